From an optimization exercise on the open Yosys and OpenROAD flow, aimed at small area; shortcuts taken in it are not production practice.
Where RTL was checked, it was by simulation tests only, not by an equivalence proof against the original.
The runs stand in the order in which they began. Some may have run side by side, so a run need not build on the results above it, and the first need not be the original design.
The series may have gaps, and a smaller design here may also do less where the tests do not look.
Function not checked in runs 2 and 3: the RTL went through the layout flow alone.
The flow treats the clock pin as an ideal source, which a real chip does not have.
Power is estimated from default activity; no workload was simulated.

<file path="flow/run.sh">
#!/bin/bash
# synth_recipe.tcl (not shown) runs the flow's synth.tcl, then flattens the netlist and writes it again
# the make line also repeats each setting of config.mk as NAME=value (left out here)
make -C /OpenROAD-flow-scripts/flow DESIGN_CONFIG=/design/flow/config.mk WORK_HOME=/design/flow/orfs CLKGATE_MAP_FILE= SYNTH_SCRIPT=/design/flow/synth_recipe.tcl finish
</file>
<file path="flow/config.mk">
export PLATFORM = sky130hd
export DESIGN_NAME = fifo_sync
export DESIGN_NICKNAME = fifo_sync
export VERILOG_FILES = /design/flow/design.v
export SDC_FILE = /design/flow/constraint.sdc
export NUM_CORES = 4
export LEC_CHECK = 0
export CAP_MARGIN = 20
export CORE_MARGIN = 2
export CORE_UTILIZATION = 40
export SLEW_MARGIN = 20
</file>
<file path="flow/constraint.sdc">
create_clock -name core_clock -period 6.0 [get_ports {clkIn}]
set_input_delay 1.2000 -clock core_clock [delete_from_list [all_inputs] [get_ports {clkIn}]]
set_output_delay 1.2000 -clock core_clock [all_outputs]
set_load 0.01 [all_outputs]
</file>
<file path="flow/design.v">
module fifo_sync 
  #(
    parameter DATA_WIDTH = 16,
    parameter FIFO_DEPTH = 16)
  (
    input clkIn,
    input rstIn,
    input wrEnIn,
    input rdEnIn,
    input [DATA_WIDTH-1:0] wrDataIn,
    output reg [DATA_WIDTH-1:0] rdDataOut,
    output isEmptyOut,
    output isFullOut);
  reg [DATA_WIDTH-1:0] fifoBuffer [FIFO_DEPTH-1:0];
  integer fifoDataCount;
  integer wrAddr;
  integer rdAddr;
  wire wrAccept = (wrEnIn == 1'b1 & fifoDataCount < FIFO_DEPTH);
  wire rdAccept = (rdEnIn == 1'b1 & fifoDataCount > 0);
  always @ (posedge clkIn)
  begin
    if (rstIn == 1'b1) begin
      fifoDataCount <= 0;
    end
    else begin
      if (rdAccept == 1'b1 & wrAccept == 1'b0) begin
        fifoDataCount <= fifoDataCount - 1;
      end
      else if (rdAccept == 1'b0 & wrAccept == 1'b1) begin
        fifoDataCount <= fifoDataCount + 1;
      end
    end
  end
  always @ (posedge clkIn)
  begin
    if (rstIn == 1'b1) begin
      wrAddr <= 0;
    end
    else if (wrAccept == 1'b1) begin
      fifoBuffer[wrAddr] <= wrDataIn;
      if (wrAddr == FIFO_DEPTH-1) begin
        wrAddr <= 0;
      end
      else begin
        wrAddr <= wrAddr + 1;
      end
    end
  end
  always @ (posedge clkIn)
  begin
    if (rstIn == 1'b1) begin
      rdAddr <= 0;
    end
    else if (rdAccept == 1'b1) begin
      rdDataOut <= fifoBuffer[rdAddr];
      if (rdAddr == FIFO_DEPTH-1) begin
        rdAddr <= 0;
      end
      else begin
        rdAddr <= rdAddr + 1;
      end
    end
  end
  assign isFullOut  = (fifoDataCount == FIFO_DEPTH) ? 1'b1 : 1'b0;
  assign isEmptyOut = (fifoDataCount == 0) ? 1'b1 : 1'b0;
endmodule
</file>
==> results of run 1 <==
## cell usage in the layout (no fill, tap or decap), drive strengths merged, types with 7 or more instances in the layout
cell type	count
dfxtp	96
nor3	14
nand3	35
nand2b	8
o21ai	33
a21o	15
nand4	17
and3	11
buf	25
edfxtp	272
mux4	80
nor2	136
xor2	51
a21oi	51
inv	24
clkinv	9
clkdlybuf4s50	36
nor4	23
nor2b	7
nand2	57
xnor2	30
or3	15
o22ai	7
ha	36
clkbuf	50
## logic make-up (layout without fill, tap and decap cells)
group	count (synthesis)	after routing	share of synthesized area, %
buffers and inverters	68	149	1.68
AO/OA/AOI/OAI	142	142	5.70
flip-flops	368	368	63.3
XOR/XNOR	81	81	4.45
AND/OR/NAND/NOR	338	338	10.5
multiplexers	81	81	11.4
adder cells (fa/ha/maj)	37	37	2.95
## worst reg2reg max path: stages, from the launching register on
cell and delay, ns:
sky130_fd_sc_hd__dfxtp_1 0.34, sky130_fd_sc_hd__nor4_1 0.41, sky130_fd_sc_hd__nand3_1 0.28, sky130_fd_sc_hd__o41ai_4 0.57, sky130_fd_sc_hd__inv_1 0.16, sky130_fd_sc_hd__ha_2 0.38, sky130_fd_sc_hd__fa_1 0.49, sky130_fd_sc_hd__a211oi_1 0.32
sky130_fd_sc_hd__o21ai_0 0.22, sky130_fd_sc_hd__a41oi_2 0.33, sky130_fd_sc_hd__o31ai_1 0.15, sky130_fd_sc_hd__a31o_2 0.31, sky130_fd_sc_hd__a31o_2 0.29, sky130_fd_sc_hd__o31ai_1 0.24, sky130_fd_sc_hd__xor2_1 0.17, sky130_fd_sc_hd__o22ai_1 0.09
## per-layer routing
| layer | part of all wire, % | routed length [µm] | track usage [%] | up-vias |
|---|---|---|---|---|
| met5 | 0 | 0 | 0 | - |
| met4 | 2.1 | 672 | 5.03 | 0 |
| met3 | 4.5 | 1460 | 2.76 | 53 |
| met2 | 49 | 16100 | 27.3 | 160 |
| met1 | 44 | 14500 | 22.0 | 4594 |
| li1 | - | - | - | 4380 |
## synthesized netlist by cell type (3+ instances only)
master / instances
sky130_fd_sc_hd__nor3_2: 4
sky130_fd_sc_hd__mux4_2: 80
sky130_fd_sc_hd__clkbuf_1: 36
sky130_fd_sc_hd__o21ai_0: 29
sky130_fd_sc_hd__a21o_1: 15
sky130_fd_sc_hd__buf_1: 5
sky130_fd_sc_hd__and4_1: 5
sky130_fd_sc_hd__edfxtp_1: 272
sky130_fd_sc_hd__inv_1: 22
sky130_fd_sc_hd__nand4_1: 15
sky130_fd_sc_hd__a211oi_1: 3
sky130_fd_sc_hd__dfxtp_1: 96
sky130_fd_sc_hd__nor2b_1: 7
sky130_fd_sc_hd__o21a_1: 3
sky130_fd_sc_hd__nand2b_1: 8
sky130_fd_sc_hd__o21bai_1: 4
sky130_fd_sc_hd__a21oi_1: 51
sky130_fd_sc_hd__nand2_1: 57
sky130_fd_sc_hd__and3_1: 11
sky130_fd_sc_hd__nand3_1: 35
sky130_fd_sc_hd__ha_1: 36
sky130_fd_sc_hd__nand3b_1: 3
sky130_fd_sc_hd__xnor2_1: 30
sky130_fd_sc_hd__nor3_1: 10
sky130_fd_sc_hd__buf_2: 3
sky130_fd_sc_hd__o22ai_1: 7
sky130_fd_sc_hd__nor4_1: 21
sky130_fd_sc_hd__or3_1: 15
sky130_fd_sc_hd__xor2_1: 51
sky130_fd_sc_hd__nor2_1: 136
## final timing paths
path                            slack, ns         startpoint                 to
worst min register to register       0.50  fifoDataCount[25]  fifoDataCount[25]
worst max-delay path                 1.12  fifoDataCount[26]  fifoDataCount[24]
worst max register to register       1.12  fifoDataCount[26]  fifoDataCount[24]
worst min-delay path                 0.50  fifoDataCount[25]  fifoDataCount[25]
## layout make-up
type,count,area (µm²)
clock buffers,50,1070
clock inverters,16,154
fillers,3464,21300
inverters,22,82.6
multi-input cells,679,5620
flip-flops and latches,368,10100
well taps,525,657
repair buffers,61,546
## registers in the layout, indices dropped and copies added, names as in the netlist
register / flops
wrAddr: 32
rdDataOut: 16
fifoBuffer: 256
fifoDataCount: 32
rdAddr: 32
## stage by stage
| stage | util [%] | setup WS, ns | power (mW) | instances |
|---|---|---|---|---|
| 6_report | 46.1 | 1.12 | 7.49 | 1721 |
| 5_1_grt | 46.1 | 0.718 | 7.92 | 1721 |
| 4_1_cts | 46.1 | 1.10 | 7.58 | 1721 |
| 3_5_place_dp | 43.0 | 0.665 | 5.23 | 1655 |
| 3_3_place_gp | 43.0 | 0.724 | 5.21 | 1655 |
| 2_1_floorplan | - | 1.26 | 4.74 | 1115 |
## power by group through the flow
stage / registers (mW) / clock network (mW) / logic, mW
3_3_place_gp: 3.11 / 0 / 2.10
3_5_place_dp: 3.11 / 0 / 2.11
6_report: 3.05 / 2.33 / 2.11
5_1_grt: 3.08 / 2.49 / 2.36
2_1_floorplan: 3.02 / 0 / 1.71
4_1_cts: 3.06 / 2.39 / 2.13
==> impl_results.md, run 1 <==
* Fraction of power consumed by sequential logic at 40.8%
* Post-CTS repair timing setup buffer count at 0
* Peak VDD IR at 368 µV
* Seq cells post-synth at 368
* Period utilization at 81.3%
* CP arrival at 5.29 ns
* CTS tree: yes
* Worst Path Buf+Inv at 1
* Antenna viol nets, final at 0
* EDFF count, synth at 272
* Fraction of layout instances using a drive strength above 1 at 16.4%
* Max-cap viol count at 0
* WL/cell at 19.0 µm
* Proportion of netlist area held by the largest area contributor at 51.3%
* Worst setup SP type: register
* Post-route worst hold slack at 0.502 ns
* Top flip-flop cell by instance count after synthesis: sky130_fd_sc_hd__edfxtp_1
* Placeable core area at 39,500 µm²
* Main area contributors after synthesis: sky130_fd_sc_hd__edfxtp_1 51%, sky130_fd_sc_hd__dfxtp_1 12%, sky130_fd_sc_hd__mux4_2 11%, sky130_fd_sc_hd__nor2_1 3.2%, sky130_fd_sc_hd__ha_1 2.8%
* Largest fanout on the critical path at 22
* Sequential element share of the synthesized area at 63.3%
* Switching Fraction at 30.6%
* Overall die area at 41,400 µm²
* Count of yosys warnings during synthesis at 1
* Sinks on the clock net at 368
* Detailed-route wire length at 32.7 mm
* Setup Skew at 0.0124 ns
* Gate count after technology mapping at 1,115
* Path depth of the worst reg2reg path at 15
* Netlist Area Pre-Place at 15,900 µm²
* Starting DRC count in detailed routing at 496
* Worst min-delay path class: reg -> reg
* CTS H-tree depth at 2
* Kind of end point of the critical path: register
* Net switching power at 2.29 mW
* Syn-to-layout area delta at 14.4%
* Crit-path max cell delay at 0.57 ns
* Global-route wire length before repair at 52.5 mm
* Placement row count at 73
* Worst rel slew slack at 34.3%
* Num CTS Buffers at 39
* Final Wtd Congestion at 0.805
* Setup repair after global routing missed its margin: false
* Global route total overflow at 0
* PD cells at 411 nW/µm²
* Worst Path Required at 6.41 ns
* Yosys cell types at 65
* Post-synth top area cell: sky130_fd_sc_hd__edfxtp_1
* Total number of nets in the final design at 1,228
* Clock network latency to the later pin of the worst-skew pair at 0.55 ns
* Post-CTS resize count at 0
* Net count after synthesis at 1,172
* Sequence of cells on the critical path: nor4_1, nand3_1, o41ai_4, inv_1, ha_2, fa_1, a211oi_1, o21ai_0, a41oi_2, o31ai_1, a31o_2, a31o_2, o31ai_1, xor2_1, o22ai_1
* CP max-delay cell: sky130_fd_sc_hd__o41ai_4
* Starting density of the core at 40.3%
* Maximum operating frequency at 205 MHz
* Dpl hpwl at 19.7 mm
* Clock edge transition at the registers on the reported setup and hold paths at 0.06 ns
* Total Negative Setup Slacks at 0 ns
* Family of cells with the greatest summed delay on the critical path: compound AO/OA/AOI/OAI gates
* Number of antenna violations at the first check in global routing at 0
* Number of buffers inserted for hold repair after clock tree synthesis at 0
* Syn avg cell area at 14.3 µm²
* Maximum number of pins on one net before global-route repair at 56
* Final Critical Period at 4.88 ns
* GRT Util Overall at 16.4%
* Post-detailed-route DRC marker count at 0
* Final number of max-transition violations at 0
* Total internal power at 5.20 mW
* Outcome: no timing/DRC/antenna violations
* Worst Hold Path Cells at 2
* Classification of the worst setup path: reg -> reg
* Cell depth of the worst setup path at 15
* Static leakage at 6.04 nW
* Io pins at 38
* # setup viols final at 0
* Die Height at 204 µm
* Number of buffers added on ports at 37
* Library cell used as clock root buffer: sky130_fd_sc_hd__clkbuf_16
* Share of power burned in combinational logic at 28.2%
* Detail-routed via count per cell at 5.34
* Post-placement cell area at 17,000 µm²
* Transition time at the pin with the least slew margin at 0.985 ns
* Share of flip-flops with an asynchronous set or reset at 0%
* Length of the first detailed-routing pass in iterations at 4
* Final standard cell area without fillers at 18,200 µm²
* Via count of the first global-routing pass at 9,304
* Relative contribution of the clock network to total power at 31.0%
* Buffer depth of the longest clock path at 3
* Final Hold Viols at 0
* Total vias in the final route at 9,187
* Die W at 204 µm
* # diodes at 0
==> inputs of run 2 (changes only) <==
==> flow/design.v (replaced) <==
module fifo_sync
  #(
    parameter DATA_WIDTH = 16,
    parameter FIFO_DEPTH = 16)
  (
    input clkIn,
    input rstIn,
    input wrEnIn,
    input rdEnIn,
    input [DATA_WIDTH-1:0] wrDataIn,
    output reg [DATA_WIDTH-1:0] rdDataOut,
    output isEmptyOut,
    output isFullOut);
  reg [DATA_WIDTH-1:0] fifoBuffer [FIFO_DEPTH-1:0];
  reg [4:0] lastIdx;
  assign isEmptyOut = lastIdx[4];
  assign isFullOut  = ~lastIdx[4] & (&lastIdx[3:0]);
  wire wrAccept = wrEnIn & ~isFullOut;
  wire rdAccept = rdEnIn & ~isEmptyOut;
  integer i;
  always @(posedge clkIn) begin
    if (wrAccept) begin
      fifoBuffer[0] <= wrDataIn;
      for (i = 1; i < FIFO_DEPTH; i = i + 1)
        fifoBuffer[i] <= fifoBuffer[i-1];
    end
  end
  always @(posedge clkIn) begin
    if (rdAccept)
      rdDataOut <= fifoBuffer[lastIdx[3:0]];
  end
  always @(posedge clkIn) begin
    if (rstIn)
      lastIdx <= 5'b11111;
    else if (wrAccept & ~rdAccept)
      lastIdx <= lastIdx + 5'd1;
    else if (rdAccept & ~wrAccept)
      lastIdx <= lastIdx - 5'd1;
  end
endmodule
--- a/flow/config.mk
+++ b/flow/config.mk
@@ -8,4 +8,6 @@
 export CAP_MARGIN = 20
 export CORE_MARGIN = 2
-export CORE_UTILIZATION = 40
+export CORE_UTILIZATION = 65
+export CTS_BUF_LIST = sky130_fd_sc_hd__clkbuf_4
+export PLACE_DENSITY = 0.75
 export SLEW_MARGIN = 20
==> impl_results.md, run 2 <==
* Period utilization at 61.4% (-20 points)
* Final standard cell area without fillers at 12,100 µm² (-34%)
* Setup Skew at 0.0304 ns (+0.0180 ns)
* Detailed-route wire length at 23.2 mm (-29%)
* Global route total overflow at 0 (unchanged)
* Net switching power at 1.84 mW (-20%)
* Placement row count at 46 (-37%)
* CTS H-tree depth at 3 (+1)
* Max-cap viol count at 0 (unchanged)
* Top flip-flop cell by instance count after synthesis: sky130_fd_sc_hd__edfxtp_1
* Registers with the most flip-flops: fifoBuffer (256), rdDataOut (16), lastIdx (5)
* Global-route wire length before repair at 35.8 mm (-32%)
* Kind of end point of the critical path: output pin
* Clock edge transition at the registers on the reported setup and hold paths at 0.07 ns (about the same)
* Share of power burned in combinational logic at 24.1% (-4.1 points)
* Io pins at 38 (unchanged)
* Final Critical Period at 3.68 ns (-1.19 ns)
* Most frequent cells in the layout: 272 x sky130_fd_sc_hd__edfxtp_1, 107 x sky130_fd_sc_hd__clkbuf_4, 37 x sky130_fd_sc_hd__clkdlybuf4s50_1, 29 x sky130_fd_sc_hd__a22oi_1, 27 x sky130_fd_sc_hd__nand3_1
* Final number of max-transition violations at 0 (unchanged)
* Worst Path Required at 4.80 ns (-1.61 ns)
* Starting density of the core at 66.8% (+27 points)
* Share of flip-flops with an asynchronous set or reset at 0% (unchanged)
* Sequential element share of the synthesized area at 77.6% (+14 points)
* Number of antenna violations at the first check in global routing at 0 (unchanged)
* Seq cells post-synth at 277 (-25%)
* PD cells at 490 nW/µm² (+19%)
* Total internal power at 4.09 mW (-21%)
* Setup repair after global routing missed its margin: false
* Netlist Area Pre-Place at 10,700 µm² (-33%)
* Syn avg cell area at 17.2 µm² (+20%)
* Transition time at the pin with the least slew margin at 1.19 ns (+0.208 ns)
* Layout fillers at 997 (-71%)
* Yosys cell types at 47 (-28%)
* Register with the most flip-flops: fifoBuffer
* Worst min-delay path class: reg -> reg
* Placeable core area at 15,900 µm² (-60%)
* Starting DRC count in detailed routing at 995 (+100%)
* Static leakage at 4.18 nW (-31%)
* WL/cell at 24.1 µm (+27%)
* Critical hold path startpoint: fifoBuffer[13][10]
* Die Height at 132 µm (-35%)
* Net count after synthesis at 644 (-45%)
* Via count of the first global-routing pass at 6,390 (-31%)
* Syn-to-layout area delta at 13.6%
* Dpl hpwl at 12.4 mm (-37%)
* Maximum number of pins on one net before global-route repair at 176 (+210%)
* Length of the first detailed-routing pass in iterations at 7 (+3)
* # diodes at 0 (unchanged)
* Reg-to-reg critical path startpoint: lastIdx[3]
* Largest fanout on the critical path at 19 (-14%)
* Relative contribution of the clock network to total power at 26.8% (-4.2 points)
* Die W at 132 µm (-35%)
* Outcome: no timing/DRC/antenna violations
* Worst setup path start: lastIdx[3]
* Post-CTS repair timing setup buffer count at 0 (unchanged)
* Sinks on the clock net at 277 (-25%)
* Maximum operating frequency at 271 MHz (+32%)
* Post-CTS resize count at 0 (unchanged)
* Number of buffers added on ports at 37 (unchanged)
* Post-detailed-route DRC marker count at 0 (unchanged)
* # setup viols final at 0 (unchanged)
* Worst rel slew slack at 20.0% (-14 points)
* Commonest cells in the netlist: 272 x sky130_fd_sc_hd__edfxtp_1, 29 x sky130_fd_sc_hd__a22oi_1, 27 x sky130_fd_sc_hd__nand3_1
* Total vias in the final route at 6,376 (-31%)
* Fraction of layout instances using a drive strength above 1 at 18.8% (+2.4 points)
* Flip-flop count of the largest register after layout at 256 (unchanged)
* Count of yosys warnings during synthesis at 2 (+1)
* Final Hold Viols at 0 (unchanged)
* Count leader, synth: sky130_fd_sc_hd__edfxtp_1
* CP arrival at 2.48 ns (-2.81 ns)
* Detail-routed via count per cell at 6.61 (+24%)
* Num CTS Buffers at 69 (+77%)
* Proportion of netlist area held by the largest area contributor at 76.7% (+25 points)
* Gate count after technology mapping at 619 (-44%)
* EDFF count, synth at 272 (unchanged)
* Antenna viol nets, final at 0 (unchanged)
* CTS tree: yes
* Library cell used as clock root buffer: sky130_fd_sc_hd__clkbuf_4
* Final Wtd Congestion at 0.831 (+3.2%)
* Buffer depth of the longest clock path at 3 (unchanged)
* Filler-free cell count of the finished design at 965 (-44%)
* Peak VDD IR at 358 µV (-2.6%)
* Post-synth top area cell: sky130_fd_sc_hd__edfxtp_1
* Placed Cells at 846 (-49%)
* Post-placement cell area at 11,200 µm² (-34%)
* Switching Fraction at 31.0% (+0.37 points)
* Leading cell type in the layout, fill and taps excluded: sky130_fd_sc_hd__edfxtp_1
* Clock network latency to the later pin of the worst-skew pair at 0.66 ns (+0.11 ns)
* Total number of nets in the final design at 726 (-41%)
* Number of buffers inserted for hold repair after clock tree synthesis at 0 (unchanged)
* Classification of the worst setup path: reg -> out
* Worst setup SP type: register
* Fraction of power consumed by sequential logic at 49.1% (+8.3 points)
* Main area contributors after synthesis: sky130_fd_sc_hd__edfxtp_1 77%, sky130_fd_sc_hd__a22oi_1 2.0%, sky130_fd_sc_hd__a22o_1 1.6%, sky130_fd_sc_hd__o22a_1 1.6%, sky130_fd_sc_hd__nand3_1 1.3%
* Overall die area at 17,400 µm² (-58%)
* GRT Util Overall at 27.2% (+11 points)
run 2: power by group through the flow:
stage	Combinational, mW	Clock (mW)	Sequential, mW
2_1_floorplan	0.981	0	2.89
3_3_place_gp	1.37	0	2.92
3_5_place_dp	1.39	0	2.94
4_1_cts	1.40	1.61	2.91
5_1_grt	1.52	1.72	2.95
6_report	1.43	1.59	2.91
run 2: area by class of cell:
| type | count | area [µm²] | area share (%) |
|---|---|---|---|
| clock buffers | 107 | 803 | 6.64 |
| clock inverters | 12 | 72.6 | 0.600 |
| inverters | 14 | 52.6 | 0.434 |
| multi-input cells | 292 | 2170 | 18.0 |
| flip-flops and latches | 277 | 8270 | 68.4 |
| well taps | 216 | 270 | 2.23 |
| repair buffers | 47 | 458 | 3.78 |
run 2: metal layers:
layer	GRT usage [%]	share of wire (%)	up-vias
met5	0	0	-
met4	11.0	2.4	0
met3	8.61	12	68
met2	38.2	45	481
met1	40.1	40	3111
li1	-	-	2716
run 2: final timing paths:
check / cells past startpoint / endpoint / slack [ns]
max: 3 / isFullOut / 2.32
max reg2reg: 5 / fifoBuffer[8][14] / 2.86
min reg2reg: 0 / fifoBuffer[14][10] / 0.43
min: 0 / fifoBuffer[14][10] / 0.43
run 2: cells by family (layout without fill, tap and decap cells):
| family | after synthesis | in the layout | synth area share, % |
|---|---|---|---|
| xor+xnor | 4 | 4 | 0.329 |
| mux | 24 | 24 | 2.97 |
| flops | 277 | 277 | 77.6 |
| simple gates | 105 | 105 | 5.26 |
| compound gates | 154 | 154 | 11.0 |
| buf+inv | 50 | 180 | 2.22 |
| fa+ha+maj | 5 | 5 | 0.658 |
run 2: critical path: stages, from the launching register on:
cell	delay [ns]
sky130_fd_sc_hd__dfxtp_1	0.85
sky130_fd_sc_hd__nand3_1	0.14
sky130_fd_sc_hd__nor2_1	0.26
sky130_fd_sc_hd__clkdlybuf4s50_1	0.59
run 2: per-stage QoR:
step                      power [mW]  util [%]  hold WS [ns]  setup TNS (ns)  setup slack, ns
after global routing            6.19      75.9         0.450               0             2.20
after floorplan                 3.87         -         0.417           -2.91           -0.991
final                           5.93      75.9         0.434               0             2.32
after detailed placement        4.33      70.4         0.427               0             2.13
after CTS                       5.93      75.9         0.435               0             2.25
after global placement          4.29      70.4         0.422               0             2.24
==> inputs of run 3 (changes only) <==
==> flow/flow/run.sh (new file) <==
#!/bin/bash
# Own layout flow: the standard flow (standard.sh) with three changes.
#  1. Synthesis runs ORFS's own synthesis script unchanged, but with the ABC
#     area script replaced by flow/abc_area.script (an area-oriented mapping).
#     Flip-flops are mapped before ABC runs, so the registers (names, count
#     and cell types) are those of the standard synthesis.
#  2. Ports are buffered with buf_1 instead of the default buffer cell.
#  3. CTS uses small clock buffers and inserts no dummy loads.
# Each tool's output goes to a log file in this folder.
set -euo pipefail
HERE=$(pwd)

# scripts folder: ORFS's scripts, with our ABC area script
mkdir -p "$HERE/scripts_alt"
for f in "$FLOW_HOME"/scripts/*; do
  ln -sf "$f" "$HERE/scripts_alt/$(basename "$f")"
done
rm -f "$HERE/scripts_alt/abc_area.script"
cp "$HERE/flow/abc_area.script" "$HERE/scripts_alt/abc_area.script"

SCRIPTS_DIR="$HERE/scripts_alt" bash standard.sh synth > "$HERE/synth.log" 2>&1

export BUFFER_PORTS_ARGS="-buffer_cell sky130_fd_sc_hd__buf_1"
export CTS_ARGS="-sink_clustering_enable -repair_clock_nets -buf_list sky130_fd_sc_hd__clkbuf_8 -dont_use_dummy_load"
bash standard.sh finish > "$HERE/layout.log" 2>&1
==> flow/flow/abc_area.script (new file) <==
strash
dch -f
amap
==> flow/standard.sh (new file) <==
#!/bin/bash
# synth_recipe.tcl (not shown) runs the flow's synth.tcl, then flattens the netlist and writes it again
# the make line also repeats each setting of config.mk as NAME=value (left out here)
make -C /OpenROAD-flow-scripts/flow DESIGN_CONFIG=/design/flow/config.mk WORK_HOME=/design/flow/orfs CLKGATE_MAP_FILE= SYNTH_SCRIPT=/design/flow/synth_recipe.tcl "${@:-finish}"
--- a/flow/config.mk
+++ b/flow/config.mk
@@ -6,8 +6,8 @@
 export NUM_CORES = 4
 export LEC_CHECK = 0
+export ABC_AREA = 1
 export CAP_MARGIN = 20
 export CORE_MARGIN = 2
 export CORE_UTILIZATION = 65
-export CTS_BUF_LIST = sky130_fd_sc_hd__clkbuf_4
 export PLACE_DENSITY = 0.75
 export SLEW_MARGIN = 20
removed: flow/run.sh
==> impl_results.md, run 3 <==
* Outcome: no timing/DRC/antenna violations
* Met1 routed wirelength after detailed routing at 8.65 mm (-7.6%)
* Proportion of netlist area held by the largest area contributor at 78.6% (+1.9 points)
* Flip-flop count of the largest register after layout at 256 (unchanged)
* Final Hold Viols at 0 (unchanged)
* Netlist Area Pre-Place at 10,400 µm² (-2.4%)
* Placement row count at 46 (unchanged)
* # diodes at 0 (unchanged)
* Global-route wire length before repair at 33.3 mm (-6.9%)
* Gate count after technology mapping at 652 (+5.3%)
* Path depth of the worst reg2reg path at 15 (+10)
* Starting DRC count in detailed routing at 832 (-16%)
* Placeable core area at 15,800 µm² (-1.1%)
* Transition time at the pin with the least slew margin at 1.11 ns (-0.0850 ns)
* Share of flip-flops with an asynchronous set or reset at 0% (unchanged)
* Total vias in the final route at 5,982 (-6.2%)
* Fraction of layout instances using a drive strength above 1 at 9.45% (-9.4 points)
* Total number of nets in the final design at 778 (+7.2%)
* Registers with the most flip-flops: fifoBuffer (256), rdDataOut (16), lastIdx (5)
* Count of yosys warnings during synthesis at 2 (unchanged)
* Maximum operating frequency at 262 MHz (-3.5%)
* Post-CTS resize count at 0 (unchanged)
* # setup viols final at 0 (unchanged)
* Syn-to-layout area delta at 11.9%
* Final number of max-transition violations at 0 (unchanged)
* Die W at 130 µm (-1.2%)
* Register-to-register path setup slack at 2.18 ns (-0.68 ns)
* Maximum number of pins on one net before global-route repair at 103 (-41%)
* Max-cap viol count at 0 (unchanged)
* WL/cell at 22.6 µm (-6.1%)
* Most common cell type on the critical path: sky130_fd_sc_hd__nor2_1
* Seq cells post-synth at 277 (unchanged)
* Via count of the first global-routing pass at 6,138 (-3.9%)
* Detailed-routed wire length on met3 at 1.91 mm (-33%)
* GRT Util Overall at 26.7% (-0.40 points)
* Reg-to-reg critical path startpoint: lastIdx[0]
* Final standard cell area without fillers at 11,600 µm² (-3.8%)
* EDFF count, synth at 272 (unchanged)
* Final Critical Period at 3.82 ns (+0.133 ns)
* Number of buffers added on ports at 37 (unchanged)
* Endpoint of the worst hold-timing path: fifoBuffer[7][12]
* Die Height at 130 µm (-1.2%)
* Io pins at 38 (unchanged)
* PD cells at 469 nW/µm² (-4.2%)
* Placed Cells at 923 (+9.1%)
* Antenna viol nets, final at 0 (unchanged)
* Crit-path max cell delay at 0.68 ns (-0.17 ns)
* Static leakage at 3.83 nW (-8.4%)
* Setup repair after global routing missed its margin: false
* Main area contributors after synthesis: sky130_fd_sc_hd__edfxtp_1 79%, sky130_fd_sc_hd__clkinv_1 4.9%, sky130_fd_sc_hd__o221ai_1 2.7%, sky130_fd_sc_hd__a22oi_1 2.3%, sky130_fd_sc_hd__nor2b_1 2.0%
* CTS tree: yes
* Sinks on the clock net at 277 (unchanged)
* Setup Skew at 0.0328 ns (+0.00237 ns)
* Worst min-delay path class: reg -> reg
* Setup WS pre-CTS at 1.74 ns (-0.382 ns)
* Syn avg cell area at 15.9 µm² (-7.4%)
* Classification of the worst setup path: reg -> reg
* Detail-routed via count per cell at 6.19 (-6.4%)
* Largest fanout on the critical path at 77 (+58)
* Area occupied by registers at 8270 µm² (about the same)
* Post-CTS repair timing setup buffer count at 0 (unchanged)
* Global route total overflow at 0 (unchanged)
* Filler-free cell count of the finished design at 967 (+0.21%)
* Terminus of the critical flop-to-flop path: lastIdx[4]
* Number of buffers inserted for hold repair after clock tree synthesis at 0 (unchanged)
* Post-synth top area cell: sky130_fd_sc_hd__edfxtp_1
* Sequential element share of the synthesized area at 79.5% (+1.9 points)
* CP arrival at 4.21 ns (+1.73 ns)
* Layout fillers at 990 (-0.70%)
* Worst rel slew slack at 25.5% (+5.5 points)
* Worst setup SP type: register
* Starting density of the core at 65.9% (-0.90 points)
* Yosys cell types at 19 (-60%)
* Library cell used as clock root buffer: sky130_fd_sc_hd__clkbuf_8
* Critical hold path startpoint: fifoBuffer[6][12]
* Post-route worst hold slack at 0.426 ns (-0.00848 ns)
* Most frequent cells in the layout: 272 x sky130_fd_sc_hd__edfxtp_1, 136 x sky130_fd_sc_hd__clkinv_1, 42 x sky130_fd_sc_hd__clkbuf_8, 37 x sky130_fd_sc_hd__buf_1, 33 x sky130_fd_sc_hd__o22ai_1
* Dpl hpwl at 12.8 mm (+3.5%)
* CTS H-tree depth at 2 (-1)
* Worst Hold Path Cells at 0 (unchanged)
* Detail Route met2 WL at 10.5 mm (about the same)
* Register with the most flip-flops: fifoBuffer
* Final Wtd Congestion at 0.783 (-5.7%)
* Post-placement cell area at 11,000 µm² (-1.7%)
* Least setup slack across all paths after layout at 2.18 ns (-0.133 ns)
* Kind of end point of the critical path: register
* CP max-delay cell: sky130_fd_sc_hd__dfxtp_1
* Total Negative Setup Slacks at 0 ns (unchanged)
* Commonest cells in the netlist: 272 x sky130_fd_sc_hd__edfxtp_1, 137 x sky130_fd_sc_hd__clkinv_1, 34 x sky130_fd_sc_hd__nor2b_1
* Worst Path Buf+Inv at 4 (+3)
* Length of the first detailed-routing pass in iterations at 5 (-2)
* Sequence of cells on the critical path: nand4_1, buf_8, nor2_1, nor2b_4, buf_4, ha_1, clkinv_2, ha_1, clkinv_1, nor2b_4, o21a_1, nor2_1, nor2_1, a21oi_1, o21ai_0
* Top flip-flop cell by instance count after synthesis: sky130_fd_sc_hd__edfxtp_1
* Number of antenna violations at the first check in global routing at 0 (unchanged)
* Buffer depth of the longest clock path at 3 (unchanged)
* Clock network latency to the later pin of the worst-skew pair at 0.55 ns (-0.11 ns)
* Family of cells with the greatest summed delay on the critical path: simple AND/OR/NAND/NOR gates
* Area of the multi-input gates at 1660 µm² (-23%)
* Count leader, synth: sky130_fd_sc_hd__edfxtp_1
* Post-detailed-route DRC marker count at 0 (unchanged)
* Peak VDD IR at 223 µV (-38%)
* Detailed-route wire length at 21.9 mm (-5.9%)
* Leading cell type in the layout, fill and taps excluded: sky130_fd_sc_hd__edfxtp_1
* Top routing layer in use: met4
* Worst Path Required at 6.39 ns (+1.59 ns)
* Clock edge transition at the registers on the reported setup and hold paths at 0.06 ns (about the same)
* Net count after synthesis at 677 (+5.1%)
* Overall die area at 17,000 µm² (-2.3%)
* Period utilization at 63.6% (+2.2 points)
* Num CTS Buffers at 42 (-39%)
[run 3: through the flow]
stage,util [%],power (mW)
6_report,73.8,5.46
3_3_place_gp,69.4,4.09
5_1_grt,73.8,5.72
3_5_place_dp,69.9,4.20
4_1_cts,73.6,5.46
2_1_floorplan,-,3.74
[run 3: area by class of cell]
type	count	area share, %
Sequential cell	277	71.1
Tap cell	216	2.32
Multi-Input combinational cell	238	14.3
Clock buffer	42	4.97
Timing Repair Buffer	57	2.90
Inverter	137	4.43
[run 3: worst max path at each step]
stage | startpoint | end | slack, ns | cells after the start
3_5_place_dp | lastIdx[0] | lastIdx[4] | 1.74 | 14
4_1_cts | lastIdx[0] | lastIdx[4] | 1.76 | 14
2_1_floorplan | wrEnIn | lastIdx[4] | -0.80 | 10
6_report | lastIdx[0] | lastIdx[4] | 2.18 | 15
5_1_grt | lastIdx[0] | lastIdx[4] | 1.85 | 15
3_3_place_gp | lastIdx[0] | lastIdx[4] | 1.98 | 14
[run 3: routing by layer]
metal / track usage [%] / up-vias
met5: 0 / -
li1: - / 2680
met4: 13.4 / 0
met3: 5.74 / 83
met1: 37.0 / 2928
met2: 41.2 / 291
[run 3: cell families after synthesis]
kind of cell    after synthesis  synth area share (%)
simple gates                 90                  5.03
flops                       277                  79.5
compound gates              143                  9.83
buf+inv                     137                  4.95
fa+ha+maj                     5                 0.674
[run 3: report_power, final]
| part | leakage, nW | switching [mW] | internal, mW |
|---|---|---|---|
| clock network | 0.302 | 0.629 | 0.619 |
| logic | 0.846 | 0.759 | 0.411 |
| registers | 2.68 | 0.264 | 2.78 |
[run 3: worst reg2reg max path, delay by kind of cell, from the launching register on]
kind / cells / cell delay (ns)
simple gates: 6 / 1.09
buf+inv: 4 / 0.95
flops: 1 / 0.68
fa+ha+maj: 2 / 0.62
compound gates: 3 / 0.35
==> inputs of run 4 (changes only) <==
--- a/flow/design.v
+++ b/flow/design.v
@@ -26,8 +26,13 @@
     end
   end
-  always @(posedge clkIn) begin
-    if (rdAccept)
-      rdDataOut <= fifoBuffer[lastIdx[3:0]];
+  reg [DATA_WIDTH-1:0] rdNext;
+  integer k;
+  always @(*) begin
+    rdNext = rdDataOut & {DATA_WIDTH{~rdAccept}};
+    for (k = 0; k < FIFO_DEPTH; k = k + 1)
+      rdNext = rdNext | (fifoBuffer[k] & {DATA_WIDTH{rdAccept & (lastIdx[3:0] == k)}});
   end
+  always @(posedge clkIn)
+    rdDataOut <= rdNext;
   always @(posedge clkIn) begin
     if (rstIn)
--- a/flow/flow/run.sh
+++ b/flow/flow/run.sh
@@ -22,4 +22,4 @@
 
 export BUFFER_PORTS_ARGS="-buffer_cell sky130_fd_sc_hd__buf_1"
-export CTS_ARGS="-sink_clustering_enable -repair_clock_nets -buf_list sky130_fd_sc_hd__clkbuf_8 -dont_use_dummy_load"
+export CTS_ARGS="-sink_clustering_enable -repair_clock_nets -dont_use_dummy_load -buf_list sky130_fd_sc_hd__clkbuf_8 -sink_clustering_size 20 -sink_clustering_max_diameter 60"
 bash standard.sh finish > "$HERE/layout.log" 2>&1
==> flow/flow/abc_area.script (replaced) <==
strash
dc2
dc2
dc2
dch -f
amap
==> impl_results.md, run 4 <==
* Outcome: no timing/DRC/antenna violations
* Worst Path Required at 6.40 ns (about the same)
* Num CTS Buffers at 17 (-60%)
* Registers with the most flip-flops: fifoBuffer (256), rdDataOut (16), lastIdx (5)
* Worst min-delay path class: reg -> reg
* Yosys cell types at 24 (+5)
* Final Hold Viols at 0 (unchanged)
* Family of cells with the greatest summed delay on the critical path: simple AND/OR/NAND/NOR gates
* Post-CTS repair timing setup buffer count at 0 (unchanged)
* Net count after synthesis at 515 (-24%)
* Syn avg cell area at 19.7 µm² (+24%)
* Post-route worst hold slack at 0.459 ns (+0.0332 ns)
* Register with the most flip-flops: fifoBuffer
* Final Wtd Congestion at 0.894 (+14%)
* Netlist Area Pre-Place at 9660 µm² (-7.1%)
* Via count of the first global-routing pass at 5,394 (-12%)
* Maximum number of pins on one net before global-route repair at 179 (+74%)
* # diodes at 0 (unchanged)
* Placement row count at 44 (-4.3%)
* Commonest cells in the netlist: 256 x sky130_fd_sc_hd__edfxtp_1, 49 x sky130_fd_sc_hd__a22oi_1, 47 x sky130_fd_sc_hd__a222oi_1
* Final number of max-transition violations at 0 (unchanged)
* Largest fanout on the critical path at 18 (-77%)
* Number of antenna violations at the first check in global routing at 0 (unchanged)
* Fraction of layout instances using a drive strength above 1 at 7.49% (-2.0 points)
* Post-placement cell area at 10,200 µm² (-7.5%)
* Die W at 126 µm (-3.5%)
* PD cells at 418 nW/µm² (-11%)
* Classification of the worst setup path: in -> reg
* Most frequent cells in the layout: 256 x sky130_fd_sc_hd__edfxtp_1, 49 x sky130_fd_sc_hd__a22oi_1, 47 x sky130_fd_sc_hd__a222oi_1, 37 x sky130_fd_sc_hd__buf_1, 21 x sky130_fd_sc_hd__dfxtp_1
* Starting density of the core at 66.4% (+0.51 points)
* Setup WS pre-CTS at 2.04 ns (+0.299 ns)
* Library cell used as clock root buffer: sky130_fd_sc_hd__clkbuf_8
* CP max-delay cell: sky130_fd_sc_hd__nand2_1
* Total number of nets in the final design at 588 (-24%)
* GRT Util Overall at 26.2% (-0.52 points)
* Least setup slack across all paths after layout at 2.52 ns (+0.339 ns)
* GR met1 Demand/Resource at 40.6% (+3.6 points)
* Leading cell type in the layout, fill and taps excluded: sky130_fd_sc_hd__edfxtp_1
* Post-synth top area cell: sky130_fd_sc_hd__edfxtp_1
* EDFF count, synth at 256 (-5.9%)
* Global-route wire length before repair at 31.4 mm (-5.9%)
* Overall die area at 15,800 µm² (-6.9%)
* Final Critical Period at 3.48 ns (-0.339 ns)
* Count of yosys warnings during synthesis at 2 (unchanged)
* Detailed-route wire length at 20.5 mm (-6.2%)
* Proportion of netlist area held by the largest area contributor at 79.6% (+1.1 points)
* Buffer depth of the longest clock path at 3 (unchanged)
* Clock edge transition at the registers on the reported setup and hold paths at 0.11 ns (+0.05 ns)
* Share of flip-flops with an asynchronous set or reset at 0% (unchanged)
* Io pins at 38 (unchanged)
* Total vias in the final route at 5,390 (-9.9%)
* CTS tree: yes
* Transition time at the pin with the least slew margin at 1.02 ns (-0.0903 ns)
* Placeable core area at 14,500 µm² (-7.8%)
* Maximum operating frequency at 287 MHz (+9.7%)
* Worst Path Buf+Inv at 3 (-1)
* Period utilization at 58.0% (-5.6 points)
* Sequence of cells on the critical path: buf_1, nand2_1, clkinv_1, nand3_1, nor2_1, buf_4, a222oi_1, nand2_1, a2111oi_0, nand3_1
* Peak VDD IR at 293 µV (+31%)
* Total Negative Setup Slacks at 0 ns (unchanged)
* Setup Skew at 0.0270 ns (-0.00576 ns)
* Max-cap viol count at 0 (unchanged)
* Global route total overflow at 0 (unchanged)
* CTS H-tree depth at 1 (-1)
* Sinks on the clock net at 277 (unchanged)
* Placed Cells at 727 (-21%)
* Crit-path max cell delay at 0.73 ns (+0.05 ns)
* Dpl hpwl at 11.7 mm (-8.5%)
* Top flip-flop cell by instance count after synthesis: sky130_fd_sc_hd__edfxtp_1
* Die Height at 126 µm (-3.5%)
* Main area contributors after synthesis: sky130_fd_sc_hd__edfxtp_1 80%, sky130_fd_sc_hd__a222oi_1 4.9%, sky130_fd_sc_hd__dfxtp_1 4.4%, sky130_fd_sc_hd__a22oi_1 3.8%, sky130_fd_sc_hd__nand4b_1 1.1%
* Kind of end point of the critical path: register
* Antenna viol nets, final at 0 (unchanged)
* Length of the first detailed-routing pass in iterations at 6 (+1)
* Worst setup SP type: input port
* Filler-free cell count of the finished design at 745 (-23%)
* # setup viols final at 0 (unchanged)
* Starting DRC count in detailed routing at 1,074 (+29%)
* WL/cell at 27.6 µm (+22%)
* Flip-flop count of the largest register after layout at 256 (unchanged)
* Number of buffers added on ports at 37 (unchanged)
* Syn-to-layout area delta at 8.08%
* Layer carrying the most global-route usage: met1
* Final standard cell area without fillers at 10,400 µm² (-10%)
* Sequential element share of the synthesized area at 84.0% (+4.4 points)
* Worst rel slew slack at 31.9% (+6.4 points)
* Routing usage on met2 at 38.8% (-2.4 points)
* Gate count after technology mapping at 490 (-25%)
* Detail-routed via count per cell at 7.23 (+17%)
* Static leakage at 3.33 nW (-13%)
* Count leader, synth: sky130_fd_sc_hd__edfxtp_1
* Setup repair after global routing missed its margin: false
* Number of buffers inserted for hold repair after clock tree synthesis at 0 (unchanged)
* CP arrival at 3.87 ns (-0.34 ns)
* Clock network latency to the later pin of the worst-skew pair at 0.53 ns (-0.02 ns)
* Post-detailed-route DRC marker count at 0 (unchanged)
* Post-CTS resize count at 0 (unchanged)
* Seq cells post-synth at 277 (unchanged)
* Met3 Use GR at 4.76% (-0.98 points)
[run 4: changes by cell type after synthesis, sizes merged, moves of 17 or more]
| cell | change |
|---|---|
| a21oi | -17 |
| o221ai | -28 |
| a222oi | +47 |
| nor2b | -33 |
| o22ai | -33 |
| a22oi | +17 |
| clkinv | -124 |
[run 4: power breakdown]
group	switching [mW]	internal, mW	total [mW]
Clock	0.527	0.259	0.786
Combinational	0.410	0.208	0.618
Sequential	0.262	2.70	2.96
[run 4: cell families after synthesis]
family / synth area share (%)
buf+inv: 0.505
fa+ha+maj: 0.726
flops: 84.0
compound gates: 10.8
simple gates: 4.03
[run 4: worst paths after layout]
check	start	cells past startpoint	endpoint	slack, ns
max reg2reg	lastIdx[3]	14	lastIdx[4]	2.77
min reg2reg	fifoBuffer[2][12]	0	fifoBuffer[3][12]	0.46
min	fifoBuffer[2][12]	0	fifoBuffer[3][12]	0.46
max	rdEnIn	10	rdDataOut[0]	2.52
[run 4: layout make-up]
type | count | area [µm²]
well taps | 184 | 230
multi-input cells | 200 | 1540
repair buffers | 54 | 279
clock buffers | 17 | 234
flip-flops and latches | 277 | 8110
fillers | 892 | 4100
inverters | 13 | 51.3
[run 4: layer usage]
metal | up-vias | wire (µm)
li1 | 2278 | -
met5 | - | 0
met1 | 2662 | 8000
met3 | 54 | 2530
met4 | 0 | 535
met2 | 396 | 9460
[run 4: stage by stage]
step	power [mW]	util (%)
after global routing	4.54	71.8
after detailed placement	3.61	70.2
after CTS	4.37	71.8
after global placement	3.55	70.2
final	4.37	71.8
after floorplan	3.34	-
==> inputs of run 5 (changes only) <==
==> flow/flow/run.sh (replaced) <==
#!/bin/bash
# Own layout flow: the standard flow (standard.sh) with these changes.
#  1. Synthesis runs ORFS's synthesis script unchanged, with the ABC area
#     script replaced by flow/abc_area.script.
#  2. The combinational logic is then replaced by a hand-placed netlist:
#     flow/gen_hand.py writes the read multiplexer, decoder and flags as
#     library cells (the counter stays behavioural and yosys/ABC maps it).
#     Its registers carry the names and cell types of the standard
#     synthesis; if they differ from the netlist of step 1, step 1's
#     netlist is kept.
#  3. Ports are buffered with buf_1 instead of the default buffer cell.
#  4. CTS uses clkbuf_8 with larger sink clusters and no dummy loads.
# Each tool's output goes to a log file of its own in this folder.
set -euo pipefail
HERE=$(pwd)
YOSYS=${YOSYS_EXE:-yosys}
LIB=$FLOW_HOME/platforms/sky130hd/lib/sky130_fd_sc_hd__tt_025C_1v80.lib
RES=$HERE/orfs/results/sky130hd/fifo_sync/base

# 1. synthesis with our ABC script
mkdir -p "$HERE/scripts_alt"
for f in "$FLOW_HOME"/scripts/*; do
  ln -sf "$f" "$HERE/scripts_alt/$(basename "$f")"
done
rm -f "$HERE/scripts_alt/abc_area.script"
cp "$HERE/flow/abc_area.script" "$HERE/scripts_alt/abc_area.script"
SCRIPTS_DIR="$HERE/scripts_alt" bash standard.sh synth > "$HERE/synth.log" 2>&1

# 2. hand-placed combinational logic
python3 "$HERE/flow/gen_hand.py" "$HERE/hand.v" > "$HERE/gen_hand.log" 2>&1
DU=$(grep -o 'sky130_fd_sc_hd__[a-z0-9_]*' "$FLOW_HOME/platforms/sky130hd/config.mk" | sort -u | sed 's/^/-dont_use /' | tr '\n' ' ')
cat > "$HERE/hand_map.ys" <<EOY
read_liberty -lib $LIB
read_verilog $HERE/hand.v
hierarchy -top fifo_sync
proc
flatten
opt
wreduce
alumacc
opt
techmap
opt
abc -script $HERE/flow/abc_area.script -liberty $LIB $DU
opt_clean -purge
hilomap -singleton -hicell sky130_fd_sc_hd__conb_1 HI -locell sky130_fd_sc_hd__conb_1 LO
splitnets
opt_clean -purge
check -assert -mapped
stat -liberty $LIB
write_verilog -noattr -nohex -nodec $HERE/hand_mapped.v
EOY
"$YOSYS" -s "$HERE/hand_map.ys" > "$HERE/hand_map.log" 2>&1 || true
regs() { grep -E '^ *sky130_fd_sc_hd__[a-z0-9_]*df[a-z0-9_]* ' "$1" | awk '{print $1, $2}' | sort; }
cp "$RES/1_2_yosys.v" "$HERE/std_1_2_yosys.v"
if [[ -s "$HERE/hand_mapped.v" ]] && [[ "$(regs "$HERE/std_1_2_yosys.v")" == "$(regs "$HERE/hand_mapped.v")" ]]; then
  echo "using the hand-placed netlist" > "$HERE/netlist_choice.log"
  cp "$HERE/hand_mapped.v" "$RES/1_2_yosys.v"
  touch "$RES/1_2_yosys.v"
else
  echo "registers differ: keeping the synthesized netlist" > "$HERE/netlist_choice.log"
fi

# 3., 4. the rest of the standard flow
export BUFFER_PORTS_ARGS="-buffer_cell sky130_fd_sc_hd__buf_1"
export CTS_ARGS="-sink_clustering_enable -repair_clock_nets -dont_use_dummy_load -buf_list sky130_fd_sc_hd__clkbuf_8 -sink_clustering_size 20 -sink_clustering_max_diameter 60"
bash standard.sh finish > "$HERE/layout.log" 2>&1
==> flow/flow/gen_hand.py (new file) <==
#!/usr/bin/env python3
"""Write a gate-level fifo_sync for sky130hd whose read multiplexer, decoder
and flags are placed by hand; the occupancy counter stays behavioural and is
mapped by yosys/ABC (see run.sh). The registers carry the names and cell
types that the standard synthesis of rtl/fifo_sync.v gives them.

usage: gen_hand.py OUT.v
"""
import sys

W, D = 16, 16
P = "sky130_fd_sc_hd__"
out = []
cells = 0


def cell(typ, pins):
    global cells
    cells += 1
    conns = ", ".join(".%s(%s)" % (p, n) for p, n in pins)
    out.append("  %s%s g%d (%s);" % (P, typ, cells, conns))


def R(k, b):
    return "\\fifoBuffer[%d][%d] " % (k, b)


out.append("module fifo_sync(clkIn, rstIn, wrEnIn, rdEnIn, wrDataIn, rdDataOut, isEmptyOut, isFullOut);")
out.append("  input clkIn; input rstIn; input wrEnIn; input rdEnIn;")
out.append("  input [15:0] wrDataIn;")
out.append("  output [15:0] rdDataOut; output isEmptyOut; output isFullOut;")
out.append("  wire [4:0] c;")
out.append("  wire [4:0] cNext;")
out.append("  wire fullN, wrAcc, rdAcc, hold;")
out.append("  wire c0n, c1n, c2n, c3n;")
out.append("  wire [3:0] plN, phN;")
out.append("  wire [15:0] sel;")
out.append("  wire [15:0] rdNext;")
for k in range(D):
    for b in range(W):
        out.append("  wire %s;" % R(k, b))

# registers, named as the standard synthesis names them
for k in range(D):
    for b in range(W):
        d = "wrDataIn[%d]" % b if k == 0 else R(k - 1, b)
        out.append("  %sedfxtp_1 \\fifoBuffer[%d][%d]$_DFFE_PP_  (.CLK(clkIn), .D(%s), .DE(wrAcc), .Q(%s));"
                   % (P, k, b, d, R(k, b)))
for b in range(W):
    out.append("  %sdfxtp_1 \\rdDataOut[%d]$_DFF_P_  (.CLK(clkIn), .D(rdNext[%d]), .Q(rdDataOut[%d]));"
               % (P, b, b, b))
for i in range(5):
    out.append("  %sdfxtp_1 \\lastIdx[%d]$_SDFFE_PP1P_  (.CLK(clkIn), .D(cNext[%d]), .Q(c[%d]));"
               % (P, i, i, i))

# flags: empty = c[4]; full = ~c[4] & (&c[3:0])
out.append("  assign isEmptyOut = c[4];")
cell("nand4_1", [("A", "c[0]"), ("B", "c[1]"), ("C", "c[2]"), ("D", "c[3]"), ("Y", "fullN")])
cell("nor2_1", [("A", "fullN"), ("B", "c[4]"), ("Y", "isFullOut")])
# wrAcc = wrEnIn & ~isFull ; rdAcc = rdEnIn & ~c[4] ; hold = ~rdAcc
cell("nor2b_1", [("A", "isFullOut"), ("B_N", "wrEnIn"), ("Y", "wrAcc")])
cell("nand2b_1", [("A_N", "c[4]"), ("B", "rdEnIn"), ("Y", "hold")])
cell("inv_1", [("A", "hold"), ("Y", "rdAcc")])

# read address decoder: sel[k] = rdAcc & (c[3:0] == k)
for i in range(4):
    cell("inv_1", [("A", "c[%d]" % i), ("Y", "c%dn" % i)])
for j in range(4):
    a = "c[0]" if j & 1 else "c0n"
    bb = "c[1]" if j & 2 else "c1n"
    cell("nand3_1", [("A", "rdAcc"), ("B", bb), ("C", a), ("Y", "plN[%d]" % j)])
for j in range(4):
    a = "c[2]" if j & 1 else "c2n"
    bb = "c[3]" if j & 2 else "c3n"
    cell("nand2_1", [("A", bb), ("B", a), ("Y", "phN[%d]" % j)])
for k in range(16):
    cell("nor2_1", [("A", "plN[%d]" % (k & 3)), ("B", "phN[%d]" % (k >> 2)), ("Y", "sel[%d]" % k)])

# read multiplexer with hold: rdNext = |(sel[k] & word k) | (hold & rdDataOut)
for b in range(W):
    ys = []
    for g in range(5):
        y = "m%d_%d" % (b, g)
        out.append("  wire %s;" % y)
        ks = [3 * g, 3 * g + 1, 3 * g + 2]
        cell("a222oi_1", [("A1", "sel[%d]" % ks[0]), ("A2", R(ks[0], b)),
                          ("B1", "sel[%d]" % ks[1]), ("B2", R(ks[1], b)),
                          ("C1", "sel[%d]" % ks[2]), ("C2", R(ks[2], b)), ("Y", y)])
        ys.append(y)
    y5 = "m%d_5" % b
    x = "m%d_x" % b
    out.append("  wire %s, %s;" % (y5, x))
    cell("a22oi_1", [("A1", "sel[15]"), ("A2", R(15, b)), ("B1", "hold"), ("B2", "rdDataOut[%d]" % b), ("Y", y5)])
    cell("nand4_1", [("A", ys[0]), ("B", ys[1]), ("C", ys[2]), ("D", ys[3]), ("Y", x)])
    cell("nand3b_1", [("A_N", x), ("B", ys[4]), ("C", y5), ("Y", "rdNext[%d]" % b)])

# occupancy counter (behavioural, mapped by ABC)
out.append("  assign cNext = rstIn ? 5'b11111 :")
out.append("                 (wrAcc & ~rdAcc) ? c + 5'd1 :")
out.append("                 (rdAcc & ~wrAcc) ? c - 5'd1 : c;")
out.append("endmodule")

open(sys.argv[1], "w").write("\n".join(out) + "\n")
==> impl_results.md, run 5 <==
* Outcome: no timing/DRC/antenna violations
* Path depth of the worst reg2reg path at 8 (-6)
* Maximum number of pins on one net before global-route repair at 202 (+13%)
* Layout fillers at 888 (-0.45%)
* Worst Hold Path Cells at 0 (unchanged)
* Leading cell type in the layout, fill and taps excluded: sky130_fd_sc_hd__edfxtp_1
* Number of buffers added on ports at 37 (unchanged)
* Most frequent cells in the layout: 256 x sky130_fd_sc_hd__edfxtp_1, 80 x sky130_fd_sc_hd__a222oi_1, 37 x sky130_fd_sc_hd__buf_1, 21 x sky130_fd_sc_hd__dfxtp_1, 18 x sky130_fd_sc_hd__clkbuf_8
* Buffer depth of the longest clock path at 3 (unchanged)
* Placeable core area at 14,400 µm² (-0.76%)
* Registers with the most flip-flops: fifoBuffer (256), rdDataOut (16), lastIdx (5)
* Post-detailed-route DRC marker count at 0 (unchanged)
* WL/cell at 24.3 µm (-12%)
* Post-route worst hold slack at 0.377 ns (-0.0816 ns)
* Setup Skew at 0.0676 ns (+0.0406 ns)
* Flip-flop count of the largest register after layout at 256 (unchanged)
* Net count after synthesis at 486 (-5.6%)
* Max-cap viol count at 0 (unchanged)
* Total number of nets in the final design at 557 (-5.3%)
* Number of buffers inserted for hold repair after clock tree synthesis at 0 (unchanged)
* Die Height at 125 µm (-0.65%)
* Total vias in the final route at 5,119 (-5.0%)
* Final core utilization at 71.3% (-0.51 points)
* Terminus of the critical flop-to-flop path: rdDataOut[9]
* Starting density of the core at 66.1% (-0.39 points)
* Post-placement cell area at 10,000 µm² (-1.6%)
* Transition time at the pin with the least slew margin at 1.11 ns (+0.0948 ns)
* PD cells at 345 nW/µm² (-18%)
* Final Wtd Congestion at 0.810 (-9.4%)
* Worst Path Required at 6.38 ns (-0.02 ns)
* Classification of the worst setup path: in -> reg
* CTS tree: yes
* Setup repair after global routing missed its margin: false
* Detail-routed via count per cell at 7.12 (-1.6%)
* GRT Util Overall at 22.2% (-4.0 points)
* Worst rel slew slack at 25.8% (-6.1 points)
* CTS H-tree depth at 1 (unchanged)
* Global-route wire length before repair at 27.3 mm (-13%)
* Final Hold Viols at 0 (unchanged)
* Endpoint of the worst hold-timing path: fifoBuffer[3][15]
* Count of yosys warnings during synthesis at 2 (unchanged)
* Detailed-route wire length at 17.5 mm (-15%)
* Antenna viol nets, final at 0 (unchanged)
* Fraction of layout instances using a drive strength above 1 at 7.29% (-0.20 points)
* Final Critical Period at 3.38 ns (-0.0963 ns)
* Syn-to-layout area delta at 7.95%
* Die W at 125 µm (-0.65%)
* Post-CTS resize count at 0 (unchanged)
* Largest fanout on the critical path at 17 (-1)
* Number of antenna violations at the first check in global routing at 0 (unchanged)
* Io pins at 38 (unchanged)
* Area occupied by registers at 8110 µm² (unchanged)
* Num CTS Buffers at 18 (+1)
* Least setup slack across all paths after layout at 2.62 ns (+0.0963 ns)
* Critical hold path startpoint: fifoBuffer[2][15]
* Placed Cells at 701 (-3.6%)
* Length of the first detailed-routing pass in iterations at 10 (+4)
* Setup WS pre-CTS at 2.15 ns (+0.109 ns)
* Post-CTS repair timing setup buffer count at 0 (unchanged)
* Worst min-delay path class: reg -> reg
* # diodes at 0 (unchanged)
* Via count of the first global-routing pass at 4,751 (-12%)
* Register with the most flip-flops: fifoBuffer
* Peak VDD IR at 234 µV (-20%)
* Total Negative Setup Slacks at 0 ns (unchanged)
* Starting DRC count in detailed routing at 1,211 (+13%)
* Static leakage at 3.37 nW (+1.1%)
* Pwr Total at 3.55 mW (-19%)
* Gate count after technology mapping at 466 (-4.9%)
* Area of the multi-input gates at 1390 µm² (-9.5%)
* Final number of max-transition violations at 0 (unchanged)
* Global route total overflow at 0 (unchanged)
* Netlist Area Pre-Place at 9530 µm² (-1.3%)
* Final standard cell area without fillers at 10,300 µm² (-1.5%)
* Placement row count at 44 (unchanged)
* Library cell used as clock root buffer: sky130_fd_sc_hd__clkbuf_8
* Register-to-register path setup slack at 2.90 ns (+0.13 ns)
* Filler-free cell count of the finished design at 719 (-3.5%)
* # setup viols final at 0 (unchanged)
* Sinks on the clock net at 277 (unchanged)
* Worst setup SP type: input port
* Clock network latency to the later pin of the worst-skew pair at 0.52 ns (about the same)
* Period utilization at 56.4% (-1.6 points)
* Syn avg cell area at 20.4 µm² (+3.7%)
* CP arrival at 3.77 ns (-0.10 ns)
* Clock edge transition at the registers on the reported setup and hold paths at 0.11 ns (about the same)
* Overall die area at 15,600 µm² (-1.3%)
* Maximum operating frequency at 296 MHz (+2.8%)
* Dpl hpwl at 11.0 mm (-6.5%)
* Kind of end point of the critical path: register
* Reg-to-reg critical path startpoint: lastIdx[4]
run 5: how the worst max path moves through the flow:
stage,from,end,depth (start not counted)
2_1_floorplan,wrEnIn,lastIdx[4],9
3_3_place_gp,rdEnIn,rdDataOut[9],8
3_5_place_dp,rdEnIn,rdDataOut[9],9
4_1_cts,rdEnIn,rdDataOut[9],9
5_1_grt,rdEnIn,rdDataOut[9],9
6_report,rdEnIn,rdDataOut[9],9
run 5: layer usage:
metal  up-vias  wire [µm]  GRT usage (%)
li1       2221          -              -
met4         0        204           4.31
met3        21       1810           4.54
met2       321       7760           31.9
met1      2556       7690           36.5
met5         -          0              0
run 5: worst max-delay path, cell delays in order:
cell and delay (ns):
sky130_fd_sc_hd__buf_1 0.07, sky130_fd_sc_hd__nand2b_1 0.57, sky130_fd_sc_hd__inv_1 0.25, sky130_fd_sc_hd__nand3_1 0.22
sky130_fd_sc_hd__nor2_1 0.19, sky130_fd_sc_hd__buf_4 0.23, sky130_fd_sc_hd__a222oi_1 0.50, sky130_fd_sc_hd__nand4_1 0.29
sky130_fd_sc_hd__nand3b_1 0.24
run 5: report_power, final:
group / leakage (nW) / internal [mW] / switching (mW)
Sequential: 2.67 / 2.38 / 0.126
Combinational: 0.570 / 0.0866 / 0.179
Clock: 0.129 / 0.272 / 0.502
Total: 3.37 / 2.74 / 0.808
run 5: final cells by class:
type,count,share of cell area (%)
Sequential cell,277,78.8
Multi-Input combinational cell,175,13.5
Timing Repair Buffer,51,2.49
Clock buffer,18,2.41
Tap cell,184,2.24
Inverter,14,0.523
==> inputs of run 6 (changes only) <==
==> flow/run.sh (new file) <==
#!/bin/bash
# synth_recipe.tcl (not shown) runs the flow's synth.tcl, then flattens the netlist and writes it again
# the make line also repeats each setting of config.mk as NAME=value (left out here)
make -C /OpenROAD-flow-scripts/flow DESIGN_CONFIG=/design/flow/config.mk WORK_HOME=/design/flow/orfs CLKGATE_MAP_FILE= SYNTH_SCRIPT=/design/flow/synth_recipe.tcl finish
--- a/flow/config.mk
+++ b/flow/config.mk
@@ -6,8 +6,10 @@
 export NUM_CORES = 4
 export LEC_CHECK = 0
-export ABC_AREA = 1
 export CAP_MARGIN = 20
 export CORE_MARGIN = 2
-export CORE_UTILIZATION = 65
-export PLACE_DENSITY = 0.75
+export CORE_UTILIZATION = 60
+export CTS_BUF_LIST = sky130_fd_sc_hd__clkbuf_8
+export CTS_CLUSTER_DIAMETER = 45
+export CTS_CLUSTER_SIZE = 14
+export PLACE_DENSITY = 0.7
 export SLEW_MARGIN = 20
removed: flow/flow/run.sh
removed: flow/flow/abc_area.script
removed: flow/flow/gen_hand.py
removed: flow/standard.sh
==> impl_results.md, run 6 <==
* Sinks on the clock net at 277 (unchanged)
* Critical hold path startpoint: fifoBuffer[10][15]
* EDFF count, synth at 256
* Peak VDD IR at 306 µV (+31%)
* Die Height at 137 µm (+9.2%)
* Buffer depth of the longest clock path at 3 (unchanged)
* Num CTS Buffers at 29 (+11)
* GR met1 Demand/Resource at 37.6% (+1.1 points)
* Number of buffers inserted for hold repair after clock tree synthesis at 0 (unchanged)
* Layout fillers at 1,139 (+28%)
* Endpoint of the worst hold-timing path: fifoBuffer[11][15]
* Flip-flop count of the largest register after layout at 256 (unchanged)
* Net switching power at 1.78 mW (+120%)
* Count of yosys warnings during synthesis at 2 (unchanged)
* Total number of nets in the final design at 679 (+22%)
* Switching Fraction at 31.8% (+9.0 points)
* Relative contribution of the clock network to total power at 23.1% (+1.3 points)
* Gate count after technology mapping at 606 (+30%)
* Fraction of layout instances using a drive strength above 1 at 13.6% (+6.3 points)
* Path depth of the worst reg2reg path at 11 (+3)
* Leading cell type in the layout, fill and taps excluded: sky130_fd_sc_hd__edfxtp_1
* Starting density of the core at 61.2% (-4.9 points)
* Global route total overflow at 0 (unchanged)
* Total internal power at 3.81 mW (+39%)
* Length of the first detailed-routing pass in iterations at 5 (-5)
* Global-route wire length before repair at 35.3 mm (+29%)
* Seq cells post-synth at 277
* Antenna viol nets, final at 0 (unchanged)
* Placement row count at 48 (+9.1%)
* Syn-to-layout area delta at 11.9%
* Post-placement cell area at 11,200 µm² (+11%)
* WL/cell at 25.9 µm (+6.6%)
* Proportion of netlist area held by the largest area contributor at 72.9%
* Yosys cell types at 57
* Post-CTS repair timing setup buffer count at 0 (unchanged)
* Met3 Use GR at 5.30% (+0.76 points)
* Library cell used as clock root buffer: sky130_fd_sc_hd__clkbuf_8
* Outcome: no timing/DRC/antenna violations
* Final Hold Viols at 0 (unchanged)
* Worst Hold Path Cells at 0 (unchanged)
* Final number of max-transition violations at 0 (unchanged)
* CP arrival at 3.05 ns (-0.72 ns)
* Filler-free cell count of the finished design at 900 (+25%)
* # diodes at 0 (unchanged)
* Post-CTS resize count at 0 (unchanged)
* Number of buffers added on ports at 37 (unchanged)
* Syn avg cell area at 17.4 µm² (-15%)
* Most frequent cells in the layout: 256 x sky130_fd_sc_hd__edfxtp_1, 37 x sky130_fd_sc_hd__clkdlybuf4s50_1, 34 x sky130_fd_sc_hd__mux2i_1, 29 x sky130_fd_sc_hd__nand2_1, 29 x sky130_fd_sc_hd__clkbuf_8
* Period utilization at 70.8% (+14 points)
* Reg-to-reg critical path startpoint: lastIdx[1]
* Final Critical Period at 4.25 ns (+0.868 ns)
* Static leakage at 4.13 nW (+23%)
* Largest fanout on the critical path at 25 (+8)
* Top flip-flop cell by instance count after synthesis: sky130_fd_sc_hd__edfxtp_1
* Registers with the most flip-flops: fifoBuffer (256), rdDataOut (16), lastIdx (5)
* Worst Path Required at 4.80 ns (-1.58 ns)
* Classification of the worst setup path: reg -> out
* Final standard cell area without fillers at 11,800 µm² (+15%)
* Commonest cells in the netlist: 256 x sky130_fd_sc_hd__edfxtp_1, 34 x sky130_fd_sc_hd__mux2i_1, 29 x sky130_fd_sc_hd__nand2_1
* Layer carrying the most global-route usage: met2
* Kind of end point of the critical path: output pin
* Worst setup SP type: register
* Worst rel slew slack at 28.1% (+2.3 points)
* Io pins at 38 (unchanged)
* Routing usage on met2 at 39.6% (+7.6 points)
* Fraction of power consumed by sequential logic at 53.4% (-17 points)
* Count leader, synth: sky130_fd_sc_hd__edfxtp_1
* Netlist Area Pre-Place at 10,500 µm² (+11%)
* Worst min-delay path class: reg -> reg
* Clock edge transition at the registers on the reported setup and hold paths at 0.09 ns (-0.02 ns)
* # setup viols final at 0 (unchanged)
* Maximum operating frequency at 235 MHz (-20%)
* Placeable core area at 17,200 µm² (+20%)
* CTS tree: yes
* Max-cap viol count at 0 (unchanged)
* Sequential element share of the synthesized area at 76.9%
* Post-detailed-route DRC marker count at 0 (unchanged)
* Die W at 137 µm (+9.2%)
* Main area contributors after synthesis: sky130_fd_sc_hd__edfxtp_1 73%, sky130_fd_sc_hd__dfxtp_1 4.0%, sky130_fd_sc_hd__mux2i_1 3.2%, sky130_fd_sc_hd__mux4_2 1.9%, sky130_fd_sc_hd__a22oi_1 1.6%
* Net count after synthesis at 631 (+30%)
* Detailed-route wire length at 23.3 mm (+33%)
* Register with the most flip-flops: fifoBuffer
* Overall die area at 18,600 µm² (+19%)
* CTS H-tree depth at 1 (unchanged)
* PD cells at 474 nW/µm² (+37%)
* Terminus of the critical flop-to-flop path: lastIdx[4]
* Final Wtd Congestion at 0.841 (+3.8%)
* Share of flip-flops with an asynchronous set or reset at 0%
* Post-route worst hold slack at 0.448 ns (+0.0708 ns)
* Placed Cells at 848 (+21%)
* Via count of the first global-routing pass at 5,966 (+26%)
* GRT Util Overall at 25.8% (+3.5 points)
* Setup repair after global routing missed its margin: false
* Pwr Total at 5.59 mW (+58%)
* Starting DRC count in detailed routing at 738 (-39%)
* Detail-routed via count per cell at 6.62 (-7.0%)
* Dpl hpwl at 13.9 mm (+27%)
* Post-synth top area cell: sky130_fd_sc_hd__edfxtp_1
* Number of antenna violations at the first check in global routing at 0 (unchanged)
* Transition time at the pin with the least slew margin at 1.08 ns (-0.0347 ns)
* Setup Skew at 0.0169 ns (-0.0507 ns)
* Register-to-register path setup slack at 2.35 ns (-0.55 ns)
* Total Negative Setup Slacks at 0 ns (unchanged)
* Maximum number of pins on one net before global-route repair at 94 (-53%)
* Clock network latency to the later pin of the worst-skew pair at 0.58 ns (+0.06 ns)
* Total vias in the final route at 5,961 (+16%)
* Share of power burned in combinational logic at 23.5% (+16 points)
==> run 6: layout make-up <==
type | instances | area (µm²) | share of cell area (%)
flip-flops and latches | 277 | 8110 | 68.8
multi-input cells | 291 | 2290 | 19.4
repair buffers | 50 | 472 | 4.00
clock buffers | 29 | 399 | 3.38
well taps | 225 | 282 | 2.39
clock inverters | 23 | 219 | 1.86
inverters | 5 | 18.8 | 0.159
==> run 6: critical path: stages (launching register included) <==
cell	delay [ns]
sky130_fd_sc_hd__dfxtp_2	0.80
sky130_fd_sc_hd__nand2_1	0.48
sky130_fd_sc_hd__nor3_1	0.55
sky130_fd_sc_hd__clkdlybuf4s50_1	0.64
==> run 6: worst max path at each step <==
stage	start	end	slack, ns	cells past startpoint
after floorplan	wrEnIn	lastIdx[4]	-1.08	9
after global placement	wrEnIn	fifoBuffer[0][7]	1.90	4
after detailed placement	wrEnIn	fifoBuffer[2][9]	1.76	4
after CTS	lastIdx[1]	isFullOut	1.72	3
after global routing	lastIdx[1]	isFullOut	1.58	3
final	lastIdx[1]	isFullOut	1.75	3
==> run 6: logic make-up after synthesis <==
family | share of synthesized area (%)
fa+ha+maj | 0.665
flops | 76.9
xor+xnor | 0.332
compound gates | 8.82
buf+inv | 1.71
simple gates | 5.46
mux | 6.11
==> run 6: metal layers <==
metal	share of wire [%]	up-vias	wire length, µm
li1	-	2571	-
met1	41	3021	9580
met2	47	307	11000
met3	8.6	62	2010
met4	3.2	0	739
met5	0	-	0
==> run 6: through the flow <==
step / utilization (%) / worst slack, ns
after floorplan: - / -1.08
after global placement: 64.8 / 1.90
after detailed placement: 64.8 / 1.76
final: 68.4 / 1.75
after CTS: 68.4 / 1.72
after global routing: 68.4 / 1.58
==> run 6: power by group through the flow <==
stage / clock (mW) / sequential, mW / combinational, mW
global route: 1.37 / 3.04 / 1.42
floorplan: 0 / 2.91 / 0.910
CTS: 1.31 / 2.99 / 1.32
finish: 1.29 / 2.98 / 1.32
detailed placement: 0 / 3.02 / 1.31
global placement: 0 / 3.00 / 1.28
==> inputs of run 7 (changes only) <==
==> flow/flow/run.sh (new file) <==
#!/bin/bash
# Own layout flow: the standard flow (standard.sh) with these changes.
#  1. Synthesis runs ORFS's synthesis script unchanged, with the ABC area
#     script replaced by flow/abc_area.script.
#  2. The combinational logic is then replaced by a hand-placed netlist:
#     flow/gen_hand.py writes the read multiplexer, decoder and flags as
#     library cells (the counter stays behavioural and yosys/ABC maps it).
#     Its registers carry the names and cell types of the standard
#     synthesis; if they differ from the netlist of step 1, step 1's
#     netlist is kept.
#  3. Ports are buffered with buf_1 instead of the default buffer cell.
#  4. CTS uses clkbuf_4 with no dummy loads; flow/upsize_clk.tcl then turns
#     any clkbuf_4 whose flip-flops see a high clock slew into a clkbuf_8.
# Each tool's output goes to a log file of its own in this folder.
set -euo pipefail
HERE=$(pwd)
YOSYS=${YOSYS_EXE:-yosys}
LIB=$FLOW_HOME/platforms/sky130hd/lib/sky130_fd_sc_hd__tt_025C_1v80.lib
RES=$HERE/orfs/results/sky130hd/fifo_sync/base

# 1. synthesis with our ABC script
mkdir -p "$HERE/scripts_alt"
for f in "$FLOW_HOME"/scripts/*; do
  ln -sf "$f" "$HERE/scripts_alt/$(basename "$f")"
done
rm -f "$HERE/scripts_alt/abc_area.script"
cp "$HERE/flow/abc_area.script" "$HERE/scripts_alt/abc_area.script"
SCRIPTS_DIR="$HERE/scripts_alt" bash standard.sh synth > "$HERE/synth.log" 2>&1

# 2. hand-placed combinational logic
python3 "$HERE/flow/gen_hand.py" "$HERE/hand.v" > "$HERE/gen_hand.log" 2>&1
DU=$(grep -o 'sky130_fd_sc_hd__[a-z0-9_]*' "$FLOW_HOME/platforms/sky130hd/config.mk" | sort -u | sed 's/^/-dont_use /' | tr '\n' ' ')
cat > "$HERE/hand_map.ys" <<EOY
read_liberty -lib $LIB
read_verilog $HERE/hand.v
hierarchy -top fifo_sync
proc
flatten
opt
wreduce
alumacc
opt
techmap
opt
abc -script $HERE/flow/abc_area.script -liberty $LIB $DU
opt_clean -purge
hilomap -singleton -hicell sky130_fd_sc_hd__conb_1 HI -locell sky130_fd_sc_hd__conb_1 LO
splitnets
opt_clean -purge
check -assert -mapped
stat -liberty $LIB
write_verilog -noattr -nohex -nodec $HERE/hand_mapped.v
EOY
"$YOSYS" -s "$HERE/hand_map.ys" > "$HERE/hand_map.log" 2>&1 || true
regs() { grep -E '^ *sky130_fd_sc_hd__[a-z0-9_]*df[a-z0-9_]* ' "$1" | awk '{print $1, $2}' | sort; }
cp "$RES/1_2_yosys.v" "$HERE/std_1_2_yosys.v"
if [[ -s "$HERE/hand_mapped.v" ]] && [[ "$(regs "$HERE/std_1_2_yosys.v")" == "$(regs "$HERE/hand_mapped.v")" ]]; then
  echo "using the hand-placed netlist" > "$HERE/netlist_choice.log"
  cp "$HERE/hand_mapped.v" "$RES/1_2_yosys.v"
  touch "$RES/1_2_yosys.v"
else
  echo "registers differ: keeping the synthesized netlist" > "$HERE/netlist_choice.log"
fi

# 3., 4. the rest of the standard flow
export BUFFER_PORTS_ARGS="-buffer_cell sky130_fd_sc_hd__buf_1"
export CTS_ARGS="-sink_clustering_enable -repair_clock_nets -dont_use_dummy_load -buf_list sky130_fd_sc_hd__clkbuf_4 -sink_clustering_size 9 -sink_clustering_max_diameter 45"
export POST_CTS_TCL="$HERE/flow/upsize_clk.tcl"
bash standard.sh finish > "$HERE/layout.log" 2>&1
==> flow/flow/abc_area.script (new file) <==
strash
dc2
dc2
dc2
dch -f
amap
==> flow/flow/gen_hand.py (new file) <==
#!/usr/bin/env python3
"""Write a gate-level fifo_sync for sky130hd whose read multiplexer, decoder
and flags are placed by hand; the occupancy counter stays behavioural and is
mapped by yosys/ABC (see run.sh). The registers carry the names and cell
types that the standard synthesis of rtl/fifo_sync.v gives them.

usage: gen_hand.py OUT.v
"""
import sys

W, D = 16, 16
P = "sky130_fd_sc_hd__"
out = []
cells = 0


def cell(typ, pins):
    global cells
    cells += 1
    conns = ", ".join(".%s(%s)" % (p, n) for p, n in pins)
    out.append("  %s%s g%d (%s);" % (P, typ, cells, conns))


def R(k, b):
    return "\\fifoBuffer[%d][%d] " % (k, b)


out.append("module fifo_sync(clkIn, rstIn, wrEnIn, rdEnIn, wrDataIn, rdDataOut, isEmptyOut, isFullOut);")
out.append("  input clkIn; input rstIn; input wrEnIn; input rdEnIn;")
out.append("  input [15:0] wrDataIn;")
out.append("  output [15:0] rdDataOut; output isEmptyOut; output isFullOut;")
out.append("  wire [4:0] c;")
out.append("  wire [4:0] cNext;")
out.append("  wire fullN, wrAcc, wrAccB, rdAcc, hold;")
out.append("  wire [15:0] de;")
out.append("  wire c0n, c1n, c2n, c3n;")
out.append("  wire [3:0] plN, phN;")
out.append("  wire [15:0] sel;")
out.append("  wire [15:0] rdNext;")
for k in range(D):
    for b in range(W):
        out.append("  wire %s;" % R(k, b))

# registers, named as the standard synthesis names them
for k in range(D):
    for b in range(W):
        d = "wrDataIn[%d]" % b if k == 0 else R(k - 1, b)
        out.append("  %sedfxtp_1 \\fifoBuffer[%d][%d]$_DFFE_PP_  (.CLK(clkIn), .D(%s), .DE(de[%d]), .Q(%s));"
                   % (P, k, b, d, b, R(k, b)))
for b in range(W):
    out.append("  %sdfxtp_1 \\rdDataOut[%d]$_DFF_P_  (.CLK(clkIn), .D(rdNext[%d]), .Q(rdDataOut[%d]));"
               % (P, b, b, b))
for i in range(5):
    out.append("  %sdfxtp_1 \\lastIdx[%d]$_SDFFE_PP1P_  (.CLK(clkIn), .D(cNext[%d]), .Q(c[%d]));"
               % (P, i, i, i))

# flags: empty = c[4]; full = ~c[4] & (&c[3:0])
out.append("  assign isEmptyOut = c[4];")
cell("nand4_1", [("A", "c[0]"), ("B", "c[1]"), ("C", "c[2]"), ("D", "c[3]"), ("Y", "fullN")])
cell("nor2_1", [("A", "fullN"), ("B", "c[4]"), ("Y", "isFullOut")])
# wrAcc = wrEnIn & ~isFull ; rdAcc = rdEnIn & ~c[4] ; hold = ~rdAcc
cell("nor2b_1", [("A", "isFullOut"), ("B_N", "wrEnIn"), ("Y", "wrAcc")])
cell("nand2b_1", [("A_N", "c[4]"), ("B", "rdEnIn"), ("Y", "hold")])
cell("inv_1", [("A", "hold"), ("Y", "rdAcc")])

# write enable tree: one buf_1 per bit column (the 16 words' flip-flops of
# that bit, which also share the column's shift chain and multiplexer)
cell("buf_2", [("A", "wrAcc"), ("X", "wrAccB")])
for b in range(W):
    cell("buf_1", [("A", "wrAccB"), ("X", "de[%d]" % b)])

# read address decoder: sel[k] = rdAcc & (c[3:0] == k)
for i in range(4):
    cell("inv_1", [("A", "c[%d]" % i), ("Y", "c%dn" % i)])
for j in range(4):
    a = "c[0]" if j & 1 else "c0n"
    bb = "c[1]" if j & 2 else "c1n"
    cell("nand3_1", [("A", "rdAcc"), ("B", bb), ("C", a), ("Y", "plN[%d]" % j)])
for j in range(4):
    a = "c[2]" if j & 1 else "c2n"
    bb = "c[3]" if j & 2 else "c3n"
    cell("nand2_1", [("A", bb), ("B", a), ("Y", "phN[%d]" % j)])
for k in range(16):
    cell("nor2_1", [("A", "plN[%d]" % (k & 3)), ("B", "phN[%d]" % (k >> 2)), ("Y", "sel[%d]" % k)])

# read multiplexer with hold: rdNext = |(sel[k] & word k) | (hold & rdDataOut)
for b in range(W):
    ys = []
    for g in range(5):
        y = "m%d_%d" % (b, g)
        out.append("  wire %s;" % y)
        ks = [3 * g, 3 * g + 1, 3 * g + 2]
        cell("a222oi_1", [("A1", "sel[%d]" % ks[0]), ("A2", R(ks[0], b)),
                          ("B1", "sel[%d]" % ks[1]), ("B2", R(ks[1], b)),
                          ("C1", "sel[%d]" % ks[2]), ("C2", R(ks[2], b)), ("Y", y)])
        ys.append(y)
    y5 = "m%d_5" % b
    x = "m%d_x" % b
    out.append("  wire %s, %s;" % (y5, x))
    cell("a22oi_1", [("A1", "sel[15]"), ("A2", R(15, b)), ("B1", "hold"), ("B2", "rdDataOut[%d]" % b), ("Y", y5)])
    cell("nand4_1", [("A", ys[0]), ("B", ys[1]), ("C", ys[2]), ("D", ys[3]), ("Y", x)])
    cell("nand3b_1", [("A_N", x), ("B", ys[4]), ("C", y5), ("Y", "rdNext[%d]" % b)])

# occupancy counter (behavioural, mapped by ABC)
out.append("  assign cNext = rstIn ? 5'b11111 :")
out.append("                 (wrAcc & ~rdAcc) ? c + 5'd1 :")
out.append("                 (rdAcc & ~wrAcc) ? c - 5'd1 : c;")
out.append("endmodule")

open(sys.argv[1], "w").write("\n".join(out) + "\n")
==> flow/flow/upsize_clk.tcl (new file) <==
estimate_parasitics -placement
set limit 0.105
set changed 0
foreach inst [get_cells *] {
  if { [get_property $inst ref_name] ne "sky130_fd_sc_hd__clkbuf_4" } { continue }
  set worst 0
  foreach opin [get_pins -of_objects $inst -filter "direction==output"] {
    foreach p [get_pins -of_objects [get_nets -of_objects $opin] -filter "direction==input"] {
      set s [get_property $p slew_max]
      if { $s > $worst } { set worst $s }
    }
  }
  if { $worst > $limit } {
    replace_cell $inst sky130_fd_sc_hd__clkbuf_8
    incr changed
  }
}
puts "upsize_clk: $changed clock buffers upsized to clkbuf_8 (limit $limit ns)"
if { $changed } {
  detailed_placement
  estimate_parasitics -placement
}
==> flow/standard.sh (new file) <==
#!/bin/bash
# synth_recipe.tcl (not shown) runs the flow's synth.tcl, then flattens the netlist and writes it again
# the make line also repeats each setting of config.mk as NAME=value (left out here)
make -C /OpenROAD-flow-scripts/flow DESIGN_CONFIG=/design/flow/config.mk WORK_HOME=/design/flow/orfs CLKGATE_MAP_FILE= SYNTH_SCRIPT=/design/flow/synth_recipe.tcl "${@:-finish}"
==> flow/config.mk (replaced) <==
export PLATFORM = sky130hd
export DESIGN_NAME = fifo_sync
export DESIGN_NICKNAME = fifo_sync
export VERILOG_FILES = /design/flow/design.v
export SDC_FILE = /design/flow/constraint.sdc
export NUM_CORES = 4
export LEC_CHECK = 0
export ABC_AREA = 1
export CAP_MARGIN = 20
export CORE_MARGIN = 2
export CORE_UTILIZATION = 65
export GPL_TIMING_DRIVEN = 0
export PLACE_DENSITY = 0.75
export SLEW_MARGIN = 20
removed: flow/run.sh
==> impl_results.md, run 7 <==
* Outcome: no timing/DRC/antenna violations
* CP max-delay cell: sky130_fd_sc_hd__or3_1
* Syn-to-layout area delta at 9.70%
* Placement row count at 44 (-8.3%)
* Final Wtd Congestion at 0.795 (-5.4%)
* Netlist Area Pre-Place at 9590 µm² (-9.0%)
* Pwr Total at 3.67 mW (-34%)
* Clock edge transition at the registers on the reported setup and hold paths at 0.10 ns (about the same)
* Kind of end point of the critical path: register
* Starting density of the core at 66.3% (+5.1 points)
* Worst min-delay path class: reg -> reg
* Count of yosys warnings during synthesis at 2 (unchanged)
* Worst setup SP type: input port
* Gate count after technology mapping at 483 (-20%)
* Crit-path max cell delay at 0.40 ns (-0.40 ns)
* Via count of the first global-routing pass at 5,520 (-7.5%)
* Maximum operating frequency at 324 MHz (+38%)
* Die Height at 125 µm (-8.1%)
* # diodes at 0 (unchanged)
* Family of cells with the greatest summed delay on the critical path: simple AND/OR/NAND/NOR gates
* Final Hold Viols at 0 (unchanged)
* Setup Skew at 0.0624 ns (+0.0455 ns)
* Worst Path Buf+Inv at 4 (+3)
* CTS tree: yes
* Number of antenna violations at the first check in global routing at 0 (unchanged)
* Sinks on the clock net at 277 (unchanged)
* Io pins at 38 (unchanged)
* Fraction of layout instances using a drive strength above 1 at 12.2% (-1.4 points)
* Net count after synthesis at 503 (-20%)
* Leading cell type in the layout, fill and taps excluded: sky130_fd_sc_hd__edfxtp_1
* Global route total overflow at 0 (unchanged)
* Peak VDD IR at 192 µV (-37%)
* Antenna viol nets, final at 0 (unchanged)
* Starting DRC count in detailed routing at 1,056 (+43%)
* Period utilization at 51.4% (-19 points)
* Worst rel slew slack at 42.0% (+14 points)
* Share of power burned in combinational logic at 7.5% (-16 points)
* Fraction of power consumed by sequential logic at 68.4% (+15 points)
* PD cells at 349 nW/µm² (-26%)
* Global-route wire length before repair at 31.2 mm (-11%)
* Static leakage at 3.46 nW (-16%)
* Die W at 125 µm (-8.1%)
* Max-cap viol count at 0 (unchanged)
* Setup repair after global routing missed its margin: false
* Final Critical Period at 3.09 ns (-1.16 ns)
* WL/cell at 27.2 µm (+5.1%)
* Worst Path Required at 6.46 ns (+1.66 ns)
* Detail-routed via count per cell at 7.24 (+9.3%)
* Syn avg cell area at 19.9 µm² (+14%)
* GRT Util Overall at 26.4% (+0.68 points)
* Flip-flop count of the largest register after layout at 256 (unchanged)
* CP arrival at 3.54 ns (+0.49 ns)
* # setup viols final at 0 (unchanged)
* Relative contribution of the clock network to total power at 24.1% (+1.0 points)
* Overall die area at 15,700 µm² (-16%)
* Number of buffers added on ports at 37 (unchanged)
* Placeable core area at 14,500 µm² (-16%)
* Detailed-route wire length at 20.6 mm (-12%)
* Switching Fraction at 24.1% (-7.7 points)
* Total Negative Setup Slacks at 0 ns (unchanged)
* Total internal power at 2.79 mW (-27%)
* Total vias in the final route at 5,475 (-8.2%)
* Total number of nets in the final design at 594 (-13%)
* Filler-free cell count of the finished design at 756 (-16%)
* Clock network latency to the later pin of the worst-skew pair at 0.57 ns (about the same)
* Net switching power at 882 µW (-50%)
* Layout fillers at 879 (-23%)
* Largest fanout on the critical path at 17 (-32%)
* Sequence of cells on the critical path: buf_1, nand2b_2, inv_1, clkinv_1, or3_1, or2_0, nor2_1, o21ai_0, clkinv_1, o221ai_1, a21oi_1, o21ai_0
* Classification of the worst setup path: in -> reg
* Placed Cells at 720 (-15%)
* Registers with the most flip-flops: fifoBuffer (256), rdDataOut (16), lastIdx (5)
* Register with the most flip-flops: fifoBuffer
* Post-route worst hold slack at 0.409 ns (-0.0396 ns)
* Maximum number of pins on one net before global-route repair at 18 (-81%)
* Post-detailed-route DRC marker count at 0 (unchanged)
* Final number of max-transition violations at 0 (unchanged)
* Most frequent cells in the layout: 256 x sky130_fd_sc_hd__edfxtp_1, 80 x sky130_fd_sc_hd__a222oi_1, 53 x sky130_fd_sc_hd__buf_1, 31 x sky130_fd_sc_hd__clkbuf_4, 21 x sky130_fd_sc_hd__dfxtp_1
* Length of the first detailed-routing pass in iterations at 7 (+2)
* Transition time at the pin with the least slew margin at 0.870 ns (-0.208 ns)
* Dpl hpwl at 12.6 mm (-9.8%)
-- run 7: layout make-up --
type                            instances  area [µm²]  share of cell area (%)
Inverter                               14        52.6                   0.499
Multi-Input combinational cell        175        1410                    13.4
Sequential cell                       277        8110                    77.0
Tap cell                              184         230                    2.19
Clock buffer                           36         302                    2.87
Timing Repair Buffer                   53         357                    3.39
Buffer                                 17        65.1                   0.618
-- run 7: path summary, 6_finish.rpt --
| kind | to | slack, ns | start | depth (start not counted) |
|---|---|---|---|---|
| setup reg to reg | lastIdx[4] | 3.15 | lastIdx[4] | 11 |
| hold / removal | fifoBuffer[7][7] | 0.41 | fifoBuffer[6][7] | 0 |
| setup / recovery | lastIdx[4] | 2.91 | rdEnIn | 12 |
| hold reg to reg | fifoBuffer[7][7] | 0.41 | fifoBuffer[6][7] | 0 |
-- run 7: stage by stage --
step | area (µm²) | util (%) | setup slack (ns)
floorplan | 9590 | - | 2.98
global placement | 9960 | 68.8 | 1.50
detailed placement | 10200 | 70.6 | 2.03
global route | 10500 | 72.7 | 2.75
finish | 10500 | 72.7 | 2.91
-- run 7: layer usage --
metal	global-route usage [%]	share of wire, %	vias to the layer above
li1	-	-	2308
met1	38.3	38	2725
met2	38.2	46	391
met3	7.27	13	51
met4	12.4	2.8	0
met5	0	0	-
-- run 7: power groups by stage --
stage | combinational [mW] | sequential [mW] | clock [mW]
global route | 0.300 | 2.53 | 0.984
finish | 0.274 | 2.51 | 0.885
global placement | 0.250 | 2.53 | 0
floorplan | 0.144 | 2.53 | 0
detailed placement | 0.275 | 2.55 | 0
==> inputs of run 8 (changes only) <==
--- a/flow/flow/run.sh
+++ b/flow/flow/run.sh
@@ -10,6 +10,6 @@
 #     netlist is kept.
 #  3. Ports are buffered with buf_1 instead of the default buffer cell.
-#  4. CTS uses clkbuf_4 with no dummy loads; flow/upsize_clk.tcl then turns
-#     any clkbuf_4 whose flip-flops see a high clock slew into a clkbuf_8.
+#  4. CTS uses clkbuf_8 with no dummy loads; flow/upsize_clk.tcl then turns
+#     any clkbuf_8 whose flip-flops see a high clock slew into a clkbuf_16.
 # Each tool's output goes to a log file of its own in this folder.
 set -euo pipefail
@@ -65,5 +65,5 @@
 # 3., 4. the rest of the standard flow
 export BUFFER_PORTS_ARGS="-buffer_cell sky130_fd_sc_hd__buf_1"
-export CTS_ARGS="-sink_clustering_enable -repair_clock_nets -dont_use_dummy_load -buf_list sky130_fd_sc_hd__clkbuf_4 -sink_clustering_size 9 -sink_clustering_max_diameter 45"
+export CTS_ARGS="-sink_clustering_enable -repair_clock_nets -dont_use_dummy_load -buf_list sky130_fd_sc_hd__clkbuf_8 -sink_clustering_size 18 -sink_clustering_max_diameter 60"
 export POST_CTS_TCL="$HERE/flow/upsize_clk.tcl"
 bash standard.sh finish > "$HERE/layout.log" 2>&1
--- a/flow/flow/gen_hand.py
+++ b/flow/flow/gen_hand.py
@@ -64,9 +64,9 @@
 cell("inv_1", [("A", "hold"), ("Y", "rdAcc")])
 
-# write enable tree: one buf_1 per bit column (the 16 words' flip-flops of
+# write enable tree: one buf_2 per bit column (the 16 words' flip-flops of
 # that bit, which also share the column's shift chain and multiplexer)
-cell("buf_2", [("A", "wrAcc"), ("X", "wrAccB")])
+cell("buf_4", [("A", "wrAcc"), ("X", "wrAccB")])
 for b in range(W):
-    cell("buf_1", [("A", "wrAccB"), ("X", "de[%d]" % b)])
+    cell("buf_2", [("A", "wrAccB"), ("X", "de[%d]" % b)])
 
 # read address decoder: sel[k] = rdAcc & (c[3:0] == k)
@@ -82,5 +82,5 @@
     cell("nand2_1", [("A", bb), ("B", a), ("Y", "phN[%d]" % j)])
 for k in range(16):
-    cell("nor2_1", [("A", "plN[%d]" % (k & 3)), ("B", "phN[%d]" % (k >> 2)), ("Y", "sel[%d]" % k)])
+    cell("nor2_2", [("A", "plN[%d]" % (k & 3)), ("B", "phN[%d]" % (k >> 2)), ("Y", "sel[%d]" % k)])
 
 # read multiplexer with hold: rdNext = |(sel[k] & word k) | (hold & rdDataOut)
@@ -99,6 +99,6 @@
     out.append("  wire %s, %s;" % (y5, x))
     cell("a22oi_1", [("A1", "sel[15]"), ("A2", R(15, b)), ("B1", "hold"), ("B2", "rdDataOut[%d]" % b), ("Y", y5)])
-    cell("nand4_1", [("A", ys[0]), ("B", ys[1]), ("C", ys[2]), ("D", ys[3]), ("Y", x)])
-    cell("nand3b_1", [("A_N", x), ("B", ys[4]), ("C", y5), ("Y", "rdNext[%d]" % b)])
+    cell("and3_1", [("A", ys[0]), ("B", ys[1]), ("C", ys[2]), ("X", x)])
+    cell("nand4_1", [("A", x), ("B", ys[3]), ("C", ys[4]), ("D", y5), ("Y", "rdNext[%d]" % b)])
 
 # occupancy counter (behavioural, mapped by ABC)
==> flow/flow/upsize_clk.tcl (replaced) <==
estimate_parasitics -placement
set limit 0.108
set changed 0
foreach inst [get_cells *] {
  if { [get_property $inst ref_name] ne "sky130_fd_sc_hd__clkbuf_8" } { continue }
  set worst 0
  foreach opin [get_pins -of_objects $inst -filter "direction==output"] {
    foreach p [get_pins -of_objects [get_nets -of_objects $opin] -filter "direction==input"] {
      set s [get_property $p slew_max]
      if { $s > $worst } { set worst $s }
    }
  }
  if { $worst > $limit } {
    replace_cell $inst sky130_fd_sc_hd__clkbuf_16
    incr changed
  }
}
puts "upsize_clk: $changed clock buffers upsized to clkbuf_16 (limit $limit ns)"
if { $changed } {
  detailed_placement
  estimate_parasitics -placement
}
==> impl_results.md, run 8 <==
* Outcome: no timing/DRC/antenna violations
* Number of antenna violations at the first check in global routing at 0 (unchanged)
* Sequence of cells on the critical path: buf_1, nand2b_1, inv_1, nand3_1, nor2_2, a222oi_1, and3_1, nand4_1
* Total number of nets in the final design at 561 (-5.6%)
* Terminus of the critical flop-to-flop path: rdDataOut[14]
* Worst setup SP type: input port
* Io pins at 38 (unchanged)
* Total Negative Setup Slacks at 0 ns (unchanged)
* Crit-path max cell delay at 0.88 ns (+0.48 ns)
* Fraction of power consumed by sequential logic at 69.2% (+0.8 points)
* Path depth of the worst reg2reg path at 7 (-4)
* Area of the multi-input gates at 1390 µm² (-1.6%)
* Most frequent cells in the layout: 256 x sky130_fd_sc_hd__edfxtp_1, 80 x sky130_fd_sc_hd__a222oi_1, 37 x sky130_fd_sc_hd__buf_1, 21 x sky130_fd_sc_hd__dfxtp_1
* CP max-delay cell: sky130_fd_sc_hd__nor2_2
* Share of power burned in combinational logic at 7.5% (about the same)
* Setup repair after global routing missed its margin: false
* Family of cells with the greatest summed delay on the critical path: simple AND/OR/NAND/NOR gates
* Worst Path Required at 6.41 ns (-0.05 ns)
* Transition time at the pin with the least slew margin at 1.15 ns (+0.275 ns)
* Reg-to-reg critical path startpoint: lastIdx[4]
* Via count of the first global-routing pass at 5,146 (-6.8%)
* Net count after synthesis at 503 (unchanged)
* Antenna viol nets, final at 0 (unchanged)
* Max-cap viol count at 0 (unchanged)
* # diodes at 0 (unchanged)
* Worst rel slew slack at 23.6% (-18 points)
* Peak VDD IR at 220 µV (+14%)
* Pwr Total at 3.62 mW (-1.3%)
* Syn-to-layout area delta at 6.78%
* Worst min-delay path class: reg -> reg
* Starting density of the core at 66.3% (about the same)
* Worst Path Buf+Inv at 2 (-2)
* CP arrival at 3.97 ns (+0.43 ns)
* Placeable core area at 14,500 µm² (+0.38%)
* Final Critical Period at 3.56 ns (+0.479 ns)
* Area occupied by registers at 8110 µm² (unchanged)
* Overall die area at 15,800 µm² (+0.43%)
* Registers with the most flip-flops: fifoBuffer (256), rdDataOut (16), lastIdx (5)
* Length of the first detailed-routing pass in iterations at 6 (-1)
* Detailed-route wire length at 19.2 mm (-6.7%)
* Clock edge transition at the registers on the reported setup and hold paths at 0.10 ns (about the same)
* CTS tree: yes
* Syn avg cell area at 19.9 µm² (+0.44%)
* # setup viols final at 0 (unchanged)
* Switching Fraction at 23.0% (-1.0 points)
* Endpoint of the worst hold-timing path: fifoBuffer[5][14]
* Register-to-register path setup slack at 2.79 ns (-0.36 ns)
* Maximum number of pins on one net before global-route repair at 19 (+1)
* Final core utilization at 70.8% (-1.9 points)
* Layout fillers at 917 (+4.3%)
* Critical hold path startpoint: fifoBuffer[4][14]
* Sinks on the clock net at 277 (unchanged)
* Global-route wire length before repair at 28.8 mm (-7.8%)
* Post-detailed-route DRC marker count at 0 (unchanged)
* WL/cell at 26.5 µm (-2.5%)
* Leading cell type in the layout, fill and taps excluded: sky130_fd_sc_hd__edfxtp_1
* Worst Hold Path Cells at 0 (unchanged)
* PD cells at 352 nW/µm² (+1.0%)
* Largest fanout on the critical path at 17 (unchanged)
* Register with the most flip-flops: fifoBuffer
* Detail-routed via count per cell at 7.24 (about the same)
* Die W at 126 µm (+0.22%)
* Final Hold Viols at 0 (unchanged)
* Filler-free cell count of the finished design at 723 (-4.4%)
* Fraction of layout instances using a drive strength above 1 at 9.65% (-2.6 points)
* Total vias in the final route at 5,235 (-4.4%)
* Kind of end point of the critical path: register
* Flip-flop count of the largest register after layout at 256 (unchanged)
* Number of buffers added on ports at 37 (unchanged)
* Die Height at 126 µm (+0.22%)
* Starting DRC count in detailed routing at 913 (-14%)
* GRT Util Overall at 23.8% (-2.7 points)
* Dpl hpwl at 10.8 mm (-14%)
* Placed Cells at 704 (-2.2%)
* Global route total overflow at 0 (unchanged)
* Final number of max-transition violations at 0 (unchanged)
* Relative contribution of the clock network to total power at 23.4% (-0.7 points)
* Net switching power at 834 µW (-5.5%)
* Clock network latency to the later pin of the worst-skew pair at 0.49 ns (-0.08 ns)
* Classification of the worst setup path: in -> reg
* Static leakage at 3.30 nW (-4.7%)
* Total internal power at 2.79 mW (about the same)
* Setup Skew at 0.0375 ns (-0.0249 ns)
* Final Wtd Congestion at 0.752 (-5.4%)
* Maximum operating frequency at 281 MHz (-13%)
* Period utilization at 59.4% (+8.0 points)
* Gate count after technology mapping at 483 (unchanged)
* Netlist Area Pre-Place at 9640 µm² (+0.44%)
* Placement row count at 44 (unchanged)
* Count of yosys warnings during synthesis at 2 (unchanged)
run 8: worst max path at each step:
stage,from,endpoint,slack [ns],cells after the start
floorplan,rdEnIn,lastIdx[4],2.98,11
global placement,rdEnIn,rdDataOut[10],2.11,8
detailed placement,rdEnIn,rdDataOut[14],2.03,8
global route,rdEnIn,rdDataOut[12],2.37,8
finish,rdEnIn,rdDataOut[14],2.44,8
run 8: power groups by stage:
stage | Clock [mW] | Combinational (mW) | Sequential (mW)
after floorplan | 0 | 0.153 | 2.53
after global placement | 0 | 0.259 | 2.53
after detailed placement | 0 | 0.274 | 2.54
after global routing | 0.928 | 0.299 | 2.53
final | 0.848 | 0.270 | 2.51
run 8: final cells by class:
class / count / share of cell area (%)
buffer: 17 / 0.851
tap: 184 / 2.24
timing repair buffer: 37 / 1.35
clock buffer: 19 / 2.76
sequential: 277 / 78.8
inverter: 14 / 0.511
multi-input combinational: 175 / 13.5
run 8: through the flow:
| step | worst slack, ns | hold slack, ns | cell area, µm² |
|---|---|---|---|
| final | 2.44 | 0.440 | 10300 |
| after detailed placement | 2.03 | 0.433 | 10000 |
| after global routing | 2.37 | 0.439 | 10300 |
| after floorplan | 2.98 | 0.426 | 9640 |
| after global placement | 2.11 | 0.429 | 10000 |
run 8: metal layers:
layer | track usage, % | vias up | part of all wire, %
met5 | 0 | - | 0
met3 | 4.12 | 53 | 10
met1 | 33.6 | 2646 | 38
met2 | 39.0 | 308 | 49
met4 | 7.56 | 0 | 2.8
li1 | - | 2228 | -
run 8: worst reg2reg max path, cell delays in order (launching register included):
cell                       delay, ns
sky130_fd_sc_hd__dfxtp_1        0.35
sky130_fd_sc_hd__nand2b_1       0.65
sky130_fd_sc_hd__inv_1          0.38
sky130_fd_sc_hd__nand3_1        0.28
sky130_fd_sc_hd__nor2_2         0.88
sky130_fd_sc_hd__a222oi_1       0.28
sky130_fd_sc_hd__and3_1         0.27
sky130_fd_sc_hd__nand4_1        0.07
==> inputs of run 9 (changes only) <==
--- a/flow/flow/run.sh
+++ b/flow/flow/run.sh
@@ -65,5 +65,5 @@
 # 3., 4. the rest of the standard flow
 export BUFFER_PORTS_ARGS="-buffer_cell sky130_fd_sc_hd__buf_1"
-export CTS_ARGS="-sink_clustering_enable -repair_clock_nets -dont_use_dummy_load -buf_list sky130_fd_sc_hd__clkbuf_8 -sink_clustering_size 18 -sink_clustering_max_diameter 60"
+export CTS_ARGS="-sink_clustering_enable -repair_clock_nets -dont_use_dummy_load -buf_list sky130_fd_sc_hd__clkbuf_8 -sink_clustering_size 20 -sink_clustering_max_diameter 60"
 export POST_CTS_TCL="$HERE/flow/upsize_clk.tcl"
 bash standard.sh finish > "$HERE/layout.log" 2>&1
--- a/flow/flow/gen_hand.py
+++ b/flow/flow/gen_hand.py
@@ -64,9 +64,9 @@
 cell("inv_1", [("A", "hold"), ("Y", "rdAcc")])
 
-# write enable tree: one buf_2 per bit column (the 16 words' flip-flops of
+# write enable tree: one buf_1 per bit column (the 16 words' flip-flops of
 # that bit, which also share the column's shift chain and multiplexer)
-cell("buf_4", [("A", "wrAcc"), ("X", "wrAccB")])
+cell("buf_2", [("A", "wrAcc"), ("X", "wrAccB")])
 for b in range(W):
-    cell("buf_2", [("A", "wrAccB"), ("X", "de[%d]" % b)])
+    cell("buf_1", [("A", "wrAccB"), ("X", "de[%d]" % b)])
 
 # read address decoder: sel[k] = rdAcc & (c[3:0] == k)
==> impl_results.md, run 9 <==
* Syn avg cell area at 19.9 µm² (-0.23%)
* Registers with the most flip-flops: fifoBuffer (256), rdDataOut (16), lastIdx (5)
* Detail-routed via count per cell at 7.20 (-0.59%)
* Path depth of the worst reg2reg path at 7 (unchanged)
* # setup viols final at 0 (unchanged)
* # diodes at 0 (unchanged)
* Length of the first detailed-routing pass in iterations at 7 (+1)
* Peak VDD IR at 226 µV (+2.9%)
* Leading cell type in the layout, fill and taps excluded: sky130_fd_sc_hd__edfxtp_1
* Register with the most flip-flops: fifoBuffer
* CP arrival at 4.02 ns (+0.05 ns)
* Post-route worst hold slack at 0.415 ns (-0.0253 ns)
* Post-placement cell area at 9980 µm² (-0.23%)
* Total vias in the final route at 5,197 (-0.73%)
* Number of antenna violations at the first check in global routing at 0 (unchanged)
* Net count after synthesis at 503 (unchanged)
* Die W at 126 µm (-0.12%)
* Reg-to-reg critical path startpoint: lastIdx[4]
* Terminus of the critical flop-to-flop path: rdDataOut[1]
* Gate count after technology mapping at 483 (unchanged)
* Maximum operating frequency at 278 MHz (-0.95%)
* Post-detailed-route DRC marker count at 0 (unchanged)
* Maximum number of pins on one net before global-route repair at 21 (+2)
* Critical hold path startpoint: fifoBuffer[8][14]
* Antenna viol nets, final at 0 (unchanged)
* Placeable core area at 14,500 µm² (-0.38%)
* WL/cell at 27.0 µm (+1.7%)
* Worst Hold Path Cells at 0 (unchanged)
* Die Height at 126 µm (-0.12%)
* Transition time at the pin with the least slew margin at 1.18 ns (+0.0358 ns)
* Total number of nets in the final design at 560 (-0.18%)
* Routing usage on met2 at 40.7% (+1.8 points)
* Period utilization at 60.0% (+0.57 points)
* Clock edge transition at the registers on the reported setup and hold paths at 0.08 ns (-0.02 ns)
* Final core utilization at 71.6% (+0.80 points)
* Global route total overflow at 0 (unchanged)
* Endpoint of the worst hold-timing path: fifoBuffer[9][14]
* Starting DRC count in detailed routing at 945 (+3.5%)
* Register-to-register path setup slack at 2.74 ns (-0.05 ns)
* PD cells at 364 nW/µm² (+3.3%)
* Worst Path Buf+Inv at 2 (unchanged)
* Final Critical Period at 3.60 ns (+0.0342 ns)
* Outcome: no timing/DRC/antenna violations
* Starting density of the core at 66.4% (+0.097 points)
* CTS tree: yes
* Largest fanout on the critical path at 17 (unchanged)
* Final number of max-transition violations at 0 (unchanged)
* GRT Util Overall at 25.0% (+1.3 points)
* Netlist Area Pre-Place at 9610 µm² (-0.23%)
* Global-route wire length before repair at 30.1 mm (+4.6%)
* Most frequent cells in the layout: 256 x sky130_fd_sc_hd__edfxtp_1, 80 x sky130_fd_sc_hd__a222oi_1, 53 x sky130_fd_sc_hd__buf_1, 21 x sky130_fd_sc_hd__dfxtp_1, 17 x sky130_fd_sc_hd__nand4_1
* Worst min-delay path class: reg -> reg
* Family of cells with the greatest summed delay on the critical path: simple AND/OR/NAND/NOR gates
* Pwr Total at 3.77 mW (+4.1%)
* Fraction of layout instances using a drive strength above 1 at 6.51% (-3.1 points)
* Overall die area at 15,800 µm² (-0.23%)
* Dpl hpwl at 10.9 mm (+0.30%)
* Max-cap viol count at 0 (unchanged)
* Setup repair after global routing missed its margin: false
* Io pins at 38 (unchanged)
* Sinks on the clock net at 277 (unchanged)
* Kind of end point of the critical path: register
* Detailed-route wire length at 19.5 mm (+1.5%)
* CP max-delay cell: sky130_fd_sc_hd__nor2_2
* Placement row count at 44 (unchanged)
* Clock network latency to the later pin of the worst-skew pair at 0.53 ns (+0.04 ns)
* Syn-to-layout area delta at 7.82%
* Sequence of cells on the critical path: buf_1, nand2b_1, inv_1, nand3_1, nor2_2, a222oi_1, and3_1, nand4_1
* Final Wtd Congestion at 0.803 (+6.7%)
* Total Negative Setup Slacks at 0 ns (unchanged)
* Flip-flop count of the largest register after layout at 256 (unchanged)
* Final Hold Viols at 0 (unchanged)
* Worst rel slew slack at 21.2% (-2.4 points)
* Crit-path max cell delay at 0.97 ns (+0.09 ns)
* Worst Path Required at 6.43 ns (+0.02 ns)
* Final standard cell area without fillers at 10,400 µm² (+0.74%)
* Via count of the first global-routing pass at 5,232 (+1.7%)
* GR met1 Demand/Resource at 35.8% (+2.2 points)
* Count of yosys warnings during synthesis at 2 (unchanged)
* Worst setup SP type: input port
* Setup Skew at 0.0595 ns (+0.0220 ns)
* Number of buffers added on ports at 37 (unchanged)
* Worst setup path start: rdEnIn
* Classification of the worst setup path: in -> reg
* Layer carrying the most global-route usage: met2
* Met3 Use GR at 4.72% (+0.59 points)
* Static leakage at 3.30 nW (about the same)
-- run 9: final cells by class --
cell class	instances	area, µm²
inverters	14	52.6
flip-flops and latches	277	8110
repair buffers	37	139
well taps	184	230
fillers	854	4110
clock buffers	18	383
plain buffers	17	65.1
multi-input cells	175	1390
-- run 9: layer usage --
metal	vias to the layer above	part of all wire (%)
met5	-	0
met4	0	2.3
met3	35	11
met2	301	49
met1	2630	38
li1	2231	-
-- run 9: how the worst max path moves through the flow --
stage | cells after the start | end | slack (ns)
global placement | 8 | rdDataOut[9] | 2.09
floorplan | 11 | lastIdx[4] | 2.98
global route | 8 | rdDataOut[0] | 2.28
finish | 8 | rdDataOut[1] | 2.40
detailed placement | 8 | rdDataOut[15] | 2.02
-- run 9: worst register-to-register path, stage by stage (launching register included) --
cell                       delay (ns)
sky130_fd_sc_hd__dfxtp_1         0.34
sky130_fd_sc_hd__nand2b_1        0.67
sky130_fd_sc_hd__inv_1           0.37
sky130_fd_sc_hd__nand3_1         0.25
sky130_fd_sc_hd__nor2_2          0.97
sky130_fd_sc_hd__a222oi_1        0.28
sky130_fd_sc_hd__and3_1          0.25
sky130_fd_sc_hd__nand4_1         0.06
-- run 9: where the power goes --
part	leakage [nW]	total (mW)	switching, mW	internal, mW
clock network	0.191	0.992	0.545	0.447
registers	2.67	2.51	0.129	2.38
logic	0.434	0.269	0.180	0.0885
total	3.30	3.77	0.854	2.92
-- run 9: stage by stage --
| step | std cells | setup slack (ns) |
|---|---|---|
| floorplan | 483 | 2.98 |
| global placement | 704 | 2.09 |
| detailed placement | 704 | 2.02 |
| global route | 722 | 2.28 |
| finish | 722 | 2.40 |
==> inputs of run 10 (changes only) <==
--- a/flow/flow/run.sh
+++ b/flow/flow/run.sh
@@ -65,5 +65,5 @@
 # 3., 4. the rest of the standard flow
 export BUFFER_PORTS_ARGS="-buffer_cell sky130_fd_sc_hd__buf_1"
-export CTS_ARGS="-sink_clustering_enable -repair_clock_nets -dont_use_dummy_load -buf_list sky130_fd_sc_hd__clkbuf_8 -sink_clustering_size 20 -sink_clustering_max_diameter 60"
+export CTS_ARGS="-sink_clustering_enable -repair_clock_nets -dont_use_dummy_load -buf_list sky130_fd_sc_hd__clkbuf_8 -sink_clustering_size 18 -sink_clustering_max_diameter 60"
 export POST_CTS_TCL="$HERE/flow/upsize_clk.tcl"
 bash standard.sh finish > "$HERE/layout.log" 2>&1
--- a/flow/config.mk
+++ b/flow/config.mk
@@ -9,6 +9,6 @@
 export CAP_MARGIN = 20
 export CORE_MARGIN = 2
-export CORE_UTILIZATION = 65
+export CORE_UTILIZATION = 70
 export GPL_TIMING_DRIVEN = 0
-export PLACE_DENSITY = 0.75
+export PLACE_DENSITY = 0.85
 export SLEW_MARGIN = 20
==> impl_results.md, run 10 <==
* Worst rel slew slack at 21.7% (+0.52 points)
* Peak VDD IR at 219 µV (-3.0%)
* Flip-flop count of the largest register after layout at 256 (unchanged)
* Outcome: no timing/DRC/antenna violations
* Fraction of layout instances using a drive strength above 1 at 6.68% (+0.17 points)
* Net switching power at 847 µW (-0.74%)
* Setup repair after global routing missed its margin: false
* Final Critical Period at 3.49 ns (-0.111 ns)
* Static leakage at 3.25 nW (-1.3%)
* GRT Util Overall at 27.8% (+2.8 points)
* Worst min-delay path class: reg -> reg
* Count of yosys warnings during synthesis at 2 (unchanged)
* Starting DRC count in detailed routing at 1,060 (+12%)
* Worst Hold Path Cells at 0 (unchanged)
* Period utilization at 58.1% (-1.8 points)
* Worst setup SP type: input port
* Pwr Total at 3.63 mW (-3.6%)
* Cell depth of the worst setup path at 8 (unchanged)
* Maximum operating frequency at 287 MHz (+3.2%)
* Clock network latency to the later pin of the worst-skew pair at 0.53 ns (about the same)
* Register with the most flip-flops: fifoBuffer
* Sinks on the clock net at 277 (unchanged)
* Die Height at 121 µm (-3.5%)
* Family of cells with the greatest summed delay on the critical path: simple AND/OR/NAND/NOR gates
* Leading cell type in the layout, fill and taps excluded: sky130_fd_sc_hd__edfxtp_1
* PD cells at 354 nW/µm² (-2.6%)
* CP arrival at 3.96 ns (-0.06 ns)
* Final number of max-transition violations at 0 (unchanged)
* Filler-free cell count of the finished design at 715 (-0.97%)
* CTS tree: yes
* Worst Path Required at 6.47 ns (+0.04 ns)
* Post-placement cell area at 9970 µm² (-0.10%)
* Gate count after technology mapping at 483 (unchanged)
* Largest fanout on the critical path at 17 (unchanged)
* Starting density of the core at 72.0% (+5.6 points)
* Length of the first detailed-routing pass in iterations at 9 (+2)
* Total internal power at 2.79 mW (-4.5%)
* Number of antenna violations at the first check in global routing at 0 (unchanged)
* Classification of the worst setup path: in -> reg
* Io pins at 38 (unchanged)
* Placed Cells at 696 (-1.1%)
* Total vias in the final route at 5,348 (+2.9%)
* Syn avg cell area at 19.9 µm² (unchanged)
* Final standard cell area without fillers at 10,300 µm² (-1.0%)
* Setup Skew at 0.0554 ns (-0.00415 ns)
* Placeable core area at 13,300 µm² (-7.8%)
* Placement row count at 42 (-4.5%)
* Die W at 121 µm (-3.5%)
* Post-detailed-route DRC marker count at 0 (unchanged)
* Overall die area at 14,700 µm² (-6.9%)
* Switching Fraction at 23.3% (+0.68 points)
* Registers with the most flip-flops: fifoBuffer (256), rdDataOut (16), lastIdx (5)
* Most frequent cells in the layout: 256 x sky130_fd_sc_hd__edfxtp_1, 80 x sky130_fd_sc_hd__a222oi_1, 53 x sky130_fd_sc_hd__buf_1, 21 x sky130_fd_sc_hd__dfxtp_1
* Syn-to-layout area delta at 6.69%
* Sequence of cells on the critical path: buf_1, nand2b_1, inv_1, nand3_1, nor2_2, a222oi_1, and3_1, nand4_1
* Maximum number of pins on one net before global-route repair at 19 (-9.5%)
* Netlist Area Pre-Place at 9610 µm² (unchanged)
* Global-route wire length before repair at 30.0 mm (-0.39%)
* Total Negative Setup Slacks at 0 ns (unchanged)
* Relative contribution of the clock network to total power at 23.2% (-3.1 points)
* Crit-path max cell delay at 0.85 ns (-0.12 ns)
* Fraction of power consumed by sequential logic at 69.3% (+2.7 points)
* Via count of the first global-routing pass at 5,255 (+0.44%)
* Net count after synthesis at 503 (unchanged)
* Layout fillers at 735 (-14%)
* Share of power burned in combinational logic at 7.5% (+0.4 points)
* Total number of nets in the final design at 561 (+0.18%)
* Final Wtd Congestion at 0.808 (+0.55%)
* WL/cell at 28.4 µm (+5.2%)
* Clock edge transition at the registers on the reported setup and hold paths at 0.10 ns (+0.02 ns)
* Register-to-register path setup slack at 2.82 ns (+0.08 ns)
* Detailed-route wire length at 20.3 mm (+4.2%)
* Detail-routed via count per cell at 7.48 (+3.9%)
* Worst Path Buf+Inv at 2 (unchanged)
* Antenna viol nets, final at 0 (unchanged)
* # setup viols final at 0 (unchanged)
* CP max-delay cell: sky130_fd_sc_hd__nor2_2
* Transition time at the pin with the least slew margin at 1.17 ns (-0.00781 ns)
* Dpl hpwl at 11.6 mm (+7.2%)
* Max-cap viol count at 0 (unchanged)
* # diodes at 0 (unchanged)
* Global route total overflow at 0 (unchanged)
* Number of buffers added on ports at 37 (unchanged)
* Final Hold Viols at 0 (unchanged)
* Kind of end point of the critical path: register
* Path depth of the worst reg2reg path at 7 (unchanged)
==> run 10: metal layers <==
layer / up-vias / track usage, % / part of all wire, %
met2: 379 / 45.6 / 50
li1: 2229 / - / -
met3: 54 / 4.84 / 12
met5: - / 0 / 0
met4: 0 / 8.55 / 3.0
met1: 2686 / 39.2 / 35
==> run 10: worst paths after layout <==
check                                 startpoint                to
worst max-delay path                      rdEnIn      rdDataOut[2]
worst max register to register        lastIdx[4]      rdDataOut[2]
worst min-delay path            fifoBuffer[6][7]  fifoBuffer[7][7]
worst min register to register  fifoBuffer[6][7]  fifoBuffer[7][7]
==> run 10: power by group through the flow <==
stage,Combinational (mW),Sequential (mW),Clock [mW]
5_1_grt,0.297,2.54,0.925
6_report,0.271,2.52,0.843
2_1_floorplan,0.150,2.53,0
3_3_place_gp,0.253,2.53,0
3_5_place_dp,0.272,2.55,0
==> run 10: per-stage QoR <==
step / util (%) / setup WS [ns] / hold WS, ns
global route: 76.8 / 2.42 / 0.417
global placement: 74.7 / 2.18 / 0.430
detailed placement: 74.7 / 2.04 / 0.432
floorplan: - / 2.98 / 0.426
finish: 76.8 / 2.51 / 0.413
==> run 10: layout make-up <==
type                       instances  area (µm²)  share of cell area, %
buffer                            17        65.1                  0.634
clock buffer                      19         284                   2.77
inverter                          14        52.6                  0.512
multi-input combinational        175        1390                   13.5
sequential                       277        8110                   79.1
tap                              176         220                   2.15
timing repair buffer              37         139                   1.35
==> inputs of run 11 (changes only) <==
--- a/flow/config.mk
+++ b/flow/config.mk
@@ -9,6 +9,6 @@
 export CAP_MARGIN = 20
 export CORE_MARGIN = 2
-export CORE_UTILIZATION = 70
+export CORE_UTILIZATION = 65
 export GPL_TIMING_DRIVEN = 0
-export PLACE_DENSITY = 0.85
+export PLACE_DENSITY = 0.75
 export SLEW_MARGIN = 20
==> impl_results.md, run 11 <==
* Detailed-route wire length at 19.6 mm (-3.4%)
* Outcome: no timing/DRC/antenna violations
* Number of antenna violations at the first check in global routing at 0 (unchanged)
* Syn-to-layout area delta at 6.79% (about the same)
* Max-cap viol count at 0 (unchanged)
* Post-detailed-route DRC marker count at 0 (unchanged)
* Placeable core area at 14,500 µm² (+8.5%)
* Maximum operating frequency at 272 MHz (-5.1%)
* Setup Skew at 0.0378 ns (-0.0176 ns)
* GRT Util Overall at 25.3% (-2.5 points)
* Pwr Total at 3.63 mW (-0.14%)
* Count of yosys warnings during synthesis at 2 (unchanged)
* Io pins at 38 (unchanged)
* Largest fanout on the critical path at 17 (unchanged)
* Register-to-register path setup slack at 2.64 ns (-0.18 ns)
* Period utilization at 61.2% (+3.1 points)
* Endpoint of the worst hold-timing path: fifoBuffer[10][2]
* Register with the most flip-flops: fifoBuffer
* Net count after synthesis at 503 (unchanged)
* Total Negative Setup Slacks at 0 ns (unchanged)
* Final Hold Viols at 0 (unchanged)
* Length of the first detailed-routing pass in iterations at 9 (unchanged)
* Total number of nets in the final design at 561 (unchanged)
* Overall die area at 15,800 µm² (+7.4%)
* Clock network latency to the later pin of the worst-skew pair at 0.50 ns (-0.03 ns)
* Classification of the worst setup path: in -> reg
* Final Critical Period at 3.67 ns (+0.187 ns)
* WL/cell at 27.1 µm (-4.5%)
* Transition time at the pin with the least slew margin at 1.18 ns (+0.00271 ns)
* Maximum number of pins on one net before global-route repair at 19 (unchanged)
* Worst setup SP type: input port
* Starting density of the core at 66.4% (-5.6 points)
* Leading cell type in the layout, fill and taps excluded: sky130_fd_sc_hd__edfxtp_1
* Terminus of the critical flop-to-flop path: rdDataOut[15]
* Worst Hold Path Cells at 0 (unchanged)
* Global route total overflow at 0 (unchanged)
* Flip-flop count of the largest register after layout at 256 (unchanged)
* Starting DRC count in detailed routing at 997 (-5.9%)
* Sinks on the clock net at 277 (unchanged)
* Worst min-delay path class: reg -> reg
* Via count of the first global-routing pass at 5,263 (+0.15%)
* Path depth of the worst reg2reg path at 7 (unchanged)
* Placement row count at 44 (+4.8%)
* Registers with the most flip-flops: fifoBuffer (256), rdDataOut (16), lastIdx (5)
* Netlist Area Pre-Place at 9610 µm² (unchanged)
* Fraction of layout instances using a drive strength above 1 at 6.68% (unchanged)
* Kind of end point of the critical path: register
* Total vias in the final route at 5,169 (-3.3%)
* Static leakage at 3.25 nW (unchanged)
* Final Wtd Congestion at 0.803 (-0.54%)
* Final number of max-transition violations at 0 (unchanged)
* Critical hold path startpoint: fifoBuffer[9][2]
* Final core utilization at 70.9% (-5.9 points)
* CTS tree: yes
* Most frequent cells in the layout: 256 x sky130_fd_sc_hd__edfxtp_1, 80 x sky130_fd_sc_hd__a222oi_1, 53 x sky130_fd_sc_hd__buf_1, 21 x sky130_fd_sc_hd__dfxtp_1
* Worst Path Required at 6.42 ns (-0.05 ns)
* Die W at 126 µm (+3.7%)
* Reg-to-reg critical path startpoint: lastIdx[4]
* Antenna viol nets, final at 0 (unchanged)
* Syn avg cell area at 19.9 µm² (unchanged)
* # setup viols final at 0 (unchanged)
* Number of buffers added on ports at 37 (unchanged)
* Layout fillers at 863 (+17%)
* # diodes at 0 (unchanged)
* CP arrival at 4.10 ns (+0.14 ns)
* Detail-routed via count per cell at 7.15 (-4.4%)
* Global-route wire length before repair at 30.4 mm (+1.1%)
* Peak VDD IR at 215 µV (-1.9%)
* Gate count after technology mapping at 483 (unchanged)
* Dpl hpwl at 10.9 mm (-6.7%)
* Clock edge transition at the registers on the reported setup and hold paths at 0.11 ns (about the same)
* Setup repair after global routing missed its margin: false
* Die Height at 126 µm (+3.7%)
* Worst rel slew slack at 21.5% (-0.18 points)
* PD cells at 353 nW/µm² (-0.24%)
run 11: power by group:
part	internal [mW]	switching, mW	total (mW)
Combinational	0.0885	0.178	0.267
Sequential	2.38	0.129	2.51
Clock	0.318	0.533	0.851
Total	2.79	0.840	3.63
run 11: final cells by class:
cell class / instances / area [µm²] / area share (%)
inverters: 14 / 52.6 / 0.512
plain buffers: 17 / 65.1 / 0.634
well taps: 184 / 230 / 2.24
flip-flops and latches: 277 / 8110 / 79.0
multi-input cells: 175 / 1390 / 13.5
repair buffers: 37 / 139 / 1.35
clock buffers: 19 / 284 / 2.77
run 11: worst max path at each step:
stage                     startpoint  slack [ns]       endpoint
after global placement        rdEnIn        2.09   rdDataOut[9]
after global routing          rdEnIn        2.23  rdDataOut[15]
final                         rdEnIn        2.33  rdDataOut[15]
after detailed placement      rdEnIn        2.02  rdDataOut[15]
after floorplan               rdEnIn        2.98     lastIdx[4]
run 11: routing by layer:
metal | vias to the layer above | wire length (µm) | track usage [%]
met2 | 308 | 9540 | 41.1
li1 | 2230 | - | -
met4 | 0 | 555 | 8.95
met1 | 2590 | 7560 | 35.1
met3 | 41 | 1950 | 5.10
met5 | - | 0 | 0
run 11: critical path, cell delays in order:
cell,delay (ns)
sky130_fd_sc_hd__buf_1,0.07
sky130_fd_sc_hd__nand2b_1,0.60
sky130_fd_sc_hd__inv_1,0.38
sky130_fd_sc_hd__nand3_1,0.26
sky130_fd_sc_hd__nor2_2,0.97
sky130_fd_sc_hd__a222oi_1,0.29
sky130_fd_sc_hd__and3_1,0.25
sky130_fd_sc_hd__nand4_1,0.07
run 11: per-stage QoR:
stage / hold slack, ns / setup WS (ns) / cell area, µm² / instances
after floorplan: 0.426 / 2.98 / 9610 / 483
after global placement: 0.430 / 2.09 / 9980 / 704
after detailed placement: 0.433 / 2.02 / 9980 / 704
after global routing: 0.440 / 2.23 / 10300 / 723
final: 0.428 / 2.33 / 10300 / 723
==> inputs of run 12 (changes only) <==
--- a/flow/flow/gen_hand.py
+++ b/flow/flow/gen_hand.py
@@ -102,8 +102,11 @@
     cell("nand4_1", [("A", x), ("B", ys[3]), ("C", ys[4]), ("D", y5), ("Y", "rdNext[%d]" % b)])
 
-# occupancy counter (behavioural, mapped by ABC)
-out.append("  assign cNext = rstIn ? 5'b11111 :")
-out.append("                 (wrAcc & ~rdAcc) ? c + 5'd1 :")
-out.append("                 (rdAcc & ~wrAcc) ? c - 5'd1 : c;")
+# occupancy counter (behavioural, mapped by ABC): bit i toggles on a lone
+# write when the bits below are all ones, on a lone read when all zeros
+out.append("  wire inc = wrAcc & hold;")
+out.append("  wire dec = rdAcc & ~wrAcc;")
+out.append("  wire [4:0] up = {inc & c[0] & c[1] & c[2] & c[3], inc & c[0] & c[1] & c[2], inc & c[0] & c[1], inc & c[0], inc};")
+out.append("  wire [4:0] dn = {dec & c0n & c1n & c2n & c3n, dec & c0n & c1n & c2n, dec & c0n & c1n, dec & c0n, dec};")
+out.append("  assign cNext = {5{rstIn}} | (c ^ (up | dn));")
 out.append("endmodule")
 
==> impl_results.md, run 12 <==
* Kind of end point of the critical path: register
* Total Negative Setup Slacks at 0 ns (unchanged)
* GR met1 Demand/Resource at 35.1% (about the same)
* CTS tree: yes
* Maximum number of pins on one net before global-route repair at 20 (+1)
* Sequence of cells on the critical path: buf_1, nand2b_1, inv_1, nand3_1, nor2_2, a222oi_1, and3_1, nand4_1
* Total number of nets in the final design at 555 (-1.1%)
* Least setup slack across all paths after layout at 2.36 ns (+0.0391 ns)
* Io pins at 38 (unchanged)
* Period utilization at 60.6% (-0.65 points)
* Met3 Use GR at 3.59% (-1.5 points)
* Fraction of layout instances using a drive strength above 1 at 6.75% (+0.075 points)
* Setup WS pre-CTS at 1.94 ns (-0.0842 ns)
* Registers with the most flip-flops: fifoBuffer (256), rdDataOut (16), lastIdx (5)
* Final standard cell area without fillers at 10,300 µm² (-0.11%)
* Total vias in the final route at 5,135 (-0.66%)
* Clock network latency to the later pin of the worst-skew pair at 0.54 ns (+0.04 ns)
* Post-route worst hold slack at 0.406 ns (-0.0218 ns)
* Worst min-delay path class: reg -> reg
* # diodes at 0 (unchanged)
* Max-cap viol count at 0 (unchanged)
* Sinks on the clock net at 277 (unchanged)
* Filler-free cell count of the finished design at 717 (-0.83%)
* Length of the first detailed-routing pass in iterations at 9 (unchanged)
* Placed Cells at 698 (-0.85%)
* Layer carrying the most global-route usage: met2
* Net count after synthesis at 497 (-1.2%)
* Leading cell type in the layout, fill and taps excluded: sky130_fd_sc_hd__edfxtp_1
* Final Wtd Congestion at 0.786 (-2.2%)
* Setup repair after global routing missed its margin: false
* Die W at 125 µm (-0.11%)
* Post-detailed-route DRC marker count at 0 (unchanged)
* Syn avg cell area at 20.1 µm² (+1.0%)
* Peak VDD IR at 224 µV (+4.0%)
* Crit-path max cell delay at 0.91 ns (-0.06 ns)
* GRT Util Overall at 24.4% (-0.92 points)
* Placeable core area at 14,500 µm² (unchanged)
* Transition time at the pin with the least slew margin at 1.13 ns (-0.0428 ns)
* Largest fanout on the critical path at 19 (+2)
* Post-placement cell area at 9960 µm² (-0.23%)
* Detail-routed via count per cell at 7.16 (+0.17%)
* Outcome: no timing/DRC/antenna violations
* Clock edge transition at the registers on the reported setup and hold paths at 0.11 ns (about the same)
* Pwr Total at 3.69 mW (+1.8%)
* Worst Path Buf+Inv at 2 (unchanged)
* Netlist Area Pre-Place at 9590 µm² (-0.23%)
* Most frequent cells in the layout: 256 x sky130_fd_sc_hd__edfxtp_1, 80 x sky130_fd_sc_hd__a222oi_1, 53 x sky130_fd_sc_hd__buf_1, 21 x sky130_fd_sc_hd__dfxtp_1, 18 x sky130_fd_sc_hd__and3_1
* CP max-delay cell: sky130_fd_sc_hd__nor2_2
* Worst Path Required at 6.42 ns (about the same)
* Final Hold Viols at 0 (unchanged)
* Via count of the first global-routing pass at 5,155 (-2.1%)
* Worst setup SP type: input port
* Starting density of the core at 66.2% (-0.16 points)
* Dpl hpwl at 10.8 mm (-0.15%)
* Number of buffers added on ports at 37 (unchanged)
* Antenna viol nets, final at 0 (unchanged)
* CP arrival at 4.05 ns (-0.05 ns)
* Flip-flop count of the largest register after layout at 256 (unchanged)
* Final number of max-transition violations at 0 (unchanged)
* Global-route wire length before repair at 29.3 mm (-3.4%)
* Final Critical Period at 3.64 ns (-0.0391 ns)
* Die Height at 125 µm (-0.11%)
* Final core utilization at 70.8% (-0.078 points)
* Routing usage on met2 at 39.7% (-1.3 points)
* Global route total overflow at 0 (unchanged)
* Family of cells with the greatest summed delay on the critical path: simple AND/OR/NAND/NOR gates
* Count of yosys warnings during synthesis at 2 (unchanged)
* Placement row count at 44 (unchanged)
* Number of antenna violations at the first check in global routing at 0 (unchanged)
* WL/cell at 27.2 µm (+0.16%)
* Gate count after technology mapping at 477 (-1.2%)
* Starting DRC count in detailed routing at 832 (-17%)
* Classification of the worst setup path: in -> reg
* Worst rel slew slack at 24.5% (+2.9 points)
* Static leakage at 3.25 nW (about the same)
* Syn-to-layout area delta at 6.93%
* Register with the most flip-flops: fifoBuffer
* Maximum operating frequency at 275 MHz (+1.1%)
* Setup Skew at 0.0801 ns (+0.0423 ns)
* Detailed-route wire length at 19.5 mm (-0.67%)
* PD cells at 360 nW/µm² (+2.0%)
* Layout fillers at 921 (+6.7%)
* Overall die area at 15,700 µm² (-0.22%)
* # setup viols final at 0 (unchanged)
-- run 12: area by class of cell --
type / count / area [µm²] / area share [%]
buffer: 17 / 65.1 / 0.634
clock buffer: 19 / 295 / 2.88
inverter: 8 / 30.0 / 0.293
multi-input combinational: 175 / 1390 / 13.5
sequential: 277 / 8110 / 79.1
tap: 184 / 230 / 2.25
timing repair buffer: 37 / 139 / 1.35
-- run 12: worst register-to-register path: stages (launching register included) --
cell and delay, ns:
sky130_fd_sc_hd__dfxtp_1 0.36, sky130_fd_sc_hd__nand2b_1 0.69, sky130_fd_sc_hd__inv_1 0.40, sky130_fd_sc_hd__nand3_1 0.26, sky130_fd_sc_hd__nor2_2 0.91, sky130_fd_sc_hd__a222oi_1 0.31
sky130_fd_sc_hd__and3_1 0.25, sky130_fd_sc_hd__nand4_1 0.07
-- run 12: routing by layer --
layer  up-vias  wire [µm]
met5         -          0
met4         0        433
met3        33       1840
met2       285       9810
met1      2604       7380
li1       2213          -
-- run 12: final timing paths --
| kind | start | to | slack (ns) | cells past startpoint |
|---|---|---|---|---|
| max | rdEnIn | rdDataOut[15] | 2.36 | 8 |
| min | fifoBuffer[7][6] | fifoBuffer[8][6] | 0.41 | 0 |
| max reg2reg | lastIdx[4] | rdDataOut[15] | 2.64 | 7 |
| min reg2reg | fifoBuffer[7][6] | fifoBuffer[8][6] | 0.41 | 0 |
-- run 12: power by group --
group | internal [mW] | total, mW | switching [mW]
logic | 0.0920 | 0.285 | 0.193
registers | 2.41 | 2.55 | 0.139
clock network | 0.331 | 0.861 | 0.530
==> inputs of run 13 (changes only) <==
--- a/flow/design.v
+++ b/flow/design.v
@@ -1,2 +1,12 @@
+module fifo_sync_place
+  #(parameter DATA_WIDTH = 16)
+  (
+    input shift,
+    input [DATA_WIDTH-1:0] word,
+    input [DATA_WIDTH-1:0] prevWord,
+    output [DATA_WIDTH-1:0] nextWord);
+  wire [DATA_WIDTH-1:0] shiftV = {DATA_WIDTH{shift}};
+  assign nextWord = (shiftV | word) & ~(shiftV & prevWord);
+endmodule
 module fifo_sync
   #(
@@ -18,12 +28,19 @@
   wire wrAccept = wrEnIn & ~isFullOut;
   wire rdAccept = rdEnIn & ~isEmptyOut;
+  wire [DATA_WIDTH-1:0] nextWord [FIFO_DEPTH-1:0];
+  genvar p;
+  generate
+    for (p = 0; p < FIFO_DEPTH; p = p + 1) begin : place
+      fifo_sync_place #(.DATA_WIDTH(DATA_WIDTH)) u_place (
+        .shift(wrAccept),
+        .word(fifoBuffer[p]),
+        .prevWord(p == 0 ? wrDataIn : fifoBuffer[p == 0 ? 0 : p - 1]),
+        .nextWord(nextWord[p]));
+    end
+  endgenerate
   integer i;
-  always @(posedge clkIn) begin
-    if (wrAccept) begin
-      fifoBuffer[0] <= wrDataIn;
-      for (i = 1; i < FIFO_DEPTH; i = i + 1)
-        fifoBuffer[i] <= fifoBuffer[i-1];
-    end
-  end
+  always @(posedge clkIn)
+    for (i = 0; i < FIFO_DEPTH; i = i + 1)
+      fifoBuffer[i] <= nextWord[i];
   reg [DATA_WIDTH-1:0] rdNext;
   integer k;
@@ -31,5 +48,6 @@
     rdNext = rdDataOut & {DATA_WIDTH{~rdAccept}};
     for (k = 0; k < FIFO_DEPTH; k = k + 1)
-      rdNext = rdNext | (fifoBuffer[k] & {DATA_WIDTH{rdAccept & (lastIdx[3:0] == k)}});
+      rdNext = rdNext | ((k % 2 == 0 ? ~fifoBuffer[k] : fifoBuffer[k])
+                         & {DATA_WIDTH{rdAccept & (lastIdx[3:0] == k)}});
   end
   always @(posedge clkIn)
--- a/flow/flow/run.sh
+++ b/flow/flow/run.sh
@@ -4,6 +4,7 @@
 #     script replaced by flow/abc_area.script.
 #  2. The combinational logic is then replaced by a hand-placed netlist:
-#     flow/gen_hand.py writes the read multiplexer, decoder and flags as
-#     library cells (the counter stays behavioural and yosys/ABC maps it).
+#     flow/gen_hand.py writes each place's next-value gate (an a2bb2oi),
+#     the read multiplexer, decoder and flags as library cells (the counter
+#     stays behavioural and yosys/ABC maps it).
 #     Its registers carry the names and cell types of the standard
 #     synthesis; if they differ from the netlist of step 1, step 1's
--- a/flow/flow/gen_hand.py
+++ b/flow/flow/gen_hand.py
@@ -33,5 +33,5 @@
 out.append("  wire [4:0] cNext;")
 out.append("  wire fullN, wrAcc, wrAccB, rdAcc, hold;")
-out.append("  wire [15:0] de;")
+out.append("  wire [15:0] sh;")
 out.append("  wire c0n, c1n, c2n, c3n;")
 out.append("  wire [3:0] plN, phN;")
@@ -42,10 +42,15 @@
         out.append("  wire %s;" % R(k, b))
 
-# registers, named as the standard synthesis names them
+# registers, named as the standard synthesis names them. A place's next
+# value is a2bb2oi(shift, word, shift, word before it) =
+# (shift | word) & ~(shift & word before it).
 for k in range(D):
     for b in range(W):
         d = "wrDataIn[%d]" % b if k == 0 else R(k - 1, b)
-        out.append("  %sedfxtp_1 \\fifoBuffer[%d][%d]$_DFFE_PP_  (.CLK(clkIn), .D(%s), .DE(de[%d]), .Q(%s));"
-                   % (P, k, b, d, b, R(k, b)))
+        n = "\\nextWord[%d][%d] " % (k, b)
+        out.append("  wire %s;" % n)
+        cell("a2bb2oi_1", [("A1_N", "sh[%d]" % b), ("A2_N", R(k, b)), ("B1", "sh[%d]" % b), ("B2", d), ("Y", n)])
+        out.append("  %sdfxtp_1 \\fifoBuffer[%d][%d]$_DFF_P_  (.CLK(clkIn), .D(%s), .Q(%s));"
+                   % (P, k, b, n, R(k, b)))
 for b in range(W):
     out.append("  %sdfxtp_1 \\rdDataOut[%d]$_DFF_P_  (.CLK(clkIn), .D(rdNext[%d]), .Q(rdDataOut[%d]));"
@@ -64,41 +69,62 @@
 cell("inv_1", [("A", "hold"), ("Y", "rdAcc")])
 
-# write enable tree: one buf_1 per bit column (the 16 words' flip-flops of
-# that bit, which also share the column's shift chain and multiplexer)
-cell("buf_2", [("A", "wrAcc"), ("X", "wrAccB")])
+# shift tree: one buf_2 per bit column (the 16 places of that bit, which
+# also share the column's shift chain and multiplexer)
+cell("buf_4", [("A", "wrAcc"), ("X", "wrAccB")])
 for b in range(W):
-    cell("buf_1", [("A", "wrAccB"), ("X", "de[%d]" % b)])
+    cell("buf_2", [("A", "wrAccB"), ("X", "sh[%d]" % b)])
 
-# read address decoder: sel[k] = rdAcc & (c[3:0] == k)
+# read address decoder: sel[k] = rdAcc & (c[3:0] == k), active high for the
+# odd places (kept as written), active low (selN) for the even ones (kept
+# inverted)
+out.append("  wire [3:0] pl, ph;")
+out.append("  wire [15:0] selN;")
 for i in range(4):
     cell("inv_1", [("A", "c[%d]" % i), ("Y", "c%dn" % i)])
-for j in range(4):
-    a = "c[0]" if j & 1 else "c0n"
-    bb = "c[1]" if j & 2 else "c1n"
-    cell("nand3_1", [("A", "rdAcc"), ("B", bb), ("C", a), ("Y", "plN[%d]" % j)])
+cell("nand3_1", [("A", "rdAcc"), ("B", "c1n"), ("C", "c[0]"), ("Y", "plN[1]")])
+cell("nand3_1", [("A", "rdAcc"), ("B", "c[1]"), ("C", "c[0]"), ("Y", "plN[3]")])
+cell("nor3_1", [("A", "hold"), ("B", "c[1]"), ("C", "c[0]"), ("Y", "pl[0]")])
+cell("nor3_1", [("A", "hold"), ("B", "c1n"), ("C", "c[0]"), ("Y", "pl[2]")])
 for j in range(4):
     a = "c[2]" if j & 1 else "c2n"
     bb = "c[3]" if j & 2 else "c3n"
     cell("nand2_1", [("A", bb), ("B", a), ("Y", "phN[%d]" % j)])
+    a = "c2n" if j & 1 else "c[2]"
+    bb = "c3n" if j & 2 else "c[3]"
+    cell("nor2_1", [("A", bb), ("B", a), ("Y", "ph[%d]" % j)])
 for k in range(16):
-    cell("nor2_2", [("A", "plN[%d]" % (k & 3)), ("B", "phN[%d]" % (k >> 2)), ("Y", "sel[%d]" % k)])
+    if k & 1:
+        cell("nor2_2", [("A", "plN[%d]" % (k & 3)), ("B", "phN[%d]" % (k >> 2)), ("Y", "sel[%d]" % k)])
+    else:
+        cell("nand2_2", [("A", "pl[%d]" % (k & 3)), ("B", "ph[%d]" % (k >> 2)), ("Y", "selN[%d]" % k)])
 
 # read multiplexer with hold: rdNext = |(sel[k] & word k) | (hold & rdDataOut)
+# odd places and the hold term: a222oi (active-low partial terms)
+# even places: o22ai on the inverted words (active-high partial terms)
 for b in range(W):
-    ys = []
-    for g in range(5):
-        y = "m%d_%d" % (b, g)
+    lo = []
+    trip = [(1, 3, 5), (7, 9, 11), (13, 15, None)]
+    for g, ks in enumerate(trip):
+        y = "m%d_l%d" % (b, g)
         out.append("  wire %s;" % y)
-        ks = [3 * g, 3 * g + 1, 3 * g + 2]
-        cell("a222oi_1", [("A1", "sel[%d]" % ks[0]), ("A2", R(ks[0], b)),
-                          ("B1", "sel[%d]" % ks[1]), ("B2", R(ks[1], b)),
-                          ("C1", "sel[%d]" % ks[2]), ("C2", R(ks[2], b)), ("Y", y)])
-        ys.append(y)
-    y5 = "m%d_5" % b
+        pins = []
+        for name, kk in zip("ABC", ks):
+            if kk is None:
+                pins += [(name + "1", "hold"), (name + "2", "rdDataOut[%d]" % b)]
+            else:
+                pins += [(name + "1", "sel[%d]" % kk), (name + "2", R(kk, b))]
+        cell("a222oi_1", pins + [("Y", y)])
+        lo.append(y)
+    hi = []
+    for g in range(4):
+        y = "m%d_h%d" % (b, g)
+        out.append("  wire %s;" % y)
+        ka, kb = 4 * g, 4 * g + 2
+        cell("o22ai_1", [("A1", "selN[%d]" % ka), ("A2", R(ka, b)), ("B1", "selN[%d]" % kb), ("B2", R(kb, b)), ("Y", y)])
+        hi.append(y)
     x = "m%d_x" % b
-    out.append("  wire %s, %s;" % (y5, x))
-    cell("a22oi_1", [("A1", "sel[15]"), ("A2", R(15, b)), ("B1", "hold"), ("B2", "rdDataOut[%d]" % b), ("Y", y5)])
-    cell("and3_1", [("A", ys[0]), ("B", ys[1]), ("C", ys[2]), ("X", x)])
-    cell("nand4_1", [("A", x), ("B", ys[3]), ("C", ys[4]), ("D", y5), ("Y", "rdNext[%d]" % b)])
+    out.append("  wire %s;" % x)
+    cell("nor4_1", [("A", hi[0]), ("B", hi[1]), ("C", hi[2]), ("D", hi[3]), ("Y", x)])
+    cell("nand4_1", [("A", lo[0]), ("B", lo[1]), ("C", lo[2]), ("D", x), ("Y", "rdNext[%d]" % b)])
 
 # occupancy counter (behavioural, mapped by ABC): bit i toggles on a lone
--- a/flow/config.mk
+++ b/flow/config.mk
@@ -13,2 +13,3 @@
 export PLACE_DENSITY = 0.75
 export SLEW_MARGIN = 20
+export SYNTH_HIERARCHICAL = 1
==> impl_results.md, run 13 <==
* Outcome: no timing/DRC/antenna violations
* Final Wtd Congestion at 0.801 (+1.9%)
* Placement row count at 43 (-2.3%)
* Register with the most flip-flops: fifoBuffer
* Leading cell type in the layout, fill and taps excluded: sky130_fd_sc_hd__dfxtp_1
* Antenna viol nets, final at 0 (unchanged)
* Switching Fraction at 28.6% (+5.3 points)
* Total internal power at 3.22 mW (+14%)
* Final Critical Period at 3.17 ns (-0.461 ns)
* Net count after synthesis at 773 (+56%)
* Maximum number of pins on one net before global-route repair at 33 (+65%)
* Gate count after technology mapping at 753 (+58%)
* Final core utilization at 71.8% (+1.0 points)
* Post-detailed-route DRC marker count at 0 (unchanged)
* Share of power burned in combinational logic at 18.0% (+10 points)
* Period utilization at 52.9% (-7.7 points)
* Final Hold Viols at 0 (unchanged)
* Die W at 123 µm (-1.6%)
* PD cells at 452 nW/µm² (+25%)
* WL/cell at 21.9 µm (-20%)
* Count of yosys warnings during synthesis at 9 (+7)
* Filler-free cell count of the finished design at 993 (+38%)
* Registers with the most flip-flops: fifoBuffer (256), rdDataOut (16), lastIdx (5)
* Sinks on the clock net at 277 (unchanged)
* Detail-routed via count per cell at 6.91 (-3.5%)
* Syn avg cell area at 12.3 µm² (-39%)
* Worst rel slew slack at 24.7% (+0.25 points)
* Max-cap viol count at 0 (unchanged)
* Netlist Area Pre-Place at 9270 µm² (-3.4%)
* Total Negative Setup Slacks at 0 ns (unchanged)
* CP arrival at 3.55 ns (-0.50 ns)
* Classification of the worst setup path: in -> reg
* Fraction of power consumed by sequential logic at 63.2% (-5.8 points)
* Transition time at the pin with the least slew margin at 1.13 ns (-0.00490 ns)
* Static leakage at 3.93 nW (+21%)
* Setup repair after global routing missed its margin: false
* Most frequent cells in the layout: 277 x sky130_fd_sc_hd__dfxtp_1, 256 x sky130_fd_sc_hd__a2bb2oi_1, 64 x sky130_fd_sc_hd__o22ai_1, 48 x sky130_fd_sc_hd__a222oi_1, 37 x sky130_fd_sc_hd__buf_1
* Flip-flop count of the largest register after layout at 256 (unchanged)
* Largest fanout on the critical path at 21 (+2)
* Starting DRC count in detailed routing at 806 (-3.1%)
* # diodes at 0 (unchanged)
* Total number of nets in the final design at 835 (+50%)
* Worst setup SP type: input port
* Maximum operating frequency at 315 MHz (+15%)
* # setup viols final at 0 (unchanged)
* Global route total overflow at 0 (unchanged)
* Starting density of the core at 66.8% (+0.53 points)
* Clock edge transition at the registers on the reported setup and hold paths at 0.11 ns (about the same)
* Io pins at 38 (unchanged)
* Placeable core area at 13,900 µm² (-4.1%)
* Kind of end point of the critical path: register
* Net switching power at 1.29 mW (+50%)
* Post-route worst hold slack at 0.431 ns (+0.0253 ns)
* CTS tree: yes
* Relative contribution of the clock network to total power at 18.8% (-4.5 points)
* Fraction of layout instances using a drive strength above 1 at 7.01% (+0.26 points)
* Length of the first detailed-routing pass in iterations at 6 (-3)
* Worst Path Required at 6.38 ns (-0.04 ns)
* Final number of max-transition violations at 0 (unchanged)
* Die Height at 123 µm (-1.6%)
* Number of antenna violations at the first check in global routing at 0 (unchanged)
* Number of buffers added on ports at 37 (unchanged)
* Peak VDD IR at 289 µV (+29%)
* Syn-to-layout area delta at 7.61%
* Detailed-route wire length at 21.7 mm (+11%)
* Setup Skew at 0.0585 ns (-0.0215 ns)
* Overall die area at 15,200 µm² (-3.3%)
* Global-route wire length before repair at 33.7 mm (+15%)
* Clock network latency to the later pin of the worst-skew pair at 0.54 ns (about the same)
* Placed Cells at 972 (+39%)
* Via count of the first global-routing pass at 6,563 (+27%)
* Dpl hpwl at 12.6 mm (+17%)
* Worst min-delay path class: reg -> reg
* Total vias in the final route at 6,864 (+34%)
* GRT Util Overall at 28.7% (+4.3 points)
## run 13: metrics by stage
stage | setup WS (ns) | area (µm²) | power (mW)
2_1_floorplan | 3.28 | 9270 | 3.43
3_3_place_gp | 2.07 | 9630 | 3.60
3_5_place_dp | 2.38 | 9660 | 3.68
6_report | 2.83 | 9970 | 4.51
5_1_grt | 2.68 | 9970 | 4.74
## run 13: final cells by class
class,count,area [µm²]
Clock buffer,19,284
Timing Repair Buffer,41,184
Tap cell,180,225
Inverter,8,30.0
Fill cell,1014,3910
Sequential cell,277,5550
Multi-Input combinational cell,451,3620
Buffer,17,87.6
## run 13: path summary, 6_finish.rpt
kind                    start               end  slack (ns)  cells after the start
max                    rdEnIn      rdDataOut[0]        2.83                      7
min          fifoBuffer[2][5]  fifoBuffer[3][5]        0.43                      1
max reg2reg        lastIdx[4]      rdDataOut[0]        3.14                      6
min reg2reg  fifoBuffer[2][5]  fifoBuffer[3][5]        0.43                      1
## run 13: per-layer routing
| layer | GRT usage, % | routed length, µm | vias up |
|---|---|---|---|
| met5 | 0 | 0 | - |
| met1 | 39.7 | 9670 | 3236 |
| li1 | - | - | 3310 |
| met3 | 5.63 | 1770 | 65 |
| met4 | 12.9 | 791 | 0 |
| met2 | 43.6 | 9470 | 253 |
## run 13: critical path: stages
cell and delay [ns]:
sky130_fd_sc_hd__buf_1 0.09, sky130_fd_sc_hd__nand2b_2 0.40, sky130_fd_sc_hd__inv_1 0.26, sky130_fd_sc_hd__nand3_1 0.27
sky130_fd_sc_hd__nor2_2 0.90, sky130_fd_sc_hd__a222oi_1 0.27, sky130_fd_sc_hd__nand4_1 0.16
## run 13: power groups by stage
stage	clock [mW]	combinational, mW	sequential [mW]
2_1_floorplan	0	0.645	2.78
3_3_place_gp	0	0.767	2.83
3_5_place_dp	0	0.812	2.87
5_1_grt	0.932	0.891	2.92
6_report	0.848	0.813	2.85
==> inputs of run 14 (changes only) <==
--- a/flow/flow/gen_hand.py
+++ b/flow/flow/gen_hand.py
@@ -68,4 +68,6 @@
 cell("nand2b_1", [("A_N", "c[4]"), ("B", "rdEnIn"), ("Y", "hold")])
 cell("inv_1", [("A", "hold"), ("Y", "rdAcc")])
+out.append("  wire holdB;")
+cell("buf_2", [("A", "hold"), ("X", "holdB")])
 
 # shift tree: one buf_2 per bit column (the 16 places of that bit, which
@@ -111,5 +113,5 @@
         for name, kk in zip("ABC", ks):
             if kk is None:
-                pins += [(name + "1", "hold"), (name + "2", "rdDataOut[%d]" % b)]
+                pins += [(name + "1", "holdB"), (name + "2", "rdDataOut[%d]" % b)]
             else:
                 pins += [(name + "1", "sel[%d]" % kk), (name + "2", R(kk, b))]
--- a/flow/config.mk
+++ b/flow/config.mk
@@ -12,4 +12,4 @@
 export GPL_TIMING_DRIVEN = 0
 export PLACE_DENSITY = 0.75
-export SLEW_MARGIN = 20
+export SLEW_MARGIN = 10
 export SYNTH_HIERARCHICAL = 1
==> impl_results.md, run 14 <==
* Peak VDD IR at 249 µV (-14%)
* Antenna viol nets, final at 0 (unchanged)
* PD cells at 453 nW/µm² (+0.17%)
* Starting DRC count in detailed routing at 807 (+0.12%)
* Final Critical Period at 2.73 ns (-0.449 ns)
* Count of yosys warnings during synthesis at 9 (unchanged)
* Global route total overflow at 0 (unchanged)
* Total Negative Setup Slacks at 0 ns (unchanged)
* Detailed-route wire length at 21.8 mm (+0.59%)
* Net count after synthesis at 774 (+0.13%)
* Static leakage at 3.93 nW (+0.14%)
* Clock network latency to the later pin of the worst-skew pair at 0.56 ns (+0.02 ns)
* Reg-to-reg critical path startpoint: lastIdx[4]
* Most frequent cells in the layout: 277 x sky130_fd_sc_hd__dfxtp_1, 256 x sky130_fd_sc_hd__a2bb2oi_1, 64 x sky130_fd_sc_hd__o22ai_1, 48 x sky130_fd_sc_hd__a222oi_1, 37 x sky130_fd_sc_hd__buf_1
* Final Hold Viols at 0 (unchanged)
* Register-to-register path setup slack at 3.62 ns (+0.48 ns)
* Number of antenna violations at the first check in global routing at 0 (unchanged)
* Final Wtd Congestion at 0.827 (+3.3%)
* Length of the first detailed-routing pass in iterations at 7 (+1)
* Clock edge transition at the registers on the reported setup and hold paths at 0.11 ns (about the same)
* Relative contribution of the clock network to total power at 19.0% (+0.2 points)
* Worst Path Buf+Inv at 2 (unchanged)
* Registers with the most flip-flops: fifoBuffer (256), rdDataOut (16), lastIdx (5)
* Overall die area at 15,200 µm² (about the same)
* Netlist Area Pre-Place at 9270 µm² (about the same)
* # diodes at 0 (unchanged)
* Worst setup SP type: input port
* Syn avg cell area at 12.3 µm² (about the same)
* Placement row count at 43 (unchanged)
* CP arrival at 3.14 ns (-0.41 ns)
* Share of power burned in combinational logic at 17.9% (about the same)
* Final number of max-transition violations at 0 (unchanged)
* Dpl hpwl at 12.7 mm (+0.79%)
* GRT Util Overall at 28.9% (+0.24 points)
* Worst setup path start: rdEnIn
* Number of buffers added on ports at 37 (unchanged)
* Maximum operating frequency at 367 MHz (+16%)
* CP max-delay cell: sky130_fd_sc_hd__nor2_2
* Terminus of the critical flop-to-flop path: rdDataOut[0]
* Placeable core area at 13,900 µm² (+0.39%)
* Die W at 123 µm (about the same)
* Fraction of layout instances using a drive strength above 1 at 7.00% (-0.0086 points)
* Gate count after technology mapping at 754 (+0.13%)
* Classification of the worst setup path: in -> reg
* Cell depth of the worst setup path at 7 (unchanged)
* Total number of nets in the final design at 836 (+0.12%)
* Outcome: no timing/DRC/antenna violations
* Critical path capture point: rdDataOut[0]
* Fraction of power consumed by sequential logic at 63.1% (about the same)
* Global-route wire length before repair at 34.0 mm (+0.74%)
* Placed Cells at 975 (+0.31%)
* Path depth of the worst reg2reg path at 6 (unchanged)
* Sinks on the clock net at 277 (unchanged)
* Filler-free cell count of the finished design at 994 (+0.10%)
* Starting density of the core at 66.5% (-0.22 points)
* Period utilization at 45.4% (-7.5 points)
* Transition time at the pin with the least slew margin at 1.12 ns (-0.00367 ns)
* Detail-routed via count per cell at 6.86 (-0.71%)
* Syn-to-layout area delta at 7.64% (about the same)
* Leading cell type in the layout, fill and taps excluded: sky130_fd_sc_hd__dfxtp_1
* Die Height at 123 µm (about the same)
* # setup viols final at 0 (unchanged)
* Net switching power at 1.30 mW (+0.89%)
* Register with the most flip-flops: fifoBuffer
* Worst Path Required at 6.41 ns (+0.03 ns)
* WL/cell at 22.0 µm (+0.48%)
* Family of cells with the greatest summed delay on the critical path: simple AND/OR/NAND/NOR gates
* Switching Fraction at 28.8% (+0.18 points)
* Worst rel slew slack at 25.0% (+0.25 points)
* Post-detailed-route DRC marker count at 0 (unchanged)
* Critical hold path startpoint: fifoBuffer[4][9]
* Total vias in the final route at 6,822 (-0.61%)
* Largest fanout on the critical path at 16 (-24%)
* Sequence of cells on the critical path: buf_1, nand2b_1, inv_1, nand3_1, nor2_2, a222oi_1, nand4_1
* Setup Skew at 0.0990 ns (+0.0405 ns)
* Via count of the first global-routing pass at 6,299 (-4.0%)
* Worst min-delay path class: reg -> reg
* Maximum number of pins on one net before global-route repair at 33 (unchanged)
* Max-cap viol count at 0 (unchanged)
* Total internal power at 3.22 mW (about the same)
* Kind of end point of the critical path: register
* Flip-flop count of the largest register after layout at 256 (unchanged)
* CTS tree: yes
* Setup repair after global routing missed its margin: false
* Io pins at 38 (unchanged)
* Crit-path max cell delay at 0.93 ns (+0.03 ns)
==> run 14: metrics by stage <==
| step | total power [mW] | util (%) | cell area (µm²) | setup slack [ns] | hold WS (ns) |
|---|---|---|---|---|---|
| floorplan | 3.43 | - | 9270 | 3.51 | 0.431 |
| global placement | 3.60 | 69.2 | 9640 | 2.83 | 0.441 |
| detailed placement | 3.68 | 69.6 | 9700 | 2.81 | 0.449 |
| global route | 4.75 | 71.6 | 9980 | 3.18 | 0.405 |
| finish | 4.52 | 71.6 | 9980 | 3.27 | 0.387 |
==> run 14: worst register-to-register path: cells and delay by family (launching register included) <==
kind	cells	cell delay, ns
AOI/OAI and AO/OA	1	0.30
buffers and inverters	1	0.15
DFF	1	0.36
and+or+nand+nor	4	1.52
==> run 14: power by group through the flow <==
stage	logic [mW]	clock network (mW)	registers, mW
after global routing	0.886	0.943	2.92
after global placement	0.767	0	2.83
after detailed placement	0.812	0	2.87
final	0.811	0.857	2.85
after floorplan	0.646	0	2.78
==> run 14: worst min-delay path by stage <==
stage	end	slack, ns	cells after the start
2_1_floorplan	fifoBuffer[14][0]	0.43	1
3_3_place_gp	fifoBuffer[11][7]	0.44	1
3_5_place_dp	fifoBuffer[12][3]	0.45	1
5_1_grt	fifoBuffer[5][9]	0.41	1
6_report	fifoBuffer[5][9]	0.39	1
==> run 14: final cells by class <==
class / instances / area, µm²
well taps: 180 / 225
inverters: 8 / 30.0
plain buffers: 18 / 92.6
flip-flops and latches: 277 / 5550
repair buffers: 41 / 199
multi-input cells: 451 / 3600
fillers: 1003 / 3950
clock buffers: 19 / 284
==> run 14: metal layers <==
layer | vias to the layer above | wire length [µm] | global-route usage (%) | share of wire (%)
met3 | 45 | 1290 | 3.83 | 5.9
met2 | 203 | 10300 | 47.6 | 47
met5 | - | 0 | 0 | 0
li1 | 3319 | - | - | -
met1 | 3255 | 9710 | 39.5 | 44
met4 | 0 | 582 | 9.59 | 2.7
==> inputs of run 15 (changes only) <==
--- a/flow/flow/gen_hand.py
+++ b/flow/flow/gen_hand.py
@@ -35,5 +35,4 @@
 out.append("  wire [15:0] sh;")
 out.append("  wire c0n, c1n, c2n, c3n;")
-out.append("  wire [3:0] plN, phN;")
 out.append("  wire [15:0] sel;")
 out.append("  wire [15:0] rdNext;")
@@ -79,23 +78,22 @@
 # read address decoder: sel[k] = rdAcc & (c[3:0] == k), active high for the
 # odd places (kept as written), active low (selN) for the even ones (kept
-# inverted)
+# inverted). pl[j] = rdAcc & (c[1:0] == j), ph[i] = (c[3:2] == i).
 out.append("  wire [3:0] pl, ph;")
 out.append("  wire [15:0] selN;")
 for i in range(4):
     cell("inv_1", [("A", "c[%d]" % i), ("Y", "c%dn" % i)])
-cell("nand3_1", [("A", "rdAcc"), ("B", "c1n"), ("C", "c[0]"), ("Y", "plN[1]")])
-cell("nand3_1", [("A", "rdAcc"), ("B", "c[1]"), ("C", "c[0]"), ("Y", "plN[3]")])
-cell("nor3_1", [("A", "hold"), ("B", "c[1]"), ("C", "c[0]"), ("Y", "pl[0]")])
-cell("nor3_1", [("A", "hold"), ("B", "c1n"), ("C", "c[0]"), ("Y", "pl[2]")])
 for j in range(4):
-    a = "c[2]" if j & 1 else "c2n"
-    bb = "c[3]" if j & 2 else "c3n"
-    cell("nand2_1", [("A", bb), ("B", a), ("Y", "phN[%d]" % j)])
-    a = "c2n" if j & 1 else "c[2]"
-    bb = "c3n" if j & 2 else "c[3]"
-    cell("nor2_1", [("A", bb), ("B", a), ("Y", "ph[%d]" % j)])
+    a = "c0n" if j & 1 else "c[0]"
+    bb = "c1n" if j & 2 else "c[1]"
+    cell("nor3_1", [("A", "hold"), ("B", bb), ("C", a), ("Y", "pl[%d]" % j)])
+for i in range(4):
+    a = "c2n" if i & 1 else "c[2]"
+    bb = "c3n" if i & 2 else "c[3]"
+    cell("nor2_1", [("A", bb), ("B", a), ("Y", "ph[%d]" % i)])
 for k in range(16):
     if k & 1:
-        cell("nor2_2", [("A", "plN[%d]" % (k & 3)), ("B", "phN[%d]" % (k >> 2)), ("Y", "sel[%d]" % k)])
+        out.append("  wire selN%d;" % k)
+        cell("nand2_1", [("A", "pl[%d]" % (k & 3)), ("B", "ph[%d]" % (k >> 2)), ("Y", "selN%d" % k)])
+        cell("inv_2", [("A", "selN%d" % k), ("Y", "sel[%d]" % k)])
     else:
         cell("nand2_2", [("A", "pl[%d]" % (k & 3)), ("B", "ph[%d]" % (k >> 2)), ("Y", "selN[%d]" % k)])
==> impl_results.md, run 15 <==
* Worst rel slew slack at 55.1% (+30 points)
* Least setup slack across all paths after layout at 3.22 ns (-0.0557 ns)
* Most frequent cells in the layout: 277 x sky130_fd_sc_hd__dfxtp_1, 256 x sky130_fd_sc_hd__a2bb2oi_1, 64 x sky130_fd_sc_hd__o22ai_1, 48 x sky130_fd_sc_hd__a222oi_1, 37 x sky130_fd_sc_hd__buf_1
* Register with the most flip-flops: fifoBuffer
* Static leakage at 3.95 nW (+0.55%)
* Dpl hpwl at 12.5 mm (-1.8%)
* Registers with the most flip-flops: fifoBuffer (256), rdDataOut (16), lastIdx (5)
* Transition time at the pin with the least slew margin at 0.669 ns (-0.456 ns)
* Gate count after technology mapping at 758 (+0.53%)
* Largest fanout on the critical path at 16 (unchanged)
* Starting density of the core at 66.8% (+0.22 points)
* GRT Util Overall at 29.2% (+0.27 points)
* Final Critical Period at 2.78 ns (+0.0557 ns)
* Placeable core area at 13,900 µm² (-0.39%)
* Fraction of layout instances using a drive strength above 1 at 6.51% (-0.49 points)
* Final Wtd Congestion at 0.791 (-4.4%)
* Overall die area at 15,200 µm² (about the same)
* Worst Path Required at 6.43 ns (+0.02 ns)
* Placement row count at 43 (unchanged)
* # diodes at 0 (unchanged)
* Number of buffers added on ports at 37 (unchanged)
* Flip-flop count of the largest register after layout at 256 (unchanged)
* Family of cells with the greatest summed delay on the critical path: simple AND/OR/NAND/NOR gates
* Max-cap viol count at 0 (unchanged)
* Syn-to-layout area delta at 6.99%
* Global route total overflow at 0 (unchanged)
* Die W at 123 µm (about the same)
* Placed Cells at 975 (unchanged)
* Total vias in the final route at 6,877 (+0.81%)
* Number of antenna violations at the first check in global routing at 0 (unchanged)
* Die Height at 123 µm (about the same)
* Sequence of cells on the critical path: buf_1, nand2b_1, nor3_1, nand2_2, o22ai_1, nor4_1, nand4_1
* WL/cell at 22.3 µm (+1.6%)
* Starting DRC count in detailed routing at 920 (+14%)
* Outcome: no timing/DRC/antenna violations
* Sinks on the clock net at 277 (unchanged)
* Peak VDD IR at 316 µV (+27%)
* Syn avg cell area at 12.2 µm² (-0.58%)
* Layout fillers at 1,009 (+0.60%)
* Maximum operating frequency at 360 MHz (-2.0%)
* CP arrival at 3.22 ns (+0.08 ns)
* Worst Path Buf+Inv at 1 (-1)
* Detail-routed via count per cell at 6.92 (+0.81%)
* PD cells at 455 nW/µm² (+0.45%)
* Worst setup SP type: input port
* Leading cell type in the layout, fill and taps excluded: sky130_fd_sc_hd__dfxtp_1
* Setup Skew at 0.0530 ns (-0.0460 ns)
* Netlist Area Pre-Place at 9270 µm² (about the same)
* Pwr Total at 4.51 mW (-0.20%)
* Setup repair after global routing missed its margin: false
* Net count after synthesis at 778 (+0.52%)
* Kind of end point of the critical path: register
* Path depth of the worst reg2reg path at 6 (unchanged)
* Post-detailed-route DRC marker count at 0 (unchanged)
* Classification of the worst setup path: in -> reg
* Total Negative Setup Slacks at 0 ns (unchanged)
* Antenna viol nets, final at 0 (unchanged)
* Cell depth of the worst setup path at 7 (unchanged)
* Filler-free cell count of the finished design at 994 (unchanged)
* Period utilization at 46.4% (+0.93 points)
* Setup WS pre-CTS at 2.81 ns (+0.000580 ns)
* Io pins at 38 (unchanged)
* Via count of the first global-routing pass at 6,496 (+3.1%)
* Final number of max-transition violations at 0 (unchanged)
* Worst Hold Path Cells at 1 (unchanged)
* Worst min-delay path class: reg -> reg
* Clock network latency to the later pin of the worst-skew pair at 0.54 ns (-0.02 ns)
* Maximum number of pins on one net before global-route repair at 33 (unchanged)
* Detailed-route wire length at 22.2 mm (+1.6%)
* Global-route wire length before repair at 34.1 mm (+0.36%)
* Crit-path max cell delay at 0.60 ns (-0.33 ns)
* # setup viols final at 0 (unchanged)
* Total number of nets in the final design at 836 (unchanged)
* Length of the first detailed-routing pass in iterations at 6 (-1)
* Count of yosys warnings during synthesis at 9 (unchanged)
* Clock edge transition at the registers on the reported setup and hold paths at 0.10 ns (about the same)
* CP max-delay cell: sky130_fd_sc_hd__nor3_1
* CTS tree: yes
* Final Hold Viols at 0 (unchanged)
## run 15: path summary, 6_finish.rpt
path | startpoint | slack, ns | endpoint
max | rdEnIn | 3.22 | rdDataOut[3]
min | fifoBuffer[11][14] | 0.42 | fifoBuffer[12][14]
max reg2reg | lastIdx[4] | 3.53 | rdDataOut[3]
min reg2reg | fifoBuffer[11][14] | 0.42 | fifoBuffer[12][14]
## run 15: report_power, final
| group | internal [mW] | leakage [nW] | switching (mW) | total [mW] |
|---|---|---|---|---|
| Sequential | 2.40 | 2.34 | 0.444 | 2.85 |
| Combinational | 0.493 | 1.47 | 0.314 | 0.807 |
| Clock | 0.317 | 0.147 | 0.536 | 0.853 |
| Total | 3.21 | 3.95 | 1.29 | 4.51 |
## run 15: cell type report
class	count	area (µm²)	share of cell area (%)
flip-flops and latches	277	5550	55.9
repair buffers	37	139	1.40
plain buffers	18	92.6	0.934
well taps	180	225	2.27
clock buffers	19	284	2.86
inverters	16	60.1	0.606
multi-input cells	447	3570	36.0
## run 15: metal layers
layer	track usage [%]	up-vias	part of all wire (%)
met5	0	-	0
met4	10.4	0	3.5
li1	-	3305	-
met1	41.6	3185	43
met3	5.40	64	9.6
met2	44.5	323	44
## run 15: per-stage QoR
step	hold slack [ns]	area (µm²)	utilization (%)
after floorplan	0.431	9270	-
after global placement	0.442	9630	69.4
after detailed placement	0.446	9630	69.4
after global routing	0.427	9920	71.4
final	0.425	9920	71.4
==> inputs of run 16 (changes only) <==
--- a/flow/flow/gen_hand.py
+++ b/flow/flow/gen_hand.py
@@ -70,9 +70,10 @@
 cell("buf_2", [("A", "hold"), ("X", "holdB")])
 
-# shift tree: one buf_2 per bit column (the 16 places of that bit, which
-# also share the column's shift chain and multiplexer)
+# shift tree: one buf_4 per two bit columns (the 16 places of a bit share
+# the column's shift chain and multiplexer)
 cell("buf_4", [("A", "wrAcc"), ("X", "wrAccB")])
-for b in range(W):
-    cell("buf_2", [("A", "wrAccB"), ("X", "sh[%d]" % b)])
+for b in range(0, W, 2):
+    cell("buf_4", [("A", "wrAccB"), ("X", "sh[%d]" % b)])
+    out.append("  assign sh[%d] = sh[%d];" % (b + 1, b))
 
 # read address decoder: sel[k] = rdAcc & (c[3:0] == k), active high for the
==> impl_results.md, run 16 <==
* Post-placement cell area at 9610 µm² (-0.21%)
* Antenna viol nets, final at 0 (unchanged)
* Sinks on the clock net at 277 (unchanged)
* Final number of max-transition violations at 0 (unchanged)
* # diodes at 0 (unchanged)
* Final standard cell area without fillers at 9900 µm² (-0.20%)
* Final Critical Period at 2.79 ns (+0.0106 ns)
* Total Negative Setup Slacks at 0 ns (unchanged)
* Post-detailed-route DRC marker count at 0 (unchanged)
* Starting density of the core at 66.6% (-0.14 points)
* Peak VDD IR at 268 µV (-15%)
* Count of yosys warnings during synthesis at 9 (unchanged)
* Worst setup SP type: input port
* Path depth of the worst reg2reg path at 6 (unchanged)
* Leading cell type in the layout, fill and taps excluded: sky130_fd_sc_hd__dfxtp_1
* Number of buffers added on ports at 37 (unchanged)
* Most frequent cells in the layout: 277 x sky130_fd_sc_hd__dfxtp_1, 256 x sky130_fd_sc_hd__a2bb2oi_1, 64 x sky130_fd_sc_hd__o22ai_1, 48 x sky130_fd_sc_hd__a222oi_1, 37 x sky130_fd_sc_hd__buf_1
* # setup viols final at 0 (unchanged)
* Final Hold Viols at 0 (unchanged)
* Filler-free cell count of the finished design at 986 (-0.80%)
* Layout fillers at 1,016 (+0.69%)
* Register-to-register path setup slack at 3.47 ns (-0.06 ns)
* Largest fanout on the critical path at 16 (unchanged)
* Setup Skew at 0.0848 ns (+0.0318 ns)
* Worst Path Required at 6.41 ns (-0.02 ns)
* Global route total overflow at 0 (unchanged)
* Maximum number of pins on one net before global-route repair at 65 (+97%)
* Worst rel slew slack at 55.1% (+0.064 points)
* Io pins at 38 (unchanged)
* Setup repair after global routing missed its margin: false
* Length of the first detailed-routing pass in iterations at 6 (unchanged)
* Detail-routed via count per cell at 6.95 (+0.47%)
* Dpl hpwl at 12.1 mm (-3.2%)
* Classification of the worst setup path: in -> reg
* Worst min-delay path class: reg -> reg
* PD cells at 455 nW/µm² (about the same)
* Die Height at 123 µm (-0.11%)
* Worst setup path start: rdEnIn
* Netlist Area Pre-Place at 9250 µm² (-0.22%)
* Overall die area at 15,200 µm² (-0.21%)
* Placed Cells at 967 (-0.82%)
* Global-route wire length before repair at 33.4 mm (-2.1%)
* Gate count after technology mapping at 750 (-1.1%)
* Critical path capture point: rdDataOut[11]
* Placeable core area at 13,900 µm² (unchanged)
* Transition time at the pin with the least slew margin at 0.668 ns (-0.000960 ns)
* Static leakage at 3.93 nW (-0.65%)
* CTS tree: yes
* Reg-to-reg critical path startpoint: lastIdx[4]
* WL/cell at 21.9 µm (-1.9%)
* Kind of end point of the critical path: register
* GRT Util Overall at 28.4% (-0.82 points)
* Die W at 123 µm (-0.11%)
* Outcome: no timing/DRC/antenna violations
* Syn-to-layout area delta at 7.01% (about the same)
* Fraction of layout instances using a drive strength above 1 at 5.58% (-0.93 points)
* Registers with the most flip-flops: fifoBuffer (256), rdDataOut (16), lastIdx (5)
* Detailed-route wire length at 21.6 mm (-2.7%)
* Clock network latency to the later pin of the worst-skew pair at 0.55 ns (about the same)
* Placement row count at 43 (unchanged)
* Final Wtd Congestion at 0.818 (+3.4%)
* Syn avg cell area at 12.3 µm² (+0.85%)
* Number of antenna violations at the first check in global routing at 0 (unchanged)
* Net count after synthesis at 770 (-1.0%)
* Clock edge transition at the registers on the reported setup and hold paths at 0.10 ns (about the same)
* CP arrival at 3.20 ns (-0.02 ns)
* Via count of the first global-routing pass at 6,415 (-1.2%)
* Total vias in the final route at 6,854 (-0.33%)
* Flip-flop count of the largest register after layout at 256 (unchanged)
* Terminus of the critical flop-to-flop path: rdDataOut[11]
* Final core utilization at 71.3% (-0.14 points)
* Register with the most flip-flops: fifoBuffer
* Total number of nets in the final design at 828 (-0.96%)
* Maximum operating frequency at 358 MHz (-0.38%)
* Starting DRC count in detailed routing at 842 (-8.5%)
* Period utilization at 46.5% (+0.18 points)
* Max-cap viol count at 0 (unchanged)
run 16: worst min-delay path by stage:
stage / end / slack (ns) / cells after the start / start
after floorplan: fifoBuffer[14][0] / 0.43 / 1 / fifoBuffer[13][0]
after global placement: fifoBuffer[11][11] / 0.44 / 1 / fifoBuffer[10][11]
after detailed placement: fifoBuffer[9][6] / 0.45 / 1 / fifoBuffer[8][6]
after global routing: fifoBuffer[15][15] / 0.42 / 1 / fifoBuffer[14][15]
final: fifoBuffer[15][15] / 0.40 / 1 / fifoBuffer[14][15]
run 16: per-layer routing:
metal / GRT usage (%) / part of all wire (%) / vias up
met1: 39.2 / 43 / 3217
met3: 4.11 / 8.7 / 53
met5: 0 / 0 / -
met2: 45.3 / 45 / 293
li1: - / - / 3291
met4: 10.9 / 3.1 / 0
run 16: report_power, final:
part	total, mW	internal, mW	switching [mW]
Clock	0.851	0.316	0.534
Combinational	0.805	0.493	0.312
Sequential	2.85	2.40	0.444
run 16: final cells by class:
| class | count | area (µm²) | area share, % |
|---|---|---|---|
| sequential | 277 | 5550 | 56.0 |
| multi-input combinational | 447 | 3570 | 36.1 |
| clock buffer | 19 | 284 | 2.87 |
| tap | 180 | 225 | 2.28 |
| timing repair buffer | 37 | 139 | 1.40 |
| buffer | 10 | 72.6 | 0.733 |
| inverter | 16 | 60.1 | 0.607 |
run 16: worst max-delay path: stages:
cell and delay [ns]:
sky130_fd_sc_hd__buf_1 0.07, sky130_fd_sc_hd__nand2b_1 0.16, sky130_fd_sc_hd__nor3_1 0.61, sky130_fd_sc_hd__nand2_2 0.58, sky130_fd_sc_hd__o22ai_1 0.36, sky130_fd_sc_hd__nor4_1 0.10
sky130_fd_sc_hd__nand4_1 0.11
run 16: per-stage QoR:
step / power [mW] / worst slack (ns) / hold slack, ns
after floorplan: 3.42 / 3.48 / 0.431
after global routing: 4.74 / 3.14 / 0.425
after global placement: 3.59 / 2.91 / 0.441
after detailed placement: 3.68 / 2.80 / 0.448
final: 4.50 / 3.21 / 0.399

[static timing again, ports no longer ideal]
The flow's constraints put no driver on any port. The routed layouts listed below were extracted and timed again, unchanged, in two steps. Step 1: set_driving_cell puts a clkbuf_16 on clkIn and a buf_2 on each other input, an assumption about the parent block. Step 2 moves the port delays by t, midway between the first and last clock arrival at a register: inputs arrive t later, outputs are due t later. That takes back most of the time a late clock gives input paths. Slacks: no drivers / after step 1 / after step 2; pairs: no drivers / after step 1.
run | shift t [ns] | setup slack, ns | worst slew at a driven data input, ns
run 1 | 0.591 | 1.121 / 1.121 / 0.689 | 0.08
run 2 | 0.683 | 2.315 / 2.277 / 2.019 | 0.03
run 3 | 0.565 | 2.182 / 2.182 / 2.182 | 0.03
run 4 | 0.555 | 2.521 / 2.537 / 1.982 | 0.03
run 5 | 0.529 | 2.617 / 2.637 / 2.108 | 0.03
run 6 | 0.611 | 1.750 / 1.712 / 1.995 | 0.05
run 7 | 0.573 | 2.914 / 2.925 / 2.352 | 0.04
run 8 | 0.510 | 2.435 / 2.448 / 1.938 | 0.04
run 9 | 0.543 | 2.401 / 2.418 / 1.874 | 0.03
run 10 | 0.537 | 2.512 / 2.526 / 1.989 | 0.04
run 11 | 0.522 | 2.325 / 2.340 / 1.818 | 0.03
run 12 | 0.539 | 2.364 / 2.381 / 1.842 | 0.03
run 13 | 0.530 | 2.825 / 2.840 / 2.310 | 0.03
run 14 | 0.547 | 3.274 / 3.295 / 2.748 | 0.03
run 15 | 0.549 | 3.219 / 3.231 / 2.682 | 0.04
run 16 | 0.545 | 3.208 / 3.222 / 2.677 | 0.04
After both steps every run listed still meets setup and hold. The setup slack of run 7, which loses most, moves by +0.011 ns with the drivers and by -0.562 ns with both steps.
